Context: an optimization exercise on an open-source flow, tuned for small area, a short achievable clock period and few clock cycles. The choices shown serve that exercise and are no tape-out recipe.
At most, simulation tests tie the RTL to the original design; equivalence was not proved.
The runs stand in the order in which they began. Some may have run side by side, so a run need not build on the results above it, and the first need not be the original design.
Some runs may be left out. An edit can pass the tests and still lose a function that they never use.
The RTL of runs 7, 9, 16, 23 and 24 was laid out without a check of its function.
No activity file was given, so power comes from the tool's default toggle rates.

[run.sh]
#!/bin/bash
# synth_recipe.tcl (not shown) runs the flow's synth.tcl, then flattens the netlist and writes it again
# the make line also repeats each setting of config.mk as NAME=value (left out here)
make -C /OpenROAD-flow-scripts/flow DESIGN_CONFIG=/design/flow/config.mk WORK_HOME=/design/flow/orfs CLKGATE_MAP_FILE= SYNTH_SCRIPT=/design/flow/synth_recipe.tcl finish
[config.mk]
export PLATFORM = sky130hd
export DESIGN_NAME = cpu
export DESIGN_NICKNAME = cpu
export VERILOG_FILES = /design/flow/design.v
export SDC_FILE = /design/flow/constraint.sdc
export NUM_CORES = 4
export LEC_CHECK = 0
export CAP_MARGIN = 20
export CORE_MARGIN = 2
export CORE_UTILIZATION = 40
export SLEW_MARGIN = 20
[constraint.sdc]
create_clock -name core_clock -period 8.0 [get_ports {clk}]
set_input_delay 1.6000 -clock core_clock [delete_from_list [all_inputs] [get_ports {clk}]]
set_output_delay 1.6000 -clock core_clock [all_outputs]
set_load 0.01 [all_outputs]
[design.v]
module vDFFE(clk, load, in, out);
  parameter n=1;
  input clk, load;
  input [n-1:0] in;
  output [n-1:0] out;
  reg [n-1:0] out;
  reg [n-1:0] vDFF_in;
  always@(*)
    vDFF_in = (load) ? in : out;
  always @(posedge clk)
    out <= vDFF_in;
endmodule
module shifter(in, shift, sout);
	input [15:0] in;
	input [1:0] shift;
	output reg [15:0] sout;
	always@(*) begin
		case(shift)
			2'b00: sout = in;
			2'b01: sout = in << 1;
			2'b10: sout = in >> 1;
			2'b11: begin
				sout = in >> 1;
				sout[15] = in[15];
			end
			default: sout = in;
		endcase
	end
endmodule
module ALU(Ain, Bin, ALUop, out, Z);
	input [15:0] Ain, Bin;
	input [1:0] ALUop;
	output reg Z;
	output reg [15:0] out;
	always@(*) begin
		casex(ALUop)
			2'b00: out = Ain + Bin;
			2'b01: out = Ain - Bin;
			2'b10: out = Ain & Bin;
			2'b11: out = ~Bin;
			default: out = 16'bxxxxxxxxxxxxxxxx;
		endcase
		Z = (out == 16'b0) ? 1'b1 : 1'b0;
	end
endmodule
module regfile(data_in, writenum, write, readnum, clk, data_out);
	input [15:0] data_in;
	input [2:0] writenum, readnum;
	input write, clk;
	output reg [15:0] data_out;
	reg [7:0] writenum_out, readnum_out;
	reg [15:0] R0, R1, R2, R3, R4, R5, R6, R7;
	always@(*) begin
		writenum_out = 8'b0;
		case(writenum)
			3'b000: writenum_out[0] = 1'b1;
			3'b001: writenum_out[1] = 1'b1;
			3'b010: writenum_out[2] = 1'b1;
			3'b011: writenum_out[3] = 1'b1;
			3'b100: writenum_out[4] = 1'b1;
			3'b101: writenum_out[5] = 1'b1;
			3'b110: writenum_out[6] = 1'b1;
			3'b111: writenum_out[7] = 1'b1;
			default: writenum_out = 8'b0;
		endcase
	end
	always@(posedge clk) begin
		if(write) begin
			case(writenum_out)
				8'b00000001: R0 <= data_in;
				8'b00000010: R1 <= data_in;
				8'b00000100: R2 <= data_in;
				8'b00001000: R3 <= data_in;
				8'b00010000: R4 <= data_in;
				8'b00100000: R5 <= data_in;
				8'b01000000: R6 <= data_in;
				8'b10000000: R7 <= data_in;
				default: {R0, R1, R2, R3, R4, R5, R6, R7} <= {8'b0, 8'b0, 8'b0, 8'b0, 8'b0, 8'b0, 8'b0, 8'b0};
			endcase
		end
	end
	always@(*) begin
		readnum_out = 8'b0;
		case(readnum)
			3'b000: readnum_out[0] = 1'b1;
			3'b001: readnum_out[1] = 1'b1;
			3'b010: readnum_out[2] = 1'b1;
			3'b011: readnum_out[3] = 1'b1;
			3'b100: readnum_out[4] = 1'b1;
			3'b101: readnum_out[5] = 1'b1;
			3'b110: readnum_out[6] = 1'b1;
			3'b111: readnum_out[7] = 1'b1;
			default: readnum_out = 8'b0;
		endcase
	end
	always@(*) begin
		case(readnum_out)
			8'b00000001: data_out = R0;
			8'b00000010: data_out = R1;
			8'b00000100: data_out = R2;
			8'b00001000: data_out = R3;
			8'b00010000: data_out = R4;
			8'b00100000: data_out = R5;
			8'b01000000: data_out = R6;
			8'b10000000: data_out = R7;
			default: data_out = 16'b0;
		endcase
	end
endmodule
module datapath(clk,readnum,vsel,loada,loadb,shift,asel,bsel,ALUop,loadc,loads,writenum,write,mdata,PC,sximm5,sximm8,Z_out,datapath_out);
  input clk;
  input [2:0] readnum, writenum;
  input [1:0] ALUop, shift;
  input write, loada, loadb, asel, bsel, loadc, loads;
  input [1:0] vsel;
  input [15:0] sximm5, sximm8, mdata;
  input [7:0] PC;
  output [15:0] datapath_out;
  output [2:0] Z_out;
  wire [15:0] data_out;
  wire [15:0] out;
  wire [15:0] sout;
  wire Z;
  wire [15:0] in;
  wire [15:0] in_loadA;
  wire [15:0] datapath_out;
  wire [2:0] Z_out;
  reg [15:0] data_in;
  reg [15:0] Ain;
  reg [15:0] Bin;
  reg [2:0] status_in;
  regfile REGFILE(.data_in(data_in),.writenum(writenum),.write(write),.readnum(readnum),.clk(clk),.data_out(data_out));
  ALU U2(.Ain(Ain),.Bin(Bin),.ALUop(ALUop),.out(out),.Z(Z));
  shifter U1(.in(in),.shift(shift),.sout(sout));
  always@(*)begin   
    case(vsel)
      2'b00: data_in = datapath_out;
      2'b01: data_in = {8'b0, PC};
      2'b10: data_in = sximm8;
      2'b11: data_in = mdata;
      default: data_in = 16'b0;
    endcase
  end
  always@(*)begin
    if(asel == 1'b1)  
      Ain = 16'b0000000000000000;
    else
      Ain = in_loadA;
  end
  always@(*)begin
    if(bsel == 1'b1)  
      Bin = sximm5;
    else
      Bin = sout;
  end
  always@(*) begin
    status_in[2] = (Ain[15]^Bin[15]) ? 0 : (out[15]^Ain[15]);
    status_in[1] = out[15];
    status_in[0] = Z;
  end
  vDFFE #(16) A(clk, loada, data_out, in_loadA);
  vDFFE #(16) B(clk, loadb, data_out, in);
  vDFFE #(16) C(clk, loadc, out, datapath_out);
  vDFFE #(3) STATUS(clk, loads, status_in, Z_out);
endmodule
module cpu(clk, reset, s, load, in, out, N, V, Z, w);
    input clk, reset, s, load;
    input [15:0] in;
    output [15:0] out;
    output reg N, V, Z, w;
    parameter Swait = 4'b0000, Sdecode = 4'b0001, SgetA = 4'b0010, SgetB = 4'b0011, Swrite = 4'b0100, Srewrite = 4'b0101, Salu = 4'b0110, Sshift = 4'b0111, Sloadout = 4'b1000;
    wire [15:0] decoder_in;
    reg [1:0] op, shift;
    reg [15:0] sximm5, sximm8;
    reg [2:0] opcode, readnum, writenum;
    reg [3:0] state;
    reg [2:0] nsel;
    reg [1:0] vsel;
    reg loada, loadb, asel, bsel, loadc, loads, write;
    wire [2:0] Z_out;
    vDFFE #(16) Instruct_Reg(clk, load, in, decoder_in);
    always@(*) begin
        op = decoder_in[12:11];
        sximm5 = { {11{decoder_in[4]}}, decoder_in[4:0] };
        sximm8 = { {8{decoder_in[7]}}, decoder_in[7:0] };
        shift = decoder_in[4:3];
        opcode = decoder_in[15:13];
    end
    always@(*)begin
       case(nsel)
            3'b001: begin
                readnum = decoder_in[2:0];
                writenum = decoder_in[2:0];
            end  
            3'b010: begin
                readnum = decoder_in[7:5];
                writenum = decoder_in[7:5];
            end  
            3'b100: begin
                readnum = decoder_in[10:8];
                writenum = decoder_in[10:8];
            end  
            default: {readnum, writenum} = 3'b0;
        endcase 
    end
    reg [3:0] state_t;
    reg w_t;
    reg [2:0] nsel_t;
    reg [1:0] vsel_t;
    reg loada_t, loadb_t, asel_t, bsel_t, loadc_t, loads_t, write_t;
    always @(posedge clk) begin
        {state_t, w_t, nsel_t, vsel_t} = {state, w, nsel, vsel};
        {loada_t, loadb_t, asel_t, bsel_t, loadc_t, loads_t, write_t} = {loada, loadb, asel, bsel, loadc, loads, write};
        if(reset == 1'b1) {w_t, state_t} = {1'b1, Swait};
        else begin
            case(state_t)
                Sdecode: begin
                    if(opcode == 3'b110 && op == 2'b10) {w_t, state_t} = {1'b0, Swrite};
                    else {w_t, state_t} = {1'b0, SgetA};
                end
                Swrite: state_t = Swait;
                Swait: begin 
                    state_t = (s == 1'b1) ? Sdecode : Swait;
                    w_t = ~s;
                end
                SgetA: state_t = SgetB;
                SgetB: begin
                    if(opcode == 3'b110 && op == 2'b0) state_t = Sshift;
                    else if(opcode == 3'b101) state_t = Salu;
                end
                Salu: state_t = Sloadout;
                Sshift: state_t = Sloadout;
                Sloadout: state_t = Srewrite;
                Srewrite: state_t = Swait;
                default: {state_t, w_t} = {Swait, 1'b1};
            endcase
        end
        case(state_t)
            SgetA: {nsel_t, loada_t, loadb_t} = {3'b100, 1'b1, 1'b0};
            SgetB: {nsel_t, loadb_t, loada_t} = {3'b001, 1'b1, 1'b0};
            Salu: {asel_t, bsel_t} = {1'b0, 1'b0};
            Sshift: {asel_t, bsel_t} = {1'b1, 1'b0};
            Sloadout: {loadc_t, loads_t} = {1'b1, 1'b1};
            Srewrite: {vsel_t, nsel_t, write_t} = {2'b0, 3'b010, 1'b1};
            Swrite: {vsel_t, nsel_t, write_t} = {2'b10, 3'b100, 1'b1};
            default: begin 
                {nsel_t, vsel_t} = {3'b0, 2'b0};
                {loada_t, loadb_t, loadc_t, loads_t, asel_t, bsel_t, write_t} = 1'b0;
            end
        endcase
        {state, w, nsel, vsel} <= {state_t, w_t, nsel_t, vsel_t};
        {loada, loadb, asel, bsel, loadc, loads, write} <= {loada_t, loadb_t, asel_t, bsel_t, loadc_t, loads_t, write_t};
    end
    datapath DP(
        .clk(clk), 
        .readnum(readnum), 
        .vsel(vsel), 
        .loada(loada), 
        .loadb(loadb), 
        .shift(shift),
        .asel(asel),
        .bsel(bsel),
        .ALUop(op),
        .loadc(loadc),
        .loads(loads),
        .writenum(writenum),
        .write(write),
        .mdata(16'b0),
        .PC(8'b0),
        .sximm5(sximm5),
        .sximm8(sximm8),
        .Z_out(Z_out),
        .datapath_out(out)
    );
    always @(*) begin
        V = Z_out[2];
        N = Z_out[1];
        Z = Z_out[0];
    end
endmodule
==> results of run 1 <==
==> logic make-up after synthesis <==
group	count (synthesis)	synth area share
flops	208	0.590
mux	25	0.0257
fa+ha+maj	24	0.0293
xor+xnor	21	0.0175
buf+inv	64	0.0300
simple gates	355	0.166
compound gates	211	0.142
==> cells in the mapped netlist (8+ instances only) <==
| library cell | n | share of area |
|---|---|---|
| edfxtp_1 | 203 | 0.58 |
| mux2i_1 | 18 | 0.017 |
| and3_1 | 11 | 0.0066 |
| o31ai_1 | 10 | 0.0072 |
| nor3_1 | 14 | 0.0067 |
| nand3_1 | 10 | 0.0048 |
| a221oi_1 | 11 | 0.0092 |
| nand3b_1 | 8 | 0.0057 |
| ha_1 | 23 | 0.027 |
| nor2b_1 | 27 | 0.016 |
| clkbuf_1 | 28 | 0.010 |
| xor2_1 | 8 | 0.0067 |
| nand2_1 | 44 | 0.016 |
| a22oi_1 | 31 | 0.022 |
| o21ai_1 | 11 | 0.0052 |
| and2_1 | 12 | 0.0072 |
| inv_1 | 16 | 0.0057 |
| xnor2_1 | 13 | 0.011 |
| o21ai_0 | 29 | 0.014 |
| nor2_1 | 174 | 0.062 |
| a21oi_1 | 50 | 0.024 |
==> layout make-up <==
cell class / count / area share
clock buffers: 31 / 0.0526
clock inverters: 11 / 0.0129
inverters: 18 / 0.00567
multi-input cells: 636 / 0.336
flip-flops and latches: 208 / 0.520
well taps: 335 / 0.0352
repair buffers: 47 / 0.0378
==> tightest hold or removal path: cells and delay by family (launching register included) <==
family / cells / cell delay (ps)
DFF: 1 / 320
AOI/OAI and AO/OA: 1 / 60
and+or+nand+nor: 1 / 60
==> through the flow <==
step | setup slack, ps | util | power (mW) | instance area, um^2 | instances
floorplan | 3680 | - | 1.74 | 10500 | 908
global placement | 2750 | 0.430 | 1.92 | 11100 | 1244
detailed placement | 2610 | 0.430 | 1.92 | 11100 | 1244
CTS | 2580 | 0.460 | 3.00 | 11900 | 1286
global route | 2160 | 0.460 | 3.12 | 11900 | 1286
finish | 2570 | 0.460 | 2.99 | 11900 | 1286
==> final timing paths <==
kind / start / endpoint / slack, ps
setup / recovery: Instruct_Reg.out[4] / DP.STATUS.out[2] / 2570
hold / removal: w / w / 480
setup reg to reg: Instruct_Reg.out[4] / DP.STATUS.out[2] / 2570
hold reg to reg: w / w / 480
==> power groups by stage <==
| stage | Clock, mW | Combinational [mW] | Sequential, mW |
|---|---|---|---|
| after floorplan | 0 | 0.431 | 1.31 |
| after global placement | 0 | 0.595 | 1.33 |
| after detailed placement | 0 | 0.597 | 1.33 |
| after CTS | 1.09 | 0.602 | 1.31 |
| after global routing | 1.14 | 0.664 | 1.31 |
| final | 1.08 | 0.606 | 1.31 |
==> per-layer routing <==
metal,part of all wire,wire [um]
met3,0.055,1500
met4,0.030,808
met1,0.44,11900
met5,0,0
met2,0.48,12900
==> out/metrics.cfg, run 1 <==
[outcome]
status=timing/DRC/antenna clean

[final_layout]
fill_cells=2361
ff_latch_area_um2=6200
layout_common_cells=edfxtp_1 (203), nor2_1 (174), a21oi_1 (49)
area_growth_pct=13.5
multi_input_area_um2=4000
drive_gt1_frac=0.0831
n_antenna_cell=0
layout_commonest_cell=edfxtp_1
fin_nets=979

[critical_path]
worstSetupPathType=flip-flop to flip-flop
r2r_cells=19
path_max_fanout=21
cp_slowest_stage_delay_ps=710
cp_num_buf_inv=4
critPathLaunchType=flip-flop
required_ps=8370
worstPathCellList=inv_1, ha_1, inv_2, a2bb2oi_1, inv_1, ha_1, inv_1, o41ai_1, nand2_1, xnor2_1, ha_1, and4_1, and3_1, nor3_1, a21oi_1, nor3_1, o211a_2, or4_1, a21oi_1
path_depth=19
worstPathArrival_ps=5800
critPathTopFamily=compound AO/OA/AOI/OAI gates
slowest_stage=o41ai_1
crit_path_end_kind=flip-flop

[logic_synthesis]
netlist_area_um2=10500
netlist_instances=908
synth_seq_cells=208
yosys_warnings=7
synth_edf_count=203
avgSynthCellArea_um2=11.6
syn_nets=952
yosysSeqAreaShare=0.590
synth_cell_types=79
synthFlopType=edfxtp_1
synthArstFlopShare=0

[clock_tree]
cts.htree.levels=1
cts_sinks=208
cts_tree=done
cts_inserted_buffers=24
clkLatencyLatePin_ps=540
cts_setup_buffers=0
cts_resized=0
postCtsHoldBufs=0
cts_root_buffer=clkbuf_16
clk_pin_slew_worst_paths_ps=60
clk_path_buf_depth=3

[detailed_routing]
drc=0
ant_nets=0
viasPerCell=5.72
drt_iter0_markers=621
wl_per_cell_um=21.0
finalWirelength_um=27000
dr.pass1.iters=6
num_vias=7352

[timing]
drv_slew=0
tightest_slew_ps=1090
rsz0062_at_grt=false
relSlewSlack=0.274
fmax_mhz=184
post-route-min-period_ps=5430
setup_viol=0
hold_viol_final=0
setup_tns_ps=0
hold_ws_ps=481
fin_worst_skew_ps=28.3
min_period_over_period=0.679

[global_routing]
grt_pass1_vias=7098
grtUsageMet2=0.321
antenna_found_initial=0
grt_max_degree=35
grtUsageTotal=0.194
grt_util_met3=0.0253
grt_pass1_wl_um=41600
grtUsageMet1=0.265
grt_busiest_layer=met2
grt_overflow=0

[hold_path]
whs_path_depth=2
worstHoldPathType=flip-flop to flip-flop

[pwr]
p_sw_mw=0.847
p_int_mw=2.14
p_leak_nw=4.26
p_seq_frac=0.436
pwr_density_cell_nw_per_um2=251
comb_power_share=0.203
p_sw_frac=0.283
ir_drop_mv=0.179
p_clk_frac=0.361

[run]
cap_violations=0

[floorplanning]
core_um2=25900
fp.dieH_um=166
die_x_um=166
die_area_um2=27600
io_pins=40
fp-row-count=59
initial_core_util=0.405

[placed_design]
io_buffers=39
gp_congestion=0.835
dp_hpwl_um=17900

Testbench counts, summed over its fixed seeds: cycles 20,508.
==> inputs of run 2 (changes only) <==
==> design.v (replaced) <==
module shifter(in, shift, sout);
  input [15:0] in;
  input [1:0] shift;
  output reg [15:0] sout;
  always @(*)
    case (shift)
      2'b00: sout = in;
      2'b01: sout = {in[14:0], 1'b0};
      2'b10: sout = {1'b0, in[15:1]};
      default: sout = {in[15], in[15:1]};
    endcase
endmodule
module ALU(Ain, Bin, is_alu, ALUop, out, V);
  input [15:0] Ain, Bin;
  input is_alu;
  input [1:0] ALUop;
  output reg [15:0] out;
  output V;
  always @(*)
    if (!is_alu) out = Bin;
    else
      case (ALUop)
        2'b00: out = Ain + Bin;
        2'b01: out = Ain - Bin;
        2'b10: out = Ain & Bin;
        default: out = ~Bin;
      endcase
  assign V = is_alu & ~(Ain[15] ^ Bin[15]) & (out[15] ^ Ain[15]);
endmodule
module regfile(clk, write, writenum, data_in, readnum_a, data_a, readnum_b, data_b);
  input clk, write;
  input [2:0] writenum, readnum_a, readnum_b;
  input [15:0] data_in;
  output [15:0] data_a, data_b;
  reg [15:0] R0, R1, R2, R3, R4, R5, R6, R7;
  always @(posedge clk)
    if (write)
      case (writenum)
        3'd0: R0 <= data_in;
        3'd1: R1 <= data_in;
        3'd2: R2 <= data_in;
        3'd3: R3 <= data_in;
        3'd4: R4 <= data_in;
        3'd5: R5 <= data_in;
        3'd6: R6 <= data_in;
        3'd7: R7 <= data_in;
      endcase
  function [15:0] rd;
    input [2:0] n;
    input [15:0] r0, r1, r2, r3, r4, r5, r6, r7;
    case (n)
      3'd0: rd = r0;
      3'd1: rd = r1;
      3'd2: rd = r2;
      3'd3: rd = r3;
      3'd4: rd = r4;
      3'd5: rd = r5;
      3'd6: rd = r6;
      default: rd = r7;
    endcase
  endfunction
  assign data_a = rd(readnum_a, R0, R1, R2, R3, R4, R5, R6, R7);
  assign data_b = rd(readnum_b, R0, R1, R2, R3, R4, R5, R6, R7);
endmodule
module cpu(clk, reset, s, load, in, out, N, V, Z, w);
  input clk, reset, s, load;
  input [15:0] in;
  output [15:0] out;
  output N, V, Z, w;
  reg [13:0] ir;
  always @(posedge clk)
    if (load) ir <= in[13:0];
  wire [13:0] I = load ? in[13:0] : ir;
  wire       is_alu  = I[13];           
  wire       is_movi = ~I[13] & I[12];  
  wire [1:0] op = I[12:11];
  wire [2:0] rn = I[10:8];
  wire [2:0] rd = I[7:5];
  wire [1:0] sh = I[4:3];
  wire [2:0] rm = I[2:0];
  wire [15:0] sximm8 = {{8{I[7]}}, I[7:0]};
  wire [15:0] a_reg, m_reg;
  wire [2:0] wnum = is_movi ? rn : rd;
  wire [15:0] result;
  wire [15:0] wdata = is_movi ? sximm8 : result;
  regfile REGFILE(.clk(clk), .write(s), .writenum(wnum), .data_in(wdata),
                  .readnum_a(rn), .data_a(a_reg), .readnum_b(rm), .data_b(m_reg));
  wire [15:0] b;
  shifter U1(.in(m_reg), .shift(sh), .sout(b));
  wire v;
  ALU U2(.Ain(a_reg), .Bin(b), .is_alu(is_alu), .ALUop(op), .out(result), .V(v));
  reg [15:0] c;
  reg v_r;
  always @(posedge clk)
    if (s & ~is_movi) begin
      c <= result;
      v_r <= v;
    end
  reg w_r;
  always @(posedge clk)
    w_r <= ~reset;
  assign out = c;
  assign N = c[15];
  assign Z = ~|c;
  assign V = v_r;
  assign w = w_r;
endmodule
==> out/metrics.cfg, run 2 <==
[outcome]
status=timing/DRC/antenna clean

[floorplanning]
die_x_um=158
die_area_um2=25000
io_pins=40
fp-row-count=56
fp.dieH_um=158
initial_core_util=0.406
core_um2=23400

[final_layout]
area_growth_pct=15.7
drive_gt1_frac=0.127
fin_nets=1034
final_area_um2=11000
multi_input_area_um2=4540
fill_cells=2198
layoutNonFillerInstCount=1328
layout_common_cells=edfxtp_1 (145), nand2_1 (137), nor2_1 (79)
ff_latch_area_um2=4650
layout_commonest_cell=edfxtp_1

[pwr]
design_power_total_mw=2.97
ir_drop_mv=0.161
pwr_density_cell_nw_per_um2=270
p_leak_nw=3.95

[placed_design]
dp_cells=1295
io_buffers=37
gp_congestion=0.908
post_dp_cell_area_um2=10500
dp_hpwl_um=22600
pre_cts_slack_ps=180

[timing]
post-route-min-period_ps=7470
tightest_slew_ps=977
setup_tns_ps=0
setup_slack_ps=526
rsz0062_at_grt=false
fin_worst_skew_ps=15.8
hold_viol_final=0
fmax_mhz=134
min_period_over_period=0.934
relSlewSlack=0.346
setup_viol=0
drv_slew=0

[detailed_routing]
num_vias=8269
drt-met1-wl_um=13300
ant_nets=0
finalWirelength_um=31700
viasPerCell=6.23
drt_iter0_markers=897
drc=0
wl_per_cell_um=23.9
dr_wl_met2_um=14100
top_layer=met4
dr.pass1.iters=7
dr_wl_met3_um=3060

[critical_path]
worstPathArrival_ps=7620
slowest_stage=clkdlybuf4s50_1
required_ps=8150
worstPathCellList=clkdlybuf4s50_1, buf_4, and3_1, nor2_1, o221ai_1, a31oi_1, a2111oi_2, buf_4, a211oi_1, a21oi_1, ha_1, a21oi_1, ha_1, nor2b_1, o31a_1, o211ai_1, a21oi_1, nand4b_1, a41o_1, and3_1, a2111oi_2, o31ai_4, o21ai_1
critPathLaunchType=input pin
critPathTopFamily=compound AO/OA/AOI/OAI gates
cpMostUsedCell=a21oi_1
cp_num_buf_inv=3
crit_path_end_kind=flip-flop
worstSetupPathType=input pin to flip-flop
cp_slowest_stage_delay_ps=660
path_max_fanout=8

[logic_synthesis]
yosysSeqAreaShare=0.489
synth_edf_count=145
syn_nets=978
synth-xor-area-share=0.0193
synth_compound_area_frac=0.207
synthMuxAreaShare=0.0720
synth_top_family_by_area=compound AO/OA/AOI/OAI gates
synthFlopType=edfxtp_1
synthArstFlopShare=0
synth_cell_types=78
netlist_instances=939
synth-simple-area-share=0.150
yosys_warnings=4
synthTopCellsByArea=edfxtp_1 (46%), nand2_1 (5.4%), mux2i_1 (5.2%)
synthTopCellsByCount=edfxtp_1 (145), nand2_1 (137), nor2_1 (79), a21oi_1 (59), o21ai_0 (50)
yosysMostFrequentCell=edfxtp_1
synth_seq_cells=160
netlist_area_um2=9510
avgSynthCellArea_um2=10.1
yosys.area_share.adder=0.0258
synth_top_cell_area_share=0.458
yosys.area.top_type=edfxtp_1

[clock_tree]
cts_sinks=160
clkLatencyLatePin_ps=440
cts_setup_buffers=0
cts_root_buffer=clkbuf_16
cts.htree.levels=4
postCtsHoldBufs=0
clk_pin_slew_worst_paths_ps=80
clk_path_buf_depth=2
cts_inserted_buffers=17
cts_resized=0
cts_tree=done

[global_routing]
grt_pass1_wl_um=47300
antenna_found_initial=1
grt_pass1_vias=7639
grtUsageTotal=0.258
grt_overflow=0
grt_max_degree=31

[hold_path]
worstHoldPathType=flip-flop to flip-flop

[run]
cap_violations=0

-- run 2: cell count changes after synthesis, sizes merged, moves of 9 or more --
cell / delta
a22oi: -18
nand2: +93
o211ai: +11
and2: -11
o221ai: +14
nor2: -95
o21ai: +12
edfxtp: -58
nor2b: -23
dfxtp: +10
nand3: +23
a31oi: +9
mux2i: +34
-- run 2: cell families (layout without fill, tap and decap cells) --
group	Yosys count	after routing
flops	160	160
fa+ha+maj	19	19
mux	64	64
simple gates	318	318
buf+inv	78	147
xor+xnor	21	21
other cells	0	1
compound gates	279	279
-- run 2: power breakdown --
group / internal [mW] / leakage, nW / switching (mW)
combinational: 0.411 / 2.25 / 0.682
sequential: 1.07 / 1.46 / 0.0405
clock: 0.402 / 0.247 / 0.368
total: 1.88 / 3.95 / 1.09
-- run 2: through the flow --
| step | util | hold WS (ps) |
|---|---|---|
| 6_report | 0.470 | 521 |
| 5_1_grt | 0.470 | 532 |
| 4_1_cts | 0.470 | 525 |
| 3_5_place_dp | 0.447 | 508 |
| 3_3_place_gp | 0.447 | 505 |
| 2_1_floorplan | - | 471 |
-- run 2: path summary, 6_finish.rpt --
check / start / end / slack [ps] / cells past startpoint
setup / recovery: in[0] / REGFILE.R2[15] / 530 / 23
hold / removal: ir[6] / ir[6] / 520 / 1
setup reg to reg: ir[2] / REGFILE.R2[15] / 1680 / 22
hold reg to reg: ir[6] / ir[6] / 520 / 1
-- run 2: final cells by class --
cell class	instances	share of cell area
Sequential cell	160	0.423
Multi-Input combinational cell	701	0.413
Timing Repair Buffer	94	0.0721
Clock buffer	19	0.0393
Tap cell	319	0.0363
Clock inverter	13	0.00921
Inverter	21	0.00716
Antenna cell	1	0.000227
-- run 2: metal layers --
metal / up-vias / global-route usage
li1: 3714 / -
met1: 3995 / 0.352
met2: 478 / 0.404
met3: 82 / 0.0531
met4: 0 / 0.104
met5: - / 0
-- run 2: worst register-to-register path, stage by stage, from the launching register on --
cell       delay [ps]
dfxtp_1           660
mux2i_4           220
inv_2             380
nand2_1           230
nor2_1            270
a222oi_1          160
buf_4             170
o31a_1            300
a2bb2oi_1         340
o21ai_0           170
buf_4             160
xnor2_1           110
ha_1              330
o21a_1            120
o31a_1            130
o211ai_1          310
a21oi_1           150
nand4b_1          270
a41o_1            320
and3_1            180
a2111oi_2         450
o31ai_4            90
o21ai_1           520
Testbench counts for the RTL of run 2, summed over its fixed seeds: cycles 3,200.
==> inputs of run 3 (changes only) <==
--- a/config.mk
+++ b/config.mk
@@ -5,7 +5,9 @@
 export SDC_FILE = /design/flow/constraint.sdc
 export NUM_CORES = 4
 export LEC_CHECK = 0
+export ABC_AREA = 1
 export CAP_MARGIN = 20
 export CORE_MARGIN = 2
 export CORE_UTILIZATION = 40
+export SETUP_SLACK_MARGIN = 2
 export SLEW_MARGIN = 20
==> out/metrics.cfg, run 3 <==
[critical_path]
crit_path_end_kind=flip-flop
critPathLaunchType=input pin
cp_slowest_stage_delay_ps=330
worstPathArrival_ps=5950
required_ps=8190
slowest_stage=a221o_1
worstSetupPathType=input pin to flip-flop
critPathTopFamily=simple AND/OR/NAND/NOR gates
rr_startpoint=ir[0]
startpoint=load
cp_num_buf_inv=8
cpMostUsedCell=nand2_2
path_max_fanout=15

[timing]
tightest_slew_ps=1150
relSlewSlack=0.228
setup_viol=0
hold_viol_final=0
setup_slack_ps=2230
fin_worst_skew_ps=14.8
drv_slew=0
hold_ws_ps=542
post-route-min-period_ps=5770
setup_tns_ps=0
rsz0062_at_grt=false
fmax_mhz=173
min_period_over_period=0.721

[pwr]
p_clk_frac=0.266
p_leak_nw=4.77
ir_drop_mv=0.127
comb_power_share=0.377
p_sw_frac=0.387
p_int_mw=1.89
p_seq_frac=0.357
pwr_density_cell_nw_per_um2=265
p_sw_mw=1.19

[logic_synthesis]
yosysSeqAreaShare=0.485
synthTopCellsByArea=edfxtp_1 (45%), nand2_1 (9.2%), nand3_1 (5.7%)
avgSynthCellArea_um2=8.80
synth_cell_types=51
yosys_warnings=4
synth_top_cell_area_share=0.454
synth_compound_area_frac=0.114
yosys.area.top_type=edfxtp_1
synth-xor-area-share=0.0128
synth_seq_cells=160
synth-simple-area-share=0.289
synth_top_family_by_area=simple AND/OR/NAND/NOR gates
syn_nets=1129
synth_edf_count=145
synthMuxAreaShare=0
synthTopCellsByCount=nand2_1 (235), edfxtp_1 (145), nand3_1 (110), nor2_1 (91), inv_1 (81)
yosys.area_share.adder=0.0256
yosysMostFrequentCell=nand2_1
netlist_instances=1090
synthFlopType=edfxtp_1
netlist_area_um2=9590
synthArstFlopShare=0

[clock_tree]
cts_sinks=160
clk_path_buf_depth=2
cts.htree.levels=4
clkLatencyLatePin_ps=450
clk_pin_slew_worst_paths_ps=70
cts_inserted_buffers=17
cts_tree=done
cts_root_buffer=clkbuf_16

[final_layout]
fin_nets=1209
n_antenna_cell=0
layout_common_cells=nand2_1 (222), edfxtp_1 (145), nand3_1 (109)
drive_gt1_frac=0.183
area_growth_pct=20.9
layout_commonest_cell=nand2_1
final_area_um2=11600

[detailed_routing]
ant_nets=0
drt_iter0_markers=1084
viasPerCell=5.90
drc=0
num_vias=8855
dr.pass1.iters=6
finalWirelength_um=32200
wl_per_cell_um=21.4

[placed_design]
io_buffers=37
gp_congestion=0.907
post_dp_cell_area_um2=10300
dp_hpwl_um=20900
pre_cts_slack_ps=667

[run]
cap_violations=0

[global_routing]
grt_max_degree=34
grt_pass1_wl_um=47700
grt_util_met3=0.0507
grt_pass1_vias=8127
antenna_found_initial=0
grtUsageMet2=0.402
grtUsageMet1=0.322
grt_busiest_layer=met2
grt_overflow=0
grtUsageTotal=0.246

[outcome]
status=timing/DRC/antenna clean

[hold_path]
worstHoldPathType=flip-flop to flip-flop
hold_path_startpoint=ir[5]

[floorplanning]
die_area_um2=25200
io_pins=40
core_um2=23500
initial_core_util=0.407
die_x_um=159
fp-row-count=56
fp.dieH_um=159

run 3: cell count changes after synthesis, sizes merged, moves of 13 or more:
cell    delta
clkbuf    -17
a21oi     -26
o21a      -15
nor2      +21
nand2    +117
nand4     +57
xnor2     -13
nand3     +91
buf       +14
inv       +75
mux2i     -52
run 3: worst register-to-register path, cell delays in order (launching register included):
cell and delay, ps:
dfxtp_1 430, nand2_8 100, nand2_8 140, buf_4 150, nand3_4 130, or2_1 280
nand3_1 120, nand2_2 90, nor2_4 160, ha_2 180, inv_1 50, nor2_2 110
nand2_2 120, nor4_4 180, nor2_1 120, a21oi_1 180, xor2_1 180, ha_1 290
nand2_1 80, inv_1 50, a221o_1 330, a31oi_2 180, nand3_1 90, nand3_1 120
nand2_2 80, nand2_2 100, o21ai_1 70, buf_4 200
run 3: power by group through the flow:
stage | combinational, mW | clock (mW) | sequential [mW]
after floorplan | 0.674 | 0 | 1.12
after global placement | 0.986 | 0 | 1.12
after detailed placement | 0.997 | 0 | 1.12
after CTS | 1.07 | 0.825 | 1.10
after global routing | 1.27 | 0.857 | 1.11
final | 1.16 | 0.817 | 1.10
run 3: cells by family after synthesis:
family	Yosys count
AOI/OAI and AO/OA	173
xor gates and xnor gates	14
adders and majority gates	19
buffers and inverters	151
DFF	160
and+or+nand+nor	573
run 3: path summary, 6_finish.rpt:
check                   end  slack (ps)  cells after the start
min                   ir[5]         540                      2
max          REGFILE.R3[15]        2230                     32
min reg2reg           ir[5]         540                      2
max reg2reg  REGFILE.R3[15]        3430                     27
run 3: cell type report:
type / instances / area [um^2]
repair buffers: 110 / 991
fillers: 2231 / 11900
well taps: 319 / 399
clock inverters: 15 / 159
multi-input cells: 784 / 4580
clock buffers: 17 / 425
flip-flops and latches: 160 / 4650
inverters: 97 / 392
run 3: per-stage QoR:
step,instances,power [mW],utilization
final,1502,3.08,0.493
after global routing,1502,3.23,0.493
after CTS,1485,2.99,0.480
after detailed placement,1430,2.12,0.438
after global placement,1430,2.10,0.438
after floorplan,1090,1.79,-
run 3: metal layers:
metal	wire length (um)	part of all wire
met5	0	0
met4	1280	0.040
met3	3350	0.10
met2	14800	0.46
met1	12800	0.40
run 3: timing repair:
| item | CTS | global route |
|---|---|---|
| cloned | 4 | 2 |
| setup endpoints to repair | 113 | 93 |
| pin swaps | 10 | 14 |
| hold buffers | 0 | 0 |
| setup buffers | 19 | 15 |
| resized for setup | 49 | 42 |
==> inputs of run 4 (changes only) <==
--- a/config.mk
+++ b/config.mk
@@ -9,5 +9,5 @@
 export CAP_MARGIN = 20
 export CORE_MARGIN = 2
 export CORE_UTILIZATION = 40
-export SETUP_SLACK_MARGIN = 2
+export SETUP_SLACK_MARGIN = 3
 export SLEW_MARGIN = 20
==> out/metrics.cfg, run 4 <==
[outcome]
status=timing/DRC/antenna clean

[pwr]
comb_power_share=0.463
p_sw_mw=1.42
pwr_density_cell_nw_per_um2=269
p_leak_nw=5.56
ir_drop_mv=0.128
p_clk_frac=0.237
design_power_total_mw=3.67
p_int_mw=2.25
p_seq_frac=0.300
p_sw_frac=0.387

[critical_path]
slowest_stage=ha_1
required_ps=8240
cpMostUsedCell=nand2_1
crit_path_end_kind=flip-flop
critPathLaunchType=input pin
worstPathArrival_ps=5750
cp_slowest_stage_delay_ps=340
worstSetupPathType=input pin to flip-flop
path_max_fanout=8

[logic_synthesis]
yosys_warnings=4
synth_seq_cells=160
yosysSeqAreaShare=0.485
synth_top_cell_area_share=0.454
synthArstFlopShare=0
synth_cell_types=51
synthTopCellsByCount=nand2_1 (235), edfxtp_1 (145), nand3_1 (110), nor2_1 (91), inv_1 (81)
avgSynthCellArea_um2=8.80
synthTopCellsByArea=edfxtp_1 (45%), nand2_1 (9.2%), nand3_1 (5.7%)
syn_nets=1129
synth_edf_count=145
netlist_instances=1090
yosysMostFrequentCell=nand2_1
synthFlopType=edfxtp_1
yosys.area.top_type=edfxtp_1
netlist_area_um2=9590

[placed_design]
io_buffers=37
dp_hpwl_um=20900
pre_cts_slack_ps=495
gp_congestion=0.920

[hold_path]
worstHoldPathType=flip-flop to flip-flop

[global_routing]
grtUsageTotal=0.273
grt_max_degree=26
grt_overflow=0
grt_pass1_wl_um=52800
antenna_found_initial=1
grt_pass1_vias=9070

[final_layout]
multi_input_area_um2=5410
drive_gt1_frac=0.377
area_growth_pct=42.0
ff_latch_area_um2=4650
layout_commonest_cell=nand2_1
fin_nets=1327
n_antenna_cell=0
fill_cells=1911
layout_common_cells=nand2_1 (178), buf_4 (150), edfxtp_1 (145)

[detailed_routing]
dr.pass1.iters=6
drt_iter0_markers=1215
viasPerCell=5.97
wl_per_cell_um=22.3
ant_nets=0
num_vias=9673
drc=0
finalWirelength_um=36100

[clock_tree]
clk_pin_slew_worst_paths_ps=80
cts_root_buffer=clkbuf_16
cts_tree=done
clkLatencyLatePin_ps=440
postCtsHoldBufs=0
cts_inserted_buffers=17
clk_path_buf_depth=2
cts_sinks=160
cts.htree.levels=4

[timing]
relSlewSlack=0.302
min_period_over_period=0.688
hold_viol_final=0
rsz0062_at_grt=true
hold_ws_ps=562
fmax_mhz=182
drv_slew=0
setup_viol=0
post-route-min-period_ps=5510
setup_slack_ps=2490
setup_tns_ps=0
tightest_slew_ps=1050
fin_worst_skew_ps=16.6

[floorplanning]
core_um2=23500
die_x_um=159
io_pins=40
fp-row-count=56
fp.dieH_um=159
initial_core_util=0.407
die_area_um2=25200

[run]
cap_violations=0

run 4: logic make-up (layout without fill, tap and decap cells):
logic type                 after synthesis  after routing  synth area share
DFF                                    160            160             0.485
and+or+nand+nor                        573            578             0.289
buffers and inverters                  151            357            0.0738
AOI/OAI and AO/OA                      173            173             0.114
xor gates and xnor gates                14             14            0.0128
adders and majority gates               19             19            0.0256
run 4: path summary, 6_finish.rpt:
path                            slack, ps  depth (start not counted)        endpoint  startpoint
worst min-delay path                  560                          2           ir[8]       ir[8]
worst max register to register       3450                         29  REGFILE.R3[13]       ir[2]
worst max-delay path                 2490                         31  REGFILE.R3[13]        load
worst min register to register        560                          2           ir[8]       ir[8]
run 4: metrics by stage:
stage	instances	utilization	area, um^2
final	1620	0.579	13600
after global routing	1620	0.579	13600
after CTS	1576	0.547	12900
after detailed placement	1423	0.439	10300
after global placement	1423	0.439	10300
after floorplan	1090	-	9680
run 4: power groups by stage:
stage               sequential [mW]  combinational, mW  clock, mW
global placement               1.12               1.01          0
finish                         1.10               1.70      0.867
detailed placement             1.12               1.02          0
global route                   1.11               1.80      0.902
floorplan                      1.12              0.700          0
CTS                            1.10               1.42      0.869
run 4: worst max-delay path: cells and delay by family:
kind / cells / cell delay [ps]
AOI/OAI and AO/OA: 6 / 970
and+or+nand+nor: 15 / 1720
buffers and inverters: 7 / 800
xor gates and xnor gates: 1 / 150
adders and majority gates: 2 / 490
run 4: cell type report:
cell class              count  area share
multi-input cells         784       0.397
flip-flops and latches    160       0.342
repair buffers            227       0.154
inverters                  97      0.0317
clock buffers              17      0.0312
well taps                 319      0.0293
clock inverters            15      0.0143
repair inverters            1    0.000643
run 4: what timing repair did:
item	4_1_cts	5_1_grt
gates cloned	8	0
pin swaps	91	72
buffers inserted	113	44
setup endpoints to repair	256	140
gates resized for setup	235	105
run 4: layer usage:
layer / global-route usage / wire length [um] / vias to the layer above
met5: 0 / 0 / -
met4: 0.120 / 1610 / 0
met3: 0.0606 / 3850 / 131
met2: 0.443 / 16700 / 608
met1: 0.350 / 14000 / 4638
li1: - / - / 4296
==> inputs of run 5 (changes only) <==
--- a/design.v
+++ b/design.v
@@ -10,22 +10,72 @@
       default: sout = {in[15], in[15:1]};
     endcase
 endmodule
-module ALU(Ain, Bin, is_alu, ALUop, out, V);
+module ALUpg(Ain, Bin, is_alu, ALUop, P, G, e);
   input [15:0] Ain, Bin;
   input is_alu;
   input [1:0] ALUop;
-  output reg [15:0] out;
-  output V;
-  always @(*)
-    if (!is_alu) out = Bin;
-    else
-      case (ALUop)
-        2'b00: out = Ain + Bin;
-        2'b01: out = Ain - Bin;
-        2'b10: out = Ain & Bin;
-        default: out = ~Bin;
-      endcase
-  assign V = is_alu & ~(Ain[15] ^ Bin[15]) & (out[15] ^ Ain[15]);
+  output [15:0] P, G;
+  output e;
+  wire is_and = is_alu & (ALUop == 2'b10);
+  wire use_a  = is_alu & (ALUop != 2'b11);
+  wire binv   = is_alu & ALUop[0];
+  wire cin    = is_alu & (ALUop == 2'b01);
+  wire [15:0] a  = use_a ? Ain : 16'd0;
+  wire [15:0] bb = binv ? ~Bin : Bin;
+  wire [15:0] p = is_and ? (Ain & Bin) : (a ^ bb);
+  wire [15:0] g = is_and ? 16'd0 : (a & bb);
+  assign P = {p[15:1], p[0] ^ cin};
+  assign G = {Ain[15], g[14:1], g[0] | (p[0] & cin)};
+  assign e = is_alu & ~(Ain[15] ^ Bin[15]);
+endmodule
+module ALUsum(P, G, out, Z);
+  input [15:0] P, G;
+  output [15:0] out;
+  output Z;
+  wire [15:0] g0 = {1'b0, G[14:1], G[0]};
+  wire [15:0] p0 = {P[15:1], 1'b0};
+  wire [15:0] g1, p1, g2, p2, g3, p3, g4, p4;
+  genvar i;
+  generate
+    for (i = 0; i < 16; i = i + 1) begin : l1
+      if (i % 2 == 1) begin
+        assign g1[i] = g0[i] | (p0[i] & g0[i-1]);
+        assign p1[i] = p0[i] & p0[i-1];
+      end else begin
+        assign g1[i] = g0[i];
+        assign p1[i] = p0[i];
+      end
+    end
+    for (i = 0; i < 16; i = i + 1) begin : l2
+      if (i % 4 >= 2) begin
+        assign g2[i] = g1[i] | (p1[i] & g1[(i/4)*4+1]);
+        assign p2[i] = p1[i] & p1[(i/4)*4+1];
+      end else begin
+        assign g2[i] = g1[i];
+        assign p2[i] = p1[i];
+      end
+    end
+    for (i = 0; i < 16; i = i + 1) begin : l3
+      if (i % 8 >= 4) begin
+        assign g3[i] = g2[i] | (p2[i] & g2[(i/8)*8+3]);
+        assign p3[i] = p2[i] & p2[(i/8)*8+3];
+      end else begin
+        assign g3[i] = g2[i];
+        assign p3[i] = p2[i];
+      end
+    end
+    for (i = 0; i < 16; i = i + 1) begin : l4
+      if (i >= 8) begin
+        assign g4[i] = g3[i] | (p3[i] & g3[7]);
+        assign p4[i] = p3[i] & p3[7];
+      end else begin
+        assign g4[i] = g3[i];
+        assign p4[i] = p3[i];
+      end
+    end
+  endgenerate
+  assign out = {P[15:1] ^ g4[14:0], P[0]};
+  assign Z = ~P[0] & ~(P[1] ^ G[0]) & ~|(P[15:2] ^ (G[14:1] | P[14:1]));
 endmodule
 module regfile(clk, write, writenum, data_in, readnum_a, data_a, readnum_b, data_b);
   input clk, write;
@@ -75,33 +125,42 @@
   wire       is_movi = ~I[13] & I[12];  
   wire [1:0] op = I[12:11];
   wire [2:0] rn = I[10:8];
-  wire [2:0] rd = I[7:5];
   wire [1:0] sh = I[4:3];
   wire [2:0] rm = I[2:0];
-  wire [15:0] sximm8 = {{8{I[7]}}, I[7:0]};
-  wire [15:0] a_reg, m_reg;
-  wire [2:0] wnum = is_movi ? rn : rd;
+  reg pw;
+  always @(posedge clk)
+    pw <= s;
+  wire       pmovi = ~ir[13] & ir[12];
+  wire [2:0] pwr = pmovi ? ir[10:8] : ir[7:5];
   wire [15:0] result;
-  wire [15:0] wdata = is_movi ? sximm8 : result;
-  regfile REGFILE(.clk(clk), .write(s), .writenum(wnum), .data_in(wdata),
-                  .readnum_a(rn), .data_a(a_reg), .readnum_b(rm), .data_b(m_reg));
+  wire [15:0] wdata = pmovi ? {{8{ir[7]}}, ir[7:0]} : result;
+  wire [15:0] ra, rb;
+  regfile REGFILE(.clk(clk), .write(pw), .writenum(pwr), .data_in(wdata),
+                  .readnum_a(rn), .data_a(ra), .readnum_b(rm), .data_b(rb));
+  wire [15:0] a = (pw && pwr == rn) ? wdata : ra;
+  wire [15:0] m = (pw && pwr == rm) ? wdata : rb;
   wire [15:0] b;
-  shifter U1(.in(m_reg), .shift(sh), .sout(b));
-  wire v;
-  ALU U2(.Ain(a_reg), .Bin(b), .is_alu(is_alu), .ALUop(op), .out(result), .V(v));
-  reg [15:0] c;
-  reg v_r;
+  shifter U1(.in(m), .shift(sh), .sout(b));
+  wire [15:0] p_in, g_in;
+  wire e_in;
+  ALUpg U2(.Ain(a), .Bin(b), .is_alu(is_alu), .ALUop(op),
+           .P(p_in), .G(g_in), .e(e_in));
+  reg [15:0] P, G;
+  reg e;
   always @(posedge clk)
     if (s & ~is_movi) begin
-      c <= result;
-      v_r <= v;
+      P <= p_in;
+      G <= g_in;
+      e <= e_in;
     end
+  wire zero;
+  ALUsum U3(.P(P), .G(G), .out(result), .Z(zero));
   reg w_r;
   always @(posedge clk)
     w_r <= ~reset;
-  assign out = c;
-  assign N = c[15];
-  assign Z = ~|c;
-  assign V = v_r;
+  assign out = result;
+  assign N = result[15];
+  assign Z = zero;
+  assign V = e & (result[15] ^ G[15]);
   assign w = w_r;
 endmodule
--- a/config.mk
+++ b/config.mk
@@ -9,5 +9,5 @@
 export CAP_MARGIN = 20
 export CORE_MARGIN = 2
 export CORE_UTILIZATION = 40
-export SETUP_SLACK_MARGIN = 3
+export SETUP_SLACK_MARGIN = 3.5
 export SLEW_MARGIN = 20
==> out/metrics.cfg, run 5 <==
[pwr]
ir_drop_mv=0.121
p_leak_nw=4.93
design_power_total_mw=2.82
pwr_density_cell_nw_per_um2=242

[final_layout]
fin_nets=1274
drive_gt1_frac=0.0979
area_growth_pct=15.1
final_area_um2=11600
layout_commonest_cell=nand2_1
layoutNonFillerInstCount=1576
layout_common_cells=nand2_1 (349), edfxtp_1 (164), inv_1 (128)
fill_cells=2408
n_antenna_cell=0

[placed_design]
io_buffers=37
post_dp_cell_area_um2=10800
dp_cells=1534
gp_congestion=0.898
dp_hpwl_um=20500

[critical_path]
cp_num_buf_inv=2
worstPathArrival_ps=2710
cpMostUsedCell=nand2_1
worstSetupPathType=flip-flop to output port
critPathLaunchType=flip-flop
worstPathCellList=ha_1, inv_1, nand2_1, nand2_1, nand2_1, nand2_1, nand2_2, ha_1, nor2_1, xnor2_1, clkdlybuf4s50_1
cp_slowest_stage_delay_ps=620
critPathTopFamily=buffers and inverters
path_max_fanout=7
crit_path_end_kind=output port
required_ps=6400
slowest_stage=clkdlybuf4s50_1

[logic_synthesis]
synth_edf_count=164
netlist_area_um2=10100
synthTopCellsByArea=edfxtp_1 (49%), nand2_1 (13%), inv_1 (4.9%)
synthArstFlopShare=0
yosys_warnings=3
avgSynthCellArea_um2=8.50
yosysSeqAreaShare=0.514
netlist_instances=1188
syn_nets=1229
synthFlopType=edfxtp_1
yosys.area.top_type=edfxtp_1
yosysMostFrequentCell=nand2_1
synth_seq_cells=177
synthTopCellsByCount=nand2_1 (353), edfxtp_1 (164), inv_1 (133), nor2_1 (105), o21ai_0 (59)
synth_top_cell_area_share=0.488
synth_cell_types=46

[detailed_routing]
drc=0
num_vias=8683
drt_iter0_markers=924
viasPerCell=5.51
dr.pass1.iters=5
wl_per_cell_um=18.8
ant_nets=0
finalWirelength_um=29600

[run]
cap_violations=0

[timing]
fin_worst_skew_ps=10.4
tightest_slew_ps=1020
min_period_over_period=0.539
fmax_mhz=232
hold_viol_final=0
post-route-min-period_ps=4310
setup_viol=0
setup_tns_ps=0
hold_ws_ps=522
drv_slew=0
relSlewSlack=0.319
rsz0062_at_grt=false

[clock_tree]
clk_pin_slew_worst_paths_ps=70
cts_sinks=177
cts.htree.levels=4
clk_path_buf_depth=2
cts_tree=done
postCtsHoldBufs=0
clkLatencyLatePin_ps=440
cts_inserted_buffers=17
cts_root_buffer=clkbuf_16

[global_routing]
antenna_found_initial=0
grt_max_degree=45
grtUsageTotal=0.229
grt_overflow=0
grt_pass1_wl_um=45600
grt_pass1_vias=7942

[floorplanning]
fp-row-count=58
die_area_um2=26500
fp.dieH_um=163
io_pins=40
core_um2=25000
initial_core_util=0.404
die_x_um=163

[outcome]
status=timing/DRC/antenna clean

[hold_path]
worstHoldPathType=flip-flop to flip-flop

## run 5: cell count changes after synthesis, moves of 14 or more
cell      previous run  this run
a21oi_1             33        56
nor2_1              91       105
inv_1               81       133
nand2_1            235       353
edfxtp_1           145       164
nand3_1            110        53
a22oi_1             21        40
nand4_1             68        34
## run 5: tightest hold or removal path, delay by kind of cell, from the launching register on
kind | cells | cell delay [ps]
AOI/OAI and AO/OA | 1 | 100
buffers and inverters | 1 | 70
DFF | 1 | 320
## run 5: report_power, final
part / leakage, nW / switching, mW / internal (mW)
registers: 1.63 / 0.0479 / 1.16
logic: 3.04 / 0.564 / 0.269
clock network: 0.259 / 0.368 / 0.406
## run 5: metrics by stage
stage,worst slack (ps),util
3_5_place_dp,2550,0.432
6_report,3690,0.466
2_1_floorplan,3590,-
3_3_place_gp,2600,0.432
4_1_cts,3590,0.464
5_1_grt,3520,0.466
## run 5: path summary, 6_finish.rpt
kind / start / endpoint / slack, ps / cells past startpoint
worst max register to register: P[1] / P[9] / 4410 / 23
worst min register to register: ir[11] / ir[11] / 520 / 2
worst max-delay path: P[1] / out[9] / 3690 / 11
worst min-delay path: ir[11] / ir[11] / 520 / 2
## run 5: what timing repair did
item	4_1_cts	5_1_grt
cloned	1	0
setup buffers	8	0
endpoints found under the hold margin	0	0
endpoints found under the setup margin	20	12
pin swaps	1	0
resized for setup	40	5
## run 5: per-layer routing
metal / vias up / track usage / wire, um
li1: 4122 / - / -
met1: 4019 / 0.315 / 12600
met2: 464 / 0.360 / 13300
met3: 78 / 0.0471 / 2840
met4: 0 / 0.0805 / 856
met5: - / 0 / 0
## run 5: logic make-up (layout without fill, tap and decap cells)
group / count (synthesis) / in the layout / share of synthesized area
buffers and inverters: 184 / 242 / 0.0765
AND/OR/NAND/NOR: 585 / 585 / 0.249
AO/OA/AOI/OAI: 211 / 211 / 0.126
XOR/XNOR: 10 / 10 / 0.00868
flip-flops: 177 / 177 / 0.514
adder cells (fa/ha/maj): 21 / 21 / 0.0260
## run 5: cell type report
type / count / area (um^2) / share of cell area
sequential: 177 / 5180 / 0.446
multi-input combinational: 827 / 4260 / 0.366
timing repair buffer: 60 / 618 / 0.0532
inverter: 150 / 612 / 0.0526
clock buffer: 20 / 437 / 0.0376
tap: 330 / 413 / 0.0355
clock inverter: 12 / 101 / 0.00872
Testbench counts for the RTL of run 5, summed over its fixed seeds: cycles 3,200.
==> inputs of run 6 (changes only) <==
--- a/config.mk
+++ b/config.mk
@@ -9,5 +9,5 @@
 export CAP_MARGIN = 20
 export CORE_MARGIN = 2
 export CORE_UTILIZATION = 40
-export SETUP_SLACK_MARGIN = 3.5
+export SETUP_SLACK_MARGIN = 4
 export SLEW_MARGIN = 20
==> out/metrics.cfg, run 6 <==
[timing]
min_period_over_period=0.492
setup_slack_ps=4060
fin_worst_skew_ps=9.65
fmax_mhz=254
relSlewSlack=0.392
post-route-min-period_ps=3940
tightest_slew_ps=911
setup_tns_ps=0
setup_viol=0
hold_viol_final=0
drv_slew=0
rsz0062_at_grt=true

[critical_path]
startpoint=P[1]
cpMostUsedCell=nand2_1
rr_startpoint=P[1]
cp_slowest_stage_delay_ps=530
slowest_stage=clkdlybuf4s50_1
rrSetupSlack_ps=4570
worstPathCellList=ha_1, inv_1, nand2_1, nand2_1, nand2_1, nand2_2, nand2_4, nand3_1, nand3_1, nand2_1, clkdlybuf4s50_1
r2r_cells=23
path_max_fanout=7
critPathLaunchType=flip-flop
path_depth=11
r2r_end=P[9]
worstSetupPathType=flip-flop to output port
cp_num_buf_inv=2
crit_path_end_kind=output port
worstPathArrival_ps=2340
critPathTopFamily=simple AND/OR/NAND/NOR gates
required_ps=6400
worstSetupEndpoint=out[11]

[placed_design]
post_dp_cell_area_um2=10800
pre_cts_slack_ps=2280
io_buffers=37
gp_congestion=0.881
dp_cells=1534
dp_hpwl_um=20400

[pwr]
p_clk_frac=0.284
p_sw_mw=1.05
pwr_density_cell_nw_per_um2=235
p_int_mw=1.92
ir_drop_mv=0.149
p_leak_nw=5.49
p_seq_frac=0.407
comb_power_share=0.309
p_sw_frac=0.353

[final_layout]
layout_commonest_cell=nand2_1
drive_gt1_frac=0.182
n_antenna_cell=0
area_growth_pct=25.2
ff_latch_area_um2=5180
fill_cells=2297
layout_common_cells=nand2_1 (336), edfxtp_1 (164), inv_1 (125)
final_area_um2=12600
layoutNonFillerInstCount=1645
multi_input_area_um2=4520
fin_nets=1343

[hold_path]
hold_path_startpoint=ir[11]
worstHoldPathType=flip-flop to flip-flop

[global_routing]
grt_max_degree=45
grt_overflow=0
grt_pass1_wl_um=47400
grt_util_met3=0.0336
grtUsageMet2=0.377
grt_busiest_layer=met2
antenna_found_initial=0
grtUsageTotal=0.236
grtUsageMet1=0.326
grt_pass1_vias=8215

[outcome]
status=timing/DRC/antenna clean

[detailed_routing]
finalWirelength_um=31600
drt_iter0_markers=951
ant_nets=0
num_vias=9005
viasPerCell=5.47
drc=0
dr.pass1.iters=5
wl_per_cell_um=19.2

[logic_synthesis]
synthArstFlopShare=0
synth_edf_count=164
yosysMostFrequentCell=nand2_1
yosys.area.top_type=edfxtp_1
synthFlopType=edfxtp_1
syn_nets=1229
yosysSeqAreaShare=0.514
yosys_warnings=3
netlist_area_um2=10100
netlist_instances=1188
synth_seq_cells=177
synthTopCellsByArea=edfxtp_1 (49%), nand2_1 (13%), inv_1 (4.9%)
synthTopCellsByCount=nand2_1 (353), edfxtp_1 (164), inv_1 (133), nor2_1 (105), o21ai_0 (59)
avgSynthCellArea_um2=8.50
synth_cell_types=46
synth_top_cell_area_share=0.488

[floorplanning]
die_x_um=163
fp-row-count=58
core_um2=25000
die_area_um2=26500
fp.dieH_um=163
initial_core_util=0.404
io_pins=40

[clock_tree]
cts_sinks=177
cts_tree=done
clkLatencyLatePin_ps=430
postCtsHoldBufs=0
cts_root_buffer=clkbuf_16
clk_pin_slew_worst_paths_ps=70
clk_path_buf_depth=2
cts.htree.levels=4
cts_inserted_buffers=17

[run]
cap_violations=0

-- run 6: per-layer routing --
layer	share of wire	up-vias
met5	0	-
met4	0.034	0
met3	0.087	81
met2	0.46	467
met1	0.42	4201
li1	-	4256
-- run 6: worst min path at each step --
stage / to / slack [ps] / depth (start not counted)
2_1_floorplan: ir[11] / 460 / 2
3_3_place_gp: ir[11] / 500 / 2
3_5_place_dp: ir[11] / 500 / 2
4_1_cts: ir[11] / 520 / 2
5_1_grt: ir[11] / 600 / 2
6_report: ir[11] / 520 / 2
-- run 6: what timing repair did --
item	4_1_cts	5_1_grt
hold endpoints to repair	0	0
gates resized for setup	102	71
buffers inserted	37	38
setup endpoints to repair	78	38
cloned	1	2
pin swaps	11	26
-- run 6: tightest hold or removal path, stage by stage (launching register included) --
cell	delay (ps)
dfxtp_1	320
o21ai_1	100
inv_1	70
-- run 6: cell families (layout without fill, tap and decap cells) --
logic type,after synthesis,count (layout),synth area share
XOR/XNOR,10,10,0.00868
AO/OA/AOI/OAI,211,211,0.126
buffers and inverters,184,311,0.0765
AND/OR/NAND/NOR,585,585,0.249
adder cells (fa/ha/maj),21,21,0.0260
flip-flops,177,177,0.514
-- run 6: power by group through the flow --
stage                     Sequential (mW)  Clock, mW  Combinational [mW]
after floorplan                      1.21          0               0.518
after global placement               1.23          0               0.781
after detailed placement             1.23          0               0.791
after CTS                            1.21      0.853               0.847
after global routing                 1.22      0.890                1.01
final                                1.21      0.844               0.920
-- run 6: through the flow --
step / utilization / hold WS, ps / total power, mW
final: 0.506 / 518 / 2.97
after global routing: 0.506 / 596 / 3.12
after detailed placement: 0.432 / 504 / 2.02
after floorplan: - / 464 / 1.73
after global placement: 0.432 / 503 / 2.01
after CTS: 0.482 / 525 / 2.91
-- run 6: cell type report --
type,instances,share of cell area
flip-flops and latches,177,0.410
multi-input cells,827,0.357
repair buffers,128,0.0980
inverters,150,0.0536
clock buffers,18,0.0340
well taps,330,0.0327
clock inverters,14,0.0133
repair inverters,1,0.000693
==> inputs of run 7 (changes only) <==
--- a/design.v
+++ b/design.v
@@ -25,13 +25,13 @@
   wire [15:0] p = is_and ? (Ain & Bin) : (a ^ bb);
   wire [15:0] g = is_and ? 16'd0 : (a & bb);
   assign P = {p[15:1], p[0] ^ cin};
-  assign G = {Ain[15], g[14:1], g[0] | (p[0] & cin)};
+  assign G = {p[15] ^ Ain[15], g[14:1], g[0] | (p[0] & cin)};
   assign e = is_alu & ~(Ain[15] ^ Bin[15]);
 endmodule
-module ALUsum(P, G, out, Z);
+module ALUsum(P, G, out, Z, c15);
   input [15:0] P, G;
   output [15:0] out;
-  output Z;
+  output Z, c15;
   wire [15:0] g0 = {1'b0, G[14:1], G[0]};
   wire [15:0] p0 = {P[15:1], 1'b0};
   wire [15:0] g1, p1, g2, p2, g3, p3, g4, p4;
@@ -75,6 +75,7 @@
     end
   endgenerate
   assign out = {P[15:1] ^ g4[14:0], P[0]};
+  assign c15 = g4[14];
   assign Z = ~P[0] & ~(P[1] ^ G[0]) & ~|(P[15:2] ^ (G[14:1] | P[14:1]));
 endmodule
 module regfile(clk, write, writenum, data_in, readnum_a, data_a, readnum_b, data_b);
@@ -120,7 +121,11 @@
   reg [13:0] ir;
   always @(posedge clk)
     if (load) ir <= in[13:0];
-  wire [13:0] I = load ? in[13:0] : ir;
+  reg replay;
+  always @(posedge clk)
+    replay <= s & ~load;
+  wire go = (s & load) | replay;
+  wire [13:0] I = replay ? ir : in[13:0];
   wire       is_alu  = I[13];           
   wire       is_movi = ~I[13] & I[12];  
   wire [1:0] op = I[12:11];
@@ -129,7 +134,7 @@
   wire [2:0] rm = I[2:0];
   reg pw;
   always @(posedge clk)
-    pw <= s;
+    pw <= go;
   wire       pmovi = ~ir[13] & ir[12];
   wire [2:0] pwr = pmovi ? ir[10:8] : ir[7:5];
   wire [15:0] result;
@@ -148,19 +153,19 @@
   reg [15:0] P, G;
   reg e;
   always @(posedge clk)
-    if (s & ~is_movi) begin
+    if (go & ~is_movi) begin
       P <= p_in;
       G <= g_in;
       e <= e_in;
     end
-  wire zero;
-  ALUsum U3(.P(P), .G(G), .out(result), .Z(zero));
+  wire zero, c15;
+  ALUsum U3(.P(P), .G(G), .out(result), .Z(zero), .c15(c15));
   reg w_r;
   always @(posedge clk)
-    w_r <= ~reset;
+    w_r <= ~reset & ~(s & ~load);
   assign out = result;
   assign N = result[15];
   assign Z = zero;
-  assign V = e & (result[15] ^ G[15]);
+  assign V = e & (c15 ^ G[15]);
   assign w = w_r;
 endmodule
==> flow/run.sh (new file) <==
#!/bin/bash
# The standard layout, with plain buf_2 cells as the port buffers (the
# default pick is a slow delay cell).
export BUFFER_PORTS_ARGS="-buffer_cell sky130_fd_sc_hd__buf_2"
bash standard.sh > standard.log 2>&1
==> standard.sh (new file) <==
#!/bin/bash
# synth_recipe.tcl (not shown) runs the flow's synth.tcl, then flattens the netlist and writes it again
# the make line also repeats each setting of config.mk as NAME=value (left out here)
make -C /OpenROAD-flow-scripts/flow DESIGN_CONFIG=/design/flow/config.mk WORK_HOME=/design/flow/orfs CLKGATE_MAP_FILE= SYNTH_SCRIPT=/design/flow/synth_recipe.tcl "${@:-finish}"
--- a/config.mk
+++ b/config.mk
@@ -9,5 +9,5 @@
 export CAP_MARGIN = 20
 export CORE_MARGIN = 2
 export CORE_UTILIZATION = 40
-export SETUP_SLACK_MARGIN = 4
+export SETUP_SLACK_MARGIN = 4.3
 export SLEW_MARGIN = 20
removed: run.sh
==> out/metrics.cfg, run 7 <==
[final_layout]
area_growth_pct=22.6
fin_nets=1235
drive_gt1_frac=0.253
final_area_um2=12300
layout_common_cells=nand2_1 (268), edfxtp_1 (175), inv_1 (101)
fin_util=0.501
n_antenna_cell=0
layout_commonest_cell=nand2_1
fill_cells=2195
layoutNonFillerInstCount=1531

[timing]
hold_ws_ps=831
fmax_mhz=270
drv_slew=0
hold_viol_final=0
setup_viol=0
setup_tns_ps=0
relSlewSlack=0.326
min_period_over_period=0.463
rsz0062_at_grt=true
fin_worst_skew_ps=9.36
post-route-min-period_ps=3700
setup_slack_ps=4300
tightest_slew_ps=1000

[floorplanning]
io_pins=40
die_area_um2=26300
initial_core_util=0.409
core_um2=24500
fp.dieH_um=162
fp-row-count=57
die_x_um=162

[critical_path]
worstSetupPathType=input pin to flip-flop
path_max_fanout=13
crit_path_end_kind=flip-flop
worstPathArrival_ps=3900
required_ps=8200
critPathLaunchType=input pin

[pwr]
p_leak_nw=5.07
pwr_density_cell_nw_per_um2=237
design_power_total_mw=2.91
ir_drop_mv=0.177

[clock_tree]
cts_root_buffer=clkbuf_16
cts_inserted_buffers=17
clkLatencyLatePin_ps=440
cts.htree.levels=4
cts_tree=done
clk_path_buf_depth=2
cts_sinks=178
clk_pin_slew_worst_paths_ps=70

[logic_synthesis]
synthTopCellsByArea=edfxtp_1 (53%), nand2_1 (11%), a22oi_1 (5.1%)
synth_seq_cells=178
yosys.area.top_type=edfxtp_1
netlist_area_um2=10000
synthArstFlopShare=0
synth_top_cell_area_share=0.525
yosys_warnings=3
syn_nets=1146
yosysMostFrequentCell=nand2_1
synthTopCellsByCount=nand2_1 (302), edfxtp_1 (175), inv_1 (110), nor2_1 (83), a22oi_1 (68)
avgSynthCellArea_um2=9.05
synthFlopType=edfxtp_1
synth_edf_count=175
yosysSeqAreaShare=0.531
netlist_instances=1105
synth_cell_types=46

[detailed_routing]
viasPerCell=5.57
dr.pass1.iters=5
drt_iter0_markers=973
ant_nets=0
finalWirelength_um=30400
num_vias=8533
drc=0
wl_per_cell_um=19.8

[placed_design]
gp_congestion=0.938
io_buffers=37
dp_cells=1440
post_dp_cell_area_um2=10500
pre_cts_slack_ps=3300
dp_hpwl_um=20600

[global_routing]
grt_pass1_vias=7810
grt_pass1_wl_um=44700
grt_max_degree=45
grtUsageMet2=0.354
antenna_found_initial=0
grtUsageTotal=0.229
grt_overflow=0
grtUsageMet1=0.315
grt_util_met3=0.0457
grt_busiest_layer=met2

[hold_path]
worstHoldPathType=flip-flop to flip-flop

[outcome]
status=timing/DRC/antenna clean

[run]
cap_violations=0

[run 7: path summary, 6_finish.rpt]
kind / from / to / slack, ps / cells past startpoint
worst max-delay path: in[1] / G[0] / 4300 / 18
worst min-delay path: REGFILE.R7[2] / P[2] / 830 / 4
worst max register to register: ir[13] / G[0] / 4540 / 21
worst min register to register: REGFILE.R7[2] / P[2] / 830 / 4
[run 7: layer usage]
layer  vias to the layer above  share of wire
met4                         0          0.038
li1                       4004              -
met5                         -              0
met2                       366           0.45
met1                      4095           0.43
met3                        68          0.080
[run 7: cells by family after synthesis]
family / synth area share
XOR/XNOR: 0.0140
AND/OR/NAND/NOR: 0.218
adder cells (fa/ha/maj): 0.0263
multiplexers: 0.00100
AO/OA/AOI/OAI: 0.137
buffers and inverters: 0.0725
flip-flops: 0.531
[run 7: final cells by class]
class                      count  area, um^2  share of cell area
sequential                   178        5320               0.433
multi-input combinational    758        4610               0.376
timing repair buffer         107         781              0.0637
inverter                     132         582              0.0474
clock buffer                  18         429              0.0350
tap                          324         405              0.0331
clock inverter                14         145              0.0118
[run 7: repair_timing]
| item | 4_1_cts | 5_1_grt |
|---|---|---|
| pin swaps | 9 | 49 |
| buffers inserted | 26 | 32 |
| endpoints found under the setup margin | 40 | 40 |
| gates resized for setup | 34 | 141 |
| hold buffers | 0 | 0 |
[run 7: power by group]
part | internal, mW | switching, mW
clock network | 0.439 | 0.384
registers | 1.16 | 0.0465
logic | 0.300 | 0.578
total | 1.90 | 1.01
[run 7: critical path: stages]
cell and delay (ps):
buf_4 120, nand2_4 80, nand2_8 90, buf_4 160
nand3_4 120, inv_8 90, a22oi_2 160, nand4_1 200
nand2_1 140, o21ai_2 70, nand2_1 80, nand2_2 80
xor2_1 140, ha_1 310, nand2_1 70, nand2_1 60
ha_2 170, a21o_1 150
==> inputs of run 8 (changes only) <==
--- a/design.v
+++ b/design.v
@@ -24,8 +24,21 @@
   wire [15:0] bb = binv ? ~Bin : Bin;
   wire [15:0] p = is_and ? (Ain & Bin) : (a ^ bb);
   wire [15:0] g = is_and ? 16'd0 : (a & bb);
-  assign P = {p[15:1], p[0] ^ cin};
-  assign G = {p[15] ^ Ain[15], g[14:1], g[0] | (p[0] & cin)};
+  wire p0 = cin ? (Ain[0] ^ Bin[0]) : p[0];
+  wire g0 = cin ? (Ain[0] | ~Bin[0]) : g[0];
+  wire [15:0] pf = {p[15:1], p0};
+  wire [15:0] gf = {p[15] ^ Ain[15], g[14:1], g0};
+  genvar i;
+  generate
+    for (i = 0; i < 16; i = i + 1) begin : pg
+      if (i % 2 == 1 && i < 15) begin
+        assign G[i] = gf[i] | (pf[i] & gf[i-1]);
+      end else begin
+        assign G[i] = gf[i];
+      end
+    end
+  endgenerate
+  assign P = pf;
   assign e = is_alu & ~(Ain[15] ^ Bin[15]);
 endmodule
 module ALUsum(P, G, out, Z, c15);
@@ -39,7 +52,7 @@
   generate
     for (i = 0; i < 16; i = i + 1) begin : l1
       if (i % 2 == 1) begin
-        assign g1[i] = g0[i] | (p0[i] & g0[i-1]);
+        assign g1[i] = g0[i];
         assign p1[i] = p0[i] & p0[i-1];
       end else begin
         assign g1[i] = g0[i];
==> out/metrics.cfg, run 8 <==
[timing]
setup_viol=0
fin_worst_skew_ps=13.1
rsz0062_at_grt=true
tightest_slew_ps=1020
min_period_over_period=0.453
fmax_mhz=276
hold_viol_final=0
relSlewSlack=0.317
setup_tns_ps=0
drv_slew=0
post-route-min-period_ps=3620

[critical_path]
r2r_cells=14
worstPathCellList=buf_2, nand2_1, nand2_4, buf_4, buf_12, o21ai_0, nand4_1, nand2_1, nand2_1, nand2_1, nand3_2, xor2_1, ha_1, nand2_1, nand2_1, nand2_1, nand2_1
crit_path_end_kind=flip-flop
rrSetupSlack_ps=4660
startpoint=in[2]
cp_slowest_stage_delay_ps=300
slowest_stage=ha_1
rr_startpoint=ir[13]
path_max_fanout=7
r2r_end=G[7]
worstSetupPathType=input pin to flip-flop
required_ps=8210
cpMostUsedCell=nand2_1
worstPathArrival_ps=3830
critPathLaunchType=input pin

[pwr]
p_seq_frac=0.424
p_sw_frac=0.350
p_sw_mw=0.985
pwr_density_cell_nw_per_um2=233
p_leak_nw=5.01
comb_power_share=0.278
p_int_mw=1.83
ir_drop_mv=0.151
p_clk_frac=0.298

[clock_tree]
clkLatencyLatePin_ps=450
cts.htree.levels=4
clk_pin_slew_worst_paths_ps=80
cts_tree=done
clk_path_buf_depth=2
cts_sinks=178
cts_root_buffer=clkbuf_16
cts_inserted_buffers=17

[global_routing]
grt_pass1_wl_um=46200
antenna_found_initial=0
grt_max_degree=46
grt_overflow=0
grtUsageTotal=0.234
grt_pass1_vias=8074

[outcome]
status=timing/DRC/antenna clean

[logic_synthesis]
netlist_instances=1118
netlist_area_um2=10100
yosys_warnings=3
synth_seq_cells=178
syn_nets=1159
avgSynthCellArea_um2=9.06
synthArstFlopShare=0
yosysSeqAreaShare=0.525
synthFlopType=edfxtp_1
yosysMostFrequentCell=nand2_1
synth_cell_types=45
yosys.area.top_type=edfxtp_1
synthTopCellsByCount=nand2_1 (305), edfxtp_1 (175), inv_1 (99), nor2_1 (90), nand3_1 (69)
synthTopCellsByArea=edfxtp_1 (52%), nand2_1 (11%), a22oi_1 (3.8%)
synth_top_cell_area_share=0.519
synth_edf_count=175

[final_layout]
multi_input_area_um2=4470
layoutNonFillerInstCount=1547
layout_common_cells=nand2_1 (295), edfxtp_1 (175), inv_1 (91)
ff_latch_area_um2=5320
fill_cells=2279
fin_util=0.483
layout_commonest_cell=nand2_1
drive_gt1_frac=0.210
fin_nets=1245
n_antenna_cell=0
area_growth_pct=19.3

[hold_path]
worstHoldPathType=flip-flop to flip-flop
whs_endpoint=P[2]
hold_path_startpoint=REGFILE.R7[2]
whs_path_depth=4

[floorplanning]
fp.dieH_um=163
core_um2=25000
initial_core_util=0.405
die_x_um=163
fp-row-count=58
io_pins=40
die_area_um2=26600

[detailed_routing]
drt_iter0_markers=1029
finalWirelength_um=31600
ant_nets=0
wl_per_cell_um=20.4
drc=0
dr.pass1.iters=8
num_vias=8764
viasPerCell=5.67

[placed_design]
dp_hpwl_um=20900
dp_cells=1461
io_buffers=37
gp_congestion=0.889

[run]
cap_violations=0

run 8: cell types whose count changed in the layout (fill, tap and decap cells not counted), sizes merged, moves of 6 or more:
cell and change:
a21oi +9, xor2 +11, a221oi +6, nor2 +11
o21ai -6, buf -7, o22ai -14, inv -13
nand3 +18, nand2 +12, a22oi -17
run 8: metrics by stage:
stage	hold slack (ps)	instance area (um^2)	total power [mW]	setup slack, ps
2_1_floorplan	695	10100	1.67	4410
6_report	784	12100	2.81	4380
3_3_place_gp	742	10600	1.89	3380
5_1_grt	877	12100	2.93	4250
4_1_cts	780	11500	2.75	4290
3_5_place_dp	763	10600	1.90	3350
run 8: metal layers:
| layer | wire [um] | GRT usage | vias to the layer above |
|---|---|---|---|
| li1 | - | - | 4014 |
| met1 | 12700 | 0.312 | 4176 |
| met2 | 14400 | 0.372 | 500 |
| met3 | 3430 | 0.0559 | 74 |
| met4 | 1070 | 0.0877 | 0 |
| met5 | 0 | 0 | - |
run 8: area by class of cell:
| cell class | instances | area share |
|---|---|---|
| clock buffers | 17 | 0.0352 |
| clock inverters | 15 | 0.0137 |
| inverters | 120 | 0.0438 |
| multi-input cells | 785 | 0.370 |
| flip-flops and latches | 178 | 0.440 |
| well taps | 330 | 0.0342 |
| repair buffers | 100 | 0.0622 |
| repair inverters | 2 | 0.00124 |
run 8: logic make-up after synthesis:
family / share of synthesized area
adder cells (fa/ha/maj): 0.0259
flip-flops: 0.525
AO/OA/AOI/OAI: 0.122
buffers and inverters: 0.0657
XOR/XNOR: 0.0277
AND/OR/NAND/NOR: 0.234
run 8: power groups by stage:
stage | sequential [mW] | combinational (mW) | clock (mW)
2_1_floorplan | 1.20 | 0.473 | 0
3_3_place_gp | 1.21 | 0.674 | 0
3_5_place_dp | 1.21 | 0.685 | 0
4_1_cts | 1.19 | 0.719 | 0.841
5_1_grt | 1.20 | 0.856 | 0.876
6_report | 1.19 | 0.781 | 0.838
run 8: worst max-delay path by stage:
stage                        to  slack, ps  cells after the start
after floorplan            G[3]       4410                     19
after global routing       G[1]       4250                     18
final                      G[1]       4380                     17
after detailed placement   G[5]       3350                     15
after global placement    G[13]       3380                     15
after CTS                 G[13]       4290                     12
run 8: timing repair:
action,in CTS,in global routing
buffers inserted,22,27
hold buffers,0,0
endpoints found under the setup margin,33,34
cloned,1,2
gates resized for setup,32,63
hold endpoints to repair,0,0
pin swaps,3,20
run 8: critical path: cells and delay by family:
kind / cells / cell delay, ps
and+or+nand+nor: 11 / 1100
buffers and inverters: 3 / 480
adders and majority gates: 1 / 300
AOI/OAI and AO/OA: 1 / 180
xor gates and xnor gates: 1 / 150
Testbench counts for the RTL of run 8, summed over its fixed seeds: cycles 3,200.
==> inputs of run 9 (changes only) <==
--- a/design.v
+++ b/design.v
@@ -165,13 +165,13 @@
            .P(p_in), .G(g_in), .e(e_in));
   reg [15:0] P, G;
   reg e;
-  always @(posedge clk)
-    if (go & ~is_movi) begin
-      P <= p_in;
-      G <= g_in;
-      e <= e_in;
-    end
   wire zero, c15;
+  wire go_alu = go & ~is_movi;
+  always @(posedge clk) begin
+    P <= go_alu ? p_in : result;
+    G <= go_alu ? g_in : 16'h8000;
+    e <= go_alu ? e_in : V;
+  end
   ALUsum U3(.P(P), .G(G), .out(result), .Z(zero), .c15(c15));
   reg w_r;
   always @(posedge clk)
--- a/config.mk
+++ b/config.mk
@@ -9,5 +9,6 @@
 export CAP_MARGIN = 20
 export CORE_MARGIN = 2
 export CORE_UTILIZATION = 40
-export SETUP_SLACK_MARGIN = 4.3
+export CTS_BUF_LIST = sky130_fd_sc_hd__clkbuf_8
+export SETUP_SLACK_MARGIN = 4.5
 export SLEW_MARGIN = 20
==> out/metrics.cfg, run 9 <==
[detailed_routing]
drt_iter0_markers=863
wl_per_cell_um=20.0
ant_nets=0
num_vias=9190
drc=0
viasPerCell=5.58
finalWirelength_um=32900
dr.pass1.iters=6

[critical_path]
slowest_stage=ha_1
worstPathArrival_ps=3900
worstSetupPathType=input pin to flip-flop
cp_slowest_stage_delay_ps=340
cp_num_buf_inv=3
required_ps=8390
path_max_fanout=7
critPathTopFamily=simple AND/OR/NAND/NOR gates
worstPathCellList=buf_8, nand2_8, nand2_8, inv_16, buf_6, a21oi_1, a211oi_1, nand4_1, nand2_1, nand2_2, nand2_1, nand3_2, xor2_1, ha_1, nand2_1, nand2_1, nand2_1, nand2_1
crit_path_end_kind=flip-flop
critPathLaunchType=input pin
cpMostUsedCell=nand2_1

[outcome]
status=timing/DRC/antenna clean

[pwr]
pwr_density_cell_nw_per_um2=240
p_leak_nw=5.25
ir_drop_mv=0.118

[final_layout]
layout_common_cells=nand2_1 (268), edfxtp_1 (143), inv_1 (115)
fill_cells=2349
layout_commonest_cell=nand2_1
area_growth_pct=25.4
fin_nets=1345
n_antenna_cell=0
drive_gt1_frac=0.279
final_area_um2=12700
fin_util=0.507

[global_routing]
grt_busiest_layer=met2
grtUsageMet1=0.317
antenna_found_initial=0
grtUsageTotal=0.243
grtUsageMet2=0.397
grt_pass1_wl_um=48200
grt_overflow=0
grt_util_met3=0.0542
grt_max_degree=43
grt_pass1_vias=8510

[logic_synthesis]
synthTopCellsByCount=nand2_1 (304), edfxtp_1 (143), inv_1 (125), nor2_1 (104), nand3_1 (76)
synth_top_cell_area_share=0.425
netlist_area_um2=10100
syn_nets=1231
yosysMostFrequentCell=nand2_1
synthArstFlopShare=0
yosysSeqAreaShare=0.495
synth_seq_cells=178
synth_cell_types=48
synth_edf_count=143
yosys_warnings=3
yosys.area.top_type=edfxtp_1
netlist_instances=1190
avgSynthCellArea_um2=8.49
synthTopCellsByArea=edfxtp_1 (43%), nand2_1 (11%), dfxtp_1 (6.9%)
synthFlopType=edfxtp_1

[timing]
fmax_mhz=285
tightest_slew_ps=1190
drv_slew=0
rsz0062_at_grt=true
relSlewSlack=0.206
min_period_over_period=0.439
setup_tns_ps=0
hold_viol_final=0
fin_worst_skew_ps=13.5
setup_viol=0
post-route-min-period_ps=3510

[floorplanning]
fp.dieH_um=163
die_area_um2=26500
io_pins=40
fp-row-count=58
initial_core_util=0.405
die_x_um=163
core_um2=25000

[placed_design]
gp_congestion=0.921
io_buffers=37
post_dp_cell_area_um2=10600
dp_hpwl_um=21200

[run]
cap_violations=0

[clock_tree]
cts.htree.levels=4
cts_sinks=178
clk_path_buf_depth=2
cts_tree=done
clk_pin_slew_worst_paths_ps=110
cts_inserted_buffers=17
clkLatencyLatePin_ps=490
cts_root_buffer=clkbuf_8

[hold_path]
worstHoldPathType=flip-flop to flip-flop

run 9: cell count changes after synthesis, sizes merged, moves of 5 or more:
cell,before,now
inv,117,140
a22oi,51,34
a31oi,1,6
edfxtp,175,143
nor2,100,112
a221oi,8,2
buf,25,36
nand3,75,86
dfxtp,3,35
a21oi,51,68
xor2,24,30
o22ai,4,10
run 9: worst paths after layout:
path	startpoint	to	slack, ps	cells past startpoint
hold / removal	G[15]	e	560	3
setup reg to reg	replay	P[9]	4690	18
hold reg to reg	G[15]	e	560	3
setup / recovery	in[2]	P[13]	4490	18
run 9: repair_timing:
item / 4_1_cts / 5_1_grt
pin swaps: 24 / 96
endpoints found under the setup margin: 45 / 44
buffers inserted: 35 / 50
hold buffers: 0 / 0
cloned: 2 / 1
resized for setup: 67 / 164
run 9: logic make-up (layout without fill, tap and decap cells):
group | Yosys count | after routing | synth area share
adders and majority gates | 21 | 21 | 0.0260
and+or+nand+nor | 562 | 564 | 0.246
xor gates and xnor gates | 35 | 35 | 0.0304
AOI/OAI and AO/OA | 211 | 211 | 0.125
buffers and inverters | 183 | 308 | 0.0788
DFF | 178 | 178 | 0.495
run 9: metal layers:
layer / up-vias / wire length [um]
met3: 78 / 2830
met1: 4374 / 13500
met2: 469 / 15400
met5: - / 0
met4: 0 / 1150
li1: 4269 / -
run 9: metrics by stage:
stage	setup slack [ps]	cells	hold WS [ps]	power [mW]
floorplan	4460	1190	554	1.85
global placement	3240	1527	538	2.14
detailed placement	3220	1527	553	2.15
CTS	4500	1596	567	2.87
global route	4370	1647	596	3.19
finish	4490	1647	563	3.04
run 9: worst min-delay path, stage by stage, from the launching register on:
cell	delay [ps]
dfxtp_1	340
a21oi_1	70
nand2_1	60
o31ai_1	60
run 9: final cells by class:
class                      instances  area (um^2)  share of cell area
sequential                       178         5040               0.398
multi-input combinational        831         5010               0.395
timing repair buffer             135         1160              0.0917
inverter                         140          637              0.0503
tap                              330          413              0.0326
clock buffer                      17          234              0.0185
clock inverter                    15          168              0.0132
timing repair inverter             1         8.76            0.000691
run 9: power by group:
part           leakage (nW)  internal, mW  total [mW]  switching (mW)
clock                 0.198         0.262       0.642           0.381
combinational          3.44         0.416        1.14           0.725
sequential             1.61          1.18        1.26          0.0770
total                  5.25          1.86        3.04            1.18
==> inputs of run 10 (changes only) <==
--- a/design.v
+++ b/design.v
@@ -165,13 +165,13 @@
            .P(p_in), .G(g_in), .e(e_in));
   reg [15:0] P, G;
   reg e;
+  always @(posedge clk)
+    if (go & ~is_movi) begin
+      P <= p_in;
+      G <= g_in;
+      e <= e_in;
+    end
   wire zero, c15;
-  wire go_alu = go & ~is_movi;
-  always @(posedge clk) begin
-    P <= go_alu ? p_in : result;
-    G <= go_alu ? g_in : 16'h8000;
-    e <= go_alu ? e_in : V;
-  end
   ALUsum U3(.P(P), .G(G), .out(result), .Z(zero), .c15(c15));
   reg w_r;
   always @(posedge clk)
--- a/config.mk
+++ b/config.mk
@@ -8,7 +8,6 @@
 export ABC_AREA = 1
 export CAP_MARGIN = 20
 export CORE_MARGIN = 2
-export CORE_UTILIZATION = 40
-export CTS_BUF_LIST = sky130_fd_sc_hd__clkbuf_8
-export SETUP_SLACK_MARGIN = 4.5
+export CORE_UTILIZATION = 55
+export SETUP_SLACK_MARGIN = 4.3
 export SLEW_MARGIN = 20
==> out/metrics.cfg, run 10 <==
[outcome]
status=timing/DRC/antenna clean

[critical_path]
r2r_cells=14
critPathLaunchType=input pin
rr_startpoint=ir[13]
path_max_fanout=7
worstPathArrival_ps=3920
required_ps=8200
crit_path_end_kind=flip-flop
startpoint=in[9]
worstSetupPathType=input pin to flip-flop

[placed_design]
io_buffers=37
post_dp_cell_area_um2=10500
dp_hpwl_um=19900
gp_congestion=0.905

[hold_path]
hold_path_startpoint=REGFILE.R7[11]
whs_path_depth=4
worstHoldPathType=flip-flop to flip-flop

[floorplanning]
core_um2=18000
die_x_um=140
fp.dieH_um=140
fp-row-count=49
io_pins=40
initial_core_util=0.562
die_area_um2=19500

[pwr]
p_seq_frac=0.427
p_sw_mw=0.960
comb_power_share=0.283
ir_drop_mv=0.171
pwr_density_cell_nw_per_um2=232
p_sw_frac=0.344
p_int_mw=1.83
p_clk_frac=0.290
p_leak_nw=5.02
design_power_total_mw=2.79

[clock_tree]
cts_tree=done
clkLatencyLatePin_ps=440
clk_path_buf_depth=2
clk_pin_slew_worst_paths_ps=80
cts_inserted_buffers=17
cts.htree.levels=4
cts_sinks=178
postCtsHoldBufs=0
cts_root_buffer=clkbuf_16

[detailed_routing]
num_vias=8520
viasPerCell=5.89
ant_nets=0
drt_iter0_markers=956
dr.pass1.iters=6
finalWirelength_um=29800
drc=0
wl_per_cell_um=20.6

[logic_synthesis]
synthTopCellsByArea=edfxtp_1 (52%), nand2_1 (11%), a22oi_1 (3.8%)
yosysSeqAreaShare=0.525
synth_cell_types=45
yosys.area.top_type=edfxtp_1
yosys_warnings=3
synth_seq_cells=178
synth_edf_count=175
avgSynthCellArea_um2=9.06
synthArstFlopShare=0
synthFlopType=edfxtp_1
synthTopCellsByCount=nand2_1 (305), edfxtp_1 (175), inv_1 (99), nor2_1 (90), nand3_1 (69)
yosysMostFrequentCell=nand2_1
netlist_instances=1118
netlist_area_um2=10100
syn_nets=1159
synth_top_cell_area_share=0.519

[final_layout]
fin_nets=1246
final_area_um2=12000
layout_commonest_cell=nand2_1
drive_gt1_frac=0.215
area_growth_pct=18.5
fin_util=0.666
n_antenna_cell=0
layout_common_cells=nand2_1 (290), edfxtp_1 (175), inv_1 (91)

[timing]
setup_tns_ps=0
drv_slew=0
setup_viol=0
relSlewSlack=0.445
fin_worst_skew_ps=11.9
tightest_slew_ps=833
post-route-min-period_ps=3720
fmax_mhz=269
min_period_over_period=0.466
hold_viol_final=0
rsz0062_at_grt=true

[global_routing]
grt_max_degree=46
antenna_found_initial=0
grt_pass1_vias=7791
grt_pass1_wl_um=44600
grt_overflow=0
grtUsageTotal=0.303

[run]
cap_violations=0

-- run 10: changes by cell type after synthesis, moves of 7 or more --
cell,change
nand3_1,-7
inv_1,-26
edfxtp_1,+32
dfxtp_1,-32
inv_2,+8
buf_2,-9
nor2_1,-14
a22oi_1,+17
a21oi_1,-15
-- run 10: per-layer routing --
| metal | global-route usage | up-vias | routed length, um |
|---|---|---|---|
| li1 | - | 4023 | - |
| met5 | 0 | - | 0 |
| met1 | 0.429 | 4015 | 12500 |
| met2 | 0.474 | 424 | 13700 |
| met3 | 0.0561 | 58 | 2590 |
| met4 | 0.101 | 0 | 903 |
-- run 10: cell type report --
class / count / area [um^2]
clock buffers: 18 / 429
clock inverters: 14 / 141
fillers: 1486 / 6020
inverters: 120 / 528
multi-input cells: 784 / 4490
flip-flops and latches: 178 / 5320
well taps: 229 / 287
repair buffers: 102 / 808
repair inverters: 2 / 10.0
-- run 10: worst paths after layout --
path | end | slack [ps]
setup / recovery | G[7] | 4280
hold / removal | P[11] | 800
hold reg to reg | P[11] | 800
setup reg to reg | G[9] | 4650
-- run 10: power groups by stage --
| stage | clock (mW) | sequential [mW] | combinational [mW] |
|---|---|---|---|
| after CTS | 0.810 | 1.19 | 0.715 |
| final | 0.810 | 1.19 | 0.788 |
| after global placement | 0 | 1.21 | 0.681 |
| after floorplan | 0 | 1.20 | 0.473 |
| after global routing | 0.848 | 1.20 | 0.866 |
| after detailed placement | 0 | 1.21 | 0.691 |
-- run 10: timing repair --
item	in CTS	in global routing
setup buffers	13	34
gates cloned	0	2
pin swaps	1	38
endpoints found under the setup margin	33	31
resized for setup	35	73
-- run 10: logic make-up (layout without fill, tap and decap cells) --
| kind of cell | count (synthesis) | in the layout | synth area share |
|---|---|---|---|
| simple gates | 535 | 535 | 0.234 |
| compound gates | 196 | 196 | 0.122 |
| flops | 178 | 178 | 0.525 |
| buf+inv | 156 | 256 | 0.0657 |
| xor+xnor | 32 | 32 | 0.0277 |
| fa+ha+maj | 21 | 21 | 0.0259 |
-- run 10: through the flow --
| step | worst slack (ps) | hold slack, ps | cells |
|---|---|---|---|
| 5_1_grt | 4220 | 846 | 1447 |
| 4_1_cts | 4300 | 791 | 1410 |
| 3_5_place_dp | 3390 | 775 | 1365 |
| 3_3_place_gp | 3400 | 773 | 1365 |
| 2_1_floorplan | 4410 | 695 | 1118 |
| 6_report | 4280 | 796 | 1447 |
-- run 10: worst max-delay path, cell delays in order --
cell and delay [ps]:
buf_2 80, nand2_1 90, nand2_4 150, nor2_1 130, nand2_2 200, clkinvlp_4 190, buf_4 160, a22oi_1 170
nand4_1 230, o21ai_2 200, o21ai_1 130, inv_1 70, nor2_1 40, ha_1 320, nand3_1 80, nand2_1 50
Testbench counts for the RTL of run 10, summed over its fixed seeds: cycles 3,200.
==> inputs of run 11 (changes only) <==
--- a/config.mk
+++ b/config.mk
@@ -8,6 +8,7 @@
 export ABC_AREA = 1
 export CAP_MARGIN = 20
 export CORE_MARGIN = 2
-export CORE_UTILIZATION = 55
+export CORE_UTILIZATION = 40
+export CTS_BUF_LIST = sky130_fd_sc_hd__clkbuf_8
 export SETUP_SLACK_MARGIN = 4.3
 export SLEW_MARGIN = 20
==> out/metrics.cfg, run 11 <==
[pwr]
ir_drop_mv=0.116
pwr_density_cell_nw_per_um2=220
p_leak_nw=4.88

[timing]
fin_worst_skew_ps=18.3
fmax_mhz=277
setup_viol=0
relSlewSlack=0.365
tightest_slew_ps=943
post-route-min-period_ps=3610
hold_viol_final=0
setup_tns_ps=0
drv_slew=0
hold_ws_ps=787
rsz0062_at_grt=true
min_period_over_period=0.451

[final_layout]
drive_gt1_frac=0.199
layout_commonest_cell=nand2_1
layoutNonFillerInstCount=1543
area_growth_pct=16.1
fill_cells=2336
fin_nets=1241
layout_common_cells=nand2_1 (298), edfxtp_1 (175), inv_1 (91)
n_antenna_cell=0

[global_routing]
grt_overflow=0
grtUsageTotal=0.231
grt_max_degree=46
grt_pass1_wl_um=45800
antenna_found_initial=0
grt_pass1_vias=7950

[logic_synthesis]
synth_edf_count=175
synthTopCellsByArea=edfxtp_1 (52%), nand2_1 (11%), a22oi_1 (3.8%)
syn_nets=1159
synthTopCellsByCount=nand2_1 (305), edfxtp_1 (175), inv_1 (99), nor2_1 (90), nand3_1 (69)
yosys_warnings=3
netlist_area_um2=10100
synthArstFlopShare=0
yosysSeqAreaShare=0.525
synth_cell_types=45
synth_seq_cells=178
netlist_instances=1118
yosysMostFrequentCell=nand2_1
synth_top_cell_area_share=0.519
synthFlopType=edfxtp_1
avgSynthCellArea_um2=9.06
yosys.area.top_type=edfxtp_1

[critical_path]
worstSetupPathType=input pin to flip-flop
required_ps=8250
critPathLaunchType=input pin
worstPathArrival_ps=3850
crit_path_end_kind=flip-flop
path_max_fanout=8

[clock_tree]
clk_path_buf_depth=2
clkLatencyLatePin_ps=490
cts_root_buffer=clkbuf_8
clk_pin_slew_worst_paths_ps=110
postCtsHoldBufs=0
cts_inserted_buffers=17
cts_tree=done
cts.htree.levels=4
cts_sinks=178

[placed_design]
io_buffers=37
gp_congestion=0.889
dp_cells=1461
dp_hpwl_um=20900

[detailed_routing]
dr_wl_met3_um=3170
viasPerCell=5.65
finalWirelength_um=31100
wl_per_cell_um=20.1
dr_wl_met2_um=14000
top_layer=met4
ant_nets=0
drt-met1-wl_um=12900
dr.pass1.iters=8
num_vias=8714
drt_iter0_markers=1075
drc=0

[floorplanning]
fp.dieH_um=163
die_x_um=163
fp-row-count=58
die_area_um2=26600
initial_core_util=0.405
io_pins=40
core_um2=25000

[outcome]
status=timing/DRC/antenna clean

[run]
cap_violations=0

[hold_path]
worstHoldPathType=flip-flop to flip-flop

[run 11: kinds of logic (layout without fill, tap and decap cells)]
family / Yosys count / count (layout) / share of synthesized area
AO/OA/AOI/OAI: 196 / 196 / 0.122
XOR/XNOR: 32 / 32 / 0.0277
adder cells (fa/ha/maj): 21 / 21 / 0.0259
buffers and inverters: 156 / 250 / 0.0657
flip-flops: 178 / 178 / 0.525
AND/OR/NAND/NOR: 535 / 536 / 0.234
[run 11: timing repair]
| item | 4_1_cts | 5_1_grt |
|---|---|---|
| setup endpoints to repair | 33 | 36 |
| buffers inserted | 16 | 30 |
| cloned | 1 | 2 |
| gates resized for setup | 23 | 58 |
| pin swaps | 1 | 12 |
[run 11: per-stage QoR]
step	setup WS [ps]	utilization	instance area (um^2)	total power, mW
floorplan	4410	-	10100	1.67
global placement	3380	0.424	10600	1.89
detailed placement	3350	0.424	10600	1.90
CTS	4270	0.450	11300	2.53
global route	4230	0.470	11800	2.71
finish	4390	0.470	11800	2.59
[run 11: report_power, final]
group	switching (mW)	total [mW]	internal, mW
Sequential	0.0427	1.19	1.15
Combinational	0.520	0.771	0.252
Clock	0.389	0.627	0.238
Total	0.952	2.59	1.64
[run 11: layout make-up]
type,count,area [um^2],share of cell area
Sequential cell,178,5320,0.452
Multi-Input combinational cell,785,4390,0.373
Timing Repair Buffer,96,706,0.0600
Inverter,120,519,0.0442
Tap cell,330,413,0.0351
Clock buffer,17,234,0.0199
Clock inverter,15,165,0.0140
Timing Repair inverter,2,15.0,0.00128
[run 11: path summary, 6_finish.rpt]
| check | start | endpoint | slack (ps) | cells past startpoint |
|---|---|---|---|---|
| hold reg to reg | REGFILE.R7[2] | P[2] | 790 | 4 |
| hold / removal | REGFILE.R7[2] | P[2] | 790 | 4 |
| setup / recovery | in[8] | G[7] | 4390 | 16 |
| setup reg to reg | ir[13] | G[7] | 4560 | 14 |
[run 11: critical path, stage by stage]
cell and delay [ps]:
buf_2 90, nand2_1 60, nand2_2 170, nor2_2 110
nand2_1 130, clkinvlp_4 250, buf_4 240, a22oi_1 150
nand4_1 160, o21ai_0 180, o21ai_0 150, inv_1 80
nor2_1 40, ha_1 310, nand3_1 80, nand2_1 60
[run 11: per-layer routing]
layer,track usage,vias to the layer above
met3,0.0411,70
li1,-,4014
met2,0.367,497
met1,0.319,4133
met5,0,-
met4,0.0833,0
==> inputs of run 12 (changes only) <==
--- a/design.v
+++ b/design.v
@@ -10,11 +10,11 @@
       default: sout = {in[15], in[15:1]};
     endcase
 endmodule
-module ALUpg(Ain, Bin, is_alu, ALUop, P, G, e);
+module ALUpg(Ain, Bin, is_alu, ALUop, T, G, e);
   input [15:0] Ain, Bin;
   input is_alu;
   input [1:0] ALUop;
-  output [15:0] P, G;
+  output [15:0] T, G;
   output e;
   wire is_and = is_alu & (ALUop == 2'b10);
   wire use_a  = is_alu & (ALUop != 2'b11);
@@ -22,37 +22,28 @@
   wire cin    = is_alu & (ALUop == 2'b01);
   wire [15:0] a  = use_a ? Ain : 16'd0;
   wire [15:0] bb = binv ? ~Bin : Bin;
-  wire [15:0] p = is_and ? (Ain & Bin) : (a ^ bb);
+  wire [15:0] t = is_and ? (Ain & Bin) : (a | bb);
   wire [15:0] g = is_and ? 16'd0 : (a & bb);
-  wire p0 = cin ? (Ain[0] ^ Bin[0]) : p[0];
+  wire p0 = cin ? (Ain[0] ^ Bin[0]) : (t[0] & ~g[0]);
   wire g0 = cin ? (Ain[0] | ~Bin[0]) : g[0];
-  wire [15:0] pf = {p[15:1], p0};
-  wire [15:0] gf = {p[15] ^ Ain[15], g[14:1], g0};
-  genvar i;
-  generate
-    for (i = 0; i < 16; i = i + 1) begin : pg
-      if (i % 2 == 1 && i < 15) begin
-        assign G[i] = gf[i] | (pf[i] & gf[i-1]);
-      end else begin
-        assign G[i] = gf[i];
-      end
-    end
-  endgenerate
-  assign P = pf;
+  wire p15 = t[15] & ~g[15];
+  assign T = {p15, t[14:1], p0};
+  assign G = {p15 ^ Ain[15], g[14:1], g0};
   assign e = is_alu & ~(Ain[15] ^ Bin[15]);
 endmodule
-module ALUsum(P, G, out, Z, c15);
-  input [15:0] P, G;
+module ALUsum(T, G, out, Z, c15);
+  input [15:0] T, G;
   output [15:0] out;
   output Z, c15;
-  wire [15:0] g0 = {1'b0, G[14:1], G[0]};
-  wire [15:0] p0 = {P[15:1], 1'b0};
+  wire [15:0] p = {T[15], T[14:1] & ~G[14:1], T[0]};
+  wire [15:0] g0 = {1'b0, G[14:0]};
+  wire [15:0] p0 = {1'b0, T[14:1], 1'b0};
   wire [15:0] g1, p1, g2, p2, g3, p3, g4, p4;
   genvar i;
   generate
     for (i = 0; i < 16; i = i + 1) begin : l1
       if (i % 2 == 1) begin
-        assign g1[i] = g0[i];
+        assign g1[i] = g0[i] | (p0[i] & g0[i-1]);
         assign p1[i] = p0[i] & p0[i-1];
       end else begin
         assign g1[i] = g0[i];
@@ -87,9 +78,9 @@
       end
     end
   endgenerate
-  assign out = {P[15:1] ^ g4[14:0], P[0]};
+  assign out = {p[15:1] ^ g4[14:0], p[0]};
   assign c15 = g4[14];
-  assign Z = ~P[0] & ~(P[1] ^ G[0]) & ~|(P[15:2] ^ (G[14:1] | P[14:1]));
+  assign Z = ~p[0] & ~(p[1] ^ G[0]) & ~|(p[15:2] ^ T[14:1]);
 endmodule
 module regfile(clk, write, writenum, data_in, readnum_a, data_a, readnum_b, data_b);
   input clk, write;
@@ -162,7 +153,7 @@
   wire [15:0] p_in, g_in;
   wire e_in;
   ALUpg U2(.Ain(a), .Bin(b), .is_alu(is_alu), .ALUop(op),
-           .P(p_in), .G(g_in), .e(e_in));
+           .T(p_in), .G(g_in), .e(e_in));
   reg [15:0] P, G;
   reg e;
   always @(posedge clk)
@@ -172,7 +163,7 @@
       e <= e_in;
     end
   wire zero, c15;
-  ALUsum U3(.P(P), .G(G), .out(result), .Z(zero), .c15(c15));
+  ALUsum U3(.T(P), .G(G), .out(result), .Z(zero), .c15(c15));
   reg w_r;
   always @(posedge clk)
     w_r <= ~reset & ~(s & ~load);
==> out/metrics.cfg, run 12 <==
[outcome]
status=timing/DRC/antenna clean

[global_routing]
grt_busiest_layer=met2
grt_util_met3=0.0358
antenna_found_initial=0
grt_pass1_wl_um=45100
grtUsageMet2=0.378
grt_pass1_vias=7794
grtUsageTotal=0.227
grt_overflow=0
grt_max_degree=34
grtUsageMet1=0.309

[critical_path]
slowest_stage=inv_4
worstSetupPathType=input pin to flip-flop
cp_slowest_stage_delay_ps=300
worstPathCellList=buf_2, nand2_2, nand2_8, inv_4, nand3_2, inv_4, nand2_1, nand2_1, nor2_1, nand3_1, nand3_1, o21ai_1, nand2_1, nand2_1, ha_1, nand2_1, nand2_1
required_ps=8240
cp_num_buf_inv=3
cpMostUsedCell=nand2_1
critPathLaunchType=input pin
crit_path_end_kind=flip-flop
worstPathArrival_ps=3910
path_max_fanout=24
critPathTopFamily=simple AND/OR/NAND/NOR gates

[detailed_routing]
finalWirelength_um=29900
wl_per_cell_um=19.2
viasPerCell=5.40
drt_iter0_markers=807
dr.pass1.iters=5
ant_nets=0
drc=0
num_vias=8413

[logic_synthesis]
synthTopCellsByArea=edfxtp_1 (52%), nand2_1 (12%), inv_1 (4.7%)
avgSynthCellArea_um2=8.68
synth_seq_cells=178
yosys_warnings=3
synthFlopType=edfxtp_1
synth_edf_count=175
yosys.area.top_type=edfxtp_1
netlist_instances=1168
synth_cell_types=49
netlist_area_um2=10100
syn_nets=1191
synthArstFlopShare=0
yosysMostFrequentCell=nand2_1
yosysSeqAreaShare=0.525
synth_top_cell_area_share=0.519
synthTopCellsByCount=nand2_1 (315), edfxtp_1 (175), inv_1 (126), nor2_1 (93), nand3_1 (79)

[timing]
tightest_slew_ps=1040
min_period_over_period=0.458
setup_viol=0
setup_tns_ps=0
drv_slew=0
relSlewSlack=0.304
hold_viol_final=0
rsz0062_at_grt=true
fmax_mhz=273
post-route-min-period_ps=3670
hold_ws_ps=812
fin_worst_skew_ps=13.9

[final_layout]
fin_util=0.450
n_antenna_cell=0
fin_nets=1238
layout_common_cells=nand2_1 (309), edfxtp_1 (175), inv_1 (128)
multi_input_area_um2=4170
ff_latch_area_um2=5320
fill_cells=2407
layout_commonest_cell=nand2_1
area_growth_pct=11.1
drive_gt1_frac=0.150

[floorplanning]
core_um2=25000
fp.dieH_um=163
die_x_um=163
io_pins=40
fp-row-count=58
die_area_um2=26600
initial_core_util=0.405

[clock_tree]
cts_tree=done
clkLatencyLatePin_ps=480
cts_inserted_buffers=17
clk_pin_slew_worst_paths_ps=90
postCtsHoldBufs=0
cts_sinks=178
cts_root_buffer=clkbuf_8
cts.htree.levels=4
clk_path_buf_depth=2

[pwr]
p_leak_nw=4.62
design_power_total_mw=2.49
ir_drop_mv=0.0951
pwr_density_cell_nw_per_um2=221

[placed_design]
io_buffers=37
gp_congestion=0.902
dp_hpwl_um=20600

[hold_path]
worstHoldPathType=flip-flop to flip-flop

[run]
cap_violations=0

==> run 12: timing repair <==
| action | 4_1_cts | 5_1_grt |
|---|---|---|
| pin swaps | 2 | 4 |
| setup buffers | 8 | 4 |
| setup endpoints to repair | 29 | 39 |
| resized for setup | 7 | 24 |
| cloned | 1 | 0 |
==> run 12: tightest hold or removal path, stage by stage (launching register included) <==
cell and delay, ps:
edfxtp_1 380, nand2_1 60, o21ai_0 70, buf_4 180
==> run 12: stage by stage <==
stage	instance area, um^2	worst slack [ps]	instances
floorplan	10100	4570	1168
global placement	10600	3520	1513
detailed placement	10600	3550	1513
CTS	11100	4310	1553
global route	11300	4220	1557
finish	11300	4330	1557
==> run 12: path summary, 6_finish.rpt <==
path	start	to	slack, ps	depth (start not counted)
max	in[2]	P[0]	4330	17
min	ir[1]	REGFILE.R7[1]	810	3
max reg2reg	replay	P[2]	4600	14
min reg2reg	ir[1]	REGFILE.R7[1]	810	3
==> run 12: cell families (layout without fill, tap and decap cells) <==
logic type      Yosys count  in the layout  synth area share
simple gates            576            577             0.254
fa+ha+maj                 3              3           0.00370
mux                       2              2           0.00198
compound gates          203            203             0.119
xor+xnor                 23             23            0.0199
buf+inv                 183            241            0.0769
flops                   178            178             0.525
==> run 12: area by class of cell <==
type | instances | share of cell area
inverter | 149 | 0.0510
sequential | 178 | 0.472
clock buffer | 17 | 0.0208
multi-input combinational | 808 | 0.370
tap | 330 | 0.0367
timing repair buffer | 61 | 0.0347
clock inverter | 14 | 0.0147
==> run 12: layer usage <==
metal  part of all wire  routed length, um
met5                  0                  0
met2               0.48              14300
met4              0.024                714
met1               0.42              12600
met3              0.078               2330
==> run 12: where the power goes <==
| group | leakage [nW] | internal [mW] | total, mW | switching, mW |
|---|---|---|---|---|
| clock | 0.202 | 0.306 | 0.642 | 0.336 |
| combinational | 2.78 | 0.197 | 0.674 | 0.477 |
| sequential | 1.64 | 1.14 | 1.18 | 0.0369 |
| total | 4.62 | 1.64 | 2.49 | 0.850 |
Testbench counts for the RTL of run 12, summed over its fixed seeds: cycles 3,200.
==> inputs of run 13 (changes only) <==
--- a/config.mk
+++ b/config.mk
@@ -10,5 +10,5 @@
 export CORE_MARGIN = 2
 export CORE_UTILIZATION = 40
 export CTS_BUF_LIST = sky130_fd_sc_hd__clkbuf_8
-export SETUP_SLACK_MARGIN = 4.3
+export SETUP_SLACK_MARGIN = 4.5
 export SLEW_MARGIN = 20
==> out/metrics.cfg, run 13 <==
[detailed_routing]
drc=0
dr.pass1.iters=8
wl_per_cell_um=19.6
drt_iter0_markers=802
finalWirelength_um=31700
num_vias=8792
ant_nets=0
viasPerCell=5.44

[pwr]
p_leak_nw=5.00
pwr_density_cell_nw_per_um2=215
design_power_total_mw=2.61
ir_drop_mv=0.0956

[critical_path]
worstPathCellList=or2_4, xnor2_1, nor2_1, nand4_1, nor4b_2, buf_2
slowest_stage=edfxtp_1
required_ps=6400
critPathLaunchType=flip-flop
critPathTopFamily=simple AND/OR/NAND/NOR gates
crit_path_end_kind=output port
worstSetupPathType=flip-flop to output port
cp_num_buf_inv=1
worstPathArrival_ps=1990
cp_slowest_stage_delay_ps=410
path_max_fanout=2

[run]
cap_violations=0

[logic_synthesis]
synth_edf_count=175
synth_cell_types=49
netlist_instances=1168
synth_top_cell_area_share=0.519
yosysSeqAreaShare=0.525
synthArstFlopShare=0
avgSynthCellArea_um2=8.68
synth_seq_cells=178
synthFlopType=edfxtp_1
yosys_warnings=3
yosys.area.top_type=edfxtp_1
syn_nets=1191
synthTopCellsByCount=nand2_1 (315), edfxtp_1 (175), inv_1 (126), nor2_1 (93), nand3_1 (79)
synthTopCellsByArea=edfxtp_1 (52%), nand2_1 (12%), inv_1 (4.7%)
netlist_area_um2=10100
yosysMostFrequentCell=nand2_1

[final_layout]
final_area_um2=12100
fill_cells=2298
ff_latch_area_um2=5320
fin_nets=1298
n_antenna_cell=0
multi_input_area_um2=4480
area_growth_pct=19.6
layout_commonest_cell=nand2_1
layout_common_cells=nand2_1 (288), edfxtp_1 (175), inv_1 (119)
drive_gt1_frac=0.225

[timing]
hold_viol_final=0
setup_viol=0
relSlewSlack=0.292
min_period_over_period=0.449
post-route-min-period_ps=3590
tightest_slew_ps=1060
setup_slack_ps=4410
hold_ws_ps=758
rsz0062_at_grt=true
fmax_mhz=279
drv_slew=0
setup_tns_ps=0
fin_worst_skew_ps=14.0

[clock_tree]
clkLatencyLatePin_ps=480
cts_sinks=178
cts_inserted_buffers=17
clk_pin_slew_worst_paths_ps=90
cts_tree=done
clk_path_buf_depth=2
cts_root_buffer=clkbuf_8
postCtsHoldBufs=0
cts.htree.levels=4

[placed_design]
post_dp_cell_area_um2=10600
io_buffers=37
gp_congestion=0.902
dp_hpwl_um=20600
pre_cts_slack_ps=3550

[floorplanning]
die_area_um2=26600
die_x_um=163
io_pins=40
core_um2=25000
initial_core_util=0.405
fp.dieH_um=163
fp-row-count=58

[outcome]
status=timing/DRC/antenna clean

[global_routing]
grt_max_degree=34
grtUsageTotal=0.235
grt_overflow=0
grt_pass1_wl_um=46600
antenna_found_initial=0
grt_pass1_vias=8081

[hold_path]
worstHoldPathType=flip-flop to flip-flop

run 13: cell types whose count changed in the layout (fill, tap and decap cells not counted), sizes merged:
cell	before	now
buf	61	120
clkinvlp	2	4
inv	152	150
nand2	336	337
run 13: per-layer routing:
metal / wire [um] / GRT usage
met1: 13200 / 0.314
met2: 15200 / 0.399
met3: 2490 / 0.0361
met4: 803 / 0.0644
met5: 0 / 0
run 13: logic make-up after synthesis:
group	count (synthesis)	share of synthesized area
AO/OA/AOI/OAI	203	0.119
AND/OR/NAND/NOR	576	0.254
buffers and inverters	183	0.0769
XOR/XNOR	23	0.0199
adder cells (fa/ha/maj)	3	0.00370
multiplexers	2	0.00198
flip-flops	178	0.525
run 13: worst paths after layout:
| path | start | end | slack [ps] | cells past startpoint |
|---|---|---|---|---|
| worst max-delay path | G[2] | Z | 4410 | 6 |
| worst min-delay path | replay | pw | 760 | 2 |
| worst max register to register | P[3] | G[10] | 4610 | 25 |
| worst min register to register | replay | pw | 760 | 2 |
run 13: power by group:
part / leakage, nW / switching [mW] / internal [mW] / total, mW
sequential: 1.64 / 0.0382 / 1.14 / 1.18
combinational: 3.16 / 0.527 / 0.260 / 0.787
clock: 0.202 / 0.338 / 0.306 / 0.644
total: 5.00 / 0.903 / 1.71 / 2.61
run 13: worst min-delay path, delay by kind of cell (launching register included):
| family | cells | cell delay (ps) |
|---|---|---|
| DFF | 1 | 530 |
| AOI/OAI and AO/OA | 1 | 140 |
| buffers and inverters | 1 | 60 |
run 13: through the flow:
step | std cells | utilization
2_1_floorplan | 1168 | -
3_3_place_gp | 1513 | 0.424
3_5_place_dp | 1513 | 0.424
4_1_cts | 1584 | 0.462
5_1_grt | 1617 | 0.484
6_report | 1617 | 0.484
run 13: repair_timing:
| action | CTS | global route |
|---|---|---|
| gates resized for setup | 42 | 84 |
| endpoints found under the hold margin | 0 | 0 |
| gates cloned | 2 | 0 |
| buffers inserted | 38 | 33 |
| setup endpoints to repair | 45 | 46 |
| pin swaps | 18 | 30 |
run 13: area by class of cell:
cell class,count,area share
sequential,178,0.439
multi-input combinational,809,0.369
timing repair buffer,120,0.0752
inverter,149,0.0499
tap,330,0.0341
clock buffer,17,0.0193
clock inverter,14,0.0136
==> inputs of run 14 (changes only) <==
--- a/config.mk
+++ b/config.mk
@@ -10,5 +10,5 @@
 export CORE_MARGIN = 2
 export CORE_UTILIZATION = 40
 export CTS_BUF_LIST = sky130_fd_sc_hd__clkbuf_8
-export SETUP_SLACK_MARGIN = 4.5
+export SETUP_SLACK_MARGIN = 3.9
 export SLEW_MARGIN = 20
==> out/metrics.cfg, run 14 <==
[outcome]
status=timing/DRC/antenna clean

[critical_path]
worstSetupPathType=input pin to flip-flop
rr_startpoint=replay
r2r_cells=16
worstPathArrival_ps=4170
required_ps=8240
worstSetupEndpoint=P[0]
path_max_fanout=24
critPathLaunchType=input pin
startpoint=in[2]
crit_path_end_kind=flip-flop
r2r_end=P[0]
rrSetupSlack_ps=4370

[logic_synthesis]
netlist_instances=1168
yosysSeqAreaShare=0.525
synth_cell_types=49
yosys.area.top_type=edfxtp_1
synth_top_cell_area_share=0.519
synthTopCellsByCount=nand2_1 (315), edfxtp_1 (175), inv_1 (126), nor2_1 (93), nand3_1 (79)
synth_edf_count=175
yosysMostFrequentCell=nand2_1
avgSynthCellArea_um2=8.68
syn_nets=1191
yosys_warnings=3
synth_seq_cells=178
synthArstFlopShare=0
synthFlopType=edfxtp_1
synthTopCellsByArea=edfxtp_1 (52%), nand2_1 (12%), inv_1 (4.7%)
netlist_area_um2=10100

[detailed_routing]
drt_iter0_markers=882
finalWirelength_um=29500
dr.pass1.iters=7
num_vias=8429
drc=0
viasPerCell=5.46
wl_per_cell_um=19.1
ant_nets=0

[timing]
setup_viol=0
setup_slack_ps=4080
hold_viol_final=0
fin_worst_skew_ps=12.9
min_period_over_period=0.490
tightest_slew_ps=1080
relSlewSlack=0.280
fmax_mhz=255
post-route-min-period_ps=3920
rsz0062_at_grt=false
drv_slew=0
setup_tns_ps=0
hold_ws_ps=824

[placed_design]
io_buffers=37
dp_hpwl_um=20600
pre_cts_slack_ps=3550
gp_congestion=0.881

[final_layout]
layout_common_cells=nand2_1 (315), edfxtp_1 (175), inv_1 (128)
area_growth_pct=8.61
drive_gt1_frac=0.127
n_antenna_cell=0
fill_cells=2473
layout_commonest_cell=nand2_1
fin_nets=1226

[global_routing]
grt_overflow=0
grtUsageTotal=0.223
antenna_found_initial=0
grt_max_degree=34
grt_pass1_wl_um=44600
grt_pass1_vias=7764

[floorplanning]
initial_core_util=0.405
die_x_um=163
core_um2=25000
io_pins=40
fp-row-count=58
fp.dieH_um=163
die_area_um2=26600

[pwr]
pwr_density_cell_nw_per_um2=222
ir_drop_mv=0.107
p_leak_nw=4.53

[clock_tree]
cts_inserted_buffers=17
cts_root_buffer=clkbuf_8
cts_tree=done
clkLatencyLatePin_ps=480
clk_pin_slew_worst_paths_ps=90
cts_setup_buffers=0
clk_path_buf_depth=2
cts_sinks=178
cts.htree.levels=4

[hold_path]
worstHoldPathType=flip-flop to flip-flop

[run]
cap_violations=0

run 14: final cells by class:
class                      count  area, um^2  area share
multi-input combinational    808        4060       0.369
timing repair buffer          49         275      0.0250
inverter                     149         564      0.0513
clock buffer                  17         234      0.0213
clock inverter                14         140      0.0127
tap                          330         413      0.0375
sequential                   178        5320       0.483
run 14: logic make-up after synthesis:
kind of cell | count (synthesis) | synth area share
simple gates | 576 | 0.254
xor+xnor | 23 | 0.0199
buf+inv | 183 | 0.0769
mux | 2 | 0.00198
compound gates | 203 | 0.119
fa+ha+maj | 3 | 0.00370
flops | 178 | 0.525
run 14: routing by layer:
layer / share of wire / track usage / vias up
li1: - / - / 4041
met1: 0.42 / 0.305 / 3938
met2: 0.46 / 0.354 / 393
met3: 0.090 / 0.0414 / 57
met4: 0.024 / 0.0809 / 0
met5: 0 / 0 / -
run 14: power breakdown:
group / internal [mW] / switching [mW] / leakage (nW)
combinational: 0.183 / 0.469 / 2.70
clock: 0.275 / 0.341 / 0.193
sequential: 1.14 / 0.0360 / 1.64
run 14: worst min path at each step:
stage / from / to / slack [ps] / depth (start not counted)
floorplan: replay / pw / 660 / 4
global placement: ir[1] / REGFILE.R7[1] / 780 / 3
detailed placement: ir[1] / REGFILE.R7[1] / 790 / 3
CTS: REGFILE.R7[5] / P[5] / 820 / 4
global route: ir[1] / REGFILE.R1[1] / 860 / 3
finish: REGFILE.R7[5] / P[5] / 820 / 4
run 14: worst max-delay path: stages:
cell and delay, ps:
buf_2 90, nand2_2 70, nand2_4 290, inv_4 130, a21oi_2 170, nand3_2 160, nor2_4 470, inv_2 210
nand3_1 130, o21ai_1 110, nand2_1 110, nand2_1 110, ha_1 200, a21oi_1 120, nand2_1 60, nand3_1 60
nand2_1 50
run 14: what timing repair did:
item                       4_1_cts  5_1_grt
setup endpoints to repair        0        1
hold buffers                     0        0
gates resized for setup          0        1
run 14: stage by stage:
step,utilization,power [mW],cell area [um^2],std cells
floorplan,-,1.63,10100,1168
global placement,0.424,1.83,10600,1513
detailed placement,0.424,1.84,10600,1513
CTS,0.439,2.43,11000,1544
global route,0.440,2.57,11000,1545
finish,0.440,2.44,11000,1545
==> inputs of run 15 (changes only) <==
--- a/config.mk
+++ b/config.mk
@@ -10,5 +10,5 @@
 export CORE_MARGIN = 2
 export CORE_UTILIZATION = 40
 export CTS_BUF_LIST = sky130_fd_sc_hd__clkbuf_8
-export SETUP_SLACK_MARGIN = 3.9
+export SETUP_SLACK_MARGIN = 4.1
 export SLEW_MARGIN = 20
==> out/metrics.cfg, run 15 <==
[outcome]
status=timing/DRC/antenna clean

[pwr]
p_sw_mw=0.849
p_sw_frac=0.346
design_power_total_mw=2.45
p_seq_frac=0.480
ir_drop_mv=0.106
comb_power_share=0.270
pwr_density_cell_nw_per_um2=221
p_int_mw=1.61
p_clk_frac=0.251
p_leak_nw=4.59

[timing]
drv_slew=0
relSlewSlack=0.266
min_period_over_period=0.472
rsz0062_at_grt=true
post-route-min-period_ps=3780
fmax_mhz=265
tightest_slew_ps=1100
setup_tns_ps=0
hold_viol_final=0
fin_worst_skew_ps=10.8
setup_viol=0

[critical_path]
r2r_end=G[15]
rrSetupSlack_ps=4540
r2r_cells=16
critPathLaunchType=input pin
rr_startpoint=replay
crit_path_end_kind=flip-flop
worstPathArrival_ps=4020
required_ps=8240
worstSetupPathType=input pin to flip-flop
path_max_fanout=24

[hold_path]
whs_endpoint=P[5]
hold_path_startpoint=REGFILE.R7[5]
worstHoldPathType=flip-flop to flip-flop
whs_path_depth=4

[detailed_routing]
ant_nets=0
drt_iter0_markers=910
finalWirelength_um=29600
drc=0
wl_per_cell_um=19.1
num_vias=8498
viasPerCell=5.47
dr.pass1.iters=6

[final_layout]
drive_gt1_frac=0.135
ff_latch_area_um2=5320
area_growth_pct=9.77
fin_nets=1235
layout_common_cells=nand2_1 (315), edfxtp_1 (175), inv_1 (128)
n_antenna_cell=0
fill_cells=2470
fin_util=0.444
layoutNonFillerInstCount=1554
layout_commonest_cell=nand2_1
multi_input_area_um2=4080

[logic_synthesis]
synthArstFlopShare=0
synthTopCellsByArea=edfxtp_1 (52%), nand2_1 (12%), inv_1 (4.7%)
avgSynthCellArea_um2=8.68
yosys.area.top_type=edfxtp_1
netlist_instances=1168
yosysSeqAreaShare=0.525
yosysMostFrequentCell=nand2_1
synth_edf_count=175
synth_cell_types=49
syn_nets=1191
synth_seq_cells=178
synthFlopType=edfxtp_1
synthTopCellsByCount=nand2_1 (315), edfxtp_1 (175), inv_1 (126), nor2_1 (93), nand3_1 (79)
netlist_area_um2=10100
yosys_warnings=3
synth_top_cell_area_share=0.519

[placed_design]
dp_cells=1513
dp_hpwl_um=20600
io_buffers=37
gp_congestion=0.881

[global_routing]
grt_pass1_wl_um=44900
grtUsageTotal=0.225
grt_overflow=0
grt_max_degree=34
antenna_found_initial=0
grt_pass1_vias=7765

[clock_tree]
clk_path_buf_depth=2
clkLatencyLatePin_ps=470
clk_pin_slew_worst_paths_ps=100
cts_tree=done
cts_sinks=178
cts_root_buffer=clkbuf_8
cts_inserted_buffers=17
postCtsHoldBufs=0
cts.htree.levels=4

[floorplanning]
io_pins=40
die_area_um2=26600
die_x_um=163
fp-row-count=58
fp.dieH_um=163
core_um2=25000
initial_core_util=0.405

[run]
cap_violations=0

## run 15: what timing repair did
item,4_1_cts,5_1_grt
buffers inserted,0,9
hold endpoints to repair,0,0
gates cloned,1,0
pin swaps,1,2
gates resized for setup,0,4
endpoints found under the setup margin,1,22
## run 15: logic make-up after synthesis
group                      synth area share
AOI/OAI and AO/OA                     0.119
xor gates and xnor gates             0.0199
and+or+nand+nor                       0.254
adders and majority gates           0.00370
muxes                               0.00198
buffers and inverters                0.0769
DFF                                   0.525
## run 15: metal layers
layer / up-vias / track usage / share of wire
met2: 399 / 0.360 / 0.46
met3: 63 / 0.0396 / 0.090
li1: 4061 / - / -
met1: 3975 / 0.307 / 0.42
met4: 0 / 0.0784 / 0.029
met5: - / 0 / 0
## run 15: layout make-up
cell class	count	share of cell area
flip-flops and latches	178	0.478
clock inverters	14	0.0126
repair buffers	58	0.0342
inverters	149	0.0508
multi-input cells	808	0.366
well taps	330	0.0371
clock buffers	17	0.0210
## run 15: how the worst max path moves through the flow
| stage | from | endpoint |
|---|---|---|
| after floorplan | in[12] | G[0] |
| after global placement | in[2] | P[0] |
| after detailed placement | in[2] | P[0] |
| after CTS | in[2] | P[0] |
| after global routing | in[2] | P[0] |
| final | in[2] | P[0] |
## run 15: power groups by stage
stage,registers (mW),logic [mW],clock network [mW]
floorplan,1.19,0.440,0
finish,1.18,0.662,0.615
global placement,1.20,0.630,0
CTS,1.18,0.642,0.617
global route,1.18,0.737,0.655
detailed placement,1.20,0.637,0
## run 15: stage by stage
stage                     hold WS (ps)  worst slack, ps  area [um^2]
after CTS                          816             4130        11000
after global placement             781             3600        10600
after floorplan                    661             4120        10100
after global routing               863             4040        11100
final                              833             4220        11100
after detailed placement           789             3550        10600
## run 15: critical path, cell delays in order
cell     delay [ps]
buf_2           110
nand2_2          80
nand2_4         220
inv_4           210
nand3_2         240
inv_2           350
nand2_1          80
nand2_1          70
nor2_1           40
nand3_1         130
nand3_1         100
o21ai_1         140
nand2_1         110
nand2_1         160
ha_1            250
nand2_1          70
nand2_1          50
==> inputs of run 16 (changes only) <==
--- a/design.v
+++ b/design.v
@@ -24,7 +24,7 @@
   wire [15:0] bb = binv ? ~Bin : Bin;
   wire [15:0] t = is_and ? (Ain & Bin) : (a | bb);
   wire [15:0] g = is_and ? 16'd0 : (a & bb);
-  wire p0 = cin ? (Ain[0] ^ Bin[0]) : (t[0] & ~g[0]);
+  wire p0 = (is_alu & ~ALUop[1]) ? (Ain[0] ^ Bin[0]) : (t[0] & ~g[0]);
   wire g0 = cin ? (Ain[0] | ~Bin[0]) : g[0];
   wire p15 = t[15] & ~g[15];
   assign T = {p15, t[14:1], p0};
--- a/config.mk
+++ b/config.mk
@@ -10,5 +10,5 @@
 export CORE_MARGIN = 2
 export CORE_UTILIZATION = 40
 export CTS_BUF_LIST = sky130_fd_sc_hd__clkbuf_8
-export SETUP_SLACK_MARGIN = 4.1
+export SETUP_SLACK_MARGIN = 4.3
 export SLEW_MARGIN = 20
==> out/metrics.cfg, run 16 <==
[final_layout]
layoutNonFillerInstCount=1594
fin_nets=1274
layout_commonest_cell=nand2_1
layout_common_cells=nand2_1 (285), edfxtp_1 (175), inv_1 (142)
area_growth_pct=13.9
drive_gt1_frac=0.164
n_antenna_cell=0
fin_util=0.461

[pwr]
ir_drop_mv=0.120
p_sw_mw=0.847
p_sw_frac=0.343
pwr_density_cell_nw_per_um2=214
p_seq_frac=0.473
p_leak_nw=4.81
comb_power_share=0.280
p_int_mw=1.62
p_clk_frac=0.246

[global_routing]
antenna_found_initial=0
grtUsageTotal=0.232
grt_pass1_vias=8338
grtUsageMet2=0.373
grt_pass1_wl_um=45800
grtUsageMet1=0.305
grt_max_degree=34
grt_busiest_layer=met2
grt_util_met3=0.0433
grt_overflow=0

[detailed_routing]
finalWirelength_um=30400
viasPerCell=5.52
wl_per_cell_um=19.1
drt_iter0_markers=1003
drc=0
dr.pass1.iters=6
ant_nets=0
num_vias=8799

[critical_path]
path_max_fanout=3
r2r_cells=11
required_ps=6400
rrSetupSlack_ps=4540
critPathLaunchType=flip-flop
rr_startpoint=replay
slowest_stage=xor2_1
worstSetupPathType=flip-flop to output port
worstPathArrival_ps=2110
crit_path_end_kind=output port
cp_slowest_stage_delay_ps=490
r2r_end=P[0]
worstPathCellList=buf_4, nand2_1, xor2_1, nand4_1, nor4_2, buf_2

[placed_design]
dp_cells=1528
pre_cts_slack_ps=3300
gp_congestion=0.916
dp_hpwl_um=21300
io_buffers=37

[clock_tree]
cts_root_buffer=clkbuf_8
postCtsHoldBufs=0
cts_sinks=178
clkLatencyLatePin_ps=480
cts_inserted_buffers=17
cts_tree=done
cts.htree.levels=4
clk_path_buf_depth=2
clk_pin_slew_worst_paths_ps=90

[logic_synthesis]
synth_edf_count=175
synthFlopType=edfxtp_1
netlist_instances=1185
yosysMostFrequentCell=nand2_1
yosys_warnings=3
netlist_area_um2=10100
syn_nets=1208
synthArstFlopShare=0
synth_top_cell_area_share=0.521
synth_cell_types=46
synthTopCellsByArea=edfxtp_1 (52%), nand2_1 (11%), inv_1 (5.4%)
synth_seq_cells=178
synthTopCellsByCount=nand2_1 (301), edfxtp_1 (175), inv_1 (145), nor2_1 (115), nand3_1 (81)
yosys.area.top_type=edfxtp_1
avgSynthCellArea_um2=8.52
yosysSeqAreaShare=0.526

[timing]
hold_ws_ps=828
min_period_over_period=0.464
relSlewSlack=0.279
setup_viol=0
fin_worst_skew_ps=13.6
hold_viol_final=0
post-route-min-period_ps=3710
fmax_mhz=269
drv_slew=0
rsz0062_at_grt=true
tightest_slew_ps=1080
setup_slack_ps=4290
setup_tns_ps=0

[floorplanning]
core_um2=25000
die_area_um2=26500
fp-row-count=58
die_x_um=163
io_pins=40
initial_core_util=0.404
fp.dieH_um=163

[hold_path]
whs_path_depth=4
hold_path_startpoint=REGFILE.R7[8]
whs_endpoint=P[8]
worstHoldPathType=flip-flop to flip-flop

[run]
cap_violations=0

[outcome]
status=timing/DRC/antenna clean

-- run 16: cell count changes in the layout (fill, tap and decap cells not counted), moves of 7 or more --
cell,before,now
o22ai_1,5,23
inv_2,19,12
inv_1,128,142
clkinvlp_4,2,9
nor2_1,92,108
a22oi_1,34,21
nand2_1,315,285
buf_4,18,41
-- run 16: worst max path at each step --
stage | startpoint | cells after the start | end
6_report | P[1] | 6 | Z
3_5_place_dp | in[4] | 11 | G[15]
5_1_grt | G[9] | 5 | Z
2_1_floorplan | in[2] | 16 | G[15]
4_1_cts | in[2] | 16 | G[15]
3_3_place_gp | in[4] | 11 | G[15]
-- run 16: cell families (layout without fill, tap and decap cells) --
| family | count (synthesis) | in the layout | synth area share |
|---|---|---|---|
| adder cells (fa/ha/maj) | 3 | 3 | 0.00372 |
| XOR/XNOR | 19 | 19 | 0.0165 |
| buffers and inverters | 198 | 277 | 0.0822 |
| AND/OR/NAND/NOR | 577 | 577 | 0.251 |
| AO/OA/AOI/OAI | 210 | 210 | 0.120 |
| flip-flops | 178 | 178 | 0.526 |
-- run 16: power groups by stage --
stage               clock network, mW  logic (mW)  registers [mW]
global placement                    0       0.612            1.19
detailed placement                  0       0.619            1.19
global route                    0.643       0.758            1.17
CTS                             0.608       0.649            1.17
finish                          0.607       0.692            1.17
floorplan                           0       0.426            1.18
-- run 16: worst max-delay path: cells and delay by family (launching register included) --
family	cells	cell delay (ps)
XOR/XNOR	1	490
AND/OR/NAND/NOR	3	420
flip-flops	1	400
buffers and inverters	2	330
-- run 16: stage by stage --
stage / cell area (um^2) / power (mW)
5_1_grt: 11500 / 2.58
6_report: 11500 / 2.47
4_1_cts: 11200 / 2.42
3_5_place_dp: 10600 / 1.81
3_3_place_gp: 10600 / 1.80
2_1_floorplan: 10100 / 1.60
-- run 16: metal layers --
metal	vias to the layer above	share of wire
li1	4161	-
met1	4162	0.42
met2	406	0.46
met3	70	0.086
met4	0	0.034
met5	-	0
-- run 16: final cells by class --
class | count | area [um^2]
clock buffer | 17 | 234
tap | 330 | 413
sequential | 178 | 5320
timing repair buffer | 81 | 552
inverter | 164 | 666
multi-input combinational | 809 | 4170
clock inverter | 15 | 145
fill | 2423 | 13500
-- run 16: timing repair --
item | in CTS | in global routing
cloned | 0 | 0
pin swaps | 4 | 11
buffers inserted | 14 | 19
endpoints found under the setup margin | 39 | 44
resized for setup | 33 | 46
==> inputs of run 17 (changes only) <==
--- a/design.v
+++ b/design.v
@@ -24,7 +24,7 @@
   wire [15:0] bb = binv ? ~Bin : Bin;
   wire [15:0] t = is_and ? (Ain & Bin) : (a | bb);
   wire [15:0] g = is_and ? 16'd0 : (a & bb);
-  wire p0 = (is_alu & ~ALUop[1]) ? (Ain[0] ^ Bin[0]) : (t[0] & ~g[0]);
+  wire p0 = cin ? (Ain[0] ^ Bin[0]) : (t[0] & ~g[0]);
   wire g0 = cin ? (Ain[0] | ~Bin[0]) : g[0];
   wire p15 = t[15] & ~g[15];
   assign T = {p15, t[14:1], p0};
--- a/config.mk
+++ b/config.mk
@@ -8,7 +8,7 @@
 export ABC_AREA = 1
 export CAP_MARGIN = 20
 export CORE_MARGIN = 2
-export CORE_UTILIZATION = 40
+export CORE_UTILIZATION = 45
 export CTS_BUF_LIST = sky130_fd_sc_hd__clkbuf_8
 export SETUP_SLACK_MARGIN = 4.3
 export SLEW_MARGIN = 20
==> out/metrics.cfg, run 17 <==
[timing]
setup_tns_ps=0
tightest_slew_ps=959
post-route-min-period_ps=3650
relSlewSlack=0.354
rsz0062_at_grt=true
drv_slew=0
setup_slack_ps=4350
setup_viol=0
min_period_over_period=0.456
fmax_mhz=274
hold_viol_final=0
fin_worst_skew_ps=17.0

[placed_design]
gp_congestion=0.882
dp_hpwl_um=20500
dp_cells=1463
post_dp_cell_area_um2=10600
io_buffers=37
pre_cts_slack_ps=3500

[final_layout]
fin_nets=1247
layoutNonFillerInstCount=1517
final_area_um2=11400
area_growth_pct=12.2
layout_commonest_cell=nand2_1
drive_gt1_frac=0.165
layout_common_cells=nand2_1 (306), edfxtp_1 (175), inv_1 (124)
n_antenna_cell=0

[pwr]
design_power_total_mw=2.49
pwr_density_cell_nw_per_um2=219
ir_drop_mv=0.111
p_leak_nw=4.68

[global_routing]
grt_pass1_wl_um=45900
antenna_found_initial=0
grt_max_degree=34
grt_pass1_vias=8155
grt_overflow=0
grtUsageTotal=0.257

[floorplanning]
initial_core_util=0.461
die_area_um2=23700
die_x_um=154
fp.dieH_um=154
fp-row-count=54
io_pins=40
core_um2=22000

[logic_synthesis]
yosysMostFrequentCell=nand2_1
synth_top_family_by_area=simple AND/OR/NAND/NOR gates
yosys_warnings=3
netlist_instances=1168
yosysSeqAreaShare=0.525
synth-xor-area-share=0.0199
yosys.area_share.adder=0.00370
avgSynthCellArea_um2=8.68
synth_seq_cells=178
synth_edf_count=175
synthTopCellsByCount=nand2_1 (315), edfxtp_1 (175), inv_1 (126), nor2_1 (93), nand3_1 (79)
syn_nets=1191
yosys.area.top_type=edfxtp_1
synth_top_cell_area_share=0.519
synthFlopType=edfxtp_1
synthTopCellsByArea=edfxtp_1 (52%), nand2_1 (12%), inv_1 (4.7%)
netlist_area_um2=10100
synthMuxAreaShare=0.00198
synth_cell_types=49
synth-simple-area-share=0.254
synthArstFlopShare=0
synth_compound_area_frac=0.119

[clock_tree]
cts_inserted_buffers=17
cts_sinks=178
clk_path_buf_depth=2
clk_pin_slew_worst_paths_ps=100
cts.htree.levels=4
clkLatencyLatePin_ps=470
cts_tree=done
cts_root_buffer=clkbuf_8
postCtsHoldBufs=0

[detailed_routing]
ant_nets=0
drt_iter0_markers=904
dr.pass1.iters=5
viasPerCell=5.70
num_vias=8652
drc=0
finalWirelength_um=30300
wl_per_cell_um=20.0

[critical_path]
path_max_fanout=2
worstPathCellList=inv_1, nand2_2, xor2_2, inv_2, nor3_4, nand4_1, nor4b_2, buf_2
cp_slowest_stage_delay_ps=380
slowest_stage=edfxtp_1
required_ps=6400
crit_path_end_kind=output port
critPathTopFamily=simple AND/OR/NAND/NOR gates
cp_num_buf_inv=3
critPathLaunchType=flip-flop
worstPathArrival_ps=2050
worstSetupPathType=flip-flop to output port

[outcome]
status=timing/DRC/antenna clean

[run]
cap_violations=0

[hold_path]
worstHoldPathType=flip-flop to flip-flop

run 17: cell count changes in the layout (fill, tap and decap cells not counted), sizes merged, moves of 4 or more:
cell,previous run,this run
nand2,313,337
nor2,122,101
o22ai,23,5
a22oi,21,34
buf,81,69
inv,162,153
and3,7,2
clkinv,6,2
clkinvlp,9,5
o21a,0,4
xor2,14,18
run 17: cell families (layout without fill, tap and decap cells):
group / after synthesis / after routing
mux: 2 / 2
xor+xnor: 23 / 23
compound gates: 203 / 203
flops: 178 / 178
buf+inv: 183 / 250
fa+ha+maj: 3 / 3
simple gates: 576 / 578
run 17: final cells by class:
cell class                      instances  area, um^2
Inverter                              149         579
Tap cell                              280         350
Clock inverter                         12         109
Fill cell                            2020       10600
Timing Repair Buffer                   69         483
Sequential cell                       178        5320
Multi-Input combinational cell        809        4250
Clock buffer                           20         275
run 17: final timing paths:
path         startpoint             to  slack, ps  cells past startpoint
max                G[1]              Z       4350                      8
min               ir[1]  REGFILE.R6[1]        790                      3
min reg2reg       ir[1]  REGFILE.R6[1]        790                      3
max reg2reg      replay          G[15]       4600                     16
run 17: timing repair:
action                                  in CTS  in global routing
buffers inserted                             8                 11
gates resized for setup                      8                 41
endpoints found under the setup margin      32                 37
pin swaps                                    2                  5
cloned                                       1                  1
run 17: per-layer routing:
layer / vias up / part of all wire / GRT usage
met5: - / 0 / 0
met4: 0 / 0.031 / 0.0966
met1: 4100 / 0.43 / 0.348
li1: 4104 / - / -
met3: 70 / 0.070 / 0.0420
met2: 378 / 0.47 / 0.416
run 17: tightest hold or removal path, cell delays in order (launching register included):
cell and delay (ps):
edfxtp_1 360, nand2_1 60, o21ai_0 70, buf_4 180
run 17: report_power, final:
group | internal, mW | total, mW | switching [mW] | leakage, nW
clock network | 0.272 | 0.607 | 0.335 | 0.188
logic | 0.213 | 0.703 | 0.490 | 2.86
registers | 1.14 | 1.18 | 0.0381 | 1.64
total | 1.63 | 2.49 | 0.863 | 4.68
run 17: metrics by stage:
step           hold WS, ps  utilization
2_1_floorplan          671            -
3_3_place_gp           759        0.481
3_5_place_dp           766        0.481
4_1_cts                782        0.505
5_1_grt                835        0.518
6_report               790        0.518
Testbench counts for the RTL of run 17, summed over its fixed seeds: cycles 3,200.
==> inputs of run 18 (changes only) <==
--- a/design.v
+++ b/design.v
@@ -82,9 +82,10 @@
   assign c15 = g4[14];
   assign Z = ~p[0] & ~(p[1] ^ G[0]) & ~|(p[15:2] ^ T[14:1]);
 endmodule
-module regfile(clk, write, writenum, data_in, readnum_a, data_a, readnum_b, data_b);
+module regfile(clk, write, writenum, data_in, sel_a, data_a, sel_b, data_b);
   input clk, write;
-  input [2:0] writenum, readnum_a, readnum_b;
+  input [2:0] writenum;
+  input [7:0] sel_a, sel_b;
   input [15:0] data_in;
   output [15:0] data_a, data_b;
   reg [15:0] R0, R1, R2, R3, R4, R5, R6, R7;
@@ -100,22 +101,10 @@
         3'd6: R6 <= data_in;
         3'd7: R7 <= data_in;
       endcase
-  function [15:0] rd;
-    input [2:0] n;
-    input [15:0] r0, r1, r2, r3, r4, r5, r6, r7;
-    case (n)
-      3'd0: rd = r0;
-      3'd1: rd = r1;
-      3'd2: rd = r2;
-      3'd3: rd = r3;
-      3'd4: rd = r4;
-      3'd5: rd = r5;
-      3'd6: rd = r6;
-      default: rd = r7;
-    endcase
-  endfunction
-  assign data_a = rd(readnum_a, R0, R1, R2, R3, R4, R5, R6, R7);
-  assign data_b = rd(readnum_b, R0, R1, R2, R3, R4, R5, R6, R7);
+  assign data_a = ({16{sel_a[0]}} & R0) | ({16{sel_a[1]}} & R1) | ({16{sel_a[2]}} & R2) | ({16{sel_a[3]}} & R3)
+                | ({16{sel_a[4]}} & R4) | ({16{sel_a[5]}} & R5) | ({16{sel_a[6]}} & R6) | ({16{sel_a[7]}} & R7);
+  assign data_b = ({16{sel_b[0]}} & R0) | ({16{sel_b[1]}} & R1) | ({16{sel_b[2]}} & R2) | ({16{sel_b[3]}} & R3)
+                | ({16{sel_b[4]}} & R4) | ({16{sel_b[5]}} & R5) | ({16{sel_b[6]}} & R6) | ({16{sel_b[7]}} & R7);
 endmodule
 module cpu(clk, reset, s, load, in, out, N, V, Z, w);
   input clk, reset, s, load;
@@ -143,9 +132,11 @@
   wire [2:0] pwr = pmovi ? ir[10:8] : ir[7:5];
   wire [15:0] result;
   wire [15:0] wdata = pmovi ? {{8{ir[7]}}, ir[7:0]} : result;
+  wire [7:0] sel_a = replay ? (8'd1 << ir[10:8]) : (8'd1 << in[10:8]);
+  wire [7:0] sel_b = replay ? (8'd1 << ir[2:0]) : (8'd1 << in[2:0]);
   wire [15:0] ra, rb;
   regfile REGFILE(.clk(clk), .write(pw), .writenum(pwr), .data_in(wdata),
-                  .readnum_a(rn), .data_a(ra), .readnum_b(rm), .data_b(rb));
+                  .sel_a(sel_a), .data_a(ra), .sel_b(sel_b), .data_b(rb));
   wire [15:0] a = (pw && pwr == rn) ? wdata : ra;
   wire [15:0] m = (pw && pwr == rm) ? wdata : rb;
   wire [15:0] b;
--- a/config.mk
+++ b/config.mk
@@ -10,5 +10,5 @@
 export CORE_MARGIN = 2
 export CORE_UTILIZATION = 45
 export CTS_BUF_LIST = sky130_fd_sc_hd__clkbuf_8
-export SETUP_SLACK_MARGIN = 4.3
+export SETUP_SLACK_MARGIN = 4.5
 export SLEW_MARGIN = 20
==> out/metrics.cfg, run 18 <==
[outcome]
status=timing/DRC/antenna clean

[floorplanning]
die_area_um2=23700
core_um2=22000
initial_core_util=0.461
fp-row-count=54
fp.dieH_um=154
io_pins=40
die_x_um=154

[pwr]
ir_drop_mv=0.106
p_leak_nw=4.74
pwr_density_cell_nw_per_um2=210
design_power_total_mw=2.41

[timing]
rsz0062_at_grt=true
hold_viol_final=0
drv_slew=0
post-route-min-period_ps=3580
min_period_over_period=0.448
setup_viol=0
hold_ws_ps=858
tightest_slew_ps=1130
setup_tns_ps=0
fin_worst_skew_ps=18.3
relSlewSlack=0.242
fmax_mhz=279

[clock_tree]
cts_inserted_buffers=17
clkLatencyLatePin_ps=470
clk_pin_slew_worst_paths_ps=100
clk_path_buf_depth=2
cts_tree=done
cts.htree.levels=4
cts_root_buffer=clkbuf_8
postCtsHoldBufs=0
cts_sinks=178

[final_layout]
layoutNonFillerInstCount=1493
layout_common_cells=nand2_1 (248), edfxtp_1 (175), inv_1 (139)
drive_gt1_frac=0.193
fin_nets=1224
layout_commonest_cell=nand2_1
n_antenna_cell=0
area_growth_pct=13.3

[global_routing]
grtUsageTotal=0.256
antenna_found_initial=0
grt_max_degree=34
grt_overflow=0
grt_pass1_wl_um=45800
grt_pass1_vias=7936

[logic_synthesis]
avgSynthCellArea_um2=8.90
yosysMostFrequentCell=nand2_1
netlist_instances=1137
synthTopCellsByCount=nand2_1 (262), edfxtp_1 (175), inv_1 (144), nand3_1 (92), nor2_1 (87)
synth_edf_count=175
synth_seq_cells=178
synthArstFlopShare=0
netlist_area_um2=10100
yosys.area.top_type=edfxtp_1
synthTopCellsByArea=edfxtp_1 (52%), nand2_1 (9.7%), inv_1 (5.3%)
yosysSeqAreaShare=0.525
yosys_warnings=3
synthFlopType=edfxtp_1
syn_nets=1160
synth_cell_types=54
synth_top_cell_area_share=0.519

[hold_path]
hold_path_startpoint=ir[13]
whs_path_depth=4
worstHoldPathType=flip-flop to flip-flop
whs_endpoint=e

[detailed_routing]
finalWirelength_um=30300
wl_per_cell_um=20.3
dr.pass1.iters=5
drt_iter0_markers=826
num_vias=8584
ant_nets=0
drc=0
viasPerCell=5.75

[critical_path]
r2r_end=G[13]
required_ps=6400
worstSetupPathType=flip-flop to output port
startpoint=P[11]
crit_path_end_kind=output port
rrSetupSlack_ps=4730
r2r_cells=13
path_max_fanout=4
rr_startpoint=ir[13]
critPathLaunchType=flip-flop
worstPathArrival_ps=1980

[placed_design]
io_buffers=37
dp_hpwl_um=20300
gp_congestion=0.926
dp_cells=1431

[run]
cap_violations=0

==> run 18: power by group <==
| part | internal, mW | switching, mW |
|---|---|---|
| clock | 0.211 | 0.332 |
| sequential | 1.13 | 0.0332 |
| combinational | 0.212 | 0.491 |
| total | 1.56 | 0.856 |
==> run 18: cells by family after synthesis <==
logic type,after synthesis,share of synthesized area
AO/OA/AOI/OAI,201,0.125
AND/OR/NAND/NOR,536,0.246
multiplexers,1,0.000989
flip-flops,178,0.525
XOR/XNOR,16,0.0138
buffers and inverters,202,0.0860
adder cells (fa/ha/maj),3,0.00371
==> run 18: area by class of cell <==
cell class                 count  area [um^2]
sequential                   178         5320
inverter                     169          681
multi-input combinational    758         4280
tap                          280          350
clock inverter                14         90.1
fill                        2011        10500
clock buffer                  17          234
timing repair buffer          77          522
==> run 18: through the flow <==
stage / cell area (um^2) / worst slack, ps / utilization
final: 11500 / 4420 / 0.522
after floorplan: 10100 / 4600 / -
after CTS: 11100 / 4460 / 0.503
after detailed placement: 10500 / 3530 / 0.479
after global placement: 10500 / 3540 / 0.479
after global routing: 11500 / 4300 / 0.522
==> run 18: critical path, cell delays in order (launching register included) <==
cell and delay, ps:
edfxtp_1 450, buf_4 170, a21oi_4 170, nand2_4 110
a21oi_4 170, nand2_4 70, a21oi_2 130, o21a_1 120
buf_2 120
==> run 18: worst max-delay path by stage <==
stage / endpoint / slack (ps) / cells after the start
floorplan: G[15] / 4600 / 15
global placement: G[15] / 3540 / 16
detailed placement: G[15] / 3530 / 16
CTS: V / 4460 / 7
global route: Z / 4300 / 8
finish: V / 4420 / 8
==> run 18: what timing repair did <==
item | in CTS | in global routing
pin swaps | 10 | 13
gates cloned | 1 | 0
resized for setup | 26 | 80
buffers inserted | 13 | 17
setup endpoints to repair | 45 | 28
==> run 18: layer usage <==
layer | share of wire | track usage
met1 | 0.41 | 0.347
met2 | 0.46 | 0.413
met3 | 0.091 | 0.0457
met4 | 0.036 | 0.0975
met5 | 0 | 0
Testbench counts for the RTL of run 18, summed over its fixed seeds: cycles 3,200.
==> inputs of run 19 (changes only) <==
--- a/config.mk
+++ b/config.mk
@@ -10,5 +10,5 @@
 export CORE_MARGIN = 2
 export CORE_UTILIZATION = 45
 export CTS_BUF_LIST = sky130_fd_sc_hd__clkbuf_8
-export SETUP_SLACK_MARGIN = 4.5
+export SETUP_SLACK_MARGIN = 4.3
 export SLEW_MARGIN = 20
==> out/metrics.cfg, run 19 <==
[hold_path]
whs_path_depth=4
worstHoldPathType=flip-flop to flip-flop

[global_routing]
grtUsageTotal=0.250
grt_max_degree=34
antenna_found_initial=0
grt_overflow=0
grt_pass1_vias=7754
grt_pass1_wl_um=44700

[logic_synthesis]
synth_seq_cells=178
syn_nets=1160
avgSynthCellArea_um2=8.90
yosys_warnings=3
yosysSeqAreaShare=0.525
synth_edf_count=175
synthFlopType=edfxtp_1
netlist_area_um2=10100
synthTopCellsByArea=edfxtp_1 (52%), nand2_1 (9.7%), inv_1 (5.3%)
synth_top_cell_area_share=0.519
synthTopCellsByCount=nand2_1 (262), edfxtp_1 (175), inv_1 (144), nand3_1 (92), nor2_1 (87)
yosysMostFrequentCell=nand2_1
netlist_instances=1137
synth_cell_types=54
yosys.area.top_type=edfxtp_1
synthArstFlopShare=0

[critical_path]
path_depth=6
required_ps=6400
critPathTopFamily=simple AND/OR/NAND/NOR gates
critPathLaunchType=flip-flop
cp_slowest_stage_delay_ps=390
cp_num_buf_inv=2
worstSetupPathType=flip-flop to output port
worstPathCellList=inv_1, nor2_1, xor2_1, o221ai_1, nor4b_2, buf_2
slowest_stage=edfxtp_1
worstPathArrival_ps=1990
crit_path_end_kind=output port
path_max_fanout=4
r2r_cells=14

[clock_tree]
cts.htree.levels=4
cts_sinks=178
cts_inserted_buffers=17
clk_path_buf_depth=2
clk_pin_slew_worst_paths_ps=100
postCtsHoldBufs=0
cts_root_buffer=clkbuf_8
clkLatencyLatePin_ps=480
cts_tree=done

[detailed_routing]
viasPerCell=5.68
finalWirelength_um=29400
wl_per_cell_um=19.9
drt_iter0_markers=836
dr.pass1.iters=5
ant_nets=0
num_vias=8396
drc=0

[pwr]
ir_drop_mv=0.112
pwr_density_cell_nw_per_um2=214
p_leak_nw=4.60

[final_layout]
area_growth_pct=8.99
layout_commonest_cell=nand2_1
drive_gt1_frac=0.151
layout_common_cells=nand2_1 (256), edfxtp_1 (175), inv_1 (144)
n_antenna_cell=0
fin_nets=1208

[timing]
relSlewSlack=0.257
tightest_slew_ps=1110
hold_viol_final=0
setup_viol=0
drv_slew=0
setup_slack_ps=4410
min_period_over_period=0.448
setup_tns_ps=0
fin_worst_skew_ps=16.0
post-route-min-period_ps=3590
fmax_mhz=279
rsz0062_at_grt=true

[placed_design]
gp_congestion=0.926
io_buffers=37
pre_cts_slack_ps=3530
dp_hpwl_um=20300

[outcome]
status=timing/DRC/antenna clean

[floorplanning]
io_pins=40
initial_core_util=0.461
fp-row-count=54
fp.dieH_um=154
core_um2=22000
die_x_um=154
die_area_um2=23700

[run]
cap_violations=0

run 19: cell counts after synthesis:
Identical to the previous run, type by type.
run 19: what timing repair did:
item | CTS | global route
pin swaps | 0 | 1
gates cloned | 0 | 1
resized for setup | 2 | 18
hold endpoints to repair | 0 | 0
buffers inserted | 1 | 13
endpoints found under the setup margin | 10 | 15
run 19: power by group:
| part | total (mW) | switching, mW | internal, mW |
|---|---|---|---|
| clock network | 0.542 | 0.332 | 0.211 |
| logic | 0.647 | 0.460 | 0.187 |
| registers | 1.17 | 0.0334 | 1.13 |
| total | 2.36 | 0.826 | 1.53 |
run 19: worst paths after layout:
kind / start / endpoint / slack (ps)
max: P[13] / Z / 4410
min: ir[13] / e / 860
max reg2reg: ir[12] / G[15] / 4670
min reg2reg: ir[13] / e / 860
run 19: layout make-up:
type | instances | area [um^2]
inverters | 169 | 651
clock buffers | 17 | 234
fillers | 2042 | 10900
multi-input cells | 758 | 4010
clock inverters | 14 | 90.1
well taps | 280 | 350
flip-flops and latches | 178 | 5320
repair buffers | 61 | 378
run 19: metrics by stage:
step / cell area, um^2 / hold WS, ps / utilization / total power [mW] / cells
3_3_place_gp: 10500 / 842 / 0.479 / 1.79 / 1431
4_1_cts: 10900 / 870 / 0.494 / 2.33 / 1463
5_1_grt: 11000 / 962 / 0.502 / 2.47 / 1477
2_1_floorplan: 10100 / 670 / - / 1.61 / 1137
6_report: 11000 / 860 / 0.502 / 2.36 / 1477
3_5_place_dp: 10500 / 840 / 0.479 / 1.80 / 1431
run 19: worst reg2reg max path: cells and delay by family (launching register included):
kind	cells	cell delay (ps)
simple gates	11	1940
compound gates	1	350
flops	1	430
fa+ha+maj	1	190
buf+inv	1	190
run 19: logic make-up after synthesis:
kind of cell    synth area share
fa+ha+maj                0.00371
buf+inv                   0.0860
mux                     0.000989
flops                      0.525
simple gates               0.246
xor+xnor                  0.0138
compound gates             0.125
run 19: metal layers:
metal,track usage,share of wire,vias to the layer above
li1,-,-,4031
met1,0.344,0.42,3901
met2,0.397,0.46,398
met3,0.0454,0.093,66
met4,0.0935,0.031,0
met5,0,0,-
==> inputs of run 20 (changes only) <==
--- a/config.mk
+++ b/config.mk
@@ -8,7 +8,7 @@
 export ABC_AREA = 1
 export CAP_MARGIN = 20
 export CORE_MARGIN = 2
-export CORE_UTILIZATION = 45
+export CORE_UTILIZATION = 50
 export CTS_BUF_LIST = sky130_fd_sc_hd__clkbuf_8
 export SETUP_SLACK_MARGIN = 4.3
 export SLEW_MARGIN = 20
==> out/metrics.cfg, run 20 <==
[logic_synthesis]
yosys_warnings=3
yosys.area.top_type=edfxtp_1
netlist_instances=1137
avgSynthCellArea_um2=8.90
syn_nets=1160
synth_top_cell_area_share=0.519
synthFlopType=edfxtp_1
synth_cell_types=54
synthArstFlopShare=0
yosysSeqAreaShare=0.525
netlist_area_um2=10100
yosysMostFrequentCell=nand2_1
synthTopCellsByArea=edfxtp_1 (52%), nand2_1 (9.7%), inv_1 (5.3%)
synth_seq_cells=178
synthTopCellsByCount=nand2_1 (262), edfxtp_1 (175), inv_1 (144), nand3_1 (92), nor2_1 (87)
synth_edf_count=175

[critical_path]
worstPathArrival_ps=2020
worstSetupPathType=flip-flop to output port
worstPathCellList=inv_1, nor2_1, xor2_1, o221ai_1, nor4b_2, buf_2
critPathLaunchType=flip-flop
crit_path_end_kind=output port
cp_slowest_stage_delay_ps=430
path_max_fanout=4
slowest_stage=edfxtp_1
required_ps=6400

[clock_tree]
cts_sinks=178
cts.htree.levels=4
cts_tree=done
clk_pin_slew_worst_paths_ps=100
postCtsHoldBufs=0
clkLatencyLatePin_ps=480
cts_root_buffer=clkbuf_8
clk_path_buf_depth=2
cts_inserted_buffers=17

[pwr]
pwr_density_cell_nw_per_um2=218
ir_drop_mv=0.123
p_leak_nw=4.59
design_power_total_mw=2.39

[final_layout]
layout_common_cells=nand2_1 (255), edfxtp_1 (175), inv_1 (144)
layout_commonest_cell=nand2_1
drive_gt1_frac=0.149
fill_cells=1901
fin_nets=1204
n_antenna_cell=0
area_growth_pct=8.73

[detailed_routing]
finalWirelength_um=29600
dr_wl_met3_um=2300
viasPerCell=5.73
dr_wl_met2_um=13700
drc=0
top_layer=met4
drt_iter0_markers=918
wl_per_cell_um=20.2
ant_nets=0
drt-met1-wl_um=12500
dr.pass1.iters=5
num_vias=8381

[timing]
drv_slew=0
min_period_over_period=0.453
hold_viol_final=0
fmax_mhz=276
rsz0062_at_grt=true
fin_worst_skew_ps=16.4
post-route-min-period_ps=3620
setup_tns_ps=0
setup_viol=0
tightest_slew_ps=983
relSlewSlack=0.343

[global_routing]
grt_pass1_vias=7692
grtUsageTotal=0.277
grt_overflow=0
grt_max_degree=34
grt_pass1_wl_um=44700
antenna_found_initial=0

[floorplanning]
fp.dieH_um=146
core_um2=20000
initial_core_util=0.505
die_x_um=146
fp-row-count=52
die_area_um2=21400
io_pins=40

[hold_path]
worstHoldPathType=flip-flop to flip-flop

[placed_design]
gp_congestion=0.910
dp_hpwl_um=20200
io_buffers=37

[outcome]
status=timing/DRC/antenna clean

[run]
cap_violations=0

## run 20: path summary, 6_finish.rpt
| kind | slack [ps] | startpoint | cells after the start | end |
|---|---|---|---|---|
| hold / removal | 860 | ir[13] | 4 | e |
| setup / recovery | 4380 | P[13] | 6 | Z |
| setup reg to reg | 4580 | ir[13] | 14 | G[15] |
| hold reg to reg | 860 | ir[13] | 4 | e |
## run 20: through the flow
step	worst slack, ps	instance area, um^2	hold slack, ps	instances	util
final	4380	11000	864	1463	0.549
after global placement	3600	10500	849	1421	0.524
after CTS	4300	10900	867	1453	0.543
after global routing	4190	11000	978	1463	0.549
after floorplan	4600	10100	670	1137	-
after detailed placement	3580	10500	838	1421	0.524
## run 20: area by class of cell
class                           instances  area, um^2  share of cell area
Multi-Input combinational cell        759        4020               0.365
Timing Repair Buffer                   56         328              0.0298
Inverter                              169         651              0.0591
Clock buffer                           17         234              0.0213
Tap cell                              270         338              0.0307
Clock inverter                         14         118              0.0107
Sequential cell                       178        5320               0.483
## run 20: cell families (layout without fill, tap and decap cells)
group | after synthesis | in the layout | synth area share
XOR/XNOR | 16 | 16 | 0.0138
multiplexers | 1 | 1 | 0.000989
AO/OA/AOI/OAI | 201 | 201 | 0.125
flip-flops | 178 | 178 | 0.525
AND/OR/NAND/NOR | 536 | 538 | 0.246
adder cells (fa/ha/maj) | 3 | 3 | 0.00371
buffers and inverters | 202 | 256 | 0.0860
## run 20: what timing repair did
item / 4_1_cts / 5_1_grt
cloned: 0 / 2
endpoints found under the hold margin: 0 / 0
endpoints found under the setup margin: 12 / 13
resized for setup: 5 / 16
setup buffers: 1 / 8
pin swaps: 0 / 2
## run 20: report_power, final
group	switching (mW)	internal, mW	total [mW]
Clock	0.338	0.243	0.582
Sequential	0.0340	1.13	1.17
Combinational	0.461	0.184	0.645
Total	0.834	1.56	2.39
## run 20: worst max-delay path: cells and delay by family (launching register included)
| kind | cells | cell delay (ps) |
|---|---|---|
| and+or+nand+nor | 2 | 490 |
| AOI/OAI and AO/OA | 1 | 190 |
| xor gates and xnor gates | 1 | 180 |
| DFF | 1 | 430 |
| buffers and inverters | 2 | 270 |
## run 20: metal layers
metal,track usage,up-vias
met5,0,-
met4,0.118,0
met3,0.0378,81
met2,0.446,374
met1,0.382,3900
li1,-,4026
==> inputs of run 21 (changes only) <==
--- a/config.mk
+++ b/config.mk
@@ -8,7 +8,7 @@
 export ABC_AREA = 1
 export CAP_MARGIN = 20
 export CORE_MARGIN = 2
-export CORE_UTILIZATION = 50
+export CORE_UTILIZATION = 45
 export CTS_BUF_LIST = sky130_fd_sc_hd__clkbuf_8
-export SETUP_SLACK_MARGIN = 4.3
+export SETUP_SLACK_MARGIN = 4.2
 export SLEW_MARGIN = 20
==> out/metrics.cfg, run 21 <==
[clock_tree]
cts_inserted_buffers=17
cts_root_buffer=clkbuf_8
cts_sinks=178
cts.htree.levels=4
clk_path_buf_depth=2
clkLatencyLatePin_ps=470
clk_pin_slew_worst_paths_ps=100
cts_tree=done
postCtsHoldBufs=0

[critical_path]
crit_path_end_kind=output port
r2r_end=G[15]
worstPathArrival_ps=2040
rrSetupSlack_ps=4600
critPathLaunchType=flip-flop
worstSetupPathType=flip-flop to output port
rr_startpoint=ir[12]
path_max_fanout=4
required_ps=6400
r2r_cells=14

[floorplanning]
core_um2=22000
fp-row-count=54
io_pins=40
die_x_um=154
die_area_um2=23700
fp.dieH_um=154
initial_core_util=0.461

[detailed_routing]
viasPerCell=5.68
drt_iter0_markers=761
finalWirelength_um=29200
drc=0
ant_nets=0
dr.pass1.iters=5
num_vias=8322
wl_per_cell_um=20.0

[timing]
hold_ws_ps=860
setup_slack_ps=4360
rsz0062_at_grt=false
relSlewSlack=0.236
fin_worst_skew_ps=15.8
min_period_over_period=0.456
fmax_mhz=274
hold_viol_final=0
drv_slew=0
setup_viol=0
tightest_slew_ps=1140
setup_tns_ps=0
post-route-min-period_ps=3640

[placed_design]
dp_hpwl_um=20300
pre_cts_slack_ps=3530
gp_congestion=0.926
io_buffers=37
post_dp_cell_area_um2=10500

[pwr]
design_power_total_mw=2.34
pwr_density_cell_nw_per_um2=215
ir_drop_mv=0.109
p_leak_nw=4.54

[outcome]
status=timing/DRC/antenna clean

[logic_synthesis]
yosysSeqAreaShare=0.525
avgSynthCellArea_um2=8.90
synth_seq_cells=178
synthFlopType=edfxtp_1
yosys.area.top_type=edfxtp_1
syn_nets=1160
synth_edf_count=175
synthTopCellsByCount=nand2_1 (262), edfxtp_1 (175), inv_1 (144), nand3_1 (92), nor2_1 (87)
netlist_area_um2=10100
synth_top_cell_area_share=0.519
synthTopCellsByArea=edfxtp_1 (52%), nand2_1 (9.7%), inv_1 (5.3%)
yosys_warnings=3
yosysMostFrequentCell=nand2_1
synth_cell_types=54
synthArstFlopShare=0
netlist_instances=1137

[global_routing]
grt_max_degree=34
grt_pass1_vias=7748
grtUsageTotal=0.250
antenna_found_initial=0
grt_overflow=0
grt_pass1_wl_um=44700

[final_layout]
fin_nets=1195
n_antenna_cell=0
fill_cells=2064
drive_gt1_frac=0.136
layout_common_cells=nand2_1 (259), edfxtp_1 (175), inv_1 (145)
area_growth_pct=7.59
final_area_um2=10900
layout_commonest_cell=nand2_1

[hold_path]
whs_path_depth=4
worstHoldPathType=flip-flop to flip-flop
hold_path_startpoint=ir[13]
whs_endpoint=e

[run]
cap_violations=0

run 21: cell counts after synthesis:
Identical to the previous run, type by type.
run 21: metrics by stage:
stage / std cells / utilization
floorplan: 1137 / -
finish: 1464 / 0.496
global placement: 1431 / 0.479
CTS: 1462 / 0.494
global route: 1464 / 0.496
detailed placement: 1431 / 0.479
run 21: critical path: stages, from the launching register on:
cell and delay [ps]:
edfxtp_1 480, inv_1 140, nor2_1 70, xor2_1 160, nor3_1 210, nand4_1 110, nor4b_1 240, buf_2 180
run 21: worst max-delay path by stage:
stage	startpoint	endpoint	slack, ps	cells past startpoint
5_1_grt	P[11]	V	4190	9
3_3_place_gp	in[0]	G[15]	3540	16
2_1_floorplan	in[2]	G[15]	4600	15
4_1_cts	P[1]	V	4250	11
6_report	P[12]	Z	4360	7
3_5_place_dp	in[0]	G[15]	3530	16
run 21: area by class of cell:
type	count	area, um^2	share of cell area
sequential	178	5320	0.488
multi-input combinational	758	3990	0.366
inverter	169	644	0.0592
tap	280	350	0.0322
timing repair buffer	48	268	0.0246
clock buffer	17	234	0.0215
clock inverter	14	90.1	0.00827
run 21: logic make-up (layout without fill, tap and decap cells):
| family | after synthesis | in the layout | synth area share |
|---|---|---|---|
| compound gates | 201 | 201 | 0.125 |
| xor+xnor | 16 | 16 | 0.0138 |
| fa+ha+maj | 3 | 3 | 0.00371 |
| buf+inv | 202 | 248 | 0.0860 |
| flops | 178 | 178 | 0.525 |
| mux | 1 | 1 | 0.000989 |
| simple gates | 536 | 537 | 0.246 |
run 21: what timing repair did:
action | CTS | global route
pin swaps | 0 | 1
gates cloned | 0 | 1
setup buffers | 0 | 1
endpoints found under the setup margin | 3 | 11
gates resized for setup | 2 | 10
hold endpoints to repair | 0 | 0
run 21: metal layers:
| layer | routed length [um] | GRT usage | vias up |
|---|---|---|---|
| li1 | - | - | 4006 |
| met1 | 12400 | 0.344 | 3842 |
| met2 | 13400 | 0.397 | 400 |
| met3 | 2480 | 0.0454 | 74 |
| met4 | 939 | 0.0935 | 0 |
| met5 | 0 | 0 | - |
run 21: report_power, final:
part	switching [mW]	internal, mW
clock network	0.332	0.211
logic	0.454	0.178
registers	0.0340	1.13
==> inputs of run 22 (changes only) <==
--- a/config.mk
+++ b/config.mk
@@ -10,5 +10,5 @@
 export CORE_MARGIN = 2
 export CORE_UTILIZATION = 45
 export CTS_BUF_LIST = sky130_fd_sc_hd__clkbuf_8
-export SETUP_SLACK_MARGIN = 4.2
+export SETUP_SLACK_MARGIN = 4.4
 export SLEW_MARGIN = 20
==> out/metrics.cfg, run 22 <==
[critical_path]
critPathLaunchType=flip-flop
worstSetupPathType=flip-flop to output port
worstPathArrival_ps=2000
cpMostUsedCell=nand2_4
crit_path_end_kind=output port
cp_slowest_stage_delay_ps=440
path_max_fanout=3
slowest_stage=edfxtp_1
required_ps=6400
cp_num_buf_inv=3
startpoint=P[10]
r2r_cells=15
worstPathCellList=buf_4, nand2_1, inv_2, nand2_4, nand2_4, a21oi_4, nand2_2, a21oi_2, o21a_1, buf_2
critPathTopFamily=flip-flops
rr_startpoint=ir[13]
path_depth=10

[clock_tree]
postCtsHoldBufs=0
clk_pin_slew_worst_paths_ps=100
clk_path_buf_depth=2
clkLatencyLatePin_ps=480
cts_tree=done
cts.htree.levels=4
cts_inserted_buffers=17
cts_sinks=178
cts_root_buffer=clkbuf_8

[final_layout]
fin_util=0.510
layoutNonFillerInstCount=1484
fin_nets=1215
n_antenna_cell=0
layout_commonest_cell=nand2_1
layout_common_cells=nand2_1 (252), edfxtp_1 (175), inv_1 (141)
drive_gt1_frac=0.168
final_area_um2=11200
area_growth_pct=10.5

[pwr]
design_power_total_mw=2.38
p_clk_frac=0.229
ir_drop_mv=0.110
p_sw_mw=0.838
comb_power_share=0.282
p_int_mw=1.54
p_leak_nw=4.68
p_sw_frac=0.352
p_seq_frac=0.490
pwr_density_cell_nw_per_um2=213

[logic_synthesis]
synth_top_cell_area_share=0.519
yosysMostFrequentCell=nand2_1
synthTopCellsByCount=nand2_1 (262), edfxtp_1 (175), inv_1 (144), nand3_1 (92), nor2_1 (87)
netlist_instances=1137
syn_nets=1160
netlist_area_um2=10100
avgSynthCellArea_um2=8.90
synthTopCellsByArea=edfxtp_1 (52%), nand2_1 (9.7%), inv_1 (5.3%)
synth_cell_types=54
yosysSeqAreaShare=0.525
yosys.area.top_type=edfxtp_1
synthFlopType=edfxtp_1
synth_seq_cells=178
yosys_warnings=3
synth_edf_count=175
synthArstFlopShare=0

[timing]
setup_slack_ps=4400
setup_viol=0
post-route-min-period_ps=3600
setup_tns_ps=0
hold_ws_ps=857
min_period_over_period=0.450
rsz0062_at_grt=true
fin_worst_skew_ps=17.0
fmax_mhz=278
drv_slew=0
hold_viol_final=0
relSlewSlack=0.260
tightest_slew_ps=1110

[global_routing]
grt_max_degree=34
antenna_found_initial=0
grt_pass1_vias=7795
grt_overflow=0
grt_pass1_wl_um=45000
grtUsageTotal=0.251

[floorplanning]
initial_core_util=0.461
core_um2=22000
die_x_um=154
fp.dieH_um=154
fp-row-count=54
die_area_um2=23700
io_pins=40

[placed_design]
post_dp_cell_area_um2=10500
dp_hpwl_um=20300
io_buffers=37
dp_cells=1431
pre_cts_slack_ps=3530
gp_congestion=0.926

[detailed_routing]
drt_iter0_markers=730
dr.pass1.iters=5
drc=0
finalWirelength_um=29700
num_vias=8466
viasPerCell=5.70
wl_per_cell_um=20.0
ant_nets=0

[hold_path]
hold_path_startpoint=ir[13]
worstHoldPathType=flip-flop to flip-flop
whs_path_depth=4

[outcome]
status=timing/DRC/antenna clean

[run]
cap_violations=0

-- run 22: per-layer routing --
layer / GRT usage / part of all wire / vias up
li1: - / - / 4061
met1: 0.346 / 0.42 / 3964
met2: 0.402 / 0.47 / 380
met3: 0.0485 / 0.084 / 61
met4: 0.0823 / 0.026 / 0
met5: 0 / 0 / -
-- run 22: cell families after synthesis --
logic type                 count (synthesis)  synth area share
AOI/OAI and AO/OA                        201             0.125
xor gates and xnor gates                  16            0.0138
adders and majority gates                  3           0.00371
buffers and inverters                    202            0.0860
DFF                                      178             0.525
muxes                                      1          0.000989
and+or+nand+nor                          536             0.246
-- run 22: final timing paths --
check	slack [ps]	to
worst min-delay path	860	e
worst min register to register	860	e
worst max register to register	4690	G[15]
worst max-delay path	4400	V
-- run 22: layout make-up --
type                       instances  area (um^2)
fill                            2030        10800
sequential                       178         5320
multi-input combinational        758         4100
inverter                         169          659
timing repair buffer              68          443
tap                              280          350
clock buffer                      17          234
clock inverter                    14         90.1
-- run 22: power by group through the flow --
stage | Sequential [mW] | Clock (mW) | Combinational [mW]
2_1_floorplan | 1.18 | 0 | 0.430
3_3_place_gp | 1.19 | 0 | 0.606
3_5_place_dp | 1.19 | 0 | 0.613
4_1_cts | 1.16 | 0.548 | 0.630
5_1_grt | 1.17 | 0.583 | 0.741
6_report | 1.17 | 0.544 | 0.671
-- run 22: tightest hold or removal path, cell delays in order, from the launching register on --
cell,delay [ps]
edfxtp_1,360
inv_2,40
nand2_1,40
o21ai_1,170
nor2_1,130
-- run 22: what timing repair did --
item | CTS | global route
setup buffers | 6 | 15
gates resized for setup | 14 | 36
cloned | 0 | 1
endpoints found under the setup margin | 33 | 17
pin swaps | 0 | 10
==> inputs of run 23 (changes only) <==
--- a/design.v
+++ b/design.v
@@ -147,13 +147,13 @@
            .T(p_in), .G(g_in), .e(e_in));
   reg [15:0] P, G;
   reg e;
-  always @(posedge clk)
-    if (go & ~is_movi) begin
-      P <= p_in;
-      G <= g_in;
-      e <= e_in;
-    end
   wire zero, c15;
+  wire go_alu = go & ~is_movi;
+  always @(posedge clk) begin
+    P <= go_alu ? p_in : result;
+    G <= go_alu ? g_in : 16'h8000;
+    e <= go_alu ? e_in : V;
+  end
   ALUsum U3(.T(P), .G(G), .out(result), .Z(zero), .c15(c15));
   reg w_r;
   always @(posedge clk)
--- a/config.mk
+++ b/config.mk
@@ -10,5 +10,5 @@
 export CORE_MARGIN = 2
 export CORE_UTILIZATION = 45
 export CTS_BUF_LIST = sky130_fd_sc_hd__clkbuf_8
-export SETUP_SLACK_MARGIN = 4.4
+export SETUP_SLACK_MARGIN = 4.5
 export SLEW_MARGIN = 20
==> out/metrics.cfg, run 23 <==
[clock_tree]
cts.htree.levels=4
cts_inserted_buffers=17
cts_tree=done
cts_sinks=178
clk_path_buf_depth=2
clkLatencyLatePin_ps=490
clk_pin_slew_worst_paths_ps=100
cts_root_buffer=clkbuf_8

[detailed_routing]
wl_per_cell_um=19.6
drc=0
num_vias=9016
viasPerCell=5.62
dr.pass1.iters=6
drt_iter0_markers=976
ant_nets=0
finalWirelength_um=31500

[global_routing]
grt_max_degree=30
grt_pass1_wl_um=48200
grt_pass1_vias=8413
antenna_found_initial=0
grtUsageTotal=0.270
grt_overflow=0

[critical_path]
worstPathArrival_ps=1880
r2r_cells=16
rrSetupSlack_ps=5040
required_ps=6400
slowest_stage=dfxtp_2
worstSetupPathType=flip-flop to output port
worstPathCellList=nand2_2, nand2_2, a21oi_4, nand2_8, a21oi_4, xor2_2, buf_2
rr_startpoint=ir[12]
cp_slowest_stage_delay_ps=340
r2r_end=P[0]
path_max_fanout=7
critPathLaunchType=flip-flop
crit_path_end_kind=output port

[pwr]
p_leak_nw=5.27
ir_drop_mv=0.118
design_power_total_mw=2.84
pwr_density_cell_nw_per_um2=239

[hold_path]
worstHoldPathType=flip-flop to flip-flop
whs_path_depth=4
whs_endpoint=e
hold_path_startpoint=e

[logic_synthesis]
yosys_warnings=3
avgSynthCellArea_um2=8.17
synthTopCellsByArea=edfxtp_1 (43%), nand2_1 (10%), inv_1 (7.8%)
yosysSeqAreaShare=0.504
synthTopCellsByCount=nand2_1 (268), inv_1 (205), edfxtp_1 (143), nand3_1 (113), nor2_1 (108)
synth_top_cell_area_share=0.433
netlist_instances=1213
yosysMostFrequentCell=nand2_1
synth_cell_types=50
synth_edf_count=143
synthArstFlopShare=0
netlist_area_um2=9910
synthFlopType=edfxtp_1
synth_seq_cells=178
yosys.area.top_type=edfxtp_1
syn_nets=1236

[run]
cap_violations=0

[timing]
tightest_slew_ps=1110
relSlewSlack=0.256
hold_viol_final=0
fin_worst_skew_ps=17.1
setup_tns_ps=0
drv_slew=0
post-route-min-period_ps=3480
rsz0062_at_grt=true
min_period_over_period=0.435
setup_viol=0
fmax_mhz=288

[floorplanning]
die_area_um2=23200
core_um2=21800
initial_core_util=0.456
fp.dieH_um=152
io_pins=40
fp-row-count=54
die_x_um=152

[final_layout]
ff_latch_area_um2=5020
fill_cells=1983
area_growth_pct=19.7
layout_commonest_cell=nand2_1
drive_gt1_frac=0.206
fin_nets=1335
multi_input_area_um2=4420
layout_common_cells=nand2_1 (239), inv_1 (196), edfxtp_1 (143)
n_antenna_cell=0

[placed_design]
io_buffers=37
dp_hpwl_um=21200
gp_congestion=0.878

[outcome]
status=timing/DRC/antenna clean

==> run 23: cell count changes after synthesis, moves of 6 or more <==
cell      change
buf_6         -7
nor2_1       +21
dfxtp_1      +32
nand4_1      -14
o21ai_1      -15
o21ai_0      +11
inv_2         -8
inv_1        +61
nand3_1      +21
o22ai_1      +42
edfxtp_1     -32
a221oi_1      +6
nand2_1       +6
a22oi_1      -25
==> run 23: logic make-up after synthesis <==
family	synth area share
flops	0.504
fa+ha+maj	0.00379
buf+inv	0.102
compound gates	0.136
simple gates	0.239
xor+xnor	0.0150
==> run 23: critical path: cells and delay by family (launching register included) <==
family | cells | cell delay, ps
AOI/OAI and AO/OA | 2 | 390
DFF | 1 | 340
and+or+nand+nor | 3 | 260
xor gates and xnor gates | 1 | 230
buffers and inverters | 1 | 170
==> run 23: layout make-up <==
type | instances | area share
sequential | 178 | 0.423
multi-input combinational | 783 | 0.372
inverter | 219 | 0.0719
timing repair buffer | 113 | 0.0703
tap | 280 | 0.0295
clock buffer | 17 | 0.0197
clock inverter | 15 | 0.0130
==> run 23: worst max path at each step <==
| stage | start | to | slack (ps) | depth (start not counted) |
|---|---|---|---|---|
| after floorplan | in[8] | G[15] | 4640 | 15 |
| after detailed placement | in[2] | P[15] | 3480 | 14 |
| after global placement | in[2] | P[15] | 3470 | 14 |
| final | G[4] | out[9] | 4520 | 7 |
| after global routing | P[11] | N | 4410 | 10 |
| after CTS | P[7] | out[10] | 4490 | 8 |
==> run 23: stage by stage <==
stage	cell area, um^2	worst slack [ps]	hold slack (ps)	util	instances
6_report	11900	4520	553	0.545	1605
2_1_floorplan	9910	4640	553	-	1213
3_3_place_gp	10400	3470	543	0.477	1512
5_1_grt	11900	4410	638	0.545	1605
3_5_place_dp	10400	3480	538	0.477	1512
4_1_cts	11200	4490	553	0.513	1561
==> run 23: power breakdown <==
group / internal [mW] / switching, mW / total (mW)
Clock: 0.281 / 0.358 / 0.639
Combinational: 0.320 / 0.672 / 0.991
Sequential: 1.15 / 0.0514 / 1.20
==> run 23: repair_timing <==
action | in CTS | in global routing
cloned | 1 | 0
gates resized for setup | 58 | 96
hold endpoints to repair | 0 | 0
setup buffers | 16 | 44
hold buffers | 0 | 0
endpoints found under the setup margin | 46 | 37
pin swaps | 11 | 33
==> run 23: per-layer routing <==
layer  vias up  GRT usage  part of all wire
li1       4291          -                 -
met3        86     0.0720              0.10
met4         0      0.103             0.033
met1      4183      0.357              0.41
met5         -          0                 0
met2       456      0.428              0.45
==> inputs of run 24 (changes only) <==
--- a/config.mk
+++ b/config.mk
@@ -10,5 +10,5 @@
 export CORE_MARGIN = 2
 export CORE_UTILIZATION = 45
 export CTS_BUF_LIST = sky130_fd_sc_hd__clkbuf_8
-export SETUP_SLACK_MARGIN = 4.5
+export SETUP_SLACK_MARGIN = 4.3
 export SLEW_MARGIN = 20
==> out/metrics.cfg, run 24 <==
[floorplanning]
initial_core_util=0.456
core_um2=21800
die_x_um=152
fp.dieH_um=152
die_area_um2=23200
io_pins=40
fp-row-count=54

[timing]
setup_viol=0
relSlewSlack=0.254
post-route-min-period_ps=3670
hold_viol_final=0
rsz0062_at_grt=true
fmax_mhz=273
drv_slew=0
tightest_slew_ps=1120
setup_tns_ps=0
min_period_over_period=0.458
fin_worst_skew_ps=17.7

[logic_synthesis]
synth_top_cell_area_share=0.433
yosys_warnings=3
yosysSeqAreaShare=0.504
yosys.area.top_type=edfxtp_1
netlist_instances=1213
synthTopCellsByArea=edfxtp_1 (43%), nand2_1 (10%), inv_1 (7.8%)
synth_edf_count=143
synth_seq_cells=178
synthFlopType=edfxtp_1
netlist_area_um2=9910
synthArstFlopShare=0
synthTopCellsByCount=nand2_1 (268), inv_1 (205), edfxtp_1 (143), nand3_1 (113), nor2_1 (108)
avgSynthCellArea_um2=8.17
yosysMostFrequentCell=nand2_1
syn_nets=1236
synth_cell_types=50

[final_layout]
fin_nets=1291
fill_cells=2052
multi_input_area_um2=4100
fin_util=0.511
layout_common_cells=nand2_1 (256), inv_1 (203), edfxtp_1 (143)
drive_gt1_frac=0.137
area_growth_pct=12.1
n_antenna_cell=0
layout_commonest_cell=nand2_1
ff_latch_area_um2=5000

[global_routing]
antenna_found_initial=0
grt_max_degree=30
grt_busiest_layer=met2
grtUsageTotal=0.266
grtUsageMet1=0.360
grt_pass1_vias=8249
grt_pass1_wl_um=47400
grt_util_met3=0.0654
grtUsageMet2=0.419
grt_overflow=0

[critical_path]
worstPathArrival_ps=4030
worstSetupEndpoint=P[15]
required_ps=8370
r2r_end=P[15]
r2r_cells=15
path_max_fanout=20
rr_startpoint=ir[12]
crit_path_end_kind=flip-flop
worstSetupPathType=input pin to flip-flop
critPathLaunchType=input pin
startpoint=in[1]
rrSetupSlack_ps=4830

[outcome]
status=timing/DRC/antenna clean

[hold_path]
whs_path_depth=4
worstHoldPathType=flip-flop to flip-flop

[placed_design]
io_buffers=37
dp_hpwl_um=21200
gp_congestion=0.878

[clock_tree]
cts_tree=done
postCtsHoldBufs=0
cts_root_buffer=clkbuf_8
cts.htree.levels=4
cts_sinks=178
clkLatencyLatePin_ps=490
clk_path_buf_depth=2
clk_pin_slew_worst_paths_ps=100
cts_inserted_buffers=17

[pwr]
p_leak_nw=4.92
ir_drop_mv=0.116
pwr_density_cell_nw_per_um2=245

[detailed_routing]
wl_per_cell_um=19.9
finalWirelength_um=31000
num_vias=8833
ant_nets=0
dr.pass1.iters=6
drt_iter0_markers=946
drc=0
viasPerCell=5.66

[run]
cap_violations=0

-- run 24: worst min-delay path by stage --
stage          from  to  slack [ps]
6_report          e   e         550
5_1_grt           e   e         640
3_3_place_gp      e   e         540
4_1_cts           e   e         550
3_5_place_dp      e   e         540
2_1_floorplan     e   e         550
-- run 24: kinds of logic after synthesis --
family / share of synthesized area
AND/OR/NAND/NOR: 0.239
buffers and inverters: 0.102
AO/OA/AOI/OAI: 0.136
flip-flops: 0.504
XOR/XNOR: 0.0150
adder cells (fa/ha/maj): 0.00379
-- run 24: worst max-delay path, stage by stage --
cell and delay, ps:
buf_2 110, inv_1 110, nor2_1 70, nor2_2 280, nand2_1 110, a21oi_1 280, nand2_4 260, inv_4 230
nand3_1 120, nand3_1 90, nand2_1 110, ha_1 210, or2_2 300, nand2_1 90, o21ai_1 60
-- run 24: per-stage QoR --
stage	area (um^2)	power (mW)	hold WS (ps)	setup slack, ps	instances
2_1_floorplan	9910	1.75	553	4640	1213
3_3_place_gp	10400	2.03	543	3470	1512
3_5_place_dp	10400	2.04	538	3480	1512
4_1_cts	10900	2.68	553	4290	1547
5_1_grt	11100	2.87	637	4130	1561
6_report	11100	2.72	554	4330	1561
-- run 24: metal layers --
layer  up-vias  share of wire
li1       4200              -
met1      4095           0.41
met2       457           0.45
met3        81           0.10
met4         0          0.034
met5         -              0
-- run 24: where the power goes --
group | total [mW] | internal (mW) | switching, mW
registers | 1.20 | 1.15 | 0.0498
logic | 0.890 | 0.266 | 0.624
clock network | 0.638 | 0.281 | 0.357
-- run 24: cell type report --
class | instances | area share
inverters | 219 | 0.0757
clock buffers | 17 | 0.0211
repair buffers | 70 | 0.0390
multi-input cells | 782 | 0.369
clock inverters | 15 | 0.0139
well taps | 280 | 0.0315
flip-flops and latches | 178 | 0.450
-- run 24: timing repair --
item | CTS | global route
resized for setup | 14 | 35
pin swaps | 1 | 5
buffers inserted | 3 | 14
setup endpoints to repair | 24 | 29

re-timing with driven ports:
Ports are ideal in the flow. The routed layouts listed here were re-timed in OpenROAD. Step 1 (the two cells are an assumption about what drives the block):
set clk [get_ports {clk}]
set_driving_cell -lib_cell sky130_fd_sc_hd__clkbuf_16 $clk
set_driving_cell -lib_cell sky130_fd_sc_hd__buf_2 [delete_from_list [all_inputs] $clk]
Step 2 also shifts input and output timing later by t, the mid clock arrival at the registers, as if the neighbouring blocks saw the same clock. Slacks: no drivers / after step 1 / after step 2; pairs: no drivers / after step 1.
run | shift t [ns] | slack for setup (ns) | worst setup path at the end | worst data-port slew with drivers (ns) | pins driven straight from the clock port
run 1 | 0.567 | 2.566 / 2.566 / 2.566 | register to register | 0.03 | 1
run 2 | 0.476 | 0.526 / 0.537 / 0.062 | input to register | 0.06 | 1
run 3 | 0.484 | 2.235 / 2.258 / 1.773 | input to register | 0.04 | 1
run 4 | 0.473 | 2.492 / 2.451 / 1.978 | input to register | 0.08 | 1
run 5 | 0.479 | 3.685 / 3.639 / 3.241 | input to register | 0.03 | 1
run 6 | 0.475 | 4.064 / 4.015 / 3.615 | input to register | 0.06 | 1
run 7 | 0.480 | 4.300 / 4.309 / 3.829 | input to register | 0.05 | 1
run 8 | 0.489 | 4.376 / 4.383 / 3.917 | input to register | 0.04 | 1
run 9 | 0.529 | 4.490 / 4.477 / 3.965 | input to register | 0.05 | 1
run 10 | 0.484 | 4.276 / 4.301 / 3.817 | input to register | 0.05 | 1
run 11 | 0.520 | 4.391 / 4.372 / 3.886 | input to register | 0.04 | 1
run 12 | 0.520 | 4.333 / 4.337 / 3.835 | input to register | 0.03 | 1
run 13 | 0.521 | 4.412 / 4.368 / 4.017 | input to register | 0.03 | 1
run 14 | 0.510 | 4.076 / 4.090 / 3.580 | input to register | 0.03 | 1
run 15 | 0.508 | 4.224 / 4.241 / 3.733 | input to register | 0.03 | 1
run 16 | 0.510 | 4.288 / 4.248 / 3.913 | input to register | 0.03 | 1
run 17 | 0.504 | 4.350 / 4.308 / 3.926 | input to register | 0.03 | 1
run 18 | 0.506 | 4.420 / 4.379 / 4.112 | input to register | 0.03 | 1
run 19 | 0.510 | 4.412 / 4.372 / 3.966 | input to register | 0.03 | 1
run 20 | 0.514 | 4.379 / 4.334 / 3.935 | input to register | 0.03 | 1
run 21 | 0.504 | 4.355 / 4.316 / 3.923 | input to register | 0.03 | 1
run 22 | 0.508 | 4.398 / 4.358 / 3.978 | input to register | 0.03 | 1
run 23 | 0.522 | 4.522 / 4.481 / 4.097 | input to register | 0.04 | 1
run 24 | 0.518 | 4.333 / 4.355 / 3.837 | input to register | 0.04 | 1
After both steps every run listed still meets setup and hold. The setup slack of run 9, which loses most, moves by -0.013 ns with the drivers and by -0.525 ns with both steps.
